What follows belongs to an exercise in optimizing a design on an open flow for small area; a production flow would make more cautious choices. Where RTL was checked, it was by simulation tests only, not by an equivalence proof against the original. Runs are listed by start time; runs that overlapped did not see each other's results, and the first one shown may already differ from the original design. The series may have gaps, and a smaller design here may also do less where the tests do not look. For run 15, only the layout was checked, not whether the RTL still works. Power figures rest on the tool's default switching activity, not on a simulated workload. No driver is modelled on the clock port, so clocking that relies on it looks cheaper here than on a real chip.

===== config.mk =====
export PLATFORM = sky130hd
export DESIGN_NAME = filter
export DESIGN_NICKNAME = filter
export VERILOG_FILES = /design/flow/design.v
export SDC_FILE = /design/flow/constraint.sdc
export NUM_CORES = 4
export LEC_CHECK = 0
export CAP_MARGIN = 20
export CORE_MARGIN = 2
export CORE_UTILIZATION = 40
export SLEW_MARGIN = 20

===== run.sh =====
#!/bin/bash
# synth_recipe.tcl (not shown) runs the flow's synth.tcl, then flattens the netlist and writes it again
# the make line also repeats each setting of config.mk as NAME=value (left out here)
make -C /OpenROAD-flow-scripts/flow DESIGN_CONFIG=/design/flow/config.mk WORK_HOME=/design/flow/orfs CLKGATE_MAP_FILE= SYNTH_SCRIPT=/design/flow/synth_recipe.tcl finish

===== design.v =====
`timescale 1 ns / 1 ns
module filter(
  input                clk         ,
  input                reset       ,
  input                sample_en   ,
  input signed [11:0]  filter_in   ,
  input [15:0]         coefdata    ,
  input                coefdata_en ,
  output signed [11:0] filter_out  ,
  output               out_valid
  );
  localparam NT = 5;      
  localparam SP = 12;     
  wire start = sample_en & ~coefdata_en;
  reg        busy;       
  reg        run;        
  reg  [5:0] step;       
  reg  [2:0] tsel;       
  reg  [3:0] lo;         
  reg  [2:0] hi;
  reg  [5:0] ncoef;      
  reg  [5:0] nsamp;      
  reg [11:0] out_reg;
  reg        valid_reg;
  wire       go    = busy & ~run & (lo == 4'd0);   
  wire       mac   = run | go;
  wire [2:0] tap   = run ? tsel : hi;
  wire       last  = mac & (step == 6'd58);
  reg [15:0] c [0:58];    
  wire cshift = coefdata_en | mac;
  integer i;
  always @(posedge clk) begin
    if (cshift) begin
      for (i = 0; i < 58; i = i + 1) c[i] <= c[i+1];
      c[58] <= coefdata_en ? coefdata : c[0];
    end
  end
  reg [11:0] d [0:59];
  reg [11:0] xb;          
  integer j;
  always @(posedge clk) begin
    for (j = 0; j < 60; j = j + 1) begin
      if ((j % SP) == SP - 1 && last && tap == (j + 1) / SP % NT)
        d[j] <= xb;
      else
        d[j] <= d[(j + 1) % 60];
    end
    if (start) xb <= filter_in;
  end
  reg [11:0] dtap;
  always @(*) begin
    case (tap)
      3'd0: dtap = d[0];
      3'd1: dtap = d[SP];
      3'd2: dtap = d[2*SP];
      3'd3: dtap = d[3*SP];
      default: dtap = d[4*SP];
    endcase
  end
  wire dval = ({1'b0, step} + 7'd1) < {1'b0, nsamp};
  wire cval = ({1'b0, step} + {1'b0, ncoef}) >= 7'd59;
  wire signed [11:0] xa = dval ? dtap : 12'd0;
  wire signed [15:0] cb = cval ? c[0] : 16'd0;
  wire signed [27:0] m  = xa * cb;
  reg  [27:0] acc;        
  wire [27:0] sum = acc + {m[26], m[26:0]};
  always @(posedge clk) acc <= (mac & ~last) ? sum : 28'd0;
  wire        rnd = sum[15] & (sum[16] | (|sum[14:0]));
  wire [11:0] y   = sum[27:16] + {11'd0, rnd};
  always @(posedge clk or posedge reset) begin
    if (reset) begin
      busy <= 1'b0; run <= 1'b0; step <= 6'd0; tsel <= 3'd0;
      lo <= 4'd0; hi <= 3'd0; ncoef <= 6'd0; nsamp <= 6'd0;
      out_reg <= 12'd0; valid_reg <= 1'b0;
    end else begin
      if (last) begin
        if (lo >= 4'd2) lo <= lo - 4'd2;
        else begin lo <= lo + SP - 2; hi <= (hi == 3'd0) ? NT - 1 : hi - 3'd1; end
      end else begin
        if (lo != 4'd0) lo <= lo - 4'd1;
        else begin lo <= SP - 1; hi <= (hi == 3'd0) ? NT - 1 : hi - 3'd1; end
      end
      if (start) busy <= 1'b1;
      if (go) begin run <= 1'b1; tsel <= hi; end
      if (mac) step <= step + 6'd1;
      if (last) begin
        busy <= 1'b0; run <= 1'b0; step <= 6'd0;
        out_reg <= y;
        if (nsamp != 6'd60) nsamp <= nsamp + 6'd1;
      end
      valid_reg <= last;
      if (coefdata_en && ncoef != 6'd59) ncoef <= ncoef + 6'd1;
    end
  end
  assign filter_out = out_reg;
  assign out_valid  = valid_reg;
endmodule

===== constraint.sdc =====
create_clock -name core_clock -period 50.0 [get_ports {clk}]
set_input_delay 10.0000 -clock core_clock [delete_from_list [all_inputs] [get_ports {clk}]]
set_output_delay 10.0000 -clock core_clock [all_outputs]
set_load 0.01 [all_outputs]

==> results of run 1 <==
worst max-delay path: cells and delay by family:
family,cells,cell delay [ns]
simple gates,1,0.87
buf+inv,5,3.04
layout by cell type, fill, tap and decap left out, drive strengths merged, types with 6 or more instances in the layout:
master         synthesis  routed
clkbuf                48     217
ha                   107     107
bufinv                 0       6
nor3b                  7       7
nor3                  23      23
a21o                  18      18
mux4                  12      12
nand4                 11      11
a2111oi                9       9
and3                  49      49
clkdlybuf4s50          0      43
o21bai                 8       8
and2                  27      27
o21ai                 42      42
nor2                  82      82
a21oi                 60      60
fa                   176     176
xor2                  26      26
nand3                 17      17
clkinv                 1      60
nand2b                 9       9
mux2                  83      83
a31oi                  7       7
o21a                   6       6
edfxtp               956     956
a211oi                 7       7
buf                   11      32
nor4                   9       9
dfrtp                 43      43
xnor2                 58      58
nand2                204     204
inv                  252     266
dfxtp                748     748
cell type report:
type                       count  share of cell area (%)
sequential                  1747                    69.4
tap                         1876                    3.64
inverter                     253                    1.47
clock inverter                82                    1.39
antenna                        1                 0.00388
timing repair buffer          75                    1.06
multi-input combinational   1109                    16.0
clock buffer                 217                    7.08
worst max-delay path by stage:
stage | startpoint | endpoint | slack (ns) | cells past startpoint
3_3_place_gp | coefdata_en | c[34][10] | 35.47 | 6
3_5_place_dp | coefdata_en | c[31][10] | 35.37 | 6
2_1_floorplan | coefdata_en | c[0][0] | 15.77 | 2
4_1_cts | coefdata_en | c[53][13] | 36.25 | 6
6_report | coefdata_en | c[21][8] | 36.28 | 6
5_1_grt | coefdata_en | c[19][10] | 35.92 | 6
power by group:
part	internal (mW)	leakage (nW)	switching, mW	total [mW]
clock network	0.686	2.67	0.534	1.22
registers	2.07	16.6	0.152	2.22
logic	0.0705	6.11	0.173	0.243
total	2.82	25.4	0.859	3.68
metrics by stage:
step           util, %  instances  setup WS (ns)
2_1_floorplan        -       3168          15.77
3_3_place_gp      42.4       5060          35.47
3_5_place_dp      42.4       5060          35.37
4_1_cts           46.3       5359          36.25
5_1_grt           46.3       5359          35.92
6_report          46.3       5360          36.28
routing by layer:
metal / vias to the layer above / wire length (um) / global-route usage, %
li1: 11400 / - / -
met1: 11800 / 42400 / 18.1
met2: 349 / 35800 / 16.9
met3: 152 / 3620 / 2.87
met4: 0 / 2120 / 4.41
met5: - / 0 / 0
logic make-up (layout without fill, tap and decap cells):
group / after synthesis / after routing / share of synthesized area, %
flip-flops: 1747 / 1747 / 79.7
buffers and inverters: 312 / 627 / 2.12
adder cells (fa/ha/maj): 283 / 283 / 8.66
other: 0 / 1 / 0
XOR/XNOR: 86 / 86 / 1.40
AND/OR/NAND/NOR: 456 / 456 / 3.78
AO/OA/AOI/OAI: 184 / 184 / 2.10
multiplexers: 100 / 100 / 2.26
==> qor.log, run 1 <==
qor: critical_path.critical_path.cell_chain buf_2, buf_4, nand2b_4, buf_4, buf_4, buf_4
qor: global_route.grt_antenna_before_repair 4
qor: die.start_util 40.3%
qor: clocking.cts_htree_levels 4
qor: yosys.synth.yosys.warnings 3
qor: yosys.synthesis.area 0.0562 mm^2
qor: yosys.synth.ff_latch_count 1747
qor: global_route.grt_pass1_wl 133 mm
qor: detailed_routing.route.detailed.vias_per_inst 4.41
qor: clocking.number_of_cts_inserted_buffers 165
qor: yosys.number_of_flops_mapped_to_enable_cells_by_yosys 956
qor: critical_path.delay_contributed_by_the_slowest_stage_of_the_critical_path 0.91 ns
qor: detailed_routing.drt-wirelength-per-cell 15.7 um
qor: power_and_ir_drop.power_density 57.1 mW/mm^2
qor: cells_and_area.multi_input_area 0.0103 mm^2
qor: yosys.avgSynthCellArea 17.7 um^2
qor: cells_and_area.flip_flop_count_of_the_largest_register_after_layout 944
qor: detailed_routing.route.antenna.remaining_nets 0
qor: yosys.netlist_top_cells_count 956 x sky130_fd_sc_hd__edfxtp_1, 748 x sky130_fd_sc_hd__dfxtp_1, 251 x sky130_fd_sc_hd__inv_1
qor: die.overall_die_height 379 um
qor: critical_path.register_to_register_setup_slack 39.28 ns
qor: critical_path.critical_path_s_most_frequent_cell sky130_fd_sc_hd__buf_4
qor: critical_path.crit_arrival 14.10 ns
qor: global_route.grt_max_degree 172
qor: clocking.maximum_number_of_buffers_from_clock_root_to_sink 3
qor: timing.timing.final.crit_period 13.72 ns
qor: power_and_ir_drop.leakage 25.4 nW
qor: worst_hold_path.whs_path_depth 0
qor: cells_and_area.layout-drive-gt1-share 11.6%
qor: detailed_routing.detail_route.iter0.violations 1987
qor: cells_and_area.layout.nets 3666
qor: global_route.grt_use_total 12.0%
qor: cells_and_area.filler_cell_count 11800
qor: placed_design.portBuffers 44
qor: clocking.insertion_delay 0.80 ns
qor: cells_and_area.layout_top_registers c x944, d x720, acc x28
qor: die.die_width 379 um
qor: clocking.tritoncts_num_sinks 1747
qor: critical_path.crit-reg2reg-launch step[0]
qor: cells_and_area.flow.area_growth_from_synthesis 14.9%
qor: timing.slew_viol_final 0
qor: clocking.post-cts-setup-buffers 0
qor: detailed_routing.num_vias 23700
qor: yosys.post-synth-top-area-fraction 51.1%
qor: timing.transition_time_at_the_pin_with_the_least_slew_margin 1.03 ns
qor: worst_hold_path.timing.hold.worst.class reg -> reg
qor: yosys.synth_cell_type_count 66
qor: die.top_level_ports 45
qor: worst_hold_path.hp-start d[31][10]
qor: clocking.post_cts_resize_count 0
qor: critical_path.timing.critical_path.required 50.38 ns
qor: placed_design.globalplace.congestion 0.798
qor: timing.rsz_0062_raised_after_global_routing false
qor: die.placementRows 137
qor: clocking.clk_root_buffer_cell sky130_fd_sc_hd__clkbuf_16
qor: clocking.clock_tree_from_tritoncts yes
qor: power_and_ir_drop.maximum_vdd_ir_drop 0.0000369 V
qor: yosys.synth_flop_cell sky130_fd_sc_hd__edfxtp_1
qor: detailed_routing.post-route-drc-count 0
qor: yosys.synthMostInstantiatedCell sky130_fd_sc_hd__edfxtp_1
qor: detailed_routing.wl 84.0 mm
qor: timing.achievable-frequency 72.9 MHz
qor: critical_path.crit_path_top_delay_cell sky130_fd_sc_hd__buf_4
qor: worst_hold_path.min_to d[30][10]
qor: timing.finalHoldViolCount 0
qor: timing.min_period_over_period 27.4%
qor: timing.worst_slew_margin_rel 31.6%
qor: global_route.gr-total-overflow 0
qor: die.dieArea 0.143 mm^2
qor: critical_path.crit_path_end_kind flop
qor: cells_and_area.final_cell_area 0.0645 mm^2
qor: power_and_ir_drop.report.power.total 3.68 mW
qor: yosys.share_of_synthesized_flip_flops_with_an_asynchronous_set_or_reset 2.46%
qor: timing.hold_slack 0.283 ns
qor: clocking.cts.hold.buffers_added 0
qor: cells_and_area.sequential_cell_area 0.0448 mm^2
qor: detailed_routing.drt_first_pass_iters 5
qor: yosys.seq_area_frac_synth 79.7%
qor: run.max_cap_violations 0
qor: timing.clock-skew-final 0.0464 ns
qor: critical_path.crit-reg2reg-capture out_reg[9]
qor: cells_and_area.top_register c
qor: die.core_region_area 0.139 mm^2
qor: critical_path.type_of_the_setup_path_with_the_least_slack in -> reg
qor: timing.tns 0 ns
qor: timing.setup_viol_count_final 0
qor: yosys.biggest_area_contributors_in_the_synthesized_netlist sky130_fd_sc_hd__edfxtp_1 51%, sky130_fd_sc_hd__dfxtp_1 27%, sky130_fd_sc_hd__fa_1 6.3%
qor: outcome.outcome timing/DRC/antenna clean
qor: clocking.clk_pin_slew_worst_paths 0.07 ns
qor: placed_design.post-dp-hpwl 50.8 mm
qor: yosys.synth.largest_area_cell sky130_fd_sc_hd__edfxtp_1
qor: critical_path.critical_path_peak_fanout 85
qor: yosys.synth_cells 3168
qor: global_route.via_count_of_the_first_global_routing_pass 23500
qor: critical_path.reg2regPathDepth 40
qor: placed_design.post_dp_cell_area 0.0590 mm^2
qor: critical_path.critPathLaunchType primary input
==> run 2, diff against run 1 <==
--- a/config.mk
+++ b/config.mk
@@ -7,5 +7,7 @@
 export LEC_CHECK = 0
 export CAP_MARGIN = 20
 export CORE_MARGIN = 2
-export CORE_UTILIZATION = 40
+export CORE_UTILIZATION = 60
+export CTS_BUF_LIST = sky130_fd_sc_hd__clkbuf_8
+export CTS_CLUSTER_SIZE = 20
 export SLEW_MARGIN = 20
==> qor.log, run 2 <==
qor: yosys.synthMuxAreaShare 2.26%
qor: critical_path.type_of_the_setup_path_with_the_least_slack in -> reg
qor: global_route.grt_pass1_wl 135 mm
qor: die.die_width 310 um
qor: timing.clock-skew-final 0.0616 ns
qor: cells_and_area.top_register c
qor: clocking.cts.hold.buffers_added 0
qor: power_and_ir_drop.power.switching_fraction 23.6%
qor: global_route.grt_antenna_before_repair 2
qor: power_and_ir_drop.comb_power_share 6.8%
qor: clocking.post_cts_resize_count 0
qor: clocking.maximum_number_of_buffers_from_clock_root_to_sink 4
qor: timing.timing.final.crit_period 13.54 ns
qor: timing.tns 0 ns
qor: critical_path.critPathLaunchType primary input
qor: power_and_ir_drop.p_int 2.71 mW
qor: critical_path.crit_arrival 13.99 ns
qor: placed_design.globalplace.congestion 0.827
qor: yosys.post_synth_fa_ha_maj_area_fraction 8.66%
qor: global_route.grt_max_degree 105
qor: detailed_routing.detail_route.iter0.violations 1596
qor: cells_and_area.layout-drive-gt1-share 13.5%
qor: yosys.post-synth-top-area-fraction 51.1%
qor: detailed_routing.wl 85.1 mm
qor: run.max_cap_violations 0
qor: clocking.cts_htree_levels 5
qor: yosys.avgSynthCellArea 17.7 um^2
qor: yosys.number_of_flops_mapped_to_enable_cells_by_yosys 956
qor: yosys.netlist_top_cells_count 956 x sky130_fd_sc_hd__edfxtp_1, 748 x sky130_fd_sc_hd__dfxtp_1, 251 x sky130_fd_sc_hd__inv_1
qor: detailed_routing.num_vias 24600
qor: cells_and_area.layout_top_registers c x944, d x720, acc x28
qor: clocking.clock_tree_from_tritoncts yes
qor: global_route.via_count_of_the_first_global_routing_pass 25200
qor: cells_and_area.flip_flop_count_of_the_largest_register_after_layout 944
qor: critical_path.timing.critical_path.required 50.45 ns
qor: timing.min_period_over_period 27.1%
qor: timing.achievable-frequency 73.9 MHz
qor: clocking.number_of_cts_inserted_buffers 278
qor: die.start_util 60.4%
qor: timing.rsz_0062_raised_after_global_routing false
qor: clocking.clk_root_buffer_cell sky130_fd_sc_hd__clkbuf_8
qor: cells_and_area.layout.cells.most_common sky130_fd_sc_hd__edfxtp_1
qor: detailed_routing.post-route-drc-count 0
qor: detailed_routing.drt_first_pass_iters 5
qor: yosys.synth.yosys.warnings 3
qor: cells_and_area.final_cell_mix 956 x sky130_fd_sc_hd__edfxtp_1, 748 x sky130_fd_sc_hd__dfxtp_1, 333 x sky130_fd_sc_hd__inv_1
qor: outcome.outcome timing/DRC/antenna clean
qor: yosys.synthesis.area 0.0562 mm^2
qor: die.overall_die_height 310 um
qor: clocking.post-cts-setup-buffers 0
qor: critical_path.critical_path_peak_fanout 99
qor: yosys.synth_cells 3168
qor: placed_design.portBuffers 44
qor: power_and_ir_drop.maximum_vdd_ir_drop 0.0000465 V
qor: yosys.share_of_synthesized_flip_flops_with_an_asynchronous_set_or_reset 2.46%
qor: yosys.synth.ff_latch_count 1747
qor: yosys.synthMostInstantiatedCell sky130_fd_sc_hd__edfxtp_1
qor: global_route.grt_use_total 18.3%
qor: clocking.clk_pin_slew_worst_paths 0.06 ns
qor: timing.finalHoldViolCount 0
qor: detailed_routing.route.antenna.remaining_nets 0
qor: placed_design.post-dp-hpwl 49.6 mm
qor: timing.transition_time_at_the_pin_with_the_least_slew_margin 1.08 ns
qor: die.top_level_ports 45
qor: global_route.gr-total-overflow 0
qor: yosys.synth_flop_cell sky130_fd_sc_hd__edfxtp_1
qor: yosys.xor_and_xnor_fraction_of_the_mapped_netlist_area 1.40%
qor: power_and_ir_drop.clockPowerShare 30.4%
qor: yosys.synth_top_family_by_area adder cells
qor: timing.slew_viol_final 0
qor: die.core_region_area 0.0930 mm^2
qor: power_and_ir_drop.report.power.total 3.55 mW
qor: cells_and_area.flow.area_growth_from_synthesis 12.6%
qor: yosys.share_of_the_synthesized_area_in_compound_gates_ao_oa_aoi_oai 2.10%
qor: clocking.insertion_delay 0.88 ns
qor: power_and_ir_drop.total_switching_power 0.836 mW
qor: timing.worst_slew_margin_rel 28.1%
qor: power_and_ir_drop.p_seq_share 62.8%
qor: yosys.simple_logic_cell_fraction_of_the_synthesized_area 3.78%
qor: detailed_routing.drt-wirelength-per-cell 17.4 um
qor: clocking.tritoncts_num_sinks 1747
qor: power_and_ir_drop.power_density 56.1 mW/mm^2
qor: worst_hold_path.timing.hold.worst.class reg -> reg
qor: critical_path.crit_path_end_kind flop
qor: timing.setup_viol_count_final 0
qor: yosys.synth.largest_area_cell sky130_fd_sc_hd__edfxtp_1
qor: yosys.synth_cell_type_count 66
qor: die.placementRows 112
qor: yosys.biggest_area_contributors_in_the_synthesized_netlist sky130_fd_sc_hd__edfxtp_1 51%, sky130_fd_sc_hd__dfxtp_1 27%, sky130_fd_sc_hd__fa_1 6.3%
qor: yosys.seq_area_frac_synth 79.7%
qor: cells_and_area.layout.nets 3780
qor: detailed_routing.route.detailed.vias_per_inst 5.02
qor: power_and_ir_drop.leakage 25.6 nW
qor: die.dieArea 0.0961 mm^2
run 2: cell families (layout without fill, tap and decap cells):
group	after synthesis	after routing
flip-flops	1747	1747
AND/OR/NAND/NOR	456	456
adder cells (fa/ha/maj)	283	283
AO/OA/AOI/OAI	184	184
buffers and inverters	312	793
multiplexers	100	100
other	0	3
XOR/XNOR	86	86
run 2: layout make-up:
| class | count | area [um^2] |
|---|---|---|
| antenna | 3 | 7.51 |
| clock buffer | 315 | 4340 |
| clock inverter | 149 | 614 |
| fill | 6329 | 29800 |
| inverter | 253 | 950 |
| multi-input combinational | 1109 | 10300 |
| sequential | 1747 | 44800 |
| tap | 1254 | 1570 |
| timing repair buffer | 76 | 703 |
run 2: metrics by stage:
stage	hold slack (ns)	util, %	instance area, um^2	worst slack (ns)	instances
2_1_floorplan	0.310	-	56200	15.77	3168
3_3_place_gp	0.310	62.6	58200	35.19	4438
3_5_place_dp	0.312	62.6	58200	34.95	4438
4_1_cts	0.304	67.9	63200	35.99	4902
5_1_grt	0.312	67.9	63200	36.21	4905
6_report	0.304	68.0	63200	36.46	4906
run 2: final timing paths:
| kind | start | to | slack (ns) | cells after the start |
|---|---|---|---|---|
| setup / recovery | coefdata_en | c[25][10] | 36.46 | 6 |
| hold / removal | d[13][1] | d[12][1] | 0.30 | 0 |
| setup reg to reg | step[0] | out_reg[11] | 39.08 | 38 |
| hold reg to reg | d[13][1] | d[12][1] | 0.30 | 0 |
| max in group asynchronous | reset | nsamp[3] | 40.02 | 3 |
| min in group asynchronous | reset | step[0] | 9.57 | 3 |
run 2: power groups by stage:
stage / clock, mW / sequential, mW / combinational (mW)
global placement: 0 / 2.25 / 0.231
floorplan: 0 / 2.24 / 0.169
detailed placement: 0 / 2.25 / 0.239
CTS: 1.12 / 2.24 / 0.239
global route: 1.18 / 2.28 / 0.263
finish: 1.08 / 2.23 / 0.241
run 2: worst max-delay path: stages:
cell and delay (ns):
sky130_fd_sc_hd__clkdlybuf4s50_1 0.45, sky130_fd_sc_hd__buf_4 0.34, sky130_fd_sc_hd__nand2b_4 0.79, sky130_fd_sc_hd__buf_4 0.77, sky130_fd_sc_hd__buf_6 0.70, sky130_fd_sc_hd__buf_6 0.74
run 2: metal layers:
metal  GRT usage, %  part of all wire (%)  wire, um
met3           4.12                   4.3      3620
met2           26.0                    44     37800
met5              0                 0.015        13
met4           8.56                   3.3      2790
met1           27.1                    48     40900
==> run 3, diff against run 2 <==
--- a/config.mk
+++ b/config.mk
@@ -8,6 +8,5 @@
 export CAP_MARGIN = 20
 export CORE_MARGIN = 2
 export CORE_UTILIZATION = 60
-export CTS_BUF_LIST = sky130_fd_sc_hd__clkbuf_8
-export CTS_CLUSTER_SIZE = 20
+export CTS_BUF_LIST = sky130_fd_sc_hd__clkbuf_4
 export SLEW_MARGIN = 20
==> qor.log, run 3 <==
qor: outcome.outcome timing/DRC/antenna clean
qor: detailed_routing.num_vias 25500
qor: placed_design.post_dp_cell_area 0.0582 mm^2
qor: clocking.post-cts-setup-buffers 0
qor: cells_and_area.flip_flop_count_of_the_largest_register_after_layout 944
qor: yosys.biggest_area_contributors_in_the_synthesized_netlist sky130_fd_sc_hd__edfxtp_1 51%, sky130_fd_sc_hd__dfxtp_1 27%, sky130_fd_sc_hd__fa_1 6.3%
qor: power_and_ir_drop.total_switching_power 0.842 mW
qor: timing.finalHoldViolCount 0
qor: global_route.grt_use_total 18.5%
qor: cells_and_area.layout_top_registers c x944, d x720, acc x28
qor: cells_and_area.layout.cells.most_common sky130_fd_sc_hd__edfxtp_1
qor: cells_and_area.final_cell_mix 956 x sky130_fd_sc_hd__edfxtp_1, 748 x sky130_fd_sc_hd__dfxtp_1, 617 x sky130_fd_sc_hd__clkbuf_4
qor: global_route.gr-total-overflow 0
qor: die.dieArea 0.0961 mm^2
qor: timing.min_period_over_period 26.6%
qor: die.die_width 310 um
qor: critical_path.type_of_the_setup_path_with_the_least_slack in -> reg
qor: worst_hold_path.timing.hold.worst.class reg -> reg
qor: clocking.clk_pin_slew_worst_paths 0.06 ns
qor: die.placementRows 112
qor: critical_path.timing.critical_path.required 50.69 ns
qor: clocking.clk_root_buffer_cell sky130_fd_sc_hd__clkbuf_4
qor: yosys.synth.ff_latch_count 1747
qor: clocking.cts.hold.buffers_added 0
qor: global_route.grt_max_degree 105
qor: timing.worst_slew_margin_rel 27.6%
qor: placed_design.globalplace.congestion 0.827
qor: cells_and_area.top_register c
qor: detailed_routing.route.detailed.vias_per_inst 4.94
qor: yosys.share_of_synthesized_flip_flops_with_an_asynchronous_set_or_reset 2.46%
qor: clocking.clock_tree_from_tritoncts yes
qor: power_and_ir_drop.maximum_vdd_ir_drop 0.0000453 V
qor: clocking.insertion_delay 1.17 ns
qor: yosys.post-synth-top-area-fraction 51.1%
qor: yosys.avgSynthCellArea 17.7 um^2
qor: placed_design.dpl_worst_slack 34.95 ns
qor: timing.timing.final.crit_period 13.29 ns
qor: cells_and_area.final_util 68.1%
qor: power_and_ir_drop.p_seq_share 62.6%
qor: timing.final_critical_path_setup_slack 36.71 ns
qor: power_and_ir_drop.power.switching_fraction 23.7%
qor: timing.clock-skew-final 0.141 ns
qor: timing.setup_viol_count_final 0
qor: power_and_ir_drop.comb_power_share 6.8%
qor: placed_design.portBuffers 44
qor: timing.achievable-frequency 75.3 MHz
qor: timing.tns 0 ns
qor: cells_and_area.filler_cell_count 6520
qor: placed_design.post-dp-hpwl 49.6 mm
qor: detailed_routing.drt_first_pass_iters 5
qor: cells_and_area.final_cell_area 0.0634 mm^2
qor: critical_path.critical_path_peak_fanout 99
qor: clocking.number_of_cts_inserted_buffers 413
qor: timing.slew_viol_final 0
qor: cells_and_area.layout.nets 3915
qor: die.start_util 60.4%
qor: yosys.number_of_flops_mapped_to_enable_cells_by_yosys 956
qor: yosys.netlist_top_cells_count 956 x sky130_fd_sc_hd__edfxtp_1, 748 x sky130_fd_sc_hd__dfxtp_1, 251 x sky130_fd_sc_hd__inv_1
qor: timing.transition_time_at_the_pin_with_the_least_slew_margin 1.09 ns
qor: die.core_region_area 0.0930 mm^2
qor: detailed_routing.detail_route.iter0.violations 1607
qor: yosys.seq_area_frac_synth 79.7%
qor: detailed_routing.drt-wirelength-per-cell 16.7 um
qor: yosys.synth_cell_type_count 66
qor: clocking.maximum_number_of_buffers_from_clock_root_to_sink 4
qor: yosys.synthMostInstantiatedCell sky130_fd_sc_hd__edfxtp_1
qor: cells_and_area.flow.area_growth_from_synthesis 12.9%
qor: timing.rsz_0062_raised_after_global_routing false
qor: die.overall_die_height 310 um
qor: critical_path.crit_path_start coefdata_en
qor: critical_path.crit-reg2reg-launch step[0]
qor: critical_path.crit_arrival 13.97 ns
qor: cells_and_area.layout-drive-gt1-share 20.2%
qor: global_route.grt_pass1_wl 137 mm
qor: die.top_level_ports 45
qor: power_and_ir_drop.leakage 25.8 nW
qor: clocking.tritoncts_num_sinks 1747
qor: global_route.via_count_of_the_first_global_routing_pass 26500
qor: critical_path.crit_path_end_kind flop
qor: clocking.cts_htree_levels 5
qor: power_and_ir_drop.clockPowerShare 30.6%
qor: yosys.synth.largest_area_cell sky130_fd_sc_hd__edfxtp_1
qor: power_and_ir_drop.p_int 2.71 mW
qor: yosys.synth_flop_cell sky130_fd_sc_hd__edfxtp_1
qor: detailed_routing.wl 86.2 mm
qor: worst_hold_path.hp-start d[51][9]
qor: yosys.synth_cells 3168
qor: detailed_routing.route.antenna.remaining_nets 0
qor: power_and_ir_drop.power_density 56.1 mW/mm^2
qor: global_route.grt_antenna_before_repair 3
qor: critical_path.critPathLaunchType primary input
qor: clocking.post_cts_resize_count 0
qor: run.max_cap_violations 0
qor: yosys.synth.yosys.warnings 3
qor: detailed_routing.post-route-drc-count 0
qor: yosys.synthesis.area 0.0562 mm^2
-- run 3: layout make-up --
class	count	area [um^2]	share of cell area, %
well taps	1254	1570	2.48
clock buffers	616	4620	7.30
clock inverters	97	469	0.740
multi-input cells	1109	10300	16.2
inverters	253	950	1.50
diodes	8	20.0	0.0316
repair buffers	76	703	1.11
flip-flops and latches	1747	44800	70.6
-- run 3: stage by stage --
step	power (mW)	cells	hold slack, ns
after detailed placement	2.49	4438	0.312
final	3.56	5160	0.254
after global routing	3.75	5159	0.225
after floorplan	2.41	3168	0.310
after global placement	2.48	4438	0.310
after CTS	3.62	5151	0.250
-- run 3: power groups by stage --
stage	registers [mW]	logic [mW]	clock network, mW
floorplan	2.24	0.169	0
global placement	2.25	0.231	0
detailed placement	2.25	0.239	0
CTS	2.24	0.239	1.13
global route	2.27	0.263	1.21
finish	2.23	0.241	1.09
-- run 3: routing by layer --
layer  vias up  GRT usage [%]  wire length [um]
li1      12100              -                 -
met1     12700           26.8             41300
met2       522           26.6             39000
met3       155           4.83              3780
met4         2           8.71              2040
met5         -              0                13
-- run 3: worst max-delay path, cell delays in order --
cell and delay (ns):
sky130_fd_sc_hd__clkdlybuf4s50_1 0.45, sky130_fd_sc_hd__buf_4 0.34, sky130_fd_sc_hd__nand2b_4 0.79, sky130_fd_sc_hd__buf_4 0.74
sky130_fd_sc_hd__buf_6 0.73, sky130_fd_sc_hd__buf_6 0.73
-- run 3: final timing paths --
check,to,slack [ns],cells past startpoint
max in group asynchronous,ncoef[0],40.24,3
max reg2reg,out_reg[11],39.14,40
min in group asynchronous,step[2],9.29,3
min reg2reg,d[50][9],0.25,0
min,d[50][9],0.25,0
max,c[16][10],36.71,6
-- run 3: kinds of logic after synthesis --
kind of cell               count (synthesis)  share of synthesized area (%)
and+or+nand+nor                          456                           3.78
muxes                                    100                           2.26
DFF                                     1747                           79.7
xor gates and xnor gates                  86                           1.40
adders and majority gates                283                           8.66
AOI/OAI and AO/OA                        184                           2.10
buffers and inverters                    312                           2.12
==> run 4, diff against run 3 <==
--- a/config.mk
+++ b/config.mk
@@ -7,6 +7,8 @@
 export LEC_CHECK = 0
 export CAP_MARGIN = 20
 export CORE_MARGIN = 2
-export CORE_UTILIZATION = 60
-export CTS_BUF_LIST = sky130_fd_sc_hd__clkbuf_4
+export CORE_UTILIZATION = 65
+export CTS_BUF_LIST = sky130_fd_sc_hd__clkbuf_16
+export CTS_CLUSTER_DIAMETER = 100
+export CTS_CLUSTER_SIZE = 30
 export SLEW_MARGIN = 20
==> qor.log, run 4 <==
qor: critical_path.delay_contributed_by_the_slowest_stage_of_the_critical_path 0.73 ns
qor: timing.rsz_0062_raised_after_global_routing false
qor: worst_hold_path.min_to d[49][9]
qor: clocking.post-cts-setup-buffers 0
qor: cells_and_area.layout.nets 3570
qor: critical_path.timing.critical_path.required 50.30 ns
qor: cells_and_area.n_antenna_cell 0
qor: cells_and_area.final_cell_mix 956 x sky130_fd_sc_hd__edfxtp_1, 748 x sky130_fd_sc_hd__dfxtp_1, 275 x sky130_fd_sc_hd__inv_1
qor: cells_and_area.flow.area_growth_from_synthesis 7.32%
qor: critical_path.reg2regPathDepth 40
qor: yosys.avgSynthCellArea 17.7 um^2
qor: outcome.outcome timing/DRC/antenna clean
qor: detailed_routing.wl 81.5 mm
qor: clocking.number_of_cts_inserted_buffers 70
qor: detailed_routing.num_vias 23400
qor: power_and_ir_drop.p_int 2.41 mW
qor: global_route.via_count_of_the_first_global_routing_pass 23600
qor: power_and_ir_drop.clockPowerShare 21.7%
qor: die.start_util 65.8%
qor: clocking.maximum_number_of_buffers_from_clock_root_to_sink 3
qor: power_and_ir_drop.leakage 23.9 nW
qor: cells_and_area.flip_flop_count_of_the_largest_register_after_layout 944
qor: worst_hold_path.hp-start d[50][9]
qor: critical_path.crit-reg2reg-launch ncoef[0]
qor: timing.clock-skew-final 0.0568 ns
qor: critical_path.critical_path_peak_fanout 211
qor: power_and_ir_drop.total_switching_power 0.739 mW
qor: clocking.clk_root_buffer_cell sky130_fd_sc_hd__clkbuf_16
qor: clocking.insertion_delay 0.67 ns
qor: critical_path.cp_num_buf_inv 6
qor: cells_and_area.layout-drive-gt1-share 7.05%
qor: die.core_region_area 0.0854 mm^2
qor: timing.transition_time_at_the_pin_with_the_least_slew_margin 1.16 ns
qor: clocking.post_cts_resize_count 0
qor: worst_hold_path.whs_path_depth 0
qor: yosys.share_of_synthesized_flip_flops_with_an_asynchronous_set_or_reset 2.46%
qor: yosys.netlist_top_cells_count 956 x sky130_fd_sc_hd__edfxtp_1, 748 x sky130_fd_sc_hd__dfxtp_1, 251 x sky130_fd_sc_hd__inv_1
qor: critical_path.worst_path_dominant_cell_family buffers and inverters
qor: yosys.synthesis.area 0.0562 mm^2
qor: critical_path.register_to_register_setup_slack 39.43 ns
qor: die.placementRows 107
qor: yosys.synth.largest_area_cell sky130_fd_sc_hd__edfxtp_1
qor: timing.tns 0 ns
qor: critical_path.crit_path_end_kind flop
qor: cells_and_area.top_register c
qor: timing.achievable-frequency 72.6 MHz
qor: global_route.grt_use_total 18.6%
qor: global_route.grt_antenna_before_repair 3
qor: die.overall_die_height 298 um
qor: detailed_routing.route.detailed.vias_per_inst 5.28
qor: cells_and_area.final_util 70.6%
qor: timing.timing.final.crit_period 13.77 ns
qor: timing.worst_slew_margin_rel 23.0%
qor: cells_and_area.multi_input_area 0.0103 mm^2
qor: yosys.synth_cells 3168
qor: critical_path.critical_path.cell_chain clkdlybuf4s50_1, buf_4, nand2b_4, buf_12, buf_12, buf_6, buf_6
qor: critical_path.crit_arrival 14.07 ns
qor: clocking.tritoncts_num_sinks 1747
qor: placed_design.globalplace.congestion 0.835
qor: clocking.clk_pin_slew_worst_paths 0.10 ns
qor: critical_path.critPathLaunchType primary input
qor: detailed_routing.drt_first_pass_iters 8
qor: die.dieArea 0.0888 mm^2
qor: die.top_level_ports 45
qor: power_and_ir_drop.power_density 52.2 mW/mm^2
qor: cells_and_area.layout.cells.most_common sky130_fd_sc_hd__edfxtp_1
qor: yosys.seq_area_frac_synth 79.7%
qor: power_and_ir_drop.comb_power_share 7.7%
qor: yosys.synth.yosys.warnings 3
qor: detailed_routing.detail_route.iter0.violations 1579
qor: timing.min_period_over_period 27.5%
qor: cells_and_area.filler_cell_count 5495
qor: clocking.clock_tree_from_tritoncts yes
qor: worst_hold_path.timing.hold.worst.class reg -> reg
qor: timing.slew_viol_final 0
qor: clocking.cts_htree_levels 3
qor: critical_path.crit-reg2reg-capture out_reg[11]
qor: yosys.number_of_flops_mapped_to_enable_cells_by_yosys 956
qor: global_route.gr-total-overflow 0
qor: placed_design.portBuffers 44
qor: cells_and_area.sequential_cell_area 0.0448 mm^2
qor: yosys.post-synth-top-area-fraction 51.1%
qor: yosys.synth_flop_cell sky130_fd_sc_hd__edfxtp_1
qor: critical_path.crit_path_top_delay_cell sky130_fd_sc_hd__buf_6
qor: detailed_routing.post-route-drc-count 0
qor: timing.setup_viol_count_final 0
qor: yosys.synth_cell_type_count 66
qor: detailed_routing.drt-wirelength-per-cell 18.4 um
qor: global_route.grt_max_degree 212
qor: placed_design.post-dp-hpwl 49.8 mm
qor: yosys.biggest_area_contributors_in_the_synthesized_netlist sky130_fd_sc_hd__edfxtp_1 51%, sky130_fd_sc_hd__dfxtp_1 27%, sky130_fd_sc_hd__fa_1 6.3%
qor: critical_path.type_of_the_setup_path_with_the_least_slack in -> reg
qor: power_and_ir_drop.p_seq_share 70.7%
qor: run.max_cap_violations 0
qor: yosys.synthMostInstantiatedCell sky130_fd_sc_hd__edfxtp_1
qor: power_and_ir_drop.maximum_vdd_ir_drop 0.0000429 V
qor: power_and_ir_drop.power.switching_fraction 23.5%
qor: yosys.synth.ff_latch_count 1747
qor: die.die_width 298 um
qor: cells_and_area.layout_top_registers c x944, d x720, acc x28
qor: timing.finalHoldViolCount 0
qor: detailed_routing.route.antenna.remaining_nets 0
qor: global_route.grt_pass1_wl 130 mm
qor: clocking.cts.hold.buffers_added 0
run 4: worst max path at each step:
stage | from | to | slack, ns | cells after the start
after CTS | coefdata_en | c[16][8] | 35.48 | 6
after global placement | coefdata_en | c[39][8] | 34.93 | 6
after detailed placement | coefdata_en | c[38][8] | 34.71 | 6
after global routing | coefdata_en | c[16][8] | 35.87 | 7
after floorplan | coefdata_en | c[0][0] | 15.77 | 2
final | coefdata_en | c[46][5] | 36.23 | 7
run 4: worst reg2reg max path, delay by kind of cell (launching register included):
| kind | cells | cell delay, ns |
|---|---|---|
| flip-flops | 1 | 0.45 |
| AO/OA/AOI/OAI | 16 | 3.56 |
| AND/OR/NAND/NOR | 5 | 1.36 |
| XOR/XNOR | 3 | 0.75 |
| buffers and inverters | 7 | 0.80 |
| adder cells (fa/ha/maj) | 9 | 3.60 |
run 4: cell families after synthesis:
kind of cell / after synthesis / share of synthesized area [%]
flops: 1747 / 79.7
simple gates: 456 / 3.78
buf+inv: 312 / 2.12
fa+ha+maj: 283 / 8.66
compound gates: 184 / 2.10
mux: 100 / 2.26
xor+xnor: 86 / 1.40
run 4: area by class of cell:
class	count	share of cell area [%]
inverters	253	1.58
multi-input cells	1109	17.1
flip-flops and latches	1747	74.3
well taps	1144	2.37
clock buffers	70	2.91
repair buffers	74	1.19
clock inverters	38	0.635
run 4: per-layer routing:
metal  vias to the layer above  wire [um]  track usage, %
met4                         2       1660            4.81
met5                         -         37               0
met1                     11800      39500            29.0
met3                       104       2890            2.37
li1                      11100          -               -
met2                       419      37400            28.5
run 4: stage by stage:
step                hold WS [ns]  power (mW)  setup WS, ns  area (um^2)  instances
floorplan                  0.310        2.41         15.77        56200       3168
global placement           0.310        2.47         34.93        58100       4326
detailed placement         0.312        2.49         34.71        58100       4326
CTS                        0.305        3.19         35.48        60200       4434
global route               0.316        3.29         35.87        60300       4435
finish                     0.299        3.15         36.23        60300       4435
run 4: power by group through the flow:
| stage | registers (mW) | clock network [mW] | logic, mW |
|---|---|---|---|
| 6_report | 2.22 | 0.682 | 0.241 |
| 5_1_grt | 2.27 | 0.750 | 0.263 |
| 4_1_cts | 2.24 | 0.706 | 0.239 |
| 3_5_place_dp | 2.25 | 0 | 0.239 |
| 3_3_place_gp | 2.25 | 0 | 0.227 |
| 2_1_floorplan | 2.24 | 0 | 0.169 |
==> run 5, diff against run 4 <==
==> design.v (replaced) <==
`timescale 1 ns / 1 ns
module filter(
  input                clk         ,
  input                reset       ,
  input                sample_en   ,
  input signed [11:0]  filter_in   ,
  input [15:0]         coefdata    ,
  input                coefdata_en ,
  output signed [11:0] filter_out  ,
  output               out_valid
  );
  wire start = sample_en & ~coefdata_en;
  reg        busy;       
  reg        run;        
  reg  [5:0] k;          
  reg  [2:0] tsel;       
  reg  [3:0] lo;         
  reg  [2:0] hi;
  reg  [5:0] f;          
  reg  [5:0] nsamp;      
  reg        pend;       
  reg        dv, cv;     
  reg [11:0] out_reg;
  reg        valid_reg;
  wire       go    = busy & ~run & (lo == 4'd0);
  wire       mac   = run | go;
  wire [2:0] tap   = run ? tsel : hi;
  wire       last  = mac & (k == 6'd60);
  wire       ins   = pend & (hi == 3'd0) & (lo == 4'd3);
  reg [15:0] c [0:58];    
  wire cshift = coefdata_en | mac;
  integer i;
  always @(posedge clk) begin
    if (cshift) begin
      for (i = 0; i < 58; i = i + 1) c[i] <= c[i+1];
      c[58] <= coefdata_en ? coefdata : c[0];
    end
  end
  reg [11:0] d [0:60];
  reg [11:0] xb;
  integer j;
  always @(posedge clk) begin
    for (j = 0; j < 60; j = j + 1) d[j] <= d[j+1];
    d[60] <= d[0];
    if (ins) d[0] <= xb;
    if (start) xb <= filter_in;
  end
  reg [11:0] dtap;
  always @(*) begin
    case (tap)
      3'd0: dtap = d[0];
      3'd1: dtap = d[12];
      3'd2: dtap = d[24];
      3'd3: dtap = d[36];
      default: dtap = d[48];
    endcase
  end
  wire dval = dv & (k != nsamp);
  wire cval = cv | (k == f);
  wire [11:0] xa = dval ? dtap : 12'd0;
  wire [15:0] cb = cval ? c[0] : 16'd0;
  reg  [27:0] accn;       
  wire [27:0] s0n;
  wire ppn_0_0 = ~(xa[0] & cb[0]);
  wire ppn_0_1 = ~(xa[0] & cb[1]);
  wire ppn_0_2 = ~(xa[0] & cb[2]);
  wire ppn_0_3 = ~(xa[0] & cb[3]);
  wire ppn_0_4 = ~(xa[0] & cb[4]);
  wire ppn_0_5 = ~(xa[0] & cb[5]);
  wire ppn_0_6 = ~(xa[0] & cb[6]);
  wire ppn_0_7 = ~(xa[0] & cb[7]);
  wire ppn_0_8 = ~(xa[0] & cb[8]);
  wire ppn_0_9 = ~(xa[0] & cb[9]);
  wire ppn_0_10 = ~(xa[0] & cb[10]);
  wire ppn_0_11 = ~(xa[0] & cb[11]);
  wire ppn_0_12 = ~(xa[0] & cb[12]);
  wire ppn_0_13 = ~(xa[0] & cb[13]);
  wire ppn_0_14 = ~(xa[0] & cb[14]);
  wire ppn_0_15 = xa[0] & cb[15];
  wire ppn_1_0 = ~(xa[1] & cb[0]);
  wire ppn_1_1 = ~(xa[1] & cb[1]);
  wire ppn_1_2 = ~(xa[1] & cb[2]);
  wire ppn_1_3 = ~(xa[1] & cb[3]);
  wire ppn_1_4 = ~(xa[1] & cb[4]);
  wire ppn_1_5 = ~(xa[1] & cb[5]);
  wire ppn_1_6 = ~(xa[1] & cb[6]);
  wire ppn_1_7 = ~(xa[1] & cb[7]);
  wire ppn_1_8 = ~(xa[1] & cb[8]);
  wire ppn_1_9 = ~(xa[1] & cb[9]);
  wire ppn_1_10 = ~(xa[1] & cb[10]);
  wire ppn_1_11 = ~(xa[1] & cb[11]);
  wire ppn_1_12 = ~(xa[1] & cb[12]);
  wire ppn_1_13 = ~(xa[1] & cb[13]);
  wire ppn_1_14 = ~(xa[1] & cb[14]);
  wire ppn_1_15 = xa[1] & cb[15];
  wire ppn_2_0 = ~(xa[2] & cb[0]);
  wire ppn_2_1 = ~(xa[2] & cb[1]);
  wire ppn_2_2 = ~(xa[2] & cb[2]);
  wire ppn_2_3 = ~(xa[2] & cb[3]);
  wire ppn_2_4 = ~(xa[2] & cb[4]);
  wire ppn_2_5 = ~(xa[2] & cb[5]);
  wire ppn_2_6 = ~(xa[2] & cb[6]);
  wire ppn_2_7 = ~(xa[2] & cb[7]);
  wire ppn_2_8 = ~(xa[2] & cb[8]);
  wire ppn_2_9 = ~(xa[2] & cb[9]);
  wire ppn_2_10 = ~(xa[2] & cb[10]);
  wire ppn_2_11 = ~(xa[2] & cb[11]);
  wire ppn_2_12 = ~(xa[2] & cb[12]);
  wire ppn_2_13 = ~(xa[2] & cb[13]);
  wire ppn_2_14 = ~(xa[2] & cb[14]);
  wire ppn_2_15 = xa[2] & cb[15];
  wire ppn_3_0 = ~(xa[3] & cb[0]);
  wire ppn_3_1 = ~(xa[3] & cb[1]);
  wire ppn_3_2 = ~(xa[3] & cb[2]);
  wire ppn_3_3 = ~(xa[3] & cb[3]);
  wire ppn_3_4 = ~(xa[3] & cb[4]);
  wire ppn_3_5 = ~(xa[3] & cb[5]);
  wire ppn_3_6 = ~(xa[3] & cb[6]);
  wire ppn_3_7 = ~(xa[3] & cb[7]);
  wire ppn_3_8 = ~(xa[3] & cb[8]);
  wire ppn_3_9 = ~(xa[3] & cb[9]);
  wire ppn_3_10 = ~(xa[3] & cb[10]);
  wire ppn_3_11 = ~(xa[3] & cb[11]);
  wire ppn_3_12 = ~(xa[3] & cb[12]);
  wire ppn_3_13 = ~(xa[3] & cb[13]);
  wire ppn_3_14 = ~(xa[3] & cb[14]);
  wire ppn_3_15 = xa[3] & cb[15];
  wire ppn_4_0 = ~(xa[4] & cb[0]);
  wire ppn_4_1 = ~(xa[4] & cb[1]);
  wire ppn_4_2 = ~(xa[4] & cb[2]);
  wire ppn_4_3 = ~(xa[4] & cb[3]);
  wire ppn_4_4 = ~(xa[4] & cb[4]);
  wire ppn_4_5 = ~(xa[4] & cb[5]);
  wire ppn_4_6 = ~(xa[4] & cb[6]);
  wire ppn_4_7 = ~(xa[4] & cb[7]);
  wire ppn_4_8 = ~(xa[4] & cb[8]);
  wire ppn_4_9 = ~(xa[4] & cb[9]);
  wire ppn_4_10 = ~(xa[4] & cb[10]);
  wire ppn_4_11 = ~(xa[4] & cb[11]);
  wire ppn_4_12 = ~(xa[4] & cb[12]);
  wire ppn_4_13 = ~(xa[4] & cb[13]);
  wire ppn_4_14 = ~(xa[4] & cb[14]);
  wire ppn_4_15 = xa[4] & cb[15];
  wire ppn_5_0 = ~(xa[5] & cb[0]);
  wire ppn_5_1 = ~(xa[5] & cb[1]);
  wire ppn_5_2 = ~(xa[5] & cb[2]);
  wire ppn_5_3 = ~(xa[5] & cb[3]);
  wire ppn_5_4 = ~(xa[5] & cb[4]);
  wire ppn_5_5 = ~(xa[5] & cb[5]);
  wire ppn_5_6 = ~(xa[5] & cb[6]);
  wire ppn_5_7 = ~(xa[5] & cb[7]);
  wire ppn_5_8 = ~(xa[5] & cb[8]);
  wire ppn_5_9 = ~(xa[5] & cb[9]);
  wire ppn_5_10 = ~(xa[5] & cb[10]);
  wire ppn_5_11 = ~(xa[5] & cb[11]);
  wire ppn_5_12 = ~(xa[5] & cb[12]);
  wire ppn_5_13 = ~(xa[5] & cb[13]);
  wire ppn_5_14 = ~(xa[5] & cb[14]);
  wire ppn_5_15 = xa[5] & cb[15];
  wire ppn_6_0 = ~(xa[6] & cb[0]);
  wire ppn_6_1 = ~(xa[6] & cb[1]);
  wire ppn_6_2 = ~(xa[6] & cb[2]);
  wire ppn_6_3 = ~(xa[6] & cb[3]);
  wire ppn_6_4 = ~(xa[6] & cb[4]);
  wire ppn_6_5 = ~(xa[6] & cb[5]);
  wire ppn_6_6 = ~(xa[6] & cb[6]);
  wire ppn_6_7 = ~(xa[6] & cb[7]);
  wire ppn_6_8 = ~(xa[6] & cb[8]);
  wire ppn_6_9 = ~(xa[6] & cb[9]);
  wire ppn_6_10 = ~(xa[6] & cb[10]);
  wire ppn_6_11 = ~(xa[6] & cb[11]);
  wire ppn_6_12 = ~(xa[6] & cb[12]);
  wire ppn_6_13 = ~(xa[6] & cb[13]);
  wire ppn_6_14 = ~(xa[6] & cb[14]);
  wire ppn_6_15 = xa[6] & cb[15];
  wire ppn_7_0 = ~(xa[7] & cb[0]);
  wire ppn_7_1 = ~(xa[7] & cb[1]);
  wire ppn_7_2 = ~(xa[7] & cb[2]);
  wire ppn_7_3 = ~(xa[7] & cb[3]);
  wire ppn_7_4 = ~(xa[7] & cb[4]);
  wire ppn_7_5 = ~(xa[7] & cb[5]);
  wire ppn_7_6 = ~(xa[7] & cb[6]);
  wire ppn_7_7 = ~(xa[7] & cb[7]);
  wire ppn_7_8 = ~(xa[7] & cb[8]);
  wire ppn_7_9 = ~(xa[7] & cb[9]);
  wire ppn_7_10 = ~(xa[7] & cb[10]);
  wire ppn_7_11 = ~(xa[7] & cb[11]);
  wire ppn_7_12 = ~(xa[7] & cb[12]);
  wire ppn_7_13 = ~(xa[7] & cb[13]);
  wire ppn_7_14 = ~(xa[7] & cb[14]);
  wire ppn_7_15 = xa[7] & cb[15];
  wire ppn_8_0 = ~(xa[8] & cb[0]);
  wire ppn_8_1 = ~(xa[8] & cb[1]);
  wire ppn_8_2 = ~(xa[8] & cb[2]);
  wire ppn_8_3 = ~(xa[8] & cb[3]);
  wire ppn_8_4 = ~(xa[8] & cb[4]);
  wire ppn_8_5 = ~(xa[8] & cb[5]);
  wire ppn_8_6 = ~(xa[8] & cb[6]);
  wire ppn_8_7 = ~(xa[8] & cb[7]);
  wire ppn_8_8 = ~(xa[8] & cb[8]);
  wire ppn_8_9 = ~(xa[8] & cb[9]);
  wire ppn_8_10 = ~(xa[8] & cb[10]);
  wire ppn_8_11 = ~(xa[8] & cb[11]);
  wire ppn_8_12 = ~(xa[8] & cb[12]);
  wire ppn_8_13 = ~(xa[8] & cb[13]);
  wire ppn_8_14 = ~(xa[8] & cb[14]);
  wire ppn_8_15 = xa[8] & cb[15];
  wire ppn_9_0 = ~(xa[9] & cb[0]);
  wire ppn_9_1 = ~(xa[9] & cb[1]);
  wire ppn_9_2 = ~(xa[9] & cb[2]);
  wire ppn_9_3 = ~(xa[9] & cb[3]);
  wire ppn_9_4 = ~(xa[9] & cb[4]);
  wire ppn_9_5 = ~(xa[9] & cb[5]);
  wire ppn_9_6 = ~(xa[9] & cb[6]);
  wire ppn_9_7 = ~(xa[9] & cb[7]);
  wire ppn_9_8 = ~(xa[9] & cb[8]);
  wire ppn_9_9 = ~(xa[9] & cb[9]);
  wire ppn_9_10 = ~(xa[9] & cb[10]);
  wire ppn_9_11 = ~(xa[9] & cb[11]);
  wire ppn_9_12 = ~(xa[9] & cb[12]);
  wire ppn_9_13 = ~(xa[9] & cb[13]);
  wire ppn_9_14 = ~(xa[9] & cb[14]);
  wire ppn_9_15 = xa[9] & cb[15];
  wire ppn_10_0 = ~(xa[10] & cb[0]);
  wire ppn_10_1 = ~(xa[10] & cb[1]);
  wire ppn_10_2 = ~(xa[10] & cb[2]);
  wire ppn_10_3 = ~(xa[10] & cb[3]);
  wire ppn_10_4 = ~(xa[10] & cb[4]);
  wire ppn_10_5 = ~(xa[10] & cb[5]);
  wire ppn_10_6 = ~(xa[10] & cb[6]);
  wire ppn_10_7 = ~(xa[10] & cb[7]);
  wire ppn_10_8 = ~(xa[10] & cb[8]);
  wire ppn_10_9 = ~(xa[10] & cb[9]);
  wire ppn_10_10 = ~(xa[10] & cb[10]);
  wire ppn_10_11 = ~(xa[10] & cb[11]);
  wire ppn_10_12 = ~(xa[10] & cb[12]);
  wire ppn_10_13 = ~(xa[10] & cb[13]);
  wire ppn_10_14 = ~(xa[10] & cb[14]);
  wire ppn_10_15 = xa[10] & cb[15];
  wire ppn_11_0 = xa[11] & cb[0];
  wire ppn_11_1 = xa[11] & cb[1];
  wire ppn_11_2 = xa[11] & cb[2];
  wire ppn_11_3 = xa[11] & cb[3];
  wire ppn_11_4 = xa[11] & cb[4];
  wire ppn_11_5 = xa[11] & cb[5];
  wire ppn_11_6 = xa[11] & cb[6];
  wire ppn_11_7 = xa[11] & cb[7];
  wire ppn_11_8 = xa[11] & cb[8];
  wire ppn_11_9 = xa[11] & cb[9];
  wire ppn_11_10 = xa[11] & cb[10];
  wire ppn_11_11 = xa[11] & cb[11];
  wire ppn_11_12 = xa[11] & cb[12];
  wire ppn_11_13 = xa[11] & cb[13];
  wire ppn_11_14 = xa[11] & cb[14];
  wire ppn_11_15 = ~(xa[11] & cb[15]);
  wire s0, c0;
  fir_han u0 (.a(ppn_0_11), .b(ppn_1_10), .s(s0), .co(c0));
  wire s1, c1;
  fir_han u1 (.a(ppn_0_12), .b(ppn_1_11), .s(s1), .co(c1));
  wire s2, c2;
  fir_han u2 (.a(ppn_0_13), .b(ppn_1_12), .s(s2), .co(c2));
  wire s3, c3;
  fir_han u3 (.a(ppn_0_14), .b(ppn_1_13), .s(s3), .co(c3));
  wire s4, c4;
  fir_ha u4 (.a(ppn_0_15), .b(ppn_1_14), .s(s4), .co(c4));
  wire s5, c5;
  fir_han u5 (.a(ppn_0_8), .b(ppn_1_7), .s(s5), .co(c5));
  wire s6, c6;
  fir_fa u6 (.a(ppn_0_9), .b(ppn_1_8), .c(ppn_2_7), .s(s6), .co(c6));
  wire s7, c7;
  fir_han u7 (.a(ppn_3_6), .b(ppn_4_5), .s(s7), .co(c7));
  wire s8, c8;
  fir_fa u8 (.a(ppn_0_10), .b(ppn_1_9), .c(ppn_2_8), .s(s8), .co(c8));
  wire s9, c9;
  fir_fa u9 (.a(ppn_3_7), .b(ppn_4_6), .c(ppn_5_5), .s(s9), .co(c9));
  wire s10, c10;
  fir_han u10 (.a(ppn_6_4), .b(ppn_7_3), .s(s10), .co(c10));
  wire s11, c11;
  fir_ha u11 (.a(s0), .b(ppn_2_9), .s(s11), .co(c11));
  wire s12, c12;
  fir_fa u12 (.a(ppn_3_8), .b(ppn_4_7), .c(ppn_5_6), .s(s12), .co(c12));
  wire s13, c13;
  fir_fa u13 (.a(ppn_6_5), .b(ppn_7_4), .c(ppn_8_3), .s(s13), .co(c13));
  wire s14, c14;
  fir_han u14 (.a(ppn_9_2), .b(ppn_10_1), .s(s14), .co(c14));
  wire s15, c15;
  fir_fa u15 (.a(c0), .b(s1), .c(ppn_2_10), .s(s15), .co(c15));
  wire s16, c16;
  fir_fa u16 (.a(ppn_3_9), .b(ppn_4_8), .c(ppn_5_7), .s(s16), .co(c16));
  wire s17, c17;
  fir_fa u17 (.a(ppn_6_6), .b(ppn_7_5), .c(ppn_8_4), .s(s17), .co(c17));
  wire s18, c18;
  fir_fa u18 (.a(ppn_9_3), .b(ppn_10_2), .c(ppn_11_1), .s(s18), .co(c18));
  wire s19, c19;
  fir_fa u19 (.a(c1), .b(s2), .c(ppn_2_11), .s(s19), .co(c19));
  wire s20, c20;
  fir_fa u20 (.a(ppn_3_10), .b(ppn_4_9), .c(ppn_5_8), .s(s20), .co(c20));
  wire s21, c21;
  fir_fa u21 (.a(ppn_6_7), .b(ppn_7_6), .c(ppn_8_5), .s(s21), .co(c21));
  wire s22, c22;
  fir_fa u22 (.a(ppn_9_4), .b(ppn_10_3), .c(ppn_11_2), .s(s22), .co(c22));
  wire s23, c23;
  fir_fa u23 (.a(c2), .b(s3), .c(ppn_2_12), .s(s23), .co(c23));
  wire s24, c24;
  fir_fa u24 (.a(ppn_3_11), .b(ppn_4_10), .c(ppn_5_9), .s(s24), .co(c24));
  wire s25, c25;
  fir_fa u25 (.a(ppn_6_8), .b(ppn_7_7), .c(ppn_8_6), .s(s25), .co(c25));
  wire s26, c26;
  fir_fa u26 (.a(ppn_9_5), .b(ppn_10_4), .c(ppn_11_3), .s(s26), .co(c26));
  wire s27, c27;
  fir_fa u27 (.a(c3), .b(s4), .c(ppn_2_13), .s(s27), .co(c27));
  wire s28, c28;
  fir_fa u28 (.a(ppn_3_12), .b(ppn_4_11), .c(ppn_5_10), .s(s28), .co(c28));
  wire s29, c29;
  fir_fa u29 (.a(ppn_6_9), .b(ppn_7_8), .c(ppn_8_7), .s(s29), .co(c29));
  wire s30, c30;
  fir_fa u30 (.a(ppn_9_6), .b(ppn_10_5), .c(ppn_11_4), .s(s30), .co(c30));
  wire s31, c31;
  fir_fa u31 (.a(c4), .b(ppn_1_15), .c(ppn_2_14), .s(s31), .co(c31));
  wire s32, c32;
  fir_fa u32 (.a(ppn_3_13), .b(ppn_4_12), .c(ppn_5_11), .s(s32), .co(c32));
  wire s33, c33;
  fir_fa u33 (.a(ppn_6_10), .b(ppn_7_9), .c(ppn_8_8), .s(s33), .co(c33));
  wire s34, c34;
  fir_fa u34 (.a(ppn_9_7), .b(ppn_10_6), .c(ppn_11_5), .s(s34), .co(c34));
  wire s35, c35;
  fir_fa u35 (.a(ppn_2_15), .b(ppn_3_14), .c(ppn_4_13), .s(s35), .co(c35));
  wire s36, c36;
  fir_fa u36 (.a(ppn_5_12), .b(ppn_6_11), .c(ppn_7_10), .s(s36), .co(c36));
  wire s37, c37;
  fir_fa u37 (.a(ppn_8_9), .b(ppn_9_8), .c(ppn_10_7), .s(s37), .co(c37));
  wire s38, c38;
  fir_fa u38 (.a(ppn_3_15), .b(ppn_4_14), .c(ppn_5_13), .s(s38), .co(c38));
  wire s39, c39;
  fir_fa u39 (.a(ppn_6_12), .b(ppn_7_11), .c(ppn_8_10), .s(s39), .co(c39));
  wire s40, c40;
  fir_fa u40 (.a(ppn_4_15), .b(ppn_5_14), .c(ppn_6_13), .s(s40), .co(c40));
  wire s41, c41;
  fir_han u41 (.a(ppn_0_5), .b(ppn_1_4), .s(s41), .co(c41));
  wire s42, c42;
  fir_fa u42 (.a(ppn_0_6), .b(ppn_1_5), .c(ppn_2_4), .s(s42), .co(c42));
  wire s43, c43;
  fir_han u43 (.a(ppn_3_3), .b(ppn_4_2), .s(s43), .co(c43));
  wire s44, c44;
  fir_fa u44 (.a(ppn_0_7), .b(ppn_1_6), .c(ppn_2_5), .s(s44), .co(c44));
  wire s45, c45;
  fir_fa u45 (.a(ppn_3_4), .b(ppn_4_3), .c(ppn_5_2), .s(s45), .co(c45));
  wire s46, c46;
  fir_han u46 (.a(ppn_6_1), .b(ppn_7_0), .s(s46), .co(c46));
  wire s47, c47;
  fir_fa u47 (.a(s5), .b(ppn_2_6), .c(ppn_3_5), .s(s47), .co(c47));
  wire s48, c48;
  fir_fa u48 (.a(ppn_4_4), .b(ppn_5_3), .c(ppn_6_2), .s(s48), .co(c48));
  wire s49, c49;
  fir_fa u49 (.a(ppn_7_1), .b(ppn_8_0), .c(accn[8]), .s(s49), .co(c49));
  wire s50, c50;
  fir_fa u50 (.a(c5), .b(s6), .c(s7), .s(s50), .co(c50));
  wire s51, c51;
  fir_fa u51 (.a(ppn_5_4), .b(ppn_6_3), .c(ppn_7_2), .s(s51), .co(c51));
  wire s52, c52;
  fir_fa u52 (.a(ppn_8_1), .b(ppn_9_0), .c(accn[9]), .s(s52), .co(c52));
  wire s53, c53;
  fir_fa u53 (.a(c6), .b(c7), .c(s8), .s(s53), .co(c53));
  wire s54, c54;
  fir_fa u54 (.a(s9), .b(s10), .c(ppn_8_2), .s(s54), .co(c54));
  wire s55, c55;
  fir_fa u55 (.a(ppn_9_1), .b(ppn_10_0), .c(accn[10]), .s(s55), .co(c55));
  wire s56, c56;
  fir_fa u56 (.a(c8), .b(c9), .c(c10), .s(s56), .co(c56));
  wire s57, c57;
  fir_fa u57 (.a(s11), .b(s12), .c(s13), .s(s57), .co(c57));
  wire s58, c58;
  fir_fa u58 (.a(s14), .b(ppn_11_0), .c(accn[11]), .s(s58), .co(c58));
  wire s59, c59;
  fir_fa u59 (.a(c11), .b(c12), .c(c13), .s(s59), .co(c59));
  wire s60, c60;
  fir_fa u60 (.a(c14), .b(s15), .c(s16), .s(s60), .co(c60));
  wire s61, c61;
  fir_fa u61 (.a(s17), .b(s18), .c(accn[12]), .s(s61), .co(c61));
  wire s62, c62;
  fir_fa u62 (.a(c15), .b(c16), .c(c17), .s(s62), .co(c62));
  wire s63, c63;
  fir_fa u63 (.a(c18), .b(s19), .c(s20), .s(s63), .co(c63));
  wire s64, c64;
  fir_fa u64 (.a(s21), .b(s22), .c(accn[13]), .s(s64), .co(c64));
  wire s65, c65;
  fir_fa u65 (.a(c19), .b(c20), .c(c21), .s(s65), .co(c65));
  wire s66, c66;
  fir_fa u66 (.a(c22), .b(s23), .c(s24), .s(s66), .co(c66));
  wire s67, c67;
  fir_fa u67 (.a(s25), .b(s26), .c(accn[14]), .s(s67), .co(c67));
  wire s68, c68;
  fir_fa u68 (.a(c23), .b(c24), .c(c25), .s(s68), .co(c68));
  wire s69, c69;
  fir_fa u69 (.a(c26), .b(s27), .c(s28), .s(s69), .co(c69));
  wire s70, c70;
  fir_fa u70 (.a(s29), .b(s30), .c(accn[15]), .s(s70), .co(c70));
  wire s71, c71;
  fir_fa u71 (.a(c27), .b(c28), .c(c29), .s(s71), .co(c71));
  wire s72, c72;
  fir_fa u72 (.a(c30), .b(s31), .c(s32), .s(s72), .co(c72));
  wire s73, c73;
  fir_fa u73 (.a(s33), .b(s34), .c(accn[16]), .s(s73), .co(c73));
  wire s74, c74;
  fir_fa u74 (.a(c31), .b(c32), .c(c33), .s(s74), .co(c74));
  wire s75, c75;
  fir_fa u75 (.a(c34), .b(s35), .c(s36), .s(s75), .co(c75));
  wire s76, c76;
  fir_fa u76 (.a(s37), .b(ppn_11_6), .c(accn[17]), .s(s76), .co(c76));
  wire s77, c77;
  fir_fa u77 (.a(c35), .b(c36), .c(c37), .s(s77), .co(c77));
  wire s78, c78;
  fir_fa u78 (.a(s38), .b(s39), .c(ppn_9_9), .s(s78), .co(c78));
  wire s79, c79;
  fir_fa u79 (.a(ppn_10_8), .b(ppn_11_7), .c(accn[18]), .s(s79), .co(c79));
  wire s80, c80;
  fir_fa u80 (.a(c38), .b(c39), .c(s40), .s(s80), .co(c80));
  wire s81, c81;
  fir_fa u81 (.a(ppn_7_12), .b(ppn_8_11), .c(ppn_9_10), .s(s81), .co(c81));
  wire s82, c82;
  fir_fa u82 (.a(ppn_10_9), .b(ppn_11_8), .c(accn[19]), .s(s82), .co(c82));
  wire s83, c83;
  fir_fa u83 (.a(c40), .b(ppn_5_15), .c(ppn_6_14), .s(s83), .co(c83));
  wire s84, c84;
  fir_fa u84 (.a(ppn_7_13), .b(ppn_8_12), .c(ppn_9_11), .s(s84), .co(c84));
  wire s85, c85;
  fir_fa u85 (.a(ppn_10_10), .b(ppn_11_9), .c(accn[20]), .s(s85), .co(c85));
  wire s86, c86;
  fir_fa u86 (.a(ppn_6_15), .b(ppn_7_14), .c(ppn_8_13), .s(s86), .co(c86));
  wire s87, c87;
  fir_fa u87 (.a(ppn_9_12), .b(ppn_10_11), .c(ppn_11_10), .s(s87), .co(c87));
  wire s88, c88;
  fir_fa u88 (.a(ppn_7_15), .b(ppn_8_14), .c(ppn_9_13), .s(s88), .co(c88));
  wire s89, c89;
  fir_han u89 (.a(ppn_0_3), .b(ppn_1_2), .s(s89), .co(c89));
  wire s90, c90;
  fir_fa u90 (.a(ppn_0_4), .b(ppn_1_3), .c(ppn_2_2), .s(s90), .co(c90));
  wire s91, c91;
  fir_han u91 (.a(ppn_3_1), .b(ppn_4_0), .s(s91), .co(c91));
  wire s92, c92;
  fir_fa u92 (.a(s41), .b(ppn_2_3), .c(ppn_3_2), .s(s92), .co(c92));
  wire s93, c93;
  fir_fa u93 (.a(ppn_4_1), .b(ppn_5_0), .c(accn[5]), .s(s93), .co(c93));
  wire s94, c94;
  fir_fa u94 (.a(c41), .b(s42), .c(s43), .s(s94), .co(c94));
  wire s95, c95;
  fir_fa u95 (.a(ppn_5_1), .b(ppn_6_0), .c(accn[6]), .s(s95), .co(c95));
  wire s96, c96;
  fir_fa u96 (.a(c42), .b(c43), .c(s44), .s(s96), .co(c96));
  wire s97, c97;
  fir_fa u97 (.a(s45), .b(s46), .c(accn[7]), .s(s97), .co(c97));
  wire s98, c98;
  fir_fa u98 (.a(c44), .b(c45), .c(c46), .s(s98), .co(c98));
  wire s99, c99;
  fir_fa u99 (.a(s47), .b(s48), .c(s49), .s(s99), .co(c99));
  wire s100, c100;
  fir_fa u100 (.a(c47), .b(c48), .c(c49), .s(s100), .co(c100));
  wire s101, c101;
  fir_fa u101 (.a(s50), .b(s51), .c(s52), .s(s101), .co(c101));
  wire s102, c102;
  fir_fa u102 (.a(c50), .b(c51), .c(c52), .s(s102), .co(c102));
  wire s103, c103;
  fir_fa u103 (.a(s53), .b(s54), .c(s55), .s(s103), .co(c103));
  wire s104, c104;
  fir_fa u104 (.a(c53), .b(c54), .c(c55), .s(s104), .co(c104));
  wire s105, c105;
  fir_fa u105 (.a(s56), .b(s57), .c(s58), .s(s105), .co(c105));
  wire s106, c106;
  fir_fa u106 (.a(c56), .b(c57), .c(c58), .s(s106), .co(c106));
  wire s107, c107;
  fir_fa u107 (.a(s59), .b(s60), .c(s61), .s(s107), .co(c107));
  wire s108, c108;
  fir_fa u108 (.a(c59), .b(c60), .c(c61), .s(s108), .co(c108));
  wire s109, c109;
  fir_fa u109 (.a(s62), .b(s63), .c(s64), .s(s109), .co(c109));
  wire s110, c110;
  fir_fa u110 (.a(c62), .b(c63), .c(c64), .s(s110), .co(c110));
  wire s111, c111;
  fir_fa u111 (.a(s65), .b(s66), .c(s67), .s(s111), .co(c111));
  wire s112, c112;
  fir_fa u112 (.a(c65), .b(c66), .c(c67), .s(s112), .co(c112));
  wire s113, c113;
  fir_fa u113 (.a(s68), .b(s69), .c(s70), .s(s113), .co(c113));
  wire s114, c114;
  fir_fa u114 (.a(c68), .b(c69), .c(c70), .s(s114), .co(c114));
  wire s115, c115;
  fir_fa u115 (.a(s71), .b(s72), .c(s73), .s(s115), .co(c115));
  wire s116, c116;
  fir_fa u116 (.a(c71), .b(c72), .c(c73), .s(s116), .co(c116));
  wire s117, c117;
  fir_fa u117 (.a(s74), .b(s75), .c(s76), .s(s117), .co(c117));
  wire s118, c118;
  fir_fa u118 (.a(c74), .b(c75), .c(c76), .s(s118), .co(c118));
  wire s119, c119;
  fir_fa u119 (.a(s77), .b(s78), .c(s79), .s(s119), .co(c119));
  wire s120, c120;
  fir_fa u120 (.a(c77), .b(c78), .c(c79), .s(s120), .co(c120));
  wire s121, c121;
  fir_fa u121 (.a(s80), .b(s81), .c(s82), .s(s121), .co(c121));
  wire s122, c122;
  fir_fa u122 (.a(c80), .b(c81), .c(c82), .s(s122), .co(c122));
  wire s123, c123;
  fir_fa u123 (.a(s83), .b(s84), .c(s85), .s(s123), .co(c123));
  wire s124, c124;
  fir_fa u124 (.a(c83), .b(c84), .c(c85), .s(s124), .co(c124));
  wire s125, c125;
  fir_fa u125 (.a(s86), .b(s87), .c(accn[21]), .s(s125), .co(c125));
  wire s126, c126;
  fir_fa u126 (.a(c86), .b(c87), .c(s88), .s(s126), .co(c126));
  wire s127, c127;
  fir_fa u127 (.a(ppn_10_12), .b(ppn_11_11), .c(accn[22]), .s(s127), .co(c127));
  wire s128, c128;
  fir_fa u128 (.a(c88), .b(ppn_8_15), .c(ppn_9_14), .s(s128), .co(c128));
  wire s129, c129;
  fir_fa u129 (.a(ppn_10_13), .b(ppn_11_12), .c(accn[23]), .s(s129), .co(c129));
  wire s130, c130;
  fir_fa u130 (.a(ppn_9_15), .b(ppn_10_14), .c(ppn_11_13), .s(s130), .co(c130));
  wire s131, c131;
  fir_han u131 (.a(ppn_0_2), .b(ppn_1_1), .s(s131), .co(c131));
  wire s132, c132;
  fir_fa u132 (.a(s89), .b(ppn_2_1), .c(ppn_3_0), .s(s132), .co(c132));
  wire s133, c133;
  fir_fa u133 (.a(c89), .b(s90), .c(s91), .s(s133), .co(c133));
  wire s134, c134;
  fir_fa u134 (.a(c90), .b(c91), .c(s92), .s(s134), .co(c134));
  wire s135, c135;
  fir_fa u135 (.a(c92), .b(c93), .c(s94), .s(s135), .co(c135));
  wire s136, c136;
  fir_fa u136 (.a(c94), .b(c95), .c(s96), .s(s136), .co(c136));
  wire s137, c137;
  fir_fa u137 (.a(c96), .b(c97), .c(s98), .s(s137), .co(c137));
  wire s138, c138;
  fir_fa u138 (.a(c98), .b(c99), .c(s100), .s(s138), .co(c138));
  wire s139, c139;
  fir_fa u139 (.a(c100), .b(c101), .c(s102), .s(s139), .co(c139));
  wire s140, c140;
  fir_fa u140 (.a(c102), .b(c103), .c(s104), .s(s140), .co(c140));
  wire s141, c141;
  fir_fa u141 (.a(c104), .b(c105), .c(s106), .s(s141), .co(c141));
  wire s142, c142;
  fir_fa u142 (.a(c106), .b(c107), .c(s108), .s(s142), .co(c142));
  wire s143, c143;
  fir_fa u143 (.a(c108), .b(c109), .c(s110), .s(s143), .co(c143));
  wire s144, c144;
  fir_fa u144 (.a(c110), .b(c111), .c(s112), .s(s144), .co(c144));
  wire s145, c145;
  fir_fa u145 (.a(c112), .b(c113), .c(s114), .s(s145), .co(c145));
  wire s146, c146;
  fir_fa u146 (.a(c114), .b(c115), .c(s116), .s(s146), .co(c146));
  wire s147, c147;
  fir_fa u147 (.a(c116), .b(c117), .c(s118), .s(s147), .co(c147));
  wire s148, c148;
  fir_fa u148 (.a(c118), .b(c119), .c(s120), .s(s148), .co(c148));
  wire s149, c149;
  fir_fa u149 (.a(c120), .b(c121), .c(s122), .s(s149), .co(c149));
  wire s150, c150;
  fir_fa u150 (.a(c122), .b(c123), .c(s124), .s(s150), .co(c150));
  wire s151, c151;
  fir_fa u151 (.a(c124), .b(c125), .c(s126), .s(s151), .co(c151));
  wire s152, c152;
  fir_fa u152 (.a(c126), .b(c127), .c(s128), .s(s152), .co(c152));
  wire s153, c153;
  fir_fa u153 (.a(c128), .b(c129), .c(s130), .s(s153), .co(c153));
  wire s154, c154;
  fir_fa u154 (.a(c130), .b(ppn_10_15), .c(ppn_11_14), .s(s154), .co(c154));
  wire s155, c155;
  fir_han u155 (.a(ppn_0_1), .b(ppn_1_0), .s(s155), .co(c155));
  wire s156, c156;
  fir_fa u156 (.a(s131), .b(ppn_2_0), .c(accn[2]), .s(s156), .co(c156));
  wire s157, c157;
  fir_fa u157 (.a(c131), .b(s132), .c(accn[3]), .s(s157), .co(c157));
  wire s158, c158;
  fir_fa u158 (.a(c132), .b(s133), .c(accn[4]), .s(s158), .co(c158));
  wire s159, c159;
  fir_fa u159 (.a(c133), .b(s134), .c(s93), .s(s159), .co(c159));
  wire s160, c160;
  fir_fa u160 (.a(c134), .b(s135), .c(s95), .s(s160), .co(c160));
  wire s161, c161;
  fir_fa u161 (.a(c135), .b(s136), .c(s97), .s(s161), .co(c161));
  wire s162, c162;
  fir_fa u162 (.a(c136), .b(s137), .c(s99), .s(s162), .co(c162));
  wire s163, c163;
  fir_fa u163 (.a(c137), .b(s138), .c(s101), .s(s163), .co(c163));
  wire s164, c164;
  fir_fa u164 (.a(c138), .b(s139), .c(s103), .s(s164), .co(c164));
  wire s165, c165;
  fir_fa u165 (.a(c139), .b(s140), .c(s105), .s(s165), .co(c165));
  wire s166, c166;
  fir_fa u166 (.a(c140), .b(s141), .c(s107), .s(s166), .co(c166));
  wire s167, c167;
  fir_fa u167 (.a(c141), .b(s142), .c(s109), .s(s167), .co(c167));
  wire s168, c168;
  fir_fa u168 (.a(c142), .b(s143), .c(s111), .s(s168), .co(c168));
  wire s169, c169;
  fir_fa u169 (.a(c143), .b(s144), .c(s113), .s(s169), .co(c169));
  wire s170, c170;
  fir_fa u170 (.a(c144), .b(s145), .c(s115), .s(s170), .co(c170));
  wire s171, c171;
  fir_fa u171 (.a(c145), .b(s146), .c(s117), .s(s171), .co(c171));
  wire s172, c172;
  fir_fa u172 (.a(c146), .b(s147), .c(s119), .s(s172), .co(c172));
  wire s173, c173;
  fir_fa u173 (.a(c147), .b(s148), .c(s121), .s(s173), .co(c173));
  wire s174, c174;
  fir_fa u174 (.a(c148), .b(s149), .c(s123), .s(s174), .co(c174));
  wire s175, c175;
  fir_fa u175 (.a(c149), .b(s150), .c(s125), .s(s175), .co(c175));
  wire s176, c176;
  fir_fa u176 (.a(c150), .b(s151), .c(s127), .s(s176), .co(c176));
  wire s177, c177;
  fir_fa u177 (.a(c151), .b(s152), .c(s129), .s(s177), .co(c177));
  wire s178, c178;
  fir_fa u178 (.a(c152), .b(s153), .c(accn[24]), .s(s178), .co(c178));
  wire s179, c179;
  fir_fa u179 (.a(c153), .b(s154), .c(accn[25]), .s(s179), .co(c179));
  wire s180, c180;
  fir_fa u180 (.a(c154), .b(ppn_11_15), .c(accn[26]), .s(s180), .co(c180));
  wire s181, c181;
  fir_han u181 (.a(ppn_0_0), .b(accn[0]), .s(s181), .co(c181));
  wire s182, c182;
  fir_fa u182 (.a(s155), .b(accn[1]), .c(c181), .s(s182), .co(c182));
  wire s183, c183;
  fir_fa u183 (.a(c155), .b(s156), .c(c182), .s(s183), .co(c183));
  wire s184, c184;
  fir_fa u184 (.a(c156), .b(s157), .c(c183), .s(s184), .co(c184));
  wire s185, c185;
  fir_fa u185 (.a(c157), .b(s158), .c(c184), .s(s185), .co(c185));
  wire s186, c186;
  fir_fa u186 (.a(c158), .b(s159), .c(c185), .s(s186), .co(c186));
  wire s187, c187;
  fir_fa u187 (.a(c159), .b(s160), .c(c186), .s(s187), .co(c187));
  wire s188, c188;
  fir_fa u188 (.a(c160), .b(s161), .c(c187), .s(s188), .co(c188));
  wire s189, c189;
  fir_fa u189 (.a(c161), .b(s162), .c(c188), .s(s189), .co(c189));
  wire s190, c190;
  fir_fa u190 (.a(c162), .b(s163), .c(c189), .s(s190), .co(c190));
  wire s191, c191;
  fir_fa u191 (.a(c163), .b(s164), .c(c190), .s(s191), .co(c191));
  wire s192, c192;
  fir_fa u192 (.a(c164), .b(s165), .c(c191), .s(s192), .co(c192));
  wire s193, c193;
  fir_fa u193 (.a(c165), .b(s166), .c(c192), .s(s193), .co(c193));
  wire s194, c194;
  fir_fa u194 (.a(c166), .b(s167), .c(c193), .s(s194), .co(c194));
  wire s195, c195;
  fir_fa u195 (.a(c167), .b(s168), .c(c194), .s(s195), .co(c195));
  wire s196, c196;
  fir_fa u196 (.a(c168), .b(s169), .c(c195), .s(s196), .co(c196));
  wire s197, c197;
  fir_fa u197 (.a(c169), .b(s170), .c(c196), .s(s197), .co(c197));
  wire s198, c198;
  fir_fa u198 (.a(c170), .b(s171), .c(c197), .s(s198), .co(c198));
  wire s199, c199;
  fir_fa u199 (.a(c171), .b(s172), .c(c198), .s(s199), .co(c199));
  wire s200, c200;
  fir_fa u200 (.a(c172), .b(s173), .c(c199), .s(s200), .co(c200));
  wire s201, c201;
  fir_fa u201 (.a(c173), .b(s174), .c(c200), .s(s201), .co(c201));
  wire s202, c202;
  fir_fa u202 (.a(c174), .b(s175), .c(c201), .s(s202), .co(c202));
  wire s203, c203;
  fir_fa u203 (.a(c175), .b(s176), .c(c202), .s(s203), .co(c203));
  wire s204, c204;
  fir_fa u204 (.a(c176), .b(s177), .c(c203), .s(s204), .co(c204));
  wire s205, c205;
  fir_fa u205 (.a(c177), .b(s178), .c(c204), .s(s205), .co(c205));
  wire s206, c206;
  fir_fa u206 (.a(c178), .b(s179), .c(c205), .s(s206), .co(c206));
  wire s207, c207;
  fir_fa u207 (.a(c179), .b(s180), .c(c206), .s(s207), .co(c207));
  wire s208, c208;
  fir_fa u208 (.a(c180), .b(accn[27]), .c(c207), .s(s208), .co(c208));
  assign s0n = {s208, s207, s206, s205, s204, s203, s202, s201, s200, s199, s198, s197, s196, s195, s194, s193, s192, s191, s190, s189, s188, s187, s186, s185, s184, s183, s182, s181};
  wire sp = (xa == 12'h800) & (cb == 16'h8000);    
  wire [27:0] sumn = {~(s0n[27] ^ sp), s0n[26:0]};    
  always @(posedge clk) accn <= mac ? sumn : 28'hfffffff;
  wire [27:0] sum = ~sumn;
  wire        rnd = sum[15] & (sum[16] | (|sum[14:0]));
  wire [11:0] y;
  wire [12:0] yc;
  assign yc[0] = rnd;
  genvar g;
  generate for (g = 0; g < 12; g = g + 1) begin : yinc
    fir_ha u (.a(sum[16+g]), .b(yc[g]), .s(y[g]), .co(yc[g+1]));
  end endgenerate
  always @(posedge clk or posedge reset) begin
    if (reset) begin
      busy <= 1'b0; run <= 1'b0; k <= 6'd2; tsel <= 3'd0;
      lo <= 4'd0; hi <= 3'd0; f <= 6'd61; nsamp <= 6'd0; pend <= 1'b0;
      dv <= 1'b0; cv <= 1'b0;
      out_reg <= 12'd0; valid_reg <= 1'b0;
    end else begin
      if (start) begin
        if (lo >= 4'd2) lo <= lo - 4'd2;
        else begin
          lo <= (hi == 3'd0) ? lo + 4'd11 : lo + 4'd10;
          hi <= (hi == 3'd0) ? 3'd4 : hi - 3'd1;
        end
      end else begin
        if (lo != 4'd0) lo <= lo - 4'd1;
        else begin
          lo <= (hi == 3'd0) ? 4'd12 : 4'd11;
          hi <= (hi == 3'd0) ? 3'd4 : hi - 3'd1;
        end
      end
      if (start) begin
        busy <= 1'b1; pend <= 1'b1;
        if (nsamp != 6'd61) nsamp <= nsamp + 6'd1;
      end
      if (ins) pend <= 1'b0;
      if (go) begin run <= 1'b1; tsel <= hi; end
      if (mac) begin k <= k + 6'd1; dv <= dval; cv <= cval; end
      else begin dv <= |nsamp[5:1]; cv <= 1'b0; end
      if (last) begin
        busy <= 1'b0; run <= 1'b0; k <= 6'd2;
        out_reg <= y;
      end
      valid_reg <= last;
      if (coefdata_en && f != 6'd2) f <= f - 6'd1;
    end
  end
  assign filter_out = out_reg;
  assign out_valid  = valid_reg;
endmodule
module fir_fa(input a, input b, input c, output s, output co);
  assign s  = a ^ b ^ c;
  assign co = (a & b) | (a & c) | (b & c);
endmodule
module fir_ha(input a, input b, output s, output co);
  assign s  = a ^ b;
  assign co = a & b;
endmodule
module fir_han(input a, input b, output s, output co);
  fir_xnor ux (.a(a), .b(b), .y(s));
  fir_or   uo (.a(a), .b(b), .y(co));
endmodule
module fir_xnor(input a, input b, output y);
  assign y = ~(a ^ b);
endmodule
module fir_or(input a, input b, output y);
  assign y = a | b;
endmodule
--- a/config.mk
+++ b/config.mk
@@ -12,3 +12,5 @@
 export CTS_CLUSTER_DIAMETER = 100
 export CTS_CLUSTER_SIZE = 30
 export SLEW_MARGIN = 20
+export SYNTH_HIERARCHICAL = 1
+export SYNTH_MINIMUM_KEEP_SIZE = 0
==> qor.log, run 5 <==
qor: critical_path.timing.critical_path.required 50.53 ns
qor: critical_path.crit-reg2reg-capture out_reg[11]
qor: cells_and_area.layout_top_registers c x944, d x732, accn x28
qor: timing.slew_viol_final 0
qor: cells_and_area.final_util 70.1%
qor: cells_and_area.layout.nets 2930
qor: timing.worst_slew_margin_rel 29.6%
qor: timing.timing.final.crit_period 14.80 ns
qor: clocking.post-cts-setup-buffers 0
qor: cells_and_area.layout-drive-gt1-share 6.58%
qor: detailed_routing.wl 72.9 mm
qor: clocking.post_cts_resize_count 0
qor: timing.achievable-frequency 67.6 MHz
qor: cells_and_area.layout.cells.most_common sky130_fd_sc_hd__edfxtp_1
qor: clocking.clk_pin_slew_worst_paths 0.11 ns
qor: critical_path.delay_contributed_by_the_slowest_stage_of_the_critical_path 0.71 ns
qor: die.overall_die_height 289 um
qor: global_route.gr-total-overflow 0
qor: yosys.synth_flop_cell sky130_fd_sc_hd__edfxtp_1
qor: cells_and_area.flow.area_growth_from_synthesis 6.81%
qor: cells_and_area.final_cell_mix 956 x sky130_fd_sc_hd__edfxtp_1, 760 x sky130_fd_sc_hd__dfxtp_1, 245 x sky130_fd_sc_hd__nand2_1
qor: timing.setup_viol_count_final 0
qor: yosys.avgSynthCellArea 20.3 um^2
qor: global_route.grt_max_degree 216
qor: die.core_region_area 0.0804 mm^2
qor: yosys.synth.yosys.warnings 9
qor: clocking.tritoncts_num_sinks 1762
qor: detailed_routing.drt_first_pass_iters 7
qor: yosys.seq_area_frac_synth 85.4%
qor: clocking.cts_htree_levels 3
qor: placed_design.post-dp-hpwl 44.4 mm
qor: placed_design.post_dp_cell_area 0.0544 mm^2
qor: critical_path.critical_path_peak_fanout 24
qor: global_route.grt_antenna_before_repair 3
qor: yosys.synth.largest_area_cell sky130_fd_sc_hd__edfxtp_1
qor: global_route.via_count_of_the_first_global_routing_pass 19900
qor: yosys.number_of_flops_mapped_to_enable_cells_by_yosys 956
qor: timing.hold_slack 0.314 ns
qor: worst_hold_path.timing.hold.worst.class reg -> reg
qor: critical_path.crit_arrival 15.33 ns
qor: yosys.share_of_synthesized_flip_flops_with_an_asynchronous_set_or_reset 2.61%
qor: critical_path.critical_path_s_most_frequent_cell sky130_fd_sc_hd__fa_1
qor: die.placementRows 104
qor: die.start_util 65.6%
qor: yosys.biggest_area_contributors_in_the_synthesized_netlist sky130_fd_sc_hd__edfxtp_1 54%, sky130_fd_sc_hd__dfxtp_1 29%, sky130_fd_sc_hd__fa_1 7.2%
qor: global_route.grt_pass1_wl 113 mm
qor: detailed_routing.detail_route.iter0.violations 1529
qor: yosys.synthMostInstantiatedCell sky130_fd_sc_hd__edfxtp_1
qor: die.dieArea 0.0835 mm^2
qor: clocking.insertion_delay 0.66 ns
qor: worst_hold_path.min_to d[57][1]
qor: critical_path.crit-reg2reg-launch run
qor: cells_and_area.flip_flop_count_of_the_largest_register_after_layout 944
qor: yosys.synthesis.area 0.0528 mm^2
qor: timing.finalHoldViolCount 0
qor: detailed_routing.route.antenna.remaining_nets 0
qor: yosys.post-synth-top-area-fraction 54.4%
qor: clocking.clk_root_buffer_cell sky130_fd_sc_hd__clkbuf_16
qor: yosys.synth_cells 2600
qor: yosys.synth.ff_latch_count 1762
qor: detailed_routing.post-route-drc-count 0
qor: placed_design.globalplace.congestion 0.855
qor: clocking.number_of_cts_inserted_buffers 68
qor: critical_path.crit_path_end_kind flop
qor: critical_path.crit_path_start run
qor: placed_design.portBuffers 44
qor: worst_hold_path.hp-start d[58][1]
qor: timing.min_period_over_period 29.6%
qor: clocking.maximum_number_of_buffers_from_clock_root_to_sink 3
qor: detailed_routing.route.detailed.vias_per_inst 5.24
qor: critical_path.critPathLaunchType flop
qor: detailed_routing.drt-wirelength-per-cell 19.4 um
qor: timing.rsz_0062_raised_after_global_routing false
qor: critical_path.type_of_the_setup_path_with_the_least_slack reg -> reg
qor: detailed_routing.num_vias 19700
qor: cells_and_area.n_antenna_cell 0
qor: critical_path.register_to_register_setup_slack 35.20 ns
qor: outcome.outcome timing/DRC/antenna clean
qor: yosys.synth_cell_type_count 57
qor: clocking.cts.hold.buffers_added 0
qor: critical_path.crit_path_top_delay_cell sky130_fd_sc_hd__mux2i_4
qor: clocking.clock_tree_from_tritoncts yes
qor: timing.transition_time_at_the_pin_with_the_least_slew_margin 1.06 ns
qor: global_route.grt_use_total 17.9%
qor: cells_and_area.top_register c
qor: run.max_cap_violations 0
qor: die.top_level_ports 45
qor: critical_path.reg2regPathDepth 36
qor: cells_and_area.final_cell_area 0.0564 mm^2
qor: worst_hold_path.whs_path_depth 0
qor: die.die_width 289 um
qor: timing.tns 0 ns
qor: yosys.netlist_top_cells_count 956 x sky130_fd_sc_hd__edfxtp_1, 760 x sky130_fd_sc_hd__dfxtp_1, 245 x sky130_fd_sc_hd__nand2_1
qor: timing.clock-skew-final 0.0358 ns
-- run 5: cell types whose count changed after synthesis, moves of 17 or more --
cell,delta
sky130_fd_sc_hd__a21oi_1,-54
sky130_fd_sc_hd__mux2_2,-39
sky130_fd_sc_hd__o21ai_0,-26
sky130_fd_sc_hd__nor2_1,-66
sky130_fd_sc_hd__nor2b_1,+26
sky130_fd_sc_hd__and3_1,-46
sky130_fd_sc_hd__inv_1,-227
sky130_fd_sc_hd__nand2_1,+41
sky130_fd_sc_hd__a21o_1,-17
sky130_fd_sc_hd__xnor2_1,-30
sky130_fd_sc_hd__ha_1,-78
sky130_fd_sc_hd__clkbuf_1,-18
-- run 5: worst max-delay path by stage --
stage / to / slack (ns) / cells after the start
after floorplan: c[0][0] / 15.55 / 3
after global placement: c[28][2] / 35.37 / 6
after detailed placement: c[31][1] / 35.18 / 6
after CTS: out_reg[11] / 35.19 / 35
after global routing: out_reg[11] / 34.68 / 36
final: out_reg[11] / 35.20 / 36
-- run 5: modules after synthesis (local to each module, per instance), a selection --
module	cell area, um^2	flops+latches
fir_ha	12.5	0
fir_fa	20.0	0
fir_xnor	8.76	0
filter	48500	1762
fir_or	6.26	0
-- run 5: metal layers --
metal	up-vias	track usage, %	routed length [um]
met1	10200	27.5	34900
met2	305	27.1	33500
met5	-	0	0
met4	0	5.23	1990
li1	9166	-	-
met3	115	2.94	2620
-- run 5: metrics by stage --
| stage | setup slack, ns | cells |
|---|---|---|
| after floorplan | 15.55 | 2600 |
| after global placement | 35.37 | 3666 |
| after detailed placement | 35.18 | 3666 |
| after CTS | 35.19 | 3764 |
| after global routing | 34.68 | 3766 |
| final | 35.20 | 3766 |
-- run 5: cell families after synthesis --
logic type,count (synthesis),share of synthesized area [%]
flops,1762,85.4
mux,48,1.05
xor+xnor,40,0.664
fa+ha+maj,220,7.93
compound gates,47,0.754
simple gates,404,3.53
buf+inv,79,0.668
-- run 5: critical path: cells and delay by family (launching register included) --
family | cells | cell delay, ns
AOI/OAI and AO/OA | 1 | 0.67
xor gates and xnor gates | 2 | 0.40
adders and majority gates | 28 | 11.53
DFF | 1 | 0.69
muxes | 2 | 0.97
and+or+nand+nor | 3 | 0.39
-- run 5: cell type report --
| class | instances | area (um^2) |
|---|---|---|
| clock buffer | 69 | 1730 |
| clock inverter | 29 | 160 |
| fill | 4969 | 24000 |
| inverter | 26 | 98.8 |
| multi-input combinational | 759 | 7360 |
| sequential | 1762 | 45100 |
| tap | 1060 | 1330 |
| timing repair buffer | 61 | 624 |
Power of run 5 is not shown: the default activity estimate is doubtful for this run.
==> run 6, diff against run 5 <==
--- a/design.v
+++ b/design.v
@@ -12,53 +12,79 @@
   wire start = sample_en & ~coefdata_en;
   reg        busy;       
   reg        run;        
-  reg  [5:0] k;          
-  reg  [2:0] tsel;       
-  reg  [3:0] lo;         
-  reg  [2:0] hi;
+  reg  [5:0] s;          
+  reg  [5:0] kk;         
+  reg  [5:0] gd;         
+  reg  [3:0] tj;         
+  reg  [2:0] ta;
   reg  [5:0] f;          
   reg  [5:0] nsamp;      
   reg        pend;       
-  reg        dv, cv;     
+  reg  [3:0] v;          
   reg [11:0] out_reg;
   reg        valid_reg;
-  wire       go    = busy & ~run & (lo == 4'd0);
-  wire       mac   = run | go;
-  wire [2:0] tap   = run ? tsel : hi;
-  wire       last  = mac & (k == 6'd60);
-  wire       ins   = pend & (hi == 3'd0) & (lo == 4'd3);
-  reg [15:0] c [0:58];    
-  wire cshift = coefdata_en | mac;
+  reg [15:0] cr [0:60];
+  reg [15:0] e  [0:3];
+  wire       vany  = |v;
+  wire       gapok = (kk == 6'd0)  | (kk == 6'd5)  | (kk == 6'd10) | (kk == 6'd15) |
+                     (kk == 6'd20) | (kk == 6'd25) | (kk == 6'd30) | (kk == 6'd35) |
+                     (kk == 6'd40) | (kk == 6'd45) | (kk == 6'd50) | (kk == 6'd55) |
+                     (kk == 6'd60);
+  wire       insc  = gapok & (vany | coefdata_en);
+  wire [15:0] newc = v[3] ? e[3] : v[2] ? e[2] : v[1] ? e[1] : v[0] ? e[0] : coefdata;
   integer i;
   always @(posedge clk) begin
-    if (cshift) begin
-      for (i = 0; i < 58; i = i + 1) c[i] <= c[i+1];
-      c[58] <= coefdata_en ? coefdata : c[0];
+    for (i = 0; i < 60; i = i + 1) cr[i] <= cr[i+1];
+    cr[60] <= cr[0];
+    if (insc) begin
+      for (i = 0; i < 12; i = i + 1)
+        if (kk == 5 * i) cr[59 - 5 * i] <= newc;
+      if (kk == 6'd60) cr[60] <= newc;
     end
+    e[0] <= coefdata; e[1] <= e[0]; e[2] <= e[1]; e[3] <= e[2];
   end
-  reg [11:0] d [0:60];
+  reg [11:0] dr [0:60];
   reg [11:0] xb;
-  integer j;
+  wire insd = pend & (gd == 6'd0);
   always @(posedge clk) begin
-    for (j = 0; j < 60; j = j + 1) d[j] <= d[j+1];
-    d[60] <= d[0];
-    if (ins) d[0] <= xb;
+    for (i = 0; i < 60; i = i + 1) dr[i] <= dr[i+1];
+    dr[60] <= insd ? xb : dr[0];
     if (start) xb <= filter_in;
   end
+  reg [15:0] ctap;
+  always @(*) begin
+    case (ta)
+      3'd0: ctap = cr[0];
+      3'd1: ctap = cr[1];
+      3'd2: ctap = cr[2];
+      3'd3: ctap = cr[3];
+      3'd4: ctap = cr[4];
+      3'd5: ctap = cr[5];
+      default: ctap = cr[6];
+    endcase
+  end
   reg [11:0] dtap;
   always @(*) begin
-    case (tap)
-      3'd0: dtap = d[0];
-      3'd1: dtap = d[12];
-      3'd2: dtap = d[24];
-      3'd3: dtap = d[36];
-      default: dtap = d[48];
+    case (tj)
+      4'd0: dtap = dr[0];
+      4'd1: dtap = dr[7];
+      4'd2: dtap = dr[14];
+      4'd3: dtap = dr[21];
+      4'd4: dtap = dr[28];
+      4'd5: dtap = dr[35];
+      4'd6: dtap = dr[42];
+      4'd7: dtap = dr[49];
+      default: dtap = dr[56];
     endcase
   end
-  wire dval = dv & (k != nsamp);
-  wire cval = cv | (k == f);
-  wire [11:0] xa = dval ? dtap : 12'd0;
-  wire [15:0] cb = cval ? c[0] : 16'd0;
+  wire       go   = busy & ~run & ~vany;
+  wire       mac  = run | go;
+  wire       last = run & (s == 6'd60);
+  wire [6:0] kr   = {1'b0, kk} + {4'd0, ta} + 7'd1;       
+  wire [5:0] k    = (kr >= 7'd61) ? kr - 7'd61 : kr[5:0];
+  wire       val  = (k >= f) & (k < nsamp);               
+  wire [11:0] xa  = val ? dtap : 12'd0;
+  wire [15:0] cb  = ctap;
   reg  [27:0] accn;       
   wire [27:0] s0n;
   wire ppn_0_0 = ~(xa[0] & cb[0]);
@@ -684,36 +710,39 @@
   generate for (g = 0; g < 12; g = g + 1) begin : yinc
     fir_ha u (.a(sum[16+g]), .b(yc[g]), .s(y[g]), .co(yc[g+1]));
   end endgenerate
+  wire [1:0] de = {1'b0, insc} + {1'b0, start};    
   always @(posedge clk or posedge reset) begin
     if (reset) begin
-      busy <= 1'b0; run <= 1'b0; k <= 6'd2; tsel <= 3'd0;
-      lo <= 4'd0; hi <= 3'd0; f <= 6'd61; nsamp <= 6'd0; pend <= 1'b0;
-      dv <= 1'b0; cv <= 1'b0;
-      out_reg <= 12'd0; valid_reg <= 1'b0;
+      busy <= 1'b0; run <= 1'b0; s <= 6'd0; kk <= 6'd0; gd <= 6'd0;
+      tj <= 4'd1; ta <= 3'd6; f <= 6'd61; nsamp <= 6'd0; pend <= 1'b0;
+      v <= 4'd0; out_reg <= 12'd0; valid_reg <= 1'b0;
     end else begin
-      if (start) begin
-        if (lo >= 4'd2) lo <= lo - 4'd2;
-        else begin
-          lo <= (hi == 3'd0) ? lo + 4'd11 : lo + 4'd10;
-          hi <= (hi == 3'd0) ? 3'd4 : hi - 3'd1;
-        end
-      end else begin
-        if (lo != 4'd0) lo <= lo - 4'd1;
-        else begin
-          lo <= (hi == 3'd0) ? 4'd12 : 4'd11;
-          hi <= (hi == 3'd0) ? 3'd4 : hi - 3'd1;
-        end
+      if (!insc) kk <= (kk == 6'd60) ? 6'd0 : kk + 6'd1;
+      v[0] <= coefdata_en & ~(insc & ~vany);
+      v[1] <= v[0] & ~(insc & v[0] & ~v[1] & ~v[2] & ~v[3]);
+      v[2] <= v[1] & ~(insc & v[1] & ~v[2] & ~v[3]);
+      v[3] <= v[2] & ~(insc & v[2] & ~v[3]);
+      if (start) gd <= (gd == 6'd0) ? 6'd59 : (gd == 6'd1) ? 6'd60 : gd - 6'd2;
+      else       gd <= (gd == 6'd0) ? 6'd60 : gd - 6'd1;
+      if (start) pend <= 1'b1;
+      else if (insd) pend <= 1'b0;
+      if (de == 2'd1) begin
+        if (ta != 3'd6) ta <= ta + 3'd1;
+        else if (tj != 4'd0) begin tj <= tj - 4'd1; ta <= 3'd0; end
+        else begin tj <= 4'd8; ta <= 3'd2; end
+      end else if (de == 2'd2) begin
+        if (ta <= 3'd4) ta <= ta + 3'd2;
+        else if (tj != 4'd0) begin tj <= tj - 4'd1; ta <= ta - 3'd5; end
+        else begin tj <= 4'd8; ta <= ta - 3'd3; end
       end
       if (start) begin
-        busy <= 1'b1; pend <= 1'b1;
+        busy <= 1'b1;
         if (nsamp != 6'd61) nsamp <= nsamp + 6'd1;
       end
-      if (ins) pend <= 1'b0;
-      if (go) begin run <= 1'b1; tsel <= hi; end
-      if (mac) begin k <= k + 6'd1; dv <= dval; cv <= cval; end
-      else begin dv <= |nsamp[5:1]; cv <= 1'b0; end
+      if (go) run <= 1'b1;
+      if (mac) s <= s + 6'd1;
       if (last) begin
-        busy <= 1'b0; run <= 1'b0; k <= 6'd2;
+        busy <= 1'b0; run <= 1'b0; s <= 6'd0;
         out_reg <= y;
       end
       valid_reg <= last;
==> qor.log, run 6 <==
qor: outcome.outcome timing/DRC/antenna clean
qor: worst_hold_path.timing.hold.worst.class reg -> reg
qor: clocking.number_of_cts_inserted_buffers 72
qor: clocking.post_cts_resize_count 0
qor: timing.slew_viol_final 0
qor: critical_path.critical_path_s_most_frequent_cell sky130_fd_sc_hd__fa_1
qor: critical_path.register_to_register_setup_slack 32.25 ns
qor: cells_and_area.final_cell_area 0.0544 mm^2
qor: placed_design.portBuffers 44
qor: yosys.synthMostInstantiatedCell sky130_fd_sc_hd__dfxtp_1
qor: timing.tns 0 ns
qor: cells_and_area.flow.area_growth_from_synthesis 7.25%
qor: yosys.post-synth-top-area-fraction 71.0%
qor: cells_and_area.final_cell_mix 1800 x sky130_fd_sc_hd__dfxtp_1, 246 x sky130_fd_sc_hd__mux2_2, 241 x sky130_fd_sc_hd__nand2_1
qor: global_route.grt_pass1_wl 137 mm
qor: critical_path.crit_path_end_kind flop
qor: cells_and_area.top_register cr
qor: clocking.clk_root_buffer_cell sky130_fd_sc_hd__clkbuf_16
qor: timing.clock-skew-final 0.0224 ns
qor: run.max_cap_violations 0
qor: cells_and_area.layout.nets 3700
qor: critical_path.crit-reg2reg-launch ta[0]
qor: cells_and_area.layout.cells.most_common sky130_fd_sc_hd__dfxtp_1
qor: clocking.cts.hold.buffers_added 0
qor: yosys.synth.ff_latch_count 1869
qor: clocking.clk_pin_slew_worst_paths 0.12 ns
qor: global_route.grt_max_degree 58
qor: die.placementRows 102
qor: critical_path.crit_arrival 18.29 ns
qor: cells_and_area.filler_cell_count 5195
qor: detailed_routing.drt_first_pass_iters 7
qor: timing.worst_slew_margin_rel 25.2%
qor: placed_design.globalplace.congestion 0.830
qor: cells_and_area.stdcell_count 4489
qor: yosys.synth_cells 3385
qor: detailed_routing.drt-wirelength-per-cell 19.0 um
qor: yosys.synthesis.area 0.0507 mm^2
qor: placed_design.post-dp-hpwl 54.3 mm
qor: yosys.number_of_flops_mapped_to_enable_cells_by_yosys 12
qor: detailed_routing.wl 85.2 mm
qor: cells_and_area.final_util 70.4%
qor: timing.min_period_over_period 35.5%
qor: placed_design.placedCellCount 4390
qor: timing.setup_viol_count_final 0
qor: die.start_util 65.6%
qor: cells_and_area.sequential_cell_area 0.0378 mm^2
qor: detailed_routing.detail_route.iter0.violations 1340
qor: cells_and_area.multi_input_area 0.0122 mm^2
qor: detailed_routing.route.detailed.vias_per_inst 5.15
qor: clocking.cts_htree_levels 3
qor: critical_path.critPathLaunchType flop
qor: cells_and_area.layout_top_registers cr x976, dr x732, e x64
qor: cells_and_area.flip_flop_count_of_the_largest_register_after_layout 976
qor: global_route.grt_use_total 21.7%
qor: clocking.insertion_delay 0.66 ns
qor: critical_path.critical_path_peak_fanout 15
qor: clocking.tritoncts_num_sinks 1869
qor: worst_hold_path.min_to cr[40][15]
qor: critical_path.crit-reg2reg-capture out_reg[11]
qor: global_route.grt_antenna_before_repair 0
qor: detailed_routing.post-route-drc-count 0
qor: yosys.seq_area_frac_synth 74.6%
qor: clocking.maximum_number_of_buffers_from_clock_root_to_sink 3
qor: die.core_region_area 0.0773 mm^2
qor: die.die_width 283 um
qor: worst_hold_path.whs_path_depth 0
qor: placed_design.post_dp_cell_area 0.0524 mm^2
qor: global_route.via_count_of_the_first_global_routing_pass 24700
qor: timing.timing.final.crit_period 17.76 ns
qor: timing.achievable-frequency 56.3 MHz
qor: clocking.clock_tree_from_tritoncts yes
qor: detailed_routing.num_vias 23100
qor: timing.rsz_0062_raised_after_global_routing false
qor: critical_path.reg2regPathDepth 50
qor: critical_path.crit_path_top_delay_cell sky130_fd_sc_hd__nor2_1
qor: timing.finalHoldViolCount 0
qor: yosys.biggest_area_contributors_in_the_synthesized_netlist sky130_fd_sc_hd__dfxtp_1 71%, sky130_fd_sc_hd__fa_1 7.6%, sky130_fd_sc_hd__mux2_2 5.5%
qor: die.dieArea 0.0803 mm^2
qor: yosys.synth.yosys.warnings 10
qor: yosys.synth_flop_cell sky130_fd_sc_hd__dfxtp_1
qor: yosys.avgSynthCellArea 15.0 um^2
qor: cells_and_area.layout-drive-gt1-share 12.0%
qor: yosys.share_of_synthesized_flip_flops_with_an_asynchronous_set_or_reset 3.05%
qor: cells_and_area.n_antenna_cell 0
qor: yosys.synth.largest_area_cell sky130_fd_sc_hd__dfxtp_1
qor: global_route.gr-total-overflow 0
qor: timing.transition_time_at_the_pin_with_the_least_slew_margin 1.12 ns
qor: detailed_routing.route.antenna.remaining_nets 0
qor: clocking.post-cts-setup-buffers 0
qor: die.overall_die_height 283 um
qor: die.top_level_ports 45
qor: yosys.synth_cell_type_count 72
qor: critical_path.timing.critical_path.required 50.54 ns
qor: critical_path.type_of_the_setup_path_with_the_least_slack reg -> reg
qor: critical_path.delay_contributed_by_the_slowest_stage_of_the_critical_path 0.86 ns
qor: worst_hold_path.hp-start cr[41][15]
qor: yosys.netlist_top_cells_count 1800 x sky130_fd_sc_hd__dfxtp_1, 246 x sky130_fd_sc_hd__mux2_2, 241 x sky130_fd_sc_hd__nand2_1
run 6: cell types whose count changed after synthesis, moves of 36 or more:
cell	change
sky130_fd_sc_hd__mux2_2	+202
sky130_fd_sc_hd__clkbuf_1	+78
sky130_fd_sc_hd__o21ai_0	+36
sky130_fd_sc_hd__nor2_1	+70
sky130_fd_sc_hd__dfxtp_1	+1040
sky130_fd_sc_hd__a21oi_1	+57
sky130_fd_sc_hd__edfxtp_1	-944
sky130_fd_sc_hd__mux2i_1	+53
run 6: how the worst max path moves through the flow:
stage,startpoint,endpoint,slack [ns],depth (start not counted)
finish,ta[0],out_reg[11],32.25,50
detailed placement,ta[0],out_reg[11],32.21,50
floorplan,ta[0],out_reg[11],33.80,52
global placement,ta[2],out_reg[11],32.62,47
CTS,ta[0],out_reg[11],32.16,50
global route,ta[0],out_reg[11],31.35,50
run 6: kinds of logic (layout without fill, tap and decap cells):
logic type | after synthesis | in the layout | share of synthesized area, %
XOR/XNOR | 39 | 39 | 0.673
AO/OA/AOI/OAI | 226 | 226 | 2.95
flip-flops | 1869 | 1869 | 74.6
multiplexers | 308 | 308 | 6.75
AND/OR/NAND/NOR | 513 | 513 | 4.74
buffers and inverters | 185 | 249 | 1.43
adder cells (fa/ha/maj) | 245 | 245 | 8.88
run 6: layer usage:
metal / wire length, um / up-vias / track usage (%)
met3: 2790 / 136 / 2.98
li1: - / 11100 / -
met1: 39500 / 11500 / 29.7
met2: 40600 / 408 / 36.3
met4: 2260 / 0 / 6.63
met5: 0 / - / 0
run 6: stage by stage:
stage               setup slack [ns]  hold slack (ns)
floorplan                      33.80            0.310
global placement               32.62            0.310
detailed placement             32.21            0.312
CTS                            32.16            0.320
global route                   31.35            0.318
finish                         32.25            0.316
run 6: critical path: cells and delay by family (launching register included):
family	cells	cell delay, ns
fa+ha+maj	33	12.85
simple gates	6	1.99
compound gates	5	1.37
flops	1	0.45
xor+xnor	2	0.38
buf+inv	3	0.30
mux	1	0.26
run 6: layout make-up:
cell class	instances	area share, %
inverters	52	0.359
clock buffers	73	3.36
repair buffers	98	1.56
flip-flops and latches	1869	69.5
multi-input cells	1331	22.5
clock inverters	26	0.338
well taps	1040	2.39
run 6: Yosys stat by module, one instance, submodules excluded, a selection:
module    flip-flops and latches  cells inside  area, um^2  copies in the design
fir_or                         0             1        6.26                    16
fir_fa                         0             1        20.0                   191
filter                      1869          3148       46500                     1
fir_xnor                       0             1        8.76                    16
fir_ha                         0             1        12.5                    14
Power of run 6 is not shown: the default activity estimate is doubtful for this run.
==> run 7, diff against run 6 <==
==> config.mk (replaced) <==
export PLATFORM = sky130hd
export DESIGN_NAME = filter
export DESIGN_NICKNAME = filter
export VERILOG_FILES = /design/flow/design.v
export SDC_FILE = /design/flow/constraint.sdc
export NUM_CORES = 4
export LEC_CHECK = 0
export CAP_MARGIN = 0
export CORE_MARGIN = 2
export CORE_UTILIZATION = 65
export CTS_BUF_LIST = sky130_fd_sc_hd__clkbuf_16
export CTS_CLUSTER_DIAMETER = 90
export CTS_CLUSTER_SIZE = 28
export GPL_TIMING_DRIVEN = 0
export SLEW_MARGIN = 0
export SYNTH_HIERARCHICAL = 1
export SYNTH_MINIMUM_KEEP_SIZE = 0
==> qor.log, run 7 <==
qor: timing.setup_viol_count_final 0
qor: global_route.grt_pass1_wl 140 mm
qor: cells_and_area.filler_cell_count 5213
qor: timing.transition_time_at_the_pin_with_the_least_slew_margin 1.32 ns
qor: critical_path.critPathLaunchType flop
qor: clocking.clk_pin_slew_worst_paths 0.10 ns
qor: clocking.insertion_delay 0.66 ns
qor: timing.tns 0 ns
qor: critical_path.reg2regPathDepth 52
qor: timing.finalHoldViolCount 0
qor: timing.timing.final.crit_period 17.96 ns
qor: cells_and_area.layout.cells.most_common sky130_fd_sc_hd__dfxtp_1
qor: detailed_routing.wl 87.1 mm
qor: placed_design.post-dp-hpwl 59.0 mm
qor: critical_path.cp_num_buf_inv 5
qor: cells_and_area.layout.nets 3786
qor: yosys.synth.largest_area_cell sky130_fd_sc_hd__dfxtp_1
qor: clocking.cts_htree_levels 3
qor: critical_path.crit_path_end_kind flop
qor: detailed_routing.route.antenna.remaining_nets 0
qor: critical_path.crit_path_top_delay_cell sky130_fd_sc_hd__clkbuf_1
qor: die.overall_die_height 283 um
qor: cells_and_area.n_antenna_cell 0
qor: global_route.grt_max_degree 32
qor: yosys.seq_area_frac_synth 74.6%
qor: critical_path.timing.critical_path.required 50.55 ns
qor: clocking.number_of_cts_inserted_buffers 77
qor: die.core_region_area 0.0773 mm^2
qor: cells_and_area.layout-drive-gt1-share 10.6%
qor: yosys.synth_cell_type_count 72
qor: clocking.post-cts-setup-buffers 0
qor: detailed_routing.num_vias 23600
qor: worst_hold_path.timing.hold.worst.class reg -> reg
qor: global_route.grt_use_total 22.2%
qor: detailed_routing.drt_first_pass_iters 5
qor: cells_and_area.multi_input_area 0.0122 mm^2
qor: clocking.post_cts_resize_count 0
qor: global_route.gr-total-overflow 0
qor: critical_path.type_of_the_setup_path_with_the_least_slack reg -> reg
qor: die.dieArea 0.0803 mm^2
qor: die.start_util 65.6%
qor: yosys.synth.ff_latch_count 1869
qor: cells_and_area.final_cell_mix 1800 x sky130_fd_sc_hd__dfxtp_1, 246 x sky130_fd_sc_hd__mux2_2, 241 x sky130_fd_sc_hd__nand2_1
qor: timing.min_period_over_period 35.9%
qor: cells_and_area.sequential_cell_area 0.0378 mm^2
qor: worst_hold_path.hp-start cr[19][4]
qor: global_route.grt_antenna_before_repair 1
qor: cells_and_area.flip_flop_count_of_the_largest_register_after_layout 976
qor: yosys.synth_cells 3385
qor: critical_path.crit-reg2reg-capture out_reg[11]
qor: critical_path.delay_contributed_by_the_slowest_stage_of_the_critical_path 0.51 ns
qor: clocking.maximum_number_of_buffers_from_clock_root_to_sink 3
qor: yosys.synth_flop_cell sky130_fd_sc_hd__dfxtp_1
qor: detailed_routing.detail_route.iter0.violations 1044
qor: critical_path.critical_path_peak_fanout 10
qor: critical_path.crit_arrival 18.51 ns
qor: timing.achievable-frequency 55.7 MHz
qor: timing.rsz_0062_raised_after_global_routing false
qor: die.placementRows 102
qor: worst_hold_path.min_to cr[18][4]
qor: placed_design.portBuffers 44
qor: yosys.share_of_synthesized_flip_flops_with_an_asynchronous_set_or_reset 3.05%
qor: timing.slew_viol_final 0
qor: yosys.synthesis.area 0.0507 mm^2
qor: clocking.cts.hold.buffers_added 0
qor: outcome.outcome timing/DRC/antenna clean
qor: critical_path.crit-reg2reg-launch ta[0]
qor: yosys.synthMostInstantiatedCell sky130_fd_sc_hd__dfxtp_1
qor: critical_path.register_to_register_setup_slack 32.04 ns
qor: die.die_width 283 um
qor: yosys.post-synth-top-area-fraction 71.0%
qor: cells_and_area.flow.area_growth_from_synthesis 7.76%
qor: cells_and_area.layout_top_registers cr x976, dr x732, e x64
qor: worst_hold_path.whs_path_depth 0
qor: placed_design.globalplace.congestion 0.842
qor: detailed_routing.post-route-drc-count 0
qor: global_route.via_count_of_the_first_global_routing_pass 25300
qor: die.top_level_ports 45
qor: clocking.tritoncts_num_sinks 1869
qor: cells_and_area.top_register cr
qor: detailed_routing.drt-wirelength-per-cell 19.0 um
qor: yosys.synth.yosys.warnings 10
qor: timing.clock-skew-final 0.0228 ns
qor: critical_path.worst_path_dominant_cell_family adder cells
qor: clocking.clk_root_buffer_cell sky130_fd_sc_hd__clkbuf_16
qor: yosys.netlist_top_cells_count 1800 x sky130_fd_sc_hd__dfxtp_1, 246 x sky130_fd_sc_hd__mux2_2, 241 x sky130_fd_sc_hd__nand2_1
qor: yosys.number_of_flops_mapped_to_enable_cells_by_yosys 12
qor: clocking.clock_tree_from_tritoncts yes
qor: critical_path.critical_path_s_most_frequent_cell sky130_fd_sc_hd__fa_1
qor: timing.worst_slew_margin_rel 11.7%
qor: yosys.biggest_area_contributors_in_the_synthesized_netlist sky130_fd_sc_hd__dfxtp_1 71%, sky130_fd_sc_hd__fa_1 7.6%, sky130_fd_sc_hd__mux2_2 5.5%
qor: yosys.avgSynthCellArea 15.0 um^2
qor: run.max_cap_violations 0
qor: detailed_routing.route.detailed.vias_per_inst 5.17
==> run 7: cells by family after synthesis <==
| group | share of synthesized area [%] |
|---|---|
| DFF | 74.6 |
| and+or+nand+nor | 4.74 |
| muxes | 6.75 |
| adders and majority gates | 8.88 |
| AOI/OAI and AO/OA | 2.95 |
| buffers and inverters | 1.43 |
| xor gates and xnor gates | 0.673 |
==> run 7: layer usage <==
| metal | track usage [%] | vias up | part of all wire (%) |
|---|---|---|---|
| li1 | - | 11200 | - |
| met3 | 2.82 | 160 | 3.3 |
| met1 | 29.8 | 11800 | 45 |
| met5 | 0 | - | 0 |
| met2 | 38.0 | 457 | 49 |
| met4 | 7.09 | 0 | 2.9 |
==> run 7: per-module statistics from Yosys (local to each module, per instance), a selection <==
module	cells inside	times used
fir_ha	1	14
fir_fa	1	191
filter	3148	1
fir_xnor	1	16
fir_or	1	16
==> run 7: cell type report <==
cell class / instances / area share, %
clock inverter: 25 / 0.366
sequential: 1869 / 69.2
buffer: 133 / 0.970
timing repair buffer: 46 / 0.856
tap: 1040 / 2.38
clock buffer: 78 / 3.57
inverter: 52 / 0.357
multi-input combinational: 1331 / 22.3
==> run 7: metrics by stage <==
step / area (um^2) / utilization (%) / cells / worst slack, ns / hold slack [ns]
floorplan: 50700 / - / 3385 / 33.80 / 0.310
global route: 54700 / 70.7 / 4574 / 31.15 / 0.322
global placement: 52500 / 67.9 / 4469 / 32.36 / 0.310
CTS: 54700 / 70.7 / 4574 / 32.00 / 0.315
finish: 54700 / 70.7 / 4574 / 32.04 / 0.319
detailed placement: 52500 / 67.9 / 4471 / 31.96 / 0.312
==> run 7: worst max path at each step <==
| stage | start | end | depth (start not counted) | slack, ns |
|---|---|---|---|---|
| floorplan | ta[0] | out_reg[11] | 52 | 33.80 |
| global route | ta[0] | out_reg[11] | 52 | 31.15 |
| detailed placement | ta[0] | out_reg[11] | 52 | 31.96 |
| CTS | ta[0] | out_reg[11] | 52 | 32.00 |
| global placement | ta[0] | out_reg[11] | 51 | 32.36 |
| finish | ta[0] | out_reg[11] | 52 | 32.04 |
Power of run 7 is not shown: the default activity estimate is doubtful for this run.
==> run 8, diff against run 7 <==
--- a/config.mk
+++ b/config.mk
@@ -7,7 +7,7 @@
 export LEC_CHECK = 0
 export CAP_MARGIN = 0
 export CORE_MARGIN = 2
-export CORE_UTILIZATION = 65
+export CORE_UTILIZATION = 75
 export CTS_BUF_LIST = sky130_fd_sc_hd__clkbuf_16
 export CTS_CLUSTER_DIAMETER = 90
 export CTS_CLUSTER_SIZE = 28
==> qor.log, run 8 <==
qor: outcome.outcome timing/DRC/antenna clean
qor: worst_hold_path.timing.hold.worst.class reg -> reg
qor: yosys.synth_cell_type_count 72
qor: clocking.post-cts-setup-buffers 0
qor: yosys.synth.yosys.warnings 10
qor: cells_and_area.top_register cr
qor: critical_path.critPathLaunchType flop
qor: global_route.via_count_of_the_first_global_routing_pass 26400
qor: cells_and_area.n_antenna_cell 0
qor: global_route.grt_use_total 28.3%
qor: clocking.insertion_delay 0.67 ns
qor: critical_path.crit_path_end_kind flop
qor: timing.timing.final.crit_period 18.07 ns
qor: timing.tns 0 ns
qor: yosys.synthMostInstantiatedCell sky130_fd_sc_hd__dfxtp_1
qor: clocking.clock_tree_from_tritoncts yes
qor: cells_and_area.sequential_cell_area 0.0378 mm^2
qor: detailed_routing.wl 96.2 mm
qor: yosys.synth.largest_area_cell sky130_fd_sc_hd__dfxtp_1
qor: detailed_routing.detail_route.iter0.violations 1541
qor: die.start_util 75.7%
qor: critical_path.delay_contributed_by_the_slowest_stage_of_the_critical_path 0.57 ns
qor: cells_and_area.final_cell_mix 1800 x sky130_fd_sc_hd__dfxtp_1, 246 x sky130_fd_sc_hd__mux2_2, 241 x sky130_fd_sc_hd__nand2_1
qor: clocking.clk_root_buffer_cell sky130_fd_sc_hd__clkbuf_16
qor: timing.finalHoldViolCount 0
qor: global_route.gr-total-overflow 0
qor: die.dieArea 0.0697 mm^2
qor: cells_and_area.layout-drive-gt1-share 10.6%
qor: clocking.post_cts_resize_count 0
qor: detailed_routing.route.detailed.vias_per_inst 5.49
qor: detailed_routing.drt_first_pass_iters 5
qor: yosys.number_of_flops_mapped_to_enable_cells_by_yosys 12
qor: placed_design.post-dp-hpwl 60.8 mm
qor: timing.worst_slew_margin_rel 7.95%
qor: placed_design.placedCellCount 4305
qor: timing.clock-skew-final 0.0263 ns
qor: clocking.maximum_number_of_buffers_from_clock_root_to_sink 3
qor: yosys.synth_cells 3385
qor: yosys.synth.ff_latch_count 1869
qor: yosys.netlist_top_cells_count 1800 x sky130_fd_sc_hd__dfxtp_1, 246 x sky130_fd_sc_hd__mux2_2, 241 x sky130_fd_sc_hd__nand2_1
qor: die.die_width 264 um
qor: die.placementRows 95
qor: cells_and_area.final_util 81.2%
qor: critical_path.crit_arrival 18.62 ns
qor: global_route.grt_max_degree 37
qor: cells_and_area.filler_cell_count 3411
qor: die.core_region_area 0.0670 mm^2
qor: die.overall_die_height 264 um
qor: die.top_level_ports 45
qor: cells_and_area.stdcell_count 4410
qor: run.max_cap_violations 0
qor: timing.setup_viol_count_final 0
qor: detailed_routing.post-route-drc-count 0
qor: timing.min_period_over_period 36.1%
qor: cells_and_area.flow.area_growth_from_synthesis 7.36%
qor: detailed_routing.route.antenna.remaining_nets 0
qor: clocking.clk_pin_slew_worst_paths 0.10 ns
qor: timing.achievable-frequency 55.4 MHz
qor: cells_and_area.flip_flop_count_of_the_largest_register_after_layout 976
qor: yosys.seq_area_frac_synth 74.6%
qor: detailed_routing.drt-wirelength-per-cell 21.8 um
qor: critical_path.crit_path_top_delay_cell sky130_fd_sc_hd__fa_1
qor: global_route.grt_antenna_before_repair 1
qor: yosys.biggest_area_contributors_in_the_synthesized_netlist sky130_fd_sc_hd__dfxtp_1 71%, sky130_fd_sc_hd__fa_1 7.6%, sky130_fd_sc_hd__mux2_2 5.5%
qor: cells_and_area.layout.cells.most_common sky130_fd_sc_hd__dfxtp_1
qor: critical_path.timing.critical_path.required 50.55 ns
qor: clocking.cts_htree_levels 3
qor: detailed_routing.num_vias 24200
qor: clocking.number_of_cts_inserted_buffers 77
qor: critical_path.critical_path_s_most_frequent_cell sky130_fd_sc_hd__fa_1
qor: placed_design.portBuffers 44
qor: global_route.grt_pass1_wl 151 mm
qor: timing.transition_time_at_the_pin_with_the_least_slew_margin 1.37 ns
qor: cells_and_area.layout_top_registers cr x976, dr x732, e x64
qor: timing.rsz_0062_raised_after_global_routing false
qor: timing.slew_viol_final 0
qor: cells_and_area.multi_input_area 0.0122 mm^2
qor: yosys.synthesis.area 0.0507 mm^2
qor: clocking.tritoncts_num_sinks 1869
qor: clocking.cts.hold.buffers_added 0
qor: critical_path.critical_path_peak_fanout 10
qor: critical_path.type_of_the_setup_path_with_the_least_slack reg -> reg
qor: yosys.share_of_synthesized_flip_flops_with_an_asynchronous_set_or_reset 3.05%
qor: placed_design.globalplace.congestion 0.856
qor: yosys.synth_flop_cell sky130_fd_sc_hd__dfxtp_1
qor: yosys.post-synth-top-area-fraction 71.0%
qor: yosys.avgSynthCellArea 15.0 um^2
qor: cells_and_area.layout.nets 3787
## run 8: modules after synthesis (local to each module, per instance), excerpt
module / cells inside / cell area [um^2]
fir_xnor: 1 / 8.76
fir_ha: 1 / 12.5
fir_or: 1 / 6.26
filter: 3148 / 46500
fir_fa: 1 / 20.0
## run 8: path summary, 6_finish.rpt
| kind | startpoint | end | slack [ns] | depth (start not counted) |
|---|---|---|---|---|
| hold / removal | dr[1][5] | dr[0][5] | 0.32 | 0 |
| min in group asynchronous | reset | tj[3] | 9.74 | 2 |
| max in group asynchronous | reset | ta[1] | 39.57 | 3 |
| setup / recovery | ta[0] | out_reg[11] | 31.93 | 52 |
| hold reg to reg | dr[1][5] | dr[0][5] | 0.32 | 0 |
| setup reg to reg | ta[0] | out_reg[11] | 31.93 | 52 |
## run 8: per-stage QoR
stage | instance area, um^2 | setup slack (ns) | hold WS, ns
floorplan | 50700 | 33.80 | 0.310
global placement | 52300 | 32.36 | 0.309
detailed placement | 52300 | 32.01 | 0.312
CTS | 54500 | 32.00 | 0.324
global route | 54500 | 31.11 | 0.317
finish | 54500 | 31.93 | 0.319
## run 8: area by class of cell
type | instances | share of cell area [%]
repair buffers | 47 | 0.868
flip-flops and latches | 1869 | 69.5
multi-input cells | 1331 | 22.4
plain buffers | 133 | 0.974
clock buffers | 78 | 3.58
inverters | 52 | 0.358
well taps | 873 | 2.01
clock inverters | 27 | 0.384
## run 8: kinds of logic (layout without fill, tap and decap cells)
group / after synthesis / in the layout / share of synthesized area [%]
xor gates and xnor gates: 39 / 39 / 0.673
DFF: 1869 / 1869 / 74.6
and+or+nand+nor: 513 / 513 / 4.74
adders and majority gates: 245 / 245 / 8.88
AOI/OAI and AO/OA: 226 / 226 / 2.95
buffers and inverters: 185 / 337 / 1.43
muxes: 308 / 308 / 6.75
## run 8: critical path: cells and delay by family, from the launching register on
family	cells	cell delay, ns
AOI/OAI and AO/OA	5	1.33
xor gates and xnor gates	2	0.37
adders and majority gates	33	12.86
buffers and inverters	5	1.12
DFF	1	0.46
muxes	1	0.26
and+or+nand+nor	6	1.52
## run 8: layer usage
| layer | GRT usage (%) | share of wire [%] | up-vias |
|---|---|---|---|
| met5 | 0 | 0.014 | - |
| met4 | 9.72 | 3.4 | 2 |
| met3 | 3.65 | 4.0 | 209 |
| met2 | 50.0 | 51 | 657 |
| met1 | 36.1 | 41 | 12100 |
| li1 | - | - | 11300 |
Power of run 8 is not shown: the default activity estimate is doubtful for this run.
==> run 9, diff against run 8 <==
==> config.mk (replaced) <==
export PLATFORM = sky130hd
export DESIGN_NAME = filter
export DESIGN_NICKNAME = filter
export VERILOG_FILES = /design/flow/design.v
export SDC_FILE = /design/flow/constraint.sdc
export NUM_CORES = 4
export LEC_CHECK = 0
export ABC_AREA = 1
export CAP_MARGIN = 20
export CORE_MARGIN = 2
export CORE_UTILIZATION = 65
export CTS_BUF_LIST = sky130_fd_sc_hd__clkbuf_16
export CTS_CLUSTER_DIAMETER = 90
export CTS_CLUSTER_SIZE = 28
export SLEW_MARGIN = 20
export SYNTH_HIERARCHICAL = 1
export SYNTH_MINIMUM_KEEP_SIZE = 0
==> qor.log, run 9 <==
qor: timing.timing.final.crit_period 16.38 ns
qor: global_route.gr-total-overflow 0
qor: cells_and_area.layout-drive-gt1-share 5.31%
qor: critical_path.crit_path_top_delay_cell sky130_fd_sc_hd__dfstp_2
qor: yosys.synth_flop_cell sky130_fd_sc_hd__dfxtp_1
qor: timing.slew_viol_final 0
qor: yosys.seq_area_frac_synth 74.5%
qor: yosys.share_of_the_synthesized_area_in_compound_gates_ao_oa_aoi_oai 4.89%
qor: global_route.grt_max_degree 58
qor: detailed_routing.wl 90.7 mm
qor: timing.min_period_over_period 32.8%
qor: critical_path.crit_path_end_kind flop
qor: critical_path.critical_path_s_most_frequent_cell sky130_fd_sc_hd__fa_1
qor: clocking.post_cts_resize_count 0
qor: clocking.cts_htree_levels 3
qor: die.core_region_area 0.0775 mm^2
qor: clocking.clock_tree_from_tritoncts yes
qor: clocking.maximum_number_of_buffers_from_clock_root_to_sink 3
qor: critical_path.critPathLaunchType flop
qor: yosys.synth_top_family_by_area adder cells
qor: timing.finalHoldViolCount 0
qor: yosys.biggest_area_contributors_in_the_synthesized_netlist sky130_fd_sc_hd__dfxtp_1 71%, sky130_fd_sc_hd__fa_1 7.6%, sky130_fd_sc_hd__nand2_1 5.4%
qor: yosys.synthMuxAreaShare 0.0887%
qor: yosys.synth_cell_type_count 57
qor: timing.tns 0 ns
qor: cells_and_area.flip_flop_count_of_the_largest_register_after_layout 976
qor: yosys.synthMostInstantiatedCell sky130_fd_sc_hd__dfxtp_1
qor: detailed_routing.num_vias 25400
qor: critical_path.crit_arrival 16.94 ns
qor: clocking.clk_root_buffer_cell sky130_fd_sc_hd__clkbuf_16
qor: timing.achievable-frequency 61.1 MHz
qor: die.start_util 65.6%
qor: global_route.grt_use_total 22.9%
qor: yosys.number_of_flops_mapped_to_enable_cells_by_yosys 12
qor: yosys.synth.yosys.warnings 10
qor: worst_hold_path.hp-start dr[15][1]
qor: yosys.synth_cells 3960
qor: timing.clock-skew-final 0.0365 ns
qor: detailed_routing.drt_first_pass_iters 7
qor: placed_design.portBuffers 44
qor: outcome.outcome timing/DRC/antenna clean
qor: clocking.post-cts-setup-buffers 0
qor: cells_and_area.flow.area_growth_from_synthesis 7.44%
qor: yosys.avgSynthCellArea 12.8 um^2
qor: critical_path.critical_path_peak_fanout 39
qor: detailed_routing.detail_route.iter0.violations 1479
qor: critical_path.crit-reg2reg-launch ta[2]
qor: yosys.post_synth_fa_ha_maj_area_fraction 8.85%
qor: detailed_routing.drt-wirelength-per-cell 18.0 um
qor: timing.setup_viol_count_final 0
qor: yosys.post-synth-top-area-fraction 70.9%
qor: timing.transition_time_at_the_pin_with_the_least_slew_margin 1.03 ns
qor: clocking.tritoncts_num_sinks 1869
qor: yosys.simple_logic_cell_fraction_of_the_synthesized_area 8.39%
qor: global_route.via_count_of_the_first_global_routing_pass 26100
qor: cells_and_area.layout_top_registers cr x976, dr x732, e x64
qor: detailed_routing.route.antenna.remaining_nets 0
qor: die.top_level_ports 45
qor: cells_and_area.final_util 70.4%
qor: cells_and_area.top_register cr
qor: cells_and_area.final_cell_mix 1800 x sky130_fd_sc_hd__dfxtp_1, 727 x sky130_fd_sc_hd__nand2_1, 258 x sky130_fd_sc_hd__inv_1
qor: timing.worst_slew_margin_rel 31.4%
qor: yosys.synth.largest_area_cell sky130_fd_sc_hd__dfxtp_1
qor: global_route.grt_antenna_before_repair 0
qor: run.max_cap_violations 0
qor: yosys.netlist_top_cells_count 1800 x sky130_fd_sc_hd__dfxtp_1, 728 x sky130_fd_sc_hd__nand2_1, 243 x sky130_fd_sc_hd__inv_1
qor: critical_path.delay_contributed_by_the_slowest_stage_of_the_critical_path 1.06 ns
qor: clocking.cts.hold.buffers_added 0
qor: die.dieArea 0.0804 mm^2
qor: yosys.xor_and_xnor_fraction_of_the_mapped_netlist_area 0.224%
qor: placed_design.globalplace.congestion 0.901
qor: cells_and_area.layout.nets 4263
qor: die.overall_die_height 284 um
qor: timing.hold_slack 0.315 ns
qor: detailed_routing.post-route-drc-count 0
qor: critical_path.timing.critical_path.required 50.57 ns
qor: clocking.number_of_cts_inserted_buffers 78
qor: placed_design.post-dp-hpwl 59.3 mm
qor: timing.rsz_0062_raised_after_global_routing false
qor: cells_and_area.n_antenna_cell 0
qor: clocking.insertion_delay 0.67 ns
qor: die.placementRows 102
qor: worst_hold_path.timing.hold.worst.class reg -> reg
qor: detailed_routing.route.detailed.vias_per_inst 5.03
qor: global_route.grt_pass1_wl 144 mm
qor: critical_path.crit_path_start ta[2]
qor: yosys.synth.ff_latch_count 1869
qor: die.die_width 284 um
qor: cells_and_area.layout.cells.most_common sky130_fd_sc_hd__dfxtp_1
qor: critical_path.type_of_the_setup_path_with_the_least_slack reg -> reg
qor: yosys.synthesis.area 0.0508 mm^2
qor: yosys.share_of_synthesized_flip_flops_with_an_asynchronous_set_or_reset 3.05%
qor: clocking.clk_pin_slew_worst_paths 0.11 ns
[run 9: changes by cell type after synthesis, sizes merged, moves of 38 or more]
| cell | before | now |
|---|---|---|
| buf | 25 | 63 |
| clkbuf | 108 | 70 |
| inv | 52 | 259 |
| mux2 | 251 | 4 |
| mux2i | 55 | 0 |
| nand2 | 241 | 739 |
| nand3 | 18 | 118 |
| nor2 | 86 | 125 |
| o21a | 3 | 81 |
| o21ai | 46 | 186 |
[run 9: metrics by stage]
stage               std cells  worst slack [ns]  instance area [um^2]
finish                   5053             33.62                 54600
CTS                      5053             33.65                 54600
global placement         4947             33.98                 52300
detailed placement       4947             33.68                 52300
floorplan                3960             35.09                 50800
global route             5053             32.77                 54600
[run 9: per-module statistics from Yosys (local to each module, per instance), a selection]
module	flops+latches	cell area (um^2)	times used
filter	1869	46300	1
fir_fa	0	20.0	191
fir_xnor	0	18.8	16
fir_ha	0	12.5	14
fir_or	0	11.3	16
[run 9: cells by family (layout without fill, tap and decap cells)]
kind of cell,after synthesis,count (layout)
and+or+nand+nor,1033,1033
xor gates and xnor gates,13,13
DFF,1869,1869
AOI/OAI and AO/OA,405,405
muxes,4,4
buffers and inverters,392,445
adders and majority gates,244,244
[run 9: worst max-delay path: cells and delay by family (launching register included)]
family,cells,cell delay (ns)
AO/OA/AOI/OAI,3,0.48
AND/OR/NAND/NOR,18,1.73
adder cells (fa/ha/maj),30,12.09
buffers and inverters,5,0.90
flip-flops,1,1.06
[run 9: cell type report]
| cell class | count | area, um^2 |
|---|---|---|
| clock buffers | 79 | 1980 |
| well taps | 1040 | 1300 |
| fillers | 5337 | 22900 |
| clock inverters | 27 | 272 |
| flip-flops and latches | 1869 | 37800 |
| multi-input cells | 1699 | 11500 |
| repair buffers | 80 | 711 |
| inverters | 259 | 972 |
[run 9: worst paths after layout]
| path | endpoint | slack (ns) | cells past startpoint |
|---|---|---|---|
| setup / recovery | out_reg[11] | 33.62 | 56 |
| hold / removal | dr[14][1] | 0.31 | 0 |
| setup reg to reg | out_reg[11] | 33.62 | 56 |
| hold reg to reg | dr[14][1] | 0.31 | 0 |
| max in group asynchronous | gd[2] | 39.51 | 3 |
| min in group asynchronous | valid_reg | 9.90 | 3 |
[run 9: metal layers]
| layer | vias to the layer above | share of wire [%] | GRT usage (%) |
|---|---|---|---|
| met3 | 131 | 3.7 | 2.67 |
| met5 | - | 0 | 0 |
| met4 | 0 | 2.8 | 6.87 |
| li1 | 12400 | - | - |
| met2 | 460 | 45 | 36.6 |
| met1 | 12400 | 48 | 33.1 |
Power of run 9 is left out: the tool's default activity adds up to more than one toggle a clock period on the data nets, which glitch-free logic cannot reach.
==> run 10, diff against run 9 <==
==> flow/run.sh (new file) <==
#!/bin/bash
# Layout flow: the standard flow (standard.sh, ORFS) with three ORFS settings
# changed; its output goes to standard.log, ORFS's own logs to orfs/logs/.
#  - REMOVE_ABC_BUFFERS=1: drop the buffers that ABC put on high-fanout nets
#    (the clock period is long; repair_design adds back any that are needed)
#  - port buffers of the smallest buffer cell
#  - clock tree without dummy loads
set -eo pipefail
bash standard.sh \
  REMOVE_ABC_BUFFERS=1 \
  "BUFFER_PORTS_ARGS=-buffer_cell sky130_fd_sc_hd__buf_1" \
  "CTS_ARGS=-sink_clustering_enable -repair_clock_nets -sink_clustering_size 28 -sink_clustering_max_diameter 90 -buf_list sky130_fd_sc_hd__clkbuf_16 -dont_use_dummy_load" \
  finish > standard.log 2>&1
==> standard.sh (new file) <==
#!/bin/bash
# synth_recipe.tcl (not shown) runs the flow's synth.tcl, then flattens the netlist and writes it again
# the make line also repeats each setting of config.mk as NAME=value (left out here)
make -C /OpenROAD-flow-scripts/flow DESIGN_CONFIG=/design/flow/config.mk WORK_HOME=/design/flow/orfs CLKGATE_MAP_FILE= SYNTH_SCRIPT=/design/flow/synth_recipe.tcl "${@:-finish}"
==> config.mk (replaced) <==
export PLATFORM = sky130hd
export DESIGN_NAME = filter
export DESIGN_NICKNAME = filter
export VERILOG_FILES = /design/flow/design.v
export SDC_FILE = /design/flow/constraint.sdc
export NUM_CORES = 4
export LEC_CHECK = 0
export CAP_MARGIN = 0
export CORE_MARGIN = 2
export CORE_UTILIZATION = 65
export CTS_BUF_LIST = sky130_fd_sc_hd__clkbuf_16
export CTS_CLUSTER_DIAMETER = 90
export CTS_CLUSTER_SIZE = 28
export SLEW_MARGIN = 0
export SYNTH_HIERARCHICAL = 1
export SYNTH_MINIMUM_KEEP_SIZE = 0
removed: run.sh
==> qor.log, run 10 <==
qor: cells_and_area.layout-drive-gt1-share 12.0%
qor: timing.setup_viol_count_final 0
qor: critical_path.delay_contributed_by_the_slowest_stage_of_the_critical_path 0.84 ns
qor: die.top_level_ports 45
qor: critical_path.critPathLaunchType flop
qor: timing.rsz_0062_raised_after_global_routing false
qor: yosys.share_of_the_synthesized_area_in_compound_gates_ao_oa_aoi_oai 2.95%
qor: die.placementRows 102
qor: yosys.post_synth_fa_ha_maj_area_fraction 8.88%
qor: global_route.grt_use_total 21.4%
qor: clocking.insertion_delay 0.67 ns
qor: critical_path.crit_path_end_kind flop
qor: clocking.clk_root_buffer_cell sky130_fd_sc_hd__clkbuf_16
qor: yosys.seq_area_frac_synth 74.6%
qor: die.overall_die_height 283 um
qor: detailed_routing.drt_first_pass_iters 6
qor: critical_path.critical_path_peak_fanout 15
qor: critical_path.crit_path_start ta[0]
qor: detailed_routing.num_vias 23000
qor: critical_path.crit_path_top_delay_cell sky130_fd_sc_hd__nor2_1
qor: cells_and_area.layout.cells.most_common sky130_fd_sc_hd__dfxtp_1
qor: clocking.post-cts-setup-buffers 0
qor: detailed_routing.drt-wirelength-per-cell 18.9 um
qor: timing.slew_viol_final 0
qor: yosys.synth_cell_type_count 72
qor: global_route.via_count_of_the_first_global_routing_pass 24400
qor: yosys.number_of_flops_mapped_to_enable_cells_by_yosys 12
qor: clocking.clk_pin_slew_worst_paths 0.11 ns
qor: critical_path.reg2regPathDepth 50
qor: worst_hold_path.timing.hold.worst.class reg -> reg
qor: detailed_routing.route.detailed.vias_per_inst 5.14
qor: yosys.synth.yosys.warnings 10
qor: yosys.share_of_synthesized_flip_flops_with_an_asynchronous_set_or_reset 3.05%
qor: clocking.post_cts_resize_count 0
qor: timing.finalHoldViolCount 0
qor: timing.worst_slew_margin_rel 22.8%
qor: detailed_routing.detail_route.iter0.violations 1305
qor: critical_path.critical_path_s_most_frequent_cell sky130_fd_sc_hd__fa_1
qor: timing.timing.final.crit_period 17.79 ns
qor: critical_path.worst_setup_path_endpoint out_reg[11]
qor: yosys.simple_logic_cell_fraction_of_the_synthesized_area 4.74%
qor: yosys.synth.ff_latch_count 1869
qor: yosys.synth_flop_cell sky130_fd_sc_hd__dfxtp_1
qor: detailed_routing.route.antenna.remaining_nets 0
qor: die.die_width 283 um
qor: cells_and_area.flip_flop_count_of_the_largest_register_after_layout 976
qor: detailed_routing.route.layer.met1.wl 40.3 mm
qor: yosys.biggest_area_contributors_in_the_synthesized_netlist sky130_fd_sc_hd__dfxtp_1 71%, sky130_fd_sc_hd__fa_1 7.6%, sky130_fd_sc_hd__mux2_2 5.5%
qor: clocking.number_of_cts_inserted_buffers 78
qor: cells_and_area.n_antenna_cell 0
qor: critical_path.timing.critical_path.required 50.49 ns
qor: detailed_routing.wl 84.5 mm
qor: critical_path.type_of_the_setup_path_with_the_least_slack reg -> reg
qor: die.dieArea 0.0803 mm^2
qor: clocking.cts.hold.buffers_added 0
qor: cells_and_area.flow.area_growth_from_synthesis 6.63%
qor: yosys.synth_top_family_by_area adder cells
qor: yosys.synthesis.area 0.0507 mm^2
qor: critical_path.register_to_register_setup_slack 32.21 ns
qor: critical_path.crit-reg2reg-launch ta[0]
qor: timing.achievable-frequency 56.2 MHz
qor: detailed_routing.route.top_layer_used met4
qor: yosys.synthMostInstantiatedCell sky130_fd_sc_hd__dfxtp_1
qor: placed_design.post-dp-hpwl 53.4 mm
qor: cells_and_area.filler_cell_count 5196
qor: detailed_routing.met3RoutedLength 2.96 mm
qor: die.start_util 65.6%
qor: yosys.avgSynthCellArea 15.0 um^2
qor: global_route.grt_antenna_before_repair 0
qor: timing.min_period_over_period 35.6%
qor: detailed_routing.post-route-drc-count 0
qor: run.max_cap_violations 0
qor: placed_design.portBuffers 44
qor: yosys.synthMuxAreaShare 6.75%
qor: global_route.grt_pass1_wl 136 mm
qor: critical_path.crit_arrival 18.28 ns
qor: cells_and_area.top_register cr
qor: cells_and_area.layout_top_registers cr x976, dr x732, e x64
qor: yosys.post-synth-top-area-fraction 71.0%
qor: yosys.xor_and_xnor_fraction_of_the_mapped_netlist_area 0.673%
qor: timing.tns 0 ns
qor: yosys.netlist_top_cells_count 1800 x sky130_fd_sc_hd__dfxtp_1, 246 x sky130_fd_sc_hd__mux2_2, 241 x sky130_fd_sc_hd__nand2_1
qor: yosys.synth.largest_area_cell sky130_fd_sc_hd__dfxtp_1
qor: detailed_routing.met2WireLength 39.2 mm
qor: global_route.grt_max_degree 58
qor: die.core_region_area 0.0773 mm^2
qor: global_route.gr-total-overflow 0
qor: outcome.outcome timing/DRC/antenna clean
qor: clocking.cts_htree_levels 3
qor: timing.clock-skew-final 0.0938 ns
qor: placed_design.globalplace.congestion 0.856
qor: clocking.tritoncts_num_sinks 1869
qor: yosys.synth_cells 3385
qor: cells_and_area.final_cell_mix 1800 x sky130_fd_sc_hd__dfxtp_1, 246 x sky130_fd_sc_hd__mux2_2, 241 x sky130_fd_sc_hd__nand2_1
qor: clocking.clock_tree_from_tritoncts yes
qor: cells_and_area.layout.nets 3711
qor: timing.transition_time_at_the_pin_with_the_least_slew_margin 1.15 ns
qor: critical_path.crit-reg2reg-capture out_reg[11]
qor: clocking.maximum_number_of_buffers_from_clock_root_to_sink 3
[run 10: changes by cell type after synthesis, moves of 43 or more]
cell	previous run	this run
sky130_fd_sc_hd__buf_2	56	13
sky130_fd_sc_hd__nand2_1	728	241
sky130_fd_sc_hd__inv_1	243	51
sky130_fd_sc_hd__o21a_1	81	3
sky130_fd_sc_hd__mux2i_1	0	55
sky130_fd_sc_hd__nand3_1	107	18
sky130_fd_sc_hd__o21ai_0	164	46
sky130_fd_sc_hd__mux2_2	4	246
[run 10: kinds of logic (layout without fill, tap and decap cells)]
| logic type | count (synthesis) | after routing |
|---|---|---|
| AO/OA/AOI/OAI | 226 | 226 |
| XOR/XNOR | 39 | 39 |
| adder cells (fa/ha/maj) | 245 | 245 |
| buffers and inverters | 185 | 233 |
| flip-flops | 1869 | 1869 |
| multiplexers | 308 | 308 |
| AND/OR/NAND/NOR | 513 | 513 |
[run 10: per-module statistics from Yosys (local to each module, per instance), a selection]
module,flip-flops and latches,cell area (um^2),cells inside,copies in the design
fir_ha,0,12.5,1,14
fir_or,0,6.26,1,16
fir_fa,0,20.0,1,191
fir_xnor,0,8.76,1,16
filter,1869,46500,3148,1
[run 10: critical path, delay by kind of cell (launching register included)]
family	cells	cell delay, ns
adder cells (fa/ha/maj)	33	13.00
AND/OR/NAND/NOR	6	1.91
AO/OA/AOI/OAI	5	1.28
flip-flops	1	0.45
XOR/XNOR	2	0.40
buffers and inverters	3	0.32
multiplexers	1	0.26
[run 10: worst min-delay path by stage]
| stage | startpoint | to | slack [ns] | cells after the start |
|---|---|---|---|---|
| after floorplan | cr[11][0] | cr[10][0] | 0.31 | 0 |
| after global placement | cr[36][10] | cr[35][10] | 0.31 | 0 |
| after detailed placement | cr[37][11] | cr[36][11] | 0.31 | 0 |
| after CTS | dr[34][8] | dr[33][8] | 0.27 | 0 |
| after global routing | dr[25][9] | dr[24][9] | 0.28 | 0 |
| final | cr[11][14] | cr[10][14] | 0.28 | 0 |
[run 10: layout make-up]
type / count / area [um^2] / share of cell area (%)
Timing Repair Buffer: 103 / 608 / 1.12
Inverter: 52 / 195 / 0.361
Clock buffer: 78 / 1950 / 3.61
Multi-Input combinational cell: 1331 / 12200 / 22.6
Tap cell: 1040 / 1300 / 2.41
Sequential cell: 1869 / 37800 / 69.9
[run 10: routing by layer]
layer,vias to the layer above,GRT usage (%)
met5,-,0
met4,0,6.56
met3,126,2.73
met2,400,34.9
met1,11400,30.4
li1,11100,-
[run 10: metrics by stage]
step           cell area (um^2)  utilization (%)  hold WS [ns]  setup WS (ns)  cells
2_1_floorplan             50200                -         0.310          33.66   3252
3_3_place_gp              52100             67.4         0.310          32.57   4395
3_5_place_dp              52100             67.4         0.312          32.31   4395
4_1_cts                   54100             70.0         0.272          32.25   4473
5_1_grt                   54100             70.0         0.282          31.31   4473
6_report                  54100             70.0         0.280          32.21   4473
Power of run 10 is not shown: the default activity estimate is doubtful for this run.
==> run 11, diff against run 10 <==
--- a/config.mk
+++ b/config.mk
@@ -11,6 +11,7 @@
 export CTS_BUF_LIST = sky130_fd_sc_hd__clkbuf_16
 export CTS_CLUSTER_DIAMETER = 90
 export CTS_CLUSTER_SIZE = 28
+export GPL_TIMING_DRIVEN = 0
 export SLEW_MARGIN = 0
 export SYNTH_HIERARCHICAL = 1
 export SYNTH_MINIMUM_KEEP_SIZE = 0
==> qor.log, run 11 <==
qor: timing.timing.final.crit_period 18.21 ns
qor: timing.min_period_over_period 36.4%
qor: critical_path.delay_contributed_by_the_slowest_stage_of_the_critical_path 1.12 ns
qor: cells_and_area.final_cell_area 0.0541 mm^2
qor: critical_path.cp_num_buf_inv 1
qor: global_route.grt_antenna_before_repair 0
qor: yosys.post-synth-top-area-fraction 71.0%
qor: clocking.tritoncts_num_sinks 1869
qor: cells_and_area.final_cell_mix 1800 x sky130_fd_sc_hd__dfxtp_1, 246 x sky130_fd_sc_hd__mux2_2, 241 x sky130_fd_sc_hd__nand2_1
qor: detailed_routing.met2WireLength 39.4 mm
qor: critical_path.type_of_the_setup_path_with_the_least_slack reg -> reg
qor: clocking.post-cts-setup-buffers 0
qor: yosys.biggest_area_contributors_in_the_synthesized_netlist sky130_fd_sc_hd__dfxtp_1 71%, sky130_fd_sc_hd__fa_1 7.6%, sky130_fd_sc_hd__mux2_2 5.5%
qor: detailed_routing.post-route-drc-count 0
qor: timing.tns 0 ns
qor: timing.finalHoldViolCount 0
qor: detailed_routing.num_vias 23100
qor: die.die_width 283 um
qor: yosys.synth.yosys.warnings 10
qor: placed_design.post_dp_cell_area 0.0521 mm^2
qor: yosys.synthMostInstantiatedCell sky130_fd_sc_hd__dfxtp_1
qor: critical_path.timing.critical_path.required 50.55 ns
qor: clocking.cts.hold.buffers_added 0
qor: global_route.grt_pass1_wl 137 mm
qor: cells_and_area.layout-drive-gt1-share 11.7%
qor: cells_and_area.layout_top_registers cr x976, dr x732, e x64
qor: cells_and_area.layout.nets 3683
qor: cells_and_area.top_register cr
qor: clocking.clk_pin_slew_worst_paths 0.10 ns
qor: run.max_cap_violations 0
qor: yosys.synth.largest_area_cell sky130_fd_sc_hd__dfxtp_1
qor: placed_design.placedCellCount 4367
qor: die.placementRows 102
qor: clocking.cts_htree_levels 3
qor: detailed_routing.wl 84.4 mm
qor: yosys.avgSynthCellArea 15.0 um^2
qor: cells_and_area.layout.cells.most_common sky130_fd_sc_hd__dfxtp_1
qor: timing.hold_slack 0.279 ns
qor: placed_design.post-dp-hpwl 54.0 mm
qor: cells_and_area.stdcell_count 4446
qor: detailed_routing.route.detailed.vias_per_inst 5.19
qor: yosys.synthesis.area 0.0507 mm^2
qor: yosys.seq_area_frac_synth 74.6%
qor: detailed_routing.drt_first_pass_iters 5
qor: detailed_routing.route.layer.met1.wl 39.9 mm
qor: detailed_routing.detail_route.iter0.violations 1255
qor: die.core_region_area 0.0773 mm^2
qor: clocking.insertion_delay 0.66 ns
qor: detailed_routing.route.antenna.remaining_nets 0
qor: clocking.post_cts_resize_count 0
qor: cells_and_area.flow.area_growth_from_synthesis 6.60%
qor: global_route.via_count_of_the_first_global_routing_pass 24600
qor: clocking.number_of_cts_inserted_buffers 78
qor: critical_path.crit_path_end_kind flop
qor: die.top_level_ports 45
qor: global_route.grt_use_total 21.6%
qor: yosys.netlist_top_cells_count 1800 x sky130_fd_sc_hd__dfxtp_1, 246 x sky130_fd_sc_hd__mux2_2, 241 x sky130_fd_sc_hd__nand2_1
qor: worst_hold_path.timing.hold.worst.class reg -> reg
qor: clocking.clock_tree_from_tritoncts yes
qor: yosys.number_of_flops_mapped_to_enable_cells_by_yosys 12
qor: yosys.synth_cells 3385
qor: clocking.maximum_number_of_buffers_from_clock_root_to_sink 3
qor: yosys.synth.ff_latch_count 1869
qor: detailed_routing.met3RoutedLength 2.88 mm
qor: global_route.grt_max_degree 47
qor: detailed_routing.drt-wirelength-per-cell 19.0 um
qor: die.overall_die_height 283 um
qor: timing.worst_slew_margin_rel 10.3%
qor: critical_path.crit_path_top_delay_cell sky130_fd_sc_hd__dfstp_2
qor: critical_path.critical_path_s_most_frequent_cell sky130_fd_sc_hd__fa_1
qor: die.start_util 65.6%
qor: yosys.share_of_synthesized_flip_flops_with_an_asynchronous_set_or_reset 3.05%
qor: cells_and_area.flip_flop_count_of_the_largest_register_after_layout 976
qor: critical_path.crit_arrival 18.77 ns
qor: yosys.synth_flop_cell sky130_fd_sc_hd__dfxtp_1
qor: timing.achievable-frequency 54.9 MHz
qor: detailed_routing.route.top_layer_used met4
qor: timing.slew_viol_final 0
qor: placed_design.globalplace.congestion 0.824
qor: die.dieArea 0.0803 mm^2
qor: timing.rsz_0062_raised_after_global_routing false
qor: global_route.gr-total-overflow 0
qor: placed_design.portBuffers 44
qor: timing.clock-skew-final 0.0719 ns
qor: outcome.outcome timing/DRC/antenna clean
qor: critical_path.worst_path_dominant_cell_family adder cells
qor: clocking.clk_root_buffer_cell sky130_fd_sc_hd__clkbuf_16
qor: timing.setup_viol_count_final 0
qor: critical_path.critPathLaunchType flop
qor: timing.transition_time_at_the_pin_with_the_least_slew_margin 1.34 ns
qor: yosys.synth_cell_type_count 72
qor: critical_path.critical_path_peak_fanout 36
[run 11: cell types whose count changed in the layout (fill, tap and decap cells not counted), sizes merged]
cell	previous run	this run
diode	0	1
buf	103	75
[run 11: metrics by stage]
stage	util, %	setup WS, ns
4_1_cts	69.9	31.42
3_5_place_dp	67.4	31.46
3_3_place_gp	66.8	30.74
2_1_floorplan	-	33.66
5_1_grt	69.9	31.00
6_report	69.9	31.79
[run 11: logic make-up (layout without fill, tap and decap cells)]
logic type	count (synthesis)	after routing	share of synthesized area, %
simple gates	513	513	4.74
fa+ha+maj	245	245	8.88
flops	1869	1869	74.6
buf+inv	185	205	1.43
xor+xnor	39	39	0.673
compound gates	226	226	2.95
other cells	0	1	0
mux	308	308	6.75
[run 11: layer usage]
layer  vias to the layer above  track usage, %
li1                      11000               -
met1                     11500            30.5
met2                       410            34.9
met3                       146            3.29
met4                         0            6.31
met5                         -               0
[run 11: modules after synthesis (local to each module, per instance), excerpt]
module,cells inside,copies in the design,flip-flops and latches
fir_or,1,16,0
fir_fa,1,191,0
fir_ha,1,14,0
filter,3148,1,1869
fir_xnor,1,16,0
[run 11: area by class of cell]
cell class / instances / area [um^2]
clock buffer: 78 / 1950
fill: 5275 / 23300
antenna: 1 / 2.50
tap: 1040 / 1300
timing repair buffer: 75 / 527
sequential: 1869 / 37800
multi-input combinational: 1331 / 12300
inverter: 52 / 195
[run 11: path summary, 6_finish.rpt]
| kind | from | to | slack [ns] | cells past startpoint |
|---|---|---|---|---|
| worst min-delay path | dr[51][11] | dr[50][11] | 0.28 | 0 |
| worst max register to register | ta[2] | out_reg[11] | 31.79 | 47 |
| max in group asynchronous | reset | f[5] | 39.92 | 3 |
| worst min register to register | dr[51][11] | dr[50][11] | 0.28 | 0 |
| min in group asynchronous | reset | out_reg[9] | 9.37 | 2 |
| worst max-delay path | ta[2] | out_reg[11] | 31.79 | 47 |
[run 11: worst register-to-register path: cells and delay by family, from the launching register on]
kind                     cells  cell delay (ns)
adder cells (fa/ha/maj)     31            12.74
AND/OR/NAND/NOR              5             1.69
AO/OA/AOI/OAI                6             1.27
flip-flops                   1             1.12
XOR/XNOR                     3             0.75
buffers and inverters        1             0.33
multiplexers                 1             0.26
Power of run 11 is not shown: the default activity estimate is doubtful for this run.
==> run 12, diff against run 11 <==
--- a/flow/run.sh
+++ b/flow/run.sh
@@ -9,5 +9,5 @@
 bash standard.sh \
   REMOVE_ABC_BUFFERS=1 \
   "BUFFER_PORTS_ARGS=-buffer_cell sky130_fd_sc_hd__buf_1" \
-  "CTS_ARGS=-sink_clustering_enable -repair_clock_nets -sink_clustering_size 28 -sink_clustering_max_diameter 90 -buf_list sky130_fd_sc_hd__clkbuf_16 -dont_use_dummy_load" \
+  "CTS_ARGS=-sink_clustering_enable -repair_clock_nets -sink_clustering_size 30 -sink_clustering_max_diameter 100 -buf_list sky130_fd_sc_hd__clkbuf_16 -dont_use_dummy_load" \
   finish > standard.log 2>&1
--- a/config.mk
+++ b/config.mk
@@ -9,8 +9,8 @@
 export CORE_MARGIN = 2
 export CORE_UTILIZATION = 65
 export CTS_BUF_LIST = sky130_fd_sc_hd__clkbuf_16
-export CTS_CLUSTER_DIAMETER = 90
-export CTS_CLUSTER_SIZE = 28
+export CTS_CLUSTER_DIAMETER = 100
+export CTS_CLUSTER_SIZE = 30
 export GPL_TIMING_DRIVEN = 0
 export SLEW_MARGIN = 0
 export SYNTH_HIERARCHICAL = 1
==> qor.log, run 12 <==
qor: timing.slew_viol_final 0
qor: yosys.synthMuxAreaShare 6.75%
qor: yosys.synth_flop_cell sky130_fd_sc_hd__dfxtp_1
qor: cells_and_area.n_antenna_cell 0
qor: yosys.synthesis.area 0.0507 mm^2
qor: yosys.seq_area_frac_synth 74.6%
qor: critical_path.worst_path_dominant_cell_family adder cells
qor: critical_path.type_of_the_setup_path_with_the_least_slack reg -> reg
qor: worst_hold_path.timing.hold.worst.class reg -> reg
qor: critical_path.cp_num_buf_inv 1
qor: clocking.number_of_cts_inserted_buffers 73
qor: clocking.clk_root_buffer_cell sky130_fd_sc_hd__clkbuf_16
qor: placed_design.globalplace.congestion 0.824
qor: die.dieArea 0.0803 mm^2
qor: yosys.synth_cell_type_count 72
qor: cells_and_area.flow.area_growth_from_synthesis 6.35%
qor: clocking.post-cts-setup-buffers 0
qor: clocking.cts_htree_levels 3
qor: die.die_width 283 um
qor: clocking.tritoncts_num_sinks 1869
qor: global_route.grt_pass1_wl 136 mm
qor: detailed_routing.detail_route.iter0.violations 1232
qor: yosys.biggest_area_contributors_in_the_synthesized_netlist sky130_fd_sc_hd__dfxtp_1 71%, sky130_fd_sc_hd__fa_1 7.6%, sky130_fd_sc_hd__mux2_2 5.5%
qor: detailed_routing.route.antenna.remaining_nets 0
qor: detailed_routing.drt-wirelength-per-cell 19.0 um
qor: die.start_util 65.6%
qor: timing.clock-skew-final 0.0654 ns
qor: detailed_routing.num_vias 23000
qor: yosys.simple_logic_cell_fraction_of_the_synthesized_area 4.74%
qor: critical_path.crit_path_end_kind flop
qor: critical_path.critical_path_s_most_frequent_cell sky130_fd_sc_hd__fa_1
qor: clocking.clock_tree_from_tritoncts yes
qor: yosys.number_of_flops_mapped_to_enable_cells_by_yosys 12
qor: detailed_routing.route.top_layer_used met4
qor: outcome.outcome timing/DRC/antenna clean
qor: yosys.avgSynthCellArea 15.0 um^2
qor: clocking.cts.hold.buffers_added 0
qor: global_route.grt_antenna_before_repair 0
qor: critical_path.delay_contributed_by_the_slowest_stage_of_the_critical_path 1.13 ns
qor: critical_path.crit_path_top_delay_cell sky130_fd_sc_hd__dfstp_2
qor: run.max_cap_violations 0
qor: yosys.synth_cells 3385
qor: clocking.post_cts_resize_count 0
qor: detailed_routing.route.detailed.vias_per_inst 5.17
qor: yosys.xor_and_xnor_fraction_of_the_mapped_netlist_area 0.673%
qor: global_route.via_count_of_the_first_global_routing_pass 24600
qor: placed_design.post-dp-hpwl 54.0 mm
qor: yosys.share_of_the_synthesized_area_in_compound_gates_ao_oa_aoi_oai 2.95%
qor: timing.hold_slack 0.297 ns
qor: cells_and_area.top_register cr
qor: timing.achievable-frequency 54.9 MHz
qor: yosys.synth.yosys.warnings 10
qor: global_route.grt_use_total 21.5%
qor: timing.tns 0 ns
qor: timing.transition_time_at_the_pin_with_the_least_slew_margin 1.35 ns
qor: yosys.share_of_synthesized_flip_flops_with_an_asynchronous_set_or_reset 3.05%
qor: cells_and_area.layout_top_registers cr x976, dr x732, e x64
qor: detailed_routing.met2WireLength 39.3 mm
qor: die.overall_die_height 283 um
qor: clocking.insertion_delay 0.66 ns
qor: detailed_routing.post-route-drc-count 0
qor: die.top_level_ports 45
qor: yosys.post-synth-top-area-fraction 71.0%
qor: yosys.synth.largest_area_cell sky130_fd_sc_hd__dfxtp_1
qor: clocking.clk_pin_slew_worst_paths 0.11 ns
qor: cells_and_area.flip_flop_count_of_the_largest_register_after_layout 976
qor: critical_path.critical_path_peak_fanout 36
qor: cells_and_area.layout.nets 3678
qor: critical_path.critPathLaunchType flop
qor: yosys.netlist_top_cells_count 1800 x sky130_fd_sc_hd__dfxtp_1, 246 x sky130_fd_sc_hd__mux2_2, 241 x sky130_fd_sc_hd__nand2_1
qor: yosys.synthMostInstantiatedCell sky130_fd_sc_hd__dfxtp_1
qor: die.core_region_area 0.0773 mm^2
qor: timing.setup_viol_count_final 0
qor: clocking.maximum_number_of_buffers_from_clock_root_to_sink 3
qor: yosys.synth_top_family_by_area adder cells
qor: critical_path.timing.critical_path.required 50.52 ns
qor: detailed_routing.met3RoutedLength 2.94 mm
qor: detailed_routing.wl 84.5 mm
qor: cells_and_area.final_cell_mix 1800 x sky130_fd_sc_hd__dfxtp_1, 246 x sky130_fd_sc_hd__mux2_2, 241 x sky130_fd_sc_hd__nand2_1
qor: global_route.gr-total-overflow 0
qor: cells_and_area.layout.cells.most_common sky130_fd_sc_hd__dfxtp_1
qor: placed_design.portBuffers 44
qor: global_route.grt_max_degree 47
qor: critical_path.crit_arrival 18.75 ns
qor: timing.rsz_0062_raised_after_global_routing false
qor: yosys.synth.ff_latch_count 1869
qor: detailed_routing.drt_first_pass_iters 5
qor: detailed_routing.route.layer.met1.wl 40.2 mm
qor: timing.worst_slew_margin_rel 9.75%
qor: timing.timing.final.crit_period 18.23 ns
qor: cells_and_area.layout-drive-gt1-share 11.6%
qor: timing.finalHoldViolCount 0
qor: timing.min_period_over_period 36.5%
qor: die.placementRows 102
qor: yosys.post_synth_fa_ha_maj_area_fraction 8.88%
[run 12: cells by family after synthesis]
| group | after synthesis |
|---|---|
| mux | 308 |
| buf+inv | 185 |
| flops | 1869 |
| simple gates | 513 |
| compound gates | 226 |
| xor+xnor | 39 |
| fa+ha+maj | 245 |
[run 12: layout make-up]
cell class                      instances  area (um^2)
Sequential cell                      1869        37800
Fill cell                            5311        23400
Multi-Input combinational cell       1331        12300
Clock buffer                           73         1830
Tap cell                             1040         1300
Timing Repair Buffer                   75          527
Inverter                               52          195
[run 12: worst reg2reg max path: cells and delay by family (launching register included)]
| kind | cells | cell delay [ns] |
|---|---|---|
| fa+ha+maj | 31 | 12.75 |
| simple gates | 5 | 1.67 |
| compound gates | 6 | 1.25 |
| flops | 1 | 1.13 |
| xor+xnor | 3 | 0.75 |
| buf+inv | 1 | 0.33 |
| mux | 1 | 0.26 |
[run 12: worst paths after layout]
kind,start,to,slack [ns],cells past startpoint
setup / recovery,ta[2],out_reg[11],31.77,47
setup reg to reg,ta[2],out_reg[11],31.77,47
hold / removal,cr[29][10],cr[28][10],0.30,0
hold reg to reg,cr[29][10],cr[28][10],0.30,0
min in group asynchronous,reset,out_reg[0],9.37,2
max in group asynchronous,reset,f[5],39.91,3
[run 12: per-module statistics from Yosys, one instance, submodules excluded, a selection]
module | area [um^2] | cells | flip-flops and latches | times used
filter | 46500 | 3148 | 1869 | 1
fir_fa | 20.0 | 1 | 0 | 191
fir_ha | 12.5 | 1 | 0 | 14
fir_or | 6.26 | 1 | 0 | 16
fir_xnor | 8.76 | 1 | 0 | 16
[run 12: per-stage QoR]
stage	cells	util (%)	worst slack (ns)	instance area (um^2)
floorplan	3252	-	33.66	50200
global placement	4336	66.8	30.74	51700
detailed placement	4367	67.4	31.46	52100
CTS	4440	69.7	31.38	53900
global route	4440	69.8	30.98	54000
finish	4440	69.8	31.77	54000
[run 12: per-layer routing]
| layer | vias to the layer above | global-route usage, % |
|---|---|---|
| met2 | 426 | 35.0 |
| met1 | 11400 | 30.3 |
| met4 | 0 | 6.55 |
| li1 | 11000 | - |
| met3 | 143 | 3.07 |
| met5 | - | 0 |
Power of run 12 is not shown: the default activity estimate is doubtful for this run.
==> run 13, diff against run 12 <==
--- a/design.v
+++ b/design.v
@@ -20,28 +20,38 @@
   reg  [5:0] f;          
   reg  [5:0] nsamp;      
   reg        pend;       
-  reg  [3:0] v;          
+  reg  [2:0] v;          
   reg [11:0] out_reg;
   reg        valid_reg;
   reg [15:0] cr [0:60];
-  reg [15:0] e  [0:3];
+  reg [15:0] e  [0:2];
   wire       vany  = |v;
-  wire       gapok = (kk == 6'd0)  | (kk == 6'd5)  | (kk == 6'd10) | (kk == 6'd15) |
-                     (kk == 6'd20) | (kk == 6'd25) | (kk == 6'd30) | (kk == 6'd35) |
-                     (kk == 6'd40) | (kk == 6'd45) | (kk == 6'd50) | (kk == 6'd55) |
-                     (kk == 6'd60);
+  wire       gapok = (kk == 6'd0) | (kk == 6'd4) | (kk == 6'd8) | (kk == 6'd12) | (kk == 6'd16) | (kk == 6'd20) | (kk == 6'd24) | (kk == 6'd28) | (kk == 6'd32) | (kk == 6'd36) | (kk == 6'd40) | (kk == 6'd44) | (kk == 6'd48) | (kk == 6'd52) | (kk == 6'd56) | (kk == 6'd60);
   wire       insc  = gapok & (vany | coefdata_en);
-  wire [15:0] newc = v[3] ? e[3] : v[2] ? e[2] : v[1] ? e[1] : v[0] ? e[0] : coefdata;
+  wire [15:0] newc = v[2] ? e[2] : v[1] ? e[1] : v[0] ? e[0] : coefdata;
   integer i;
   always @(posedge clk) begin
     for (i = 0; i < 60; i = i + 1) cr[i] <= cr[i+1];
     cr[60] <= cr[0];
     if (insc) begin
-      for (i = 0; i < 12; i = i + 1)
-        if (kk == 5 * i) cr[59 - 5 * i] <= newc;
+      if (kk == 6'd0) cr[59] <= newc;
+      if (kk == 6'd4) cr[55] <= newc;
+      if (kk == 6'd8) cr[51] <= newc;
+      if (kk == 6'd12) cr[47] <= newc;
+      if (kk == 6'd16) cr[43] <= newc;
+      if (kk == 6'd20) cr[39] <= newc;
+      if (kk == 6'd24) cr[35] <= newc;
+      if (kk == 6'd28) cr[31] <= newc;
+      if (kk == 6'd32) cr[27] <= newc;
+      if (kk == 6'd36) cr[23] <= newc;
+      if (kk == 6'd40) cr[19] <= newc;
+      if (kk == 6'd44) cr[15] <= newc;
+      if (kk == 6'd48) cr[11] <= newc;
+      if (kk == 6'd52) cr[7] <= newc;
+      if (kk == 6'd56) cr[3] <= newc;
       if (kk == 6'd60) cr[60] <= newc;
     end
-    e[0] <= coefdata; e[1] <= e[0]; e[2] <= e[1]; e[3] <= e[2];
+    e[0] <= coefdata; e[1] <= e[0]; e[2] <= e[1];
   end
   reg [11:0] dr [0:60];
   reg [11:0] xb;
@@ -715,13 +725,12 @@
     if (reset) begin
       busy <= 1'b0; run <= 1'b0; s <= 6'd0; kk <= 6'd0; gd <= 6'd0;
       tj <= 4'd1; ta <= 3'd6; f <= 6'd61; nsamp <= 6'd0; pend <= 1'b0;
-      v <= 4'd0; out_reg <= 12'd0; valid_reg <= 1'b0;
+      v <= 3'd0; out_reg <= 12'd0; valid_reg <= 1'b0;
     end else begin
       if (!insc) kk <= (kk == 6'd60) ? 6'd0 : kk + 6'd1;
       v[0] <= coefdata_en & ~(insc & ~vany);
-      v[1] <= v[0] & ~(insc & v[0] & ~v[1] & ~v[2] & ~v[3]);
-      v[2] <= v[1] & ~(insc & v[1] & ~v[2] & ~v[3]);
-      v[3] <= v[2] & ~(insc & v[2] & ~v[3]);
+      v[1] <= v[0] & ~(insc & v[0] & ~v[1] & ~v[2]);
+      v[2] <= v[1] & ~(insc & v[1] & ~v[2]);
       if (start) gd <= (gd == 6'd0) ? 6'd59 : (gd == 6'd1) ? 6'd60 : gd - 6'd2;
       else       gd <= (gd == 6'd0) ? 6'd60 : gd - 6'd1;
       if (start) pend <= 1'b1;
--- a/flow/run.sh
+++ b/flow/run.sh
@@ -9,5 +9,5 @@
 bash standard.sh \
   REMOVE_ABC_BUFFERS=1 \
   "BUFFER_PORTS_ARGS=-buffer_cell sky130_fd_sc_hd__buf_1" \
-  "CTS_ARGS=-sink_clustering_enable -repair_clock_nets -sink_clustering_size 30 -sink_clustering_max_diameter 100 -buf_list sky130_fd_sc_hd__clkbuf_16 -dont_use_dummy_load" \
+  "CTS_ARGS=-sink_clustering_enable -repair_clock_nets -sink_clustering_size 18 -sink_clustering_max_diameter 70 -buf_list sky130_fd_sc_hd__clkbuf_8 -dont_use_dummy_load" \
   finish > standard.log 2>&1
--- a/config.mk
+++ b/config.mk
@@ -5,13 +5,13 @@
 export SDC_FILE = /design/flow/constraint.sdc
 export NUM_CORES = 4
 export LEC_CHECK = 0
-export CAP_MARGIN = 0
+export CAP_MARGIN = 10
 export CORE_MARGIN = 2
 export CORE_UTILIZATION = 65
 export CTS_BUF_LIST = sky130_fd_sc_hd__clkbuf_16
 export CTS_CLUSTER_DIAMETER = 100
 export CTS_CLUSTER_SIZE = 30
 export GPL_TIMING_DRIVEN = 0
-export SLEW_MARGIN = 0
+export SLEW_MARGIN = 10
 export SYNTH_HIERARCHICAL = 1
 export SYNTH_MINIMUM_KEEP_SIZE = 0
==> qor.log, run 13 <==
qor: outcome.outcome timing/DRC/antenna clean
qor: critical_path.register_to_register_setup_slack 32.30 ns
qor: die.start_util 66.0%
qor: clocking.cts_htree_levels 3
qor: die.top_level_ports 45
qor: cells_and_area.layout_top_registers cr x976, dr x732, e x48
qor: timing.clock-skew-final 0.126 ns
qor: yosys.share_of_synthesized_flip_flops_with_an_asynchronous_set_or_reset 3.02%
qor: clocking.cts.hold.buffers_added 0
qor: cells_and_area.flow.area_growth_from_synthesis 5.84%
qor: yosys.synth.yosys.warnings 10
qor: yosys.synth.ff_latch_count 1852
qor: die.placementRows 101
qor: die.die_width 282 um
qor: critical_path.crit_path_end_kind flop
qor: timing.slew_viol_final 0
qor: clocking.post_cts_resize_count 0
qor: clocking.clk_pin_slew_worst_paths 0.10 ns
qor: global_route.grt_max_degree 49
qor: critical_path.cp_num_buf_inv 1
qor: clocking.clk_root_buffer_cell sky130_fd_sc_hd__clkbuf_8
qor: critical_path.worst_path_dominant_cell_family adder cells
qor: yosys.synth.largest_area_cell sky130_fd_sc_hd__dfxtp_1
qor: critical_path.crit_arrival 18.33 ns
qor: detailed_routing.wl 83.2 mm
qor: yosys.number_of_flops_mapped_to_enable_cells_by_yosys 12
qor: critical_path.critical_path_s_most_frequent_cell sky130_fd_sc_hd__fa_1
qor: clocking.insertion_delay 0.78 ns
qor: global_route.grt_use_total 21.5%
qor: cells_and_area.layout.nets 3962
qor: worst_hold_path.timing.hold.worst.class reg -> reg
qor: die.core_region_area 0.0762 mm^2
qor: placed_design.globalplace.congestion 0.836
qor: yosys.synthesis.area 0.0503 mm^2
qor: timing.worst_slew_margin_rel 18.0%
qor: timing.timing.final.crit_period 17.70 ns
qor: yosys.synthMostInstantiatedCell sky130_fd_sc_hd__dfxtp_1
qor: critical_path.critical_path_peak_fanout 48
qor: placed_design.portBuffers 44
qor: critical_path.type_of_the_setup_path_with_the_least_slack reg -> reg
qor: cells_and_area.top_register cr
qor: yosys.synth_cell_type_count 80
qor: yosys.biggest_area_contributors_in_the_synthesized_netlist sky130_fd_sc_hd__dfxtp_1 71%, sky130_fd_sc_hd__fa_1 7.6%, sky130_fd_sc_hd__nand2_1 2.5%
qor: critical_path.timing.critical_path.required 50.63 ns
qor: critical_path.crit_path_top_delay_cell sky130_fd_sc_hd__dfstp_2
qor: detailed_routing.post-route-drc-count 0
qor: yosys.post-synth-top-area-fraction 71.1%
qor: global_route.grt_pass1_wl 135 mm
qor: clocking.tritoncts_num_sinks 1852
qor: cells_and_area.final_util 69.8%
qor: detailed_routing.detail_route.iter0.violations 1474
qor: cells_and_area.flip_flop_count_of_the_largest_register_after_layout 976
qor: placed_design.post-dp-hpwl 54.4 mm
qor: yosys.synth_cells 3652
qor: timing.setup_viol_count_final 0
qor: run.max_cap_violations 0
qor: die.dieArea 0.0796 mm^2
qor: timing.finalHoldViolCount 0
qor: cells_and_area.final_cell_mix 1784 x sky130_fd_sc_hd__dfxtp_1, 335 x sky130_fd_sc_hd__nand2_1, 233 x sky130_fd_sc_hd__nor2_1
qor: clocking.clock_tree_from_tritoncts yes
qor: detailed_routing.drt-wirelength-per-cell 17.6 um
qor: detailed_routing.drt_first_pass_iters 5
qor: yosys.synth_flop_cell sky130_fd_sc_hd__dfxtp_1
qor: critical_path.critPathLaunchType flop
qor: cells_and_area.layout-drive-gt1-share 7.38%
qor: cells_and_area.filler_cell_count 5285
qor: timing.achievable-frequency 56.5 MHz
qor: clocking.number_of_cts_inserted_buffers 115
qor: clocking.maximum_number_of_buffers_from_clock_root_to_sink 3
qor: clocking.post-cts-setup-buffers 0
qor: detailed_routing.route.antenna.remaining_nets 0
qor: timing.transition_time_at_the_pin_with_the_least_slew_margin 1.22 ns
qor: global_route.via_count_of_the_first_global_routing_pass 25500
qor: cells_and_area.layout.cells.most_common sky130_fd_sc_hd__dfxtp_1
qor: die.overall_die_height 282 um
qor: timing.tns 0 ns
qor: timing.hold_slack 0.287 ns
qor: yosys.netlist_top_cells_count 1784 x sky130_fd_sc_hd__dfxtp_1, 335 x sky130_fd_sc_hd__nand2_1, 242 x sky130_fd_sc_hd__nor2_1
qor: timing.rsz_0062_raised_after_global_routing false
qor: yosys.avgSynthCellArea 13.8 um^2
qor: critical_path.delay_contributed_by_the_slowest_stage_of_the_critical_path 1.23 ns
qor: yosys.seq_area_frac_synth 74.6%
qor: detailed_routing.num_vias 24300
qor: global_route.gr-total-overflow 0
qor: timing.min_period_over_period 35.4%
qor: detailed_routing.route.detailed.vias_per_inst 5.16
qor: global_route.grt_antenna_before_repair 1
==> run 13: cell count changes in the layout (fill, tap and decap cells not counted), sizes merged, moves of 9 or more <==
cell	previous run	this run
mux2	251	57
clkbuf	73	115
mux2i	55	38
a221oi	1	12
nor2b	17	27
nand2	241	335
dfxtp	1800	1784
nor2	86	251
a22o	10	1
and3	26	3
a21oi	63	223
o21ai	46	126
==> run 13: per-layer routing <==
layer / up-vias / share of wire [%] / track usage [%]
met1: 12000 / 50 / 31.4
li1: 11800 / - / -
met3: 156 / 3.6 / 3.16
met5: - / 0 / 0
met4: 0 / 2.3 / 6.29
met2: 434 / 45 / 33.8
==> run 13: area by class of cell <==
cell class,instances,area [um^2],area share (%)
antenna,1,2.50,0.00470
clock buffer,115,1580,2.98
inverter,50,188,0.353
multi-input combinational,1596,12100,22.7
sequential,1852,37500,70.5
tap,1030,1290,2.42
timing repair buffer,72,566,1.06
==> run 13: worst reg2reg max path: cells and delay by family, from the launching register on <==
kind                       cells  cell delay (ns)
AOI/OAI and AO/OA              5             0.94
xor gates and xnor gates       4             1.01
adders and majority gates     30            12.22
buffers and inverters          1             0.22
DFF                            1             1.23
muxes                          1             0.26
and+or+nand+nor                7             1.71
==> run 13: cell families after synthesis <==
family	count (synthesis)	share of synthesized area, %
AO/OA/AOI/OAI	457	5.24
buffers and inverters	204	1.75
adder cells (fa/ha/maj)	244	8.94
AND/OR/NAND/NOR	756	6.59
XOR/XNOR	40	0.697
multiplexers	99	2.21
flip-flops	1852	74.6
==> run 13: per-module statistics from Yosys (local to each module, per instance), a selection <==
module	area [um^2]	cells inside	copies in the design
filter	46000	3415	1
fir_fa	20.0	1	191
fir_ha	12.5	1	14
fir_or	6.26	1	16
fir_xnor	8.76	1	16
==> run 13: final timing paths <==
kind | startpoint | endpoint | depth (start not counted)
setup / recovery | ta[2] | out_reg[11] | 48
hold / removal | cr[38][15] | cr[37][15] | 0
setup reg to reg | ta[2] | out_reg[11] | 48
hold reg to reg | cr[38][15] | cr[37][15] | 0
max in group asynchronous | reset | f[0] | 3
min in group asynchronous | reset | s[4] | 2
==> run 13: metrics by stage <==
step,worst slack [ns],cells,cell area [um^2]
after floorplan,32.64,3498,49600
after global placement,30.66,4572,51000
after detailed placement,32.26,4600,51600
after CTS,32.23,4715,53200
after global routing,31.55,4716,53200
final,32.30,4716,53200
Power of run 13 is not shown: the default activity estimate is doubtful for this run.
==> run 14, diff against run 13 <==
--- a/flow/run.sh
+++ b/flow/run.sh
@@ -9,5 +9,5 @@
 bash standard.sh \
   REMOVE_ABC_BUFFERS=1 \
   "BUFFER_PORTS_ARGS=-buffer_cell sky130_fd_sc_hd__buf_1" \
-  "CTS_ARGS=-sink_clustering_enable -repair_clock_nets -sink_clustering_size 18 -sink_clustering_max_diameter 70 -buf_list sky130_fd_sc_hd__clkbuf_8 -dont_use_dummy_load" \
+  "CTS_ARGS=-sink_clustering_enable -repair_clock_nets -sink_clustering_size 10 -sink_clustering_max_diameter 50 -buf_list sky130_fd_sc_hd__clkbuf_4 -dont_use_dummy_load" \
   finish > standard.log 2>&1
==> qor.log, run 14 <==
qor: cells_and_area.flow.area_growth_from_synthesis 5.79%
qor: timing.timing.final.crit_period 17.73 ns
qor: die.top_level_ports 45
qor: cells_and_area.layout_top_registers cr x976, dr x732, e x48
qor: timing.slew_viol_final 0
qor: critical_path.timing.critical_path.required 50.86 ns
qor: yosys.avgSynthCellArea 13.8 um^2
qor: timing.clock-skew-final 0.194 ns
qor: yosys.synth_flop_cell sky130_fd_sc_hd__dfxtp_1
qor: yosys.synth_cell_type_count 80
qor: timing.tns 0 ns
qor: timing.worst_slew_margin_rel 17.0%
qor: global_route.gr-total-overflow 0
qor: detailed_routing.wl 83.9 mm
qor: yosys.seq_area_frac_synth 74.6%
qor: yosys.synth_cells 3652
qor: cells_and_area.layout.cells.most_common sky130_fd_sc_hd__dfxtp_1
qor: cells_and_area.flip_flop_count_of_the_largest_register_after_layout 976
qor: clocking.post-cts-setup-buffers 0
qor: die.core_region_area 0.0762 mm^2
qor: detailed_routing.post-route-drc-count 0
qor: placed_design.globalplace.congestion 0.836
qor: critical_path.crit-reg2reg-launch ta[2]
qor: clocking.tritoncts_num_sinks 1852
qor: timing.achievable-frequency 56.4 MHz
qor: cells_and_area.final_util 69.8%
qor: yosys.number_of_flops_mapped_to_enable_cells_by_yosys 12
qor: critical_path.crit_arrival 18.59 ns
qor: die.overall_die_height 282 um
qor: cells_and_area.top_register cr
qor: clocking.insertion_delay 1.08 ns
qor: die.dieArea 0.0796 mm^2
qor: yosys.netlist_top_cells_count 1784 x sky130_fd_sc_hd__dfxtp_1, 335 x sky130_fd_sc_hd__nand2_1, 242 x sky130_fd_sc_hd__nor2_1
qor: run.max_cap_violations 0
qor: critical_path.crit_path_start ta[2]
qor: global_route.grt_use_total 21.9%
qor: detailed_routing.detail_route.iter0.violations 1383
qor: clocking.cts.hold.buffers_added 0
qor: yosys.synthesis.area 0.0503 mm^2
qor: timing.hold_slack 0.223 ns
qor: yosys.biggest_area_contributors_in_the_synthesized_netlist sky130_fd_sc_hd__dfxtp_1 71%, sky130_fd_sc_hd__fa_1 7.6%, sky130_fd_sc_hd__nand2_1 2.5%
qor: critical_path.worst_path_dominant_cell_family adder cells
qor: global_route.via_count_of_the_first_global_routing_pass 26400
qor: clocking.cts_htree_levels 4
qor: global_route.grt_max_degree 49
qor: timing.rsz_0062_raised_after_global_routing false
qor: critical_path.delay_contributed_by_the_slowest_stage_of_the_critical_path 1.25 ns
qor: cells_and_area.layout-drive-gt1-share 9.64%
qor: critical_path.reg2regPathDepth 48
qor: critical_path.critical_path_peak_fanout 48
qor: timing.min_period_over_period 35.5%
qor: global_route.grt_pass1_wl 137 mm
qor: detailed_routing.route.antenna.remaining_nets 0
qor: yosys.synth.ff_latch_count 1852
qor: critical_path.type_of_the_setup_path_with_the_least_slack reg -> reg
qor: detailed_routing.drt-wirelength-per-cell 17.4 um
qor: detailed_routing.num_vias 24800
qor: worst_hold_path.timing.hold.worst.class reg -> reg
qor: placed_design.dpl_worst_slack 32.26 ns
qor: detailed_routing.drt_first_pass_iters 8
qor: global_route.grt_antenna_before_repair 2
qor: die.die_width 282 um
qor: critical_path.crit-reg2reg-capture out_reg[11]
qor: critical_path.cp_num_buf_inv 1
qor: critical_path.crit_path_end_kind flop
qor: die.placementRows 101
qor: clocking.post_cts_resize_count 0
qor: detailed_routing.route.detailed.vias_per_inst 5.15
qor: cells_and_area.final_cell_mix 1784 x sky130_fd_sc_hd__dfxtp_1, 335 x sky130_fd_sc_hd__nand2_1, 233 x sky130_fd_sc_hd__nor2_1
qor: outcome.outcome timing/DRC/antenna clean
qor: timing.transition_time_at_the_pin_with_the_least_slew_margin 1.24 ns
qor: yosys.share_of_synthesized_flip_flops_with_an_asynchronous_set_or_reset 3.02%
qor: critical_path.crit_path_top_delay_cell sky130_fd_sc_hd__dfstp_2
qor: timing.setup_viol_count_final 0
qor: clocking.clk_root_buffer_cell sky130_fd_sc_hd__clkbuf_4
qor: yosys.post-synth-top-area-fraction 71.1%
qor: placed_design.post-dp-hpwl 54.4 mm
qor: critical_path.critical_path_s_most_frequent_cell sky130_fd_sc_hd__fa_1
qor: yosys.synth.largest_area_cell sky130_fd_sc_hd__dfxtp_1
qor: die.start_util 66.0%
qor: yosys.synthMostInstantiatedCell sky130_fd_sc_hd__dfxtp_1
qor: timing.final_critical_path_setup_slack 32.27 ns
qor: cells_and_area.layout.nets 4054
qor: critical_path.critPathLaunchType flop
qor: critical_path.register_to_register_setup_slack 32.27 ns
qor: worst_hold_path.hp-start dr[60][3]
qor: clocking.maximum_number_of_buffers_from_clock_root_to_sink 3
qor: placed_design.portBuffers 44
qor: critical_path.cp.depth 48
qor: clocking.clk_pin_slew_worst_paths 0.11 ns
qor: clocking.number_of_cts_inserted_buffers 207
qor: yosys.synth.yosys.warnings 10
qor: clocking.clock_tree_from_tritoncts yes
qor: critical_path.worst_setup_path_endpoint out_reg[11]
qor: timing.finalHoldViolCount 0
==> run 14: cell counts after synthesis <==
Identical to the previous run, type by type.
==> run 14: kinds of logic (layout without fill, tap and decap cells) <==
| logic type | count (synthesis) | after routing | synth area share, % |
|---|---|---|---|
| other cells | 0 | 3 | 0 |
| xor+xnor | 40 | 40 | 0.697 |
| flops | 1852 | 1852 | 74.6 |
| buf+inv | 204 | 329 | 1.75 |
| compound gates | 457 | 457 | 5.24 |
| fa+ha+maj | 244 | 244 | 8.94 |
| simple gates | 756 | 756 | 6.59 |
| mux | 99 | 99 | 2.21 |
==> run 14: per-stage QoR <==
stage,cell area (um^2),instances
floorplan,49600,3498
global placement,51000,4572
detailed placement,51600,4600
CTS,53100,4807
global route,53200,4810
finish,53200,4810
==> run 14: how the worst min path moves through the flow <==
stage | end | slack [ns] | depth (start not counted)
final | dr[59][3] | 0.22 | 0
after global routing | dr[59][3] | 0.22 | 0
after CTS | dr[59][3] | 0.21 | 0
after detailed placement | cr[49][10] | 0.31 | 0
after global placement | cr[28][3] | 0.31 | 0
after floorplan | cr[10][0] | 0.31 | 0
==> run 14: Yosys stat by module (local to each module, per instance), excerpt <==
module	cells	flip-flops and latches
fir_fa	1	0
fir_ha	1	0
fir_or	1	0
fir_xnor	1	0
filter	3415	1852
==> run 14: per-layer routing <==
metal,up-vias,global-route usage (%),part of all wire (%)
met5,-,0,0
met4,0,7.13,1.9
met1,12100,31.3,49
li1,12000,-,-
met3,157,4.49,4.5
met2,554,33.9,45
==> run 14: area by class of cell <==
type / instances / area (um^2)
repair buffers: 72 / 566
fillers: 5337 / 23000
well taps: 1030 / 1290
inverters: 50 / 188
flip-flops and latches: 1852 / 37500
multi-input cells: 1596 / 12100
diodes: 3 / 7.51
clock buffers: 207 / 1550
Power of run 14 is not shown: the default activity estimate is doubtful for this run.
==> run 15, diff against run 14 <==
==> design.v (replaced) <==
`timescale 1 ns / 1 ns
module filter(
  input                clk         ,
  input                reset       ,
  input                sample_en   ,
  input signed [11:0]  filter_in   ,
  input [15:0]         coefdata    ,
  input                coefdata_en ,
  output signed [11:0] filter_out  ,
  output               out_valid
  );
  wire start = sample_en & ~coefdata_en;
  reg        busy;       
  reg        run;        
  reg  [5:0] s;          
  reg  [5:0] kk;         
  reg  [5:0] gd;         
  reg  [3:0] tj;         
  reg  [2:0] ta;
  reg  [5:0] f;          
  reg  [5:0] nsamp;      
  reg        pend;       
  reg  [2:0] v;          
  reg [11:0] out_reg;
  reg        valid_reg;
  reg [15:0] cr [0:60];
  reg [15:0] e  [0:2];
  wire       vany  = |v;
  wire       gapok = (kk == 6'd0) | (kk == 6'd4) | (kk == 6'd8) | (kk == 6'd12) | (kk == 6'd16) | (kk == 6'd20) | (kk == 6'd24) | (kk == 6'd28) | (kk == 6'd32) | (kk == 6'd36) | (kk == 6'd40) | (kk == 6'd44) | (kk == 6'd48) | (kk == 6'd52) | (kk == 6'd56) | (kk == 6'd60);
  wire       insc  = gapok & (vany | coefdata_en);
  wire [15:0] newc = v[2] ? e[2] : v[1] ? e[1] : v[0] ? e[0] : coefdata;
  integer i;
  always @(posedge clk) begin
    for (i = 0; i < 60; i = i + 1) cr[i] <= cr[i+1];
    cr[60] <= cr[0];
    if (insc) begin
      if (kk == 6'd0) cr[59] <= newc;
      if (kk == 6'd4) cr[55] <= newc;
      if (kk == 6'd8) cr[51] <= newc;
      if (kk == 6'd12) cr[47] <= newc;
      if (kk == 6'd16) cr[43] <= newc;
      if (kk == 6'd20) cr[39] <= newc;
      if (kk == 6'd24) cr[35] <= newc;
      if (kk == 6'd28) cr[31] <= newc;
      if (kk == 6'd32) cr[27] <= newc;
      if (kk == 6'd36) cr[23] <= newc;
      if (kk == 6'd40) cr[19] <= newc;
      if (kk == 6'd44) cr[15] <= newc;
      if (kk == 6'd48) cr[11] <= newc;
      if (kk == 6'd52) cr[7] <= newc;
      if (kk == 6'd56) cr[3] <= newc;
      if (kk == 6'd60) cr[60] <= newc;
    end
    e[0] <= coefdata; e[1] <= e[0]; e[2] <= e[1];
  end
  reg [11:0] dr [0:60];
  reg [11:0] xb;
  wire insd = pend & (gd == 6'd0);
  always @(posedge clk) begin
    for (i = 0; i < 60; i = i + 1) dr[i] <= dr[i+1];
    dr[60] <= insd ? xb : dr[0];
    if (start) xb <= filter_in;
  end
  reg [15:0] ctap;
  always @(*) begin
    case (ta)
      3'd0: ctap = cr[0];
      3'd1: ctap = cr[1];
      3'd2: ctap = cr[2];
      3'd3: ctap = cr[3];
      3'd4: ctap = cr[4];
      3'd5: ctap = cr[5];
      default: ctap = cr[6];
    endcase
  end
  reg [11:0] dtap;
  always @(*) begin
    case (tj)
      4'd0: dtap = dr[0];
      4'd1: dtap = dr[7];
      4'd2: dtap = dr[14];
      4'd3: dtap = dr[21];
      4'd4: dtap = dr[28];
      4'd5: dtap = dr[35];
      4'd6: dtap = dr[42];
      4'd7: dtap = dr[49];
      default: dtap = dr[56];
    endcase
  end
  wire       go   = busy & ~run & ~vany;
  wire       mac  = run | go;
  wire       last = run & (s == 6'd60);
  wire [6:0] kr   = {1'b0, kk} + {4'd0, ta} + 7'd1;       
  wire [5:0] k    = (kr >= 7'd61) ? kr - 7'd61 : kr[5:0];
  wire       val  = (k >= f) & (k < nsamp);               
  wire [11:0] xa  = val ? dtap : 12'd0;
  wire [15:0] cb  = ctap;
  reg  [27:0] accn;       
  wire [27:0] s0n;
  wire bo0 = xa[0] ^ 1'b0;
  wire bt0 = (xa[1] & ~xa[0] & ~1'b0) | (~xa[1] & xa[0] & 1'b0);
  wire bn0 = xa[1];
  wire bp0_0;
  fir_bsn ub0_0 (.one(bo0), .two(bt0), .neg(bn0), .a(cb[0]), .b(1'b0), .y(bp0_0));
  wire bp0_1;
  fir_bsn ub0_1 (.one(bo0), .two(bt0), .neg(bn0), .a(cb[1]), .b(cb[0]), .y(bp0_1));
  wire bp0_2;
  fir_bsn ub0_2 (.one(bo0), .two(bt0), .neg(bn0), .a(cb[2]), .b(cb[1]), .y(bp0_2));
  wire bp0_3;
  fir_bsn ub0_3 (.one(bo0), .two(bt0), .neg(bn0), .a(cb[3]), .b(cb[2]), .y(bp0_3));
  wire bp0_4;
  fir_bsn ub0_4 (.one(bo0), .two(bt0), .neg(bn0), .a(cb[4]), .b(cb[3]), .y(bp0_4));
  wire bp0_5;
  fir_bsn ub0_5 (.one(bo0), .two(bt0), .neg(bn0), .a(cb[5]), .b(cb[4]), .y(bp0_5));
  wire bp0_6;
  fir_bsn ub0_6 (.one(bo0), .two(bt0), .neg(bn0), .a(cb[6]), .b(cb[5]), .y(bp0_6));
  wire bp0_7;
  fir_bsn ub0_7 (.one(bo0), .two(bt0), .neg(bn0), .a(cb[7]), .b(cb[6]), .y(bp0_7));
  wire bp0_8;
  fir_bsn ub0_8 (.one(bo0), .two(bt0), .neg(bn0), .a(cb[8]), .b(cb[7]), .y(bp0_8));
  wire bp0_9;
  fir_bsn ub0_9 (.one(bo0), .two(bt0), .neg(bn0), .a(cb[9]), .b(cb[8]), .y(bp0_9));
  wire bp0_10;
  fir_bsn ub0_10 (.one(bo0), .two(bt0), .neg(bn0), .a(cb[10]), .b(cb[9]), .y(bp0_10));
  wire bp0_11;
  fir_bsn ub0_11 (.one(bo0), .two(bt0), .neg(bn0), .a(cb[11]), .b(cb[10]), .y(bp0_11));
  wire bp0_12;
  fir_bsn ub0_12 (.one(bo0), .two(bt0), .neg(bn0), .a(cb[12]), .b(cb[11]), .y(bp0_12));
  wire bp0_13;
  fir_bsn ub0_13 (.one(bo0), .two(bt0), .neg(bn0), .a(cb[13]), .b(cb[12]), .y(bp0_13));
  wire bp0_14;
  fir_bsn ub0_14 (.one(bo0), .two(bt0), .neg(bn0), .a(cb[14]), .b(cb[13]), .y(bp0_14));
  wire bp0_15;
  fir_bsn ub0_15 (.one(bo0), .two(bt0), .neg(bn0), .a(cb[15]), .b(cb[14]), .y(bp0_15));
  wire bp0_16;
  fir_bs ub0_16 (.one(bo0), .two(bt0), .neg(bn0), .a(cb[15]), .b(cb[15]), .y(bp0_16));
  wire bq0 = ~bn0;
  wire bo1 = xa[2] ^ xa[1];
  wire bt1 = (xa[3] & ~xa[2] & ~xa[1]) | (~xa[3] & xa[2] & xa[1]);
  wire bn1 = xa[3];
  wire bp1_0;
  fir_bsn ub1_0 (.one(bo1), .two(bt1), .neg(bn1), .a(cb[0]), .b(1'b0), .y(bp1_0));
  wire bp1_1;
  fir_bsn ub1_1 (.one(bo1), .two(bt1), .neg(bn1), .a(cb[1]), .b(cb[0]), .y(bp1_1));
  wire bp1_2;
  fir_bsn ub1_2 (.one(bo1), .two(bt1), .neg(bn1), .a(cb[2]), .b(cb[1]), .y(bp1_2));
  wire bp1_3;
  fir_bsn ub1_3 (.one(bo1), .two(bt1), .neg(bn1), .a(cb[3]), .b(cb[2]), .y(bp1_3));
  wire bp1_4;
  fir_bsn ub1_4 (.one(bo1), .two(bt1), .neg(bn1), .a(cb[4]), .b(cb[3]), .y(bp1_4));
  wire bp1_5;
  fir_bsn ub1_5 (.one(bo1), .two(bt1), .neg(bn1), .a(cb[5]), .b(cb[4]), .y(bp1_5));
  wire bp1_6;
  fir_bsn ub1_6 (.one(bo1), .two(bt1), .neg(bn1), .a(cb[6]), .b(cb[5]), .y(bp1_6));
  wire bp1_7;
  fir_bsn ub1_7 (.one(bo1), .two(bt1), .neg(bn1), .a(cb[7]), .b(cb[6]), .y(bp1_7));
  wire bp1_8;
  fir_bsn ub1_8 (.one(bo1), .two(bt1), .neg(bn1), .a(cb[8]), .b(cb[7]), .y(bp1_8));
  wire bp1_9;
  fir_bsn ub1_9 (.one(bo1), .two(bt1), .neg(bn1), .a(cb[9]), .b(cb[8]), .y(bp1_9));
  wire bp1_10;
  fir_bsn ub1_10 (.one(bo1), .two(bt1), .neg(bn1), .a(cb[10]), .b(cb[9]), .y(bp1_10));
  wire bp1_11;
  fir_bsn ub1_11 (.one(bo1), .two(bt1), .neg(bn1), .a(cb[11]), .b(cb[10]), .y(bp1_11));
  wire bp1_12;
  fir_bsn ub1_12 (.one(bo1), .two(bt1), .neg(bn1), .a(cb[12]), .b(cb[11]), .y(bp1_12));
  wire bp1_13;
  fir_bsn ub1_13 (.one(bo1), .two(bt1), .neg(bn1), .a(cb[13]), .b(cb[12]), .y(bp1_13));
  wire bp1_14;
  fir_bsn ub1_14 (.one(bo1), .two(bt1), .neg(bn1), .a(cb[14]), .b(cb[13]), .y(bp1_14));
  wire bp1_15;
  fir_bsn ub1_15 (.one(bo1), .two(bt1), .neg(bn1), .a(cb[15]), .b(cb[14]), .y(bp1_15));
  wire bp1_16;
  fir_bs ub1_16 (.one(bo1), .two(bt1), .neg(bn1), .a(cb[15]), .b(cb[15]), .y(bp1_16));
  wire bq1 = ~bn1;
  wire bo2 = xa[4] ^ xa[3];
  wire bt2 = (xa[5] & ~xa[4] & ~xa[3]) | (~xa[5] & xa[4] & xa[3]);
  wire bn2 = xa[5];
  wire bp2_0;
  fir_bsn ub2_0 (.one(bo2), .two(bt2), .neg(bn2), .a(cb[0]), .b(1'b0), .y(bp2_0));
  wire bp2_1;
  fir_bsn ub2_1 (.one(bo2), .two(bt2), .neg(bn2), .a(cb[1]), .b(cb[0]), .y(bp2_1));
  wire bp2_2;
  fir_bsn ub2_2 (.one(bo2), .two(bt2), .neg(bn2), .a(cb[2]), .b(cb[1]), .y(bp2_2));
  wire bp2_3;
  fir_bsn ub2_3 (.one(bo2), .two(bt2), .neg(bn2), .a(cb[3]), .b(cb[2]), .y(bp2_3));
  wire bp2_4;
  fir_bsn ub2_4 (.one(bo2), .two(bt2), .neg(bn2), .a(cb[4]), .b(cb[3]), .y(bp2_4));
  wire bp2_5;
  fir_bsn ub2_5 (.one(bo2), .two(bt2), .neg(bn2), .a(cb[5]), .b(cb[4]), .y(bp2_5));
  wire bp2_6;
  fir_bsn ub2_6 (.one(bo2), .two(bt2), .neg(bn2), .a(cb[6]), .b(cb[5]), .y(bp2_6));
  wire bp2_7;
  fir_bsn ub2_7 (.one(bo2), .two(bt2), .neg(bn2), .a(cb[7]), .b(cb[6]), .y(bp2_7));
  wire bp2_8;
  fir_bsn ub2_8 (.one(bo2), .two(bt2), .neg(bn2), .a(cb[8]), .b(cb[7]), .y(bp2_8));
  wire bp2_9;
  fir_bsn ub2_9 (.one(bo2), .two(bt2), .neg(bn2), .a(cb[9]), .b(cb[8]), .y(bp2_9));
  wire bp2_10;
  fir_bsn ub2_10 (.one(bo2), .two(bt2), .neg(bn2), .a(cb[10]), .b(cb[9]), .y(bp2_10));
  wire bp2_11;
  fir_bsn ub2_11 (.one(bo2), .two(bt2), .neg(bn2), .a(cb[11]), .b(cb[10]), .y(bp2_11));
  wire bp2_12;
  fir_bsn ub2_12 (.one(bo2), .two(bt2), .neg(bn2), .a(cb[12]), .b(cb[11]), .y(bp2_12));
  wire bp2_13;
  fir_bsn ub2_13 (.one(bo2), .two(bt2), .neg(bn2), .a(cb[13]), .b(cb[12]), .y(bp2_13));
  wire bp2_14;
  fir_bsn ub2_14 (.one(bo2), .two(bt2), .neg(bn2), .a(cb[14]), .b(cb[13]), .y(bp2_14));
  wire bp2_15;
  fir_bsn ub2_15 (.one(bo2), .two(bt2), .neg(bn2), .a(cb[15]), .b(cb[14]), .y(bp2_15));
  wire bp2_16;
  fir_bs ub2_16 (.one(bo2), .two(bt2), .neg(bn2), .a(cb[15]), .b(cb[15]), .y(bp2_16));
  wire bq2 = ~bn2;
  wire bo3 = xa[6] ^ xa[5];
  wire bt3 = (xa[7] & ~xa[6] & ~xa[5]) | (~xa[7] & xa[6] & xa[5]);
  wire bn3 = xa[7];
  wire bp3_0;
  fir_bsn ub3_0 (.one(bo3), .two(bt3), .neg(bn3), .a(cb[0]), .b(1'b0), .y(bp3_0));
  wire bp3_1;
  fir_bsn ub3_1 (.one(bo3), .two(bt3), .neg(bn3), .a(cb[1]), .b(cb[0]), .y(bp3_1));
  wire bp3_2;
  fir_bsn ub3_2 (.one(bo3), .two(bt3), .neg(bn3), .a(cb[2]), .b(cb[1]), .y(bp3_2));
  wire bp3_3;
  fir_bsn ub3_3 (.one(bo3), .two(bt3), .neg(bn3), .a(cb[3]), .b(cb[2]), .y(bp3_3));
  wire bp3_4;
  fir_bsn ub3_4 (.one(bo3), .two(bt3), .neg(bn3), .a(cb[4]), .b(cb[3]), .y(bp3_4));
  wire bp3_5;
  fir_bsn ub3_5 (.one(bo3), .two(bt3), .neg(bn3), .a(cb[5]), .b(cb[4]), .y(bp3_5));
  wire bp3_6;
  fir_bsn ub3_6 (.one(bo3), .two(bt3), .neg(bn3), .a(cb[6]), .b(cb[5]), .y(bp3_6));
  wire bp3_7;
  fir_bsn ub3_7 (.one(bo3), .two(bt3), .neg(bn3), .a(cb[7]), .b(cb[6]), .y(bp3_7));
  wire bp3_8;
  fir_bsn ub3_8 (.one(bo3), .two(bt3), .neg(bn3), .a(cb[8]), .b(cb[7]), .y(bp3_8));
  wire bp3_9;
  fir_bsn ub3_9 (.one(bo3), .two(bt3), .neg(bn3), .a(cb[9]), .b(cb[8]), .y(bp3_9));
  wire bp3_10;
  fir_bsn ub3_10 (.one(bo3), .two(bt3), .neg(bn3), .a(cb[10]), .b(cb[9]), .y(bp3_10));
  wire bp3_11;
  fir_bsn ub3_11 (.one(bo3), .two(bt3), .neg(bn3), .a(cb[11]), .b(cb[10]), .y(bp3_11));
  wire bp3_12;
  fir_bsn ub3_12 (.one(bo3), .two(bt3), .neg(bn3), .a(cb[12]), .b(cb[11]), .y(bp3_12));
  wire bp3_13;
  fir_bsn ub3_13 (.one(bo3), .two(bt3), .neg(bn3), .a(cb[13]), .b(cb[12]), .y(bp3_13));
  wire bp3_14;
  fir_bsn ub3_14 (.one(bo3), .two(bt3), .neg(bn3), .a(cb[14]), .b(cb[13]), .y(bp3_14));
  wire bp3_15;
  fir_bsn ub3_15 (.one(bo3), .two(bt3), .neg(bn3), .a(cb[15]), .b(cb[14]), .y(bp3_15));
  wire bp3_16;
  fir_bs ub3_16 (.one(bo3), .two(bt3), .neg(bn3), .a(cb[15]), .b(cb[15]), .y(bp3_16));
  wire bq3 = ~bn3;
  wire bo4 = xa[8] ^ xa[7];
  wire bt4 = (xa[9] & ~xa[8] & ~xa[7]) | (~xa[9] & xa[8] & xa[7]);
  wire bn4 = xa[9];
  wire bp4_0;
  fir_bsn ub4_0 (.one(bo4), .two(bt4), .neg(bn4), .a(cb[0]), .b(1'b0), .y(bp4_0));
  wire bp4_1;
  fir_bsn ub4_1 (.one(bo4), .two(bt4), .neg(bn4), .a(cb[1]), .b(cb[0]), .y(bp4_1));
  wire bp4_2;
  fir_bsn ub4_2 (.one(bo4), .two(bt4), .neg(bn4), .a(cb[2]), .b(cb[1]), .y(bp4_2));
  wire bp4_3;
  fir_bsn ub4_3 (.one(bo4), .two(bt4), .neg(bn4), .a(cb[3]), .b(cb[2]), .y(bp4_3));
  wire bp4_4;
  fir_bsn ub4_4 (.one(bo4), .two(bt4), .neg(bn4), .a(cb[4]), .b(cb[3]), .y(bp4_4));
  wire bp4_5;
  fir_bsn ub4_5 (.one(bo4), .two(bt4), .neg(bn4), .a(cb[5]), .b(cb[4]), .y(bp4_5));
  wire bp4_6;
  fir_bsn ub4_6 (.one(bo4), .two(bt4), .neg(bn4), .a(cb[6]), .b(cb[5]), .y(bp4_6));
  wire bp4_7;
  fir_bsn ub4_7 (.one(bo4), .two(bt4), .neg(bn4), .a(cb[7]), .b(cb[6]), .y(bp4_7));
  wire bp4_8;
  fir_bsn ub4_8 (.one(bo4), .two(bt4), .neg(bn4), .a(cb[8]), .b(cb[7]), .y(bp4_8));
  wire bp4_9;
  fir_bsn ub4_9 (.one(bo4), .two(bt4), .neg(bn4), .a(cb[9]), .b(cb[8]), .y(bp4_9));
  wire bp4_10;
  fir_bsn ub4_10 (.one(bo4), .two(bt4), .neg(bn4), .a(cb[10]), .b(cb[9]), .y(bp4_10));
  wire bp4_11;
  fir_bsn ub4_11 (.one(bo4), .two(bt4), .neg(bn4), .a(cb[11]), .b(cb[10]), .y(bp4_11));
  wire bp4_12;
  fir_bsn ub4_12 (.one(bo4), .two(bt4), .neg(bn4), .a(cb[12]), .b(cb[11]), .y(bp4_12));
  wire bp4_13;
  fir_bsn ub4_13 (.one(bo4), .two(bt4), .neg(bn4), .a(cb[13]), .b(cb[12]), .y(bp4_13));
  wire bp4_14;
  fir_bsn ub4_14 (.one(bo4), .two(bt4), .neg(bn4), .a(cb[14]), .b(cb[13]), .y(bp4_14));
  wire bp4_15;
  fir_bsn ub4_15 (.one(bo4), .two(bt4), .neg(bn4), .a(cb[15]), .b(cb[14]), .y(bp4_15));
  wire bp4_16;
  fir_bs ub4_16 (.one(bo4), .two(bt4), .neg(bn4), .a(cb[15]), .b(cb[15]), .y(bp4_16));
  wire bq4 = ~bn4;
  wire bo5 = xa[10] ^ xa[9];
  wire bt5 = (xa[11] & ~xa[10] & ~xa[9]) | (~xa[11] & xa[10] & xa[9]);
  wire bn5 = xa[11];
  wire bp5_0;
  fir_bsn ub5_0 (.one(bo5), .two(bt5), .neg(bn5), .a(cb[0]), .b(1'b0), .y(bp5_0));
  wire bp5_1;
  fir_bsn ub5_1 (.one(bo5), .two(bt5), .neg(bn5), .a(cb[1]), .b(cb[0]), .y(bp5_1));
  wire bp5_2;
  fir_bsn ub5_2 (.one(bo5), .two(bt5), .neg(bn5), .a(cb[2]), .b(cb[1]), .y(bp5_2));
  wire bp5_3;
  fir_bsn ub5_3 (.one(bo5), .two(bt5), .neg(bn5), .a(cb[3]), .b(cb[2]), .y(bp5_3));
  wire bp5_4;
  fir_bsn ub5_4 (.one(bo5), .two(bt5), .neg(bn5), .a(cb[4]), .b(cb[3]), .y(bp5_4));
  wire bp5_5;
  fir_bsn ub5_5 (.one(bo5), .two(bt5), .neg(bn5), .a(cb[5]), .b(cb[4]), .y(bp5_5));
  wire bp5_6;
  fir_bsn ub5_6 (.one(bo5), .two(bt5), .neg(bn5), .a(cb[6]), .b(cb[5]), .y(bp5_6));
  wire bp5_7;
  fir_bsn ub5_7 (.one(bo5), .two(bt5), .neg(bn5), .a(cb[7]), .b(cb[6]), .y(bp5_7));
  wire bp5_8;
  fir_bsn ub5_8 (.one(bo5), .two(bt5), .neg(bn5), .a(cb[8]), .b(cb[7]), .y(bp5_8));
  wire bp5_9;
  fir_bsn ub5_9 (.one(bo5), .two(bt5), .neg(bn5), .a(cb[9]), .b(cb[8]), .y(bp5_9));
  wire bp5_10;
  fir_bsn ub5_10 (.one(bo5), .two(bt5), .neg(bn5), .a(cb[10]), .b(cb[9]), .y(bp5_10));
  wire bp5_11;
  fir_bsn ub5_11 (.one(bo5), .two(bt5), .neg(bn5), .a(cb[11]), .b(cb[10]), .y(bp5_11));
  wire bp5_12;
  fir_bsn ub5_12 (.one(bo5), .two(bt5), .neg(bn5), .a(cb[12]), .b(cb[11]), .y(bp5_12));
  wire bp5_13;
  fir_bsn ub5_13 (.one(bo5), .two(bt5), .neg(bn5), .a(cb[13]), .b(cb[12]), .y(bp5_13));
  wire bp5_14;
  fir_bsn ub5_14 (.one(bo5), .two(bt5), .neg(bn5), .a(cb[14]), .b(cb[13]), .y(bp5_14));
  wire bp5_15;
  fir_bsn ub5_15 (.one(bo5), .two(bt5), .neg(bn5), .a(cb[15]), .b(cb[14]), .y(bp5_15));
  wire bp5_16;
  fir_bs ub5_16 (.one(bo5), .two(bt5), .neg(bn5), .a(cb[15]), .b(cb[15]), .y(bp5_16));
  wire bq5 = ~bn5;
  wire s0, c0;
  fir_han u0 (.a(bp0_8), .b(bp1_6), .s(s0), .co(c0));
  wire s1, c1;
  fir_han u1 (.a(bp0_9), .b(bp1_7), .s(s1), .co(c1));
  wire s2, c2;
  fir_fa u2 (.a(bp0_10), .b(bp1_8), .c(bp2_6), .s(s2), .co(c2));
  wire s3, c3;
  fir_han u3 (.a(bp3_4), .b(bp4_2), .s(s3), .co(c3));
  wire s4, c4;
  fir_fa u4 (.a(bp0_11), .b(bp1_9), .c(bp2_7), .s(s4), .co(c4));
  wire s5, c5;
  fir_han u5 (.a(bp3_5), .b(bp4_3), .s(s5), .co(c5));
  wire s6, c6;
  fir_fa u6 (.a(bp0_12), .b(bp1_10), .c(bp2_8), .s(s6), .co(c6));
  wire s7, c7;
  fir_han u7 (.a(bp3_6), .b(bp4_4), .s(s7), .co(c7));
  wire s8, c8;
  fir_fa u8 (.a(bp0_13), .b(bp1_11), .c(bp2_9), .s(s8), .co(c8));
  wire s9, c9;
  fir_han u9 (.a(bp3_7), .b(bp4_5), .s(s9), .co(c9));
  wire s10, c10;
  fir_fa u10 (.a(bp0_14), .b(bp1_12), .c(bp2_10), .s(s10), .co(c10));
  wire s11, c11;
  fir_han u11 (.a(bp3_8), .b(bp4_6), .s(s11), .co(c11));
  wire s12, c12;
  fir_fa u12 (.a(bp0_15), .b(bp1_13), .c(bp2_11), .s(s12), .co(c12));
  wire s13, c13;
  fir_han u13 (.a(bp3_9), .b(bp4_7), .s(s13), .co(c13));
  wire s14, c14;
  fir_ha u14 (.a(bp0_16), .b(bp1_14), .s(s14), .co(c14));
  wire s15, c15;
  fir_fa u15 (.a(bp2_12), .b(bp3_10), .c(bp4_8), .s(s15), .co(c15));
  wire s16, c16;
  fir_ha u16 (.a(bp1_15), .b(bp2_13), .s(s16), .co(c16));
  wire s17, c17;
  fir_han u17 (.a(bp3_11), .b(bp4_9), .s(s17), .co(c17));
  wire s18, c18;
  fir_fa u18 (.a(bp1_16), .b(bp2_14), .c(bp3_12), .s(s18), .co(c18));
  wire s19, c19;
  fir_han u19 (.a(bp2_15), .b(bp3_13), .s(s19), .co(c19));
  wire s20, c20;
  fir_han u20 (.a(bp0_4), .b(bp1_2), .s(s20), .co(c20));
  wire s21, c21;
  fir_han u21 (.a(bp0_5), .b(bp1_3), .s(s21), .co(c21));
  wire s22, c22;
  fir_fa u22 (.a(bp0_6), .b(bp1_4), .c(bp2_2), .s(s22), .co(c22));
  wire s23, c23;
  fir_han u23 (.a(bp3_0), .b(bq3), .s(s23), .co(c23));
  wire s24, c24;
  fir_fa u24 (.a(bp0_7), .b(bp1_5), .c(bp2_3), .s(s24), .co(c24));
  wire s25, c25;
  fir_han u25 (.a(bp3_1), .b(accn[7]), .s(s25), .co(c25));
  wire s26, c26;
  fir_fa u26 (.a(s0), .b(bp2_4), .c(bp3_2), .s(s26), .co(c26));
  wire s27, c27;
  fir_fa u27 (.a(bp4_0), .b(bq4), .c(accn[8]), .s(s27), .co(c27));
  wire s28, c28;
  fir_fa u28 (.a(c0), .b(s1), .c(bp2_5), .s(s28), .co(c28));
  wire s29, c29;
  fir_fa u29 (.a(bp3_3), .b(bp4_1), .c(accn[9]), .s(s29), .co(c29));
  wire s30, c30;
  fir_fa u30 (.a(c1), .b(s2), .c(s3), .s(s30), .co(c30));
  wire s31, c31;
  fir_fa u31 (.a(bp5_0), .b(bq5), .c(accn[10]), .s(s31), .co(c31));
  wire s32, c32;
  fir_fa u32 (.a(c2), .b(c3), .c(s4), .s(s32), .co(c32));
  wire s33, c33;
  fir_fa u33 (.a(s5), .b(bp5_1), .c(accn[11]), .s(s33), .co(c33));
  wire s34, c34;
  fir_fa u34 (.a(c4), .b(c5), .c(s6), .s(s34), .co(c34));
  wire s35, c35;
  fir_fa u35 (.a(s7), .b(bp5_2), .c(accn[12]), .s(s35), .co(c35));
  wire s36, c36;
  fir_fa u36 (.a(c6), .b(c7), .c(s8), .s(s36), .co(c36));
  wire s37, c37;
  fir_fa u37 (.a(s9), .b(bp5_3), .c(accn[13]), .s(s37), .co(c37));
  wire s38, c38;
  fir_fa u38 (.a(c8), .b(c9), .c(s10), .s(s38), .co(c38));
  wire s39, c39;
  fir_fa u39 (.a(s11), .b(bp5_4), .c(accn[14]), .s(s39), .co(c39));
  wire s40, c40;
  fir_fa u40 (.a(c10), .b(c11), .c(s12), .s(s40), .co(c40));
  wire s41, c41;
  fir_fa u41 (.a(s13), .b(bp5_5), .c(accn[15]), .s(s41), .co(c41));
  wire s42, c42;
  fir_fa u42 (.a(c12), .b(c13), .c(s14), .s(s42), .co(c42));
  wire s43, c43;
  fir_fa u43 (.a(s15), .b(bp5_6), .c(accn[16]), .s(s43), .co(c43));
  wire s44, c44;
  fir_fa u44 (.a(c14), .b(c15), .c(s16), .s(s44), .co(c44));
  wire s45, c45;
  fir_fa u45 (.a(s17), .b(bp5_7), .c(accn[17]), .s(s45), .co(c45));
  wire s46, c46;
  fir_fa u46 (.a(c16), .b(c17), .c(s18), .s(s46), .co(c46));
  wire s47, c47;
  fir_fa u47 (.a(bp4_10), .b(bp5_8), .c(accn[18]), .s(s47), .co(c47));
  wire s48, c48;
  fir_ha u48 (.a(c18), .b(s19), .s(s48), .co(c48));
  wire s49, c49;
  fir_fa u49 (.a(bp4_11), .b(bp5_9), .c(accn[19]), .s(s49), .co(c49));
  wire s50, c50;
  fir_fa u50 (.a(c19), .b(bp2_16), .c(bp3_14), .s(s50), .co(c50));
  wire s51, c51;
  fir_fa u51 (.a(bp4_12), .b(bp5_10), .c(accn[20]), .s(s51), .co(c51));
  wire s52, c52;
  fir_ha u52 (.a(bp3_15), .b(bp4_13), .s(s52), .co(c52));
  wire s53, c53;
  fir_han u53 (.a(bp5_11), .b(accn[21]), .s(s53), .co(c53));
  wire s54, c54;
  fir_fa u54 (.a(bp3_16), .b(bp4_14), .c(bp5_12), .s(s54), .co(c54));
  wire s55, c55;
  fir_han u55 (.a(bp4_15), .b(bp5_13), .s(s55), .co(c55));
  wire s56, c56;
  fir_han u56 (.a(bp0_2), .b(bp1_0), .s(s56), .co(c56));
  wire s57, c57;
  fir_han u57 (.a(bp0_3), .b(bp1_1), .s(s57), .co(c57));
  wire s58, c58;
  fir_fa u58 (.a(s20), .b(bp2_0), .c(bq2), .s(s58), .co(c58));
  wire s59, c59;
  fir_fa u59 (.a(c20), .b(s21), .c(bp2_1), .s(s59), .co(c59));
  wire s60, c60;
  fir_fa u60 (.a(c21), .b(s22), .c(s23), .s(s60), .co(c60));
  wire s61, c61;
  fir_fa u61 (.a(c22), .b(c23), .c(s24), .s(s61), .co(c61));
  wire s62, c62;
  fir_fa u62 (.a(c24), .b(c25), .c(s26), .s(s62), .co(c62));
  wire s63, c63;
  fir_fa u63 (.a(c26), .b(c27), .c(s28), .s(s63), .co(c63));
  wire s64, c64;
  fir_fa u64 (.a(c28), .b(c29), .c(s30), .s(s64), .co(c64));
  wire s65, c65;
  fir_fa u65 (.a(c30), .b(c31), .c(s32), .s(s65), .co(c65));
  wire s66, c66;
  fir_fa u66 (.a(c32), .b(c33), .c(s34), .s(s66), .co(c66));
  wire s67, c67;
  fir_fa u67 (.a(c34), .b(c35), .c(s36), .s(s67), .co(c67));
  wire s68, c68;
  fir_fa u68 (.a(c36), .b(c37), .c(s38), .s(s68), .co(c68));
  wire s69, c69;
  fir_fa u69 (.a(c38), .b(c39), .c(s40), .s(s69), .co(c69));
  wire s70, c70;
  fir_fa u70 (.a(c40), .b(c41), .c(s42), .s(s70), .co(c70));
  wire s71, c71;
  fir_fa u71 (.a(c42), .b(c43), .c(s44), .s(s71), .co(c71));
  wire s72, c72;
  fir_fa u72 (.a(c44), .b(c45), .c(s46), .s(s72), .co(c72));
  wire s73, c73;
  fir_fa u73 (.a(c46), .b(c47), .c(s48), .s(s73), .co(c73));
  wire s74, c74;
  fir_fa u74 (.a(c48), .b(c49), .c(s50), .s(s74), .co(c74));
  wire s75, c75;
  fir_fa u75 (.a(c50), .b(c51), .c(s52), .s(s75), .co(c75));
  wire s76, c76;
  fir_fa u76 (.a(c52), .b(c53), .c(s54), .s(s76), .co(c76));
  wire s77, c77;
  fir_ha u77 (.a(c54), .b(s55), .s(s77), .co(c77));
  wire s78, c78;
  fir_fa u78 (.a(c55), .b(bp4_16), .c(bp5_14), .s(s78), .co(c78));
  wire s79, c79;
  fir_han u79 (.a(bp5_15), .b(accn[25]), .s(s79), .co(c79));
  wire s80, c80;
  fir_han u80 (.a(bp0_0), .b(bq0), .s(s80), .co(c80));
  wire s81, c81;
  fir_han u81 (.a(bp0_1), .b(accn[1]), .s(s81), .co(c81));
  wire s82, c82;
  fir_fa u82 (.a(s56), .b(bq1), .c(accn[2]), .s(s82), .co(c82));
  wire s83, c83;
  fir_fa u83 (.a(c56), .b(s57), .c(accn[3]), .s(s83), .co(c83));
  wire s84, c84;
  fir_fa u84 (.a(c57), .b(s58), .c(accn[4]), .s(s84), .co(c84));
  wire s85, c85;
  fir_fa u85 (.a(c58), .b(s59), .c(accn[5]), .s(s85), .co(c85));
  wire s86, c86;
  fir_fa u86 (.a(c59), .b(s60), .c(accn[6]), .s(s86), .co(c86));
  wire s87, c87;
  fir_fa u87 (.a(c60), .b(s61), .c(s25), .s(s87), .co(c87));
  wire s88, c88;
  fir_fa u88 (.a(c61), .b(s62), .c(s27), .s(s88), .co(c88));
  wire s89, c89;
  fir_fa u89 (.a(c62), .b(s63), .c(s29), .s(s89), .co(c89));
  wire s90, c90;
  fir_fa u90 (.a(c63), .b(s64), .c(s31), .s(s90), .co(c90));
  wire s91, c91;
  fir_fa u91 (.a(c64), .b(s65), .c(s33), .s(s91), .co(c91));
  wire s92, c92;
  fir_fa u92 (.a(c65), .b(s66), .c(s35), .s(s92), .co(c92));
  wire s93, c93;
  fir_fa u93 (.a(c66), .b(s67), .c(s37), .s(s93), .co(c93));
  wire s94, c94;
  fir_fa u94 (.a(c67), .b(s68), .c(s39), .s(s94), .co(c94));
  wire s95, c95;
  fir_fa u95 (.a(c68), .b(s69), .c(s41), .s(s95), .co(c95));
  wire s96, c96;
  fir_fa u96 (.a(c69), .b(s70), .c(s43), .s(s96), .co(c96));
  wire s97, c97;
  fir_fa u97 (.a(c70), .b(s71), .c(s45), .s(s97), .co(c97));
  wire s98, c98;
  fir_fa u98 (.a(c71), .b(s72), .c(s47), .s(s98), .co(c98));
  wire s99, c99;
  fir_fa u99 (.a(c72), .b(s73), .c(s49), .s(s99), .co(c99));
  wire s100, c100;
  fir_fa u100 (.a(c73), .b(s74), .c(s51), .s(s100), .co(c100));
  wire s101, c101;
  fir_fa u101 (.a(c74), .b(s75), .c(s53), .s(s101), .co(c101));
  wire s102, c102;
  fir_fa u102 (.a(c75), .b(s76), .c(accn[22]), .s(s102), .co(c102));
  wire s103, c103;
  fir_fa u103 (.a(c76), .b(s77), .c(accn[23]), .s(s103), .co(c103));
  wire s104, c104;
  fir_fa u104 (.a(c77), .b(s78), .c(accn[24]), .s(s104), .co(c104));
  wire s105, c105;
  fir_ha u105 (.a(c78), .b(s79), .s(s105), .co(c105));
  wire s106, c106;
  fir_fa u106 (.a(c79), .b(bp5_16), .c(accn[26]), .s(s106), .co(c106));
  wire s107, c107;
  fir_han u107 (.a(s80), .b(accn[0]), .s(s107), .co(c107));
  wire s108, c108;
  fir_fa u108 (.a(c80), .b(s81), .c(c107), .s(s108), .co(c108));
  wire s109, c109;
  fir_fa u109 (.a(c81), .b(s82), .c(c108), .s(s109), .co(c109));
  wire s110, c110;
  fir_fa u110 (.a(c82), .b(s83), .c(c109), .s(s110), .co(c110));
  wire s111, c111;
  fir_fa u111 (.a(c83), .b(s84), .c(c110), .s(s111), .co(c111));
  wire s112, c112;
  fir_fa u112 (.a(c84), .b(s85), .c(c111), .s(s112), .co(c112));
  wire s113, c113;
  fir_fa u113 (.a(c85), .b(s86), .c(c112), .s(s113), .co(c113));
  wire s114, c114;
  fir_fa u114 (.a(c86), .b(s87), .c(c113), .s(s114), .co(c114));
  wire s115, c115;
  fir_fa u115 (.a(c87), .b(s88), .c(c114), .s(s115), .co(c115));
  wire s116, c116;
  fir_fa u116 (.a(c88), .b(s89), .c(c115), .s(s116), .co(c116));
  wire s117, c117;
  fir_fa u117 (.a(c89), .b(s90), .c(c116), .s(s117), .co(c117));
  wire s118, c118;
  fir_fa u118 (.a(c90), .b(s91), .c(c117), .s(s118), .co(c118));
  wire s119, c119;
  fir_fa u119 (.a(c91), .b(s92), .c(c118), .s(s119), .co(c119));
  wire s120, c120;
  fir_fa u120 (.a(c92), .b(s93), .c(c119), .s(s120), .co(c120));
  wire s121, c121;
  fir_fa u121 (.a(c93), .b(s94), .c(c120), .s(s121), .co(c121));
  wire s122, c122;
  fir_fa u122 (.a(c94), .b(s95), .c(c121), .s(s122), .co(c122));
  wire s123, c123;
  fir_fa u123 (.a(c95), .b(s96), .c(c122), .s(s123), .co(c123));
  wire s124, c124;
  fir_fa u124 (.a(c96), .b(s97), .c(c123), .s(s124), .co(c124));
  wire s125, c125;
  fir_fa u125 (.a(c97), .b(s98), .c(c124), .s(s125), .co(c125));
  wire s126, c126;
  fir_fa u126 (.a(c98), .b(s99), .c(c125), .s(s126), .co(c126));
  wire s127, c127;
  fir_fa u127 (.a(c99), .b(s100), .c(c126), .s(s127), .co(c127));
  wire s128, c128;
  fir_fa u128 (.a(c100), .b(s101), .c(c127), .s(s128), .co(c128));
  wire s129, c129;
  fir_fa u129 (.a(c101), .b(s102), .c(c128), .s(s129), .co(c129));
  wire s130, c130;
  fir_fa u130 (.a(c102), .b(s103), .c(c129), .s(s130), .co(c130));
  wire s131, c131;
  fir_fa u131 (.a(c103), .b(s104), .c(c130), .s(s131), .co(c131));
  wire s132, c132;
  fir_fa u132 (.a(c104), .b(s105), .c(c131), .s(s132), .co(c132));
  wire s133, c133;
  fir_fa u133 (.a(c105), .b(s106), .c(c132), .s(s133), .co(c133));
  wire s134, c134;
  fir_fa u134 (.a(c106), .b(accn[27]), .c(c133), .s(s134), .co(c134));
  wire s135 = ~s134;
  assign s0n = {s135, s133, s132, s131, s130, s129, s128, s127, s126, s125, s124, s123, s122, s121, s120, s119, s118, s117, s116, s115, s114, s113, s112, s111, s110, s109, s108, s107};
  wire sp = (xa == 12'h800) & (cb == 16'h8000);    
  wire [27:0] sumn = {s0n[27] ^ sp, s0n[26:0]};
  always @(posedge clk) accn <= mac ? sumn : 28'hfffffff;
  wire [27:0] sum = ~sumn;
  wire        rnd = sum[15] & (sum[16] | (|sum[14:0]));
  wire [11:0] y;
  wire [12:0] yc;
  assign yc[0] = rnd;
  genvar g;
  generate for (g = 0; g < 12; g = g + 1) begin : yinc
    fir_ha u (.a(sum[16+g]), .b(yc[g]), .s(y[g]), .co(yc[g+1]));
  end endgenerate
  wire [1:0] de = {1'b0, insc} + {1'b0, start};    
  always @(posedge clk or posedge reset) begin
    if (reset) begin
      busy <= 1'b0; run <= 1'b0; s <= 6'd0; kk <= 6'd0; gd <= 6'd0;
      tj <= 4'd1; ta <= 3'd6; f <= 6'd61; nsamp <= 6'd0; pend <= 1'b0;
      v <= 3'd0; out_reg <= 12'd0; valid_reg <= 1'b0;
    end else begin
      if (!insc) kk <= (kk == 6'd60) ? 6'd0 : kk + 6'd1;
      v[0] <= coefdata_en & ~(insc & ~vany);
      v[1] <= v[0] & ~(insc & v[0] & ~v[1] & ~v[2]);
      v[2] <= v[1] & ~(insc & v[1] & ~v[2]);
      if (start) gd <= (gd == 6'd0) ? 6'd59 : (gd == 6'd1) ? 6'd60 : gd - 6'd2;
      else       gd <= (gd == 6'd0) ? 6'd60 : gd - 6'd1;
      if (start) pend <= 1'b1;
      else if (insd) pend <= 1'b0;
      if (de == 2'd1) begin
        if (ta != 3'd6) ta <= ta + 3'd1;
        else if (tj != 4'd0) begin tj <= tj - 4'd1; ta <= 3'd0; end
        else begin tj <= 4'd8; ta <= 3'd2; end
      end else if (de == 2'd2) begin
        if (ta <= 3'd4) ta <= ta + 3'd2;
        else if (tj != 4'd0) begin tj <= tj - 4'd1; ta <= ta - 3'd5; end
        else begin tj <= 4'd8; ta <= ta - 3'd3; end
      end
      if (start) begin
        busy <= 1'b1;
        if (nsamp != 6'd61) nsamp <= nsamp + 6'd1;
      end
      if (go) run <= 1'b1;
      if (mac) s <= s + 6'd1;
      if (last) begin
        busy <= 1'b0; run <= 1'b0; s <= 6'd0;
        out_reg <= y;
      end
      valid_reg <= last;
      if (coefdata_en && f != 6'd2) f <= f - 6'd1;
    end
  end
  assign filter_out = out_reg;
  assign out_valid  = valid_reg;
endmodule
module fir_fa(input a, input b, input c, output s, output co);
  assign s  = a ^ b ^ c;
  assign co = (a & b) | (a & c) | (b & c);
endmodule
module fir_ha(input a, input b, output s, output co);
  assign s  = a ^ b;
  assign co = a & b;
endmodule
module fir_han(input a, input b, output s, output co);
  fir_xnor ux (.a(a), .b(b), .y(s));
  fir_or   uo (.a(a), .b(b), .y(co));
endmodule
module fir_xnor(input a, input b, output y);
  assign y = ~(a ^ b);
endmodule
module fir_or(input a, input b, output y);
  assign y = a | b;
endmodule
module fir_bs(input one, input two, input neg, input a, input b, output y);
  assign y = ((one & a) | (two & b)) ^ neg;
endmodule
module fir_bsn(input one, input two, input neg, input a, input b, output y);
  assign y = ~(((one & a) | (two & b)) ^ neg);
endmodule
--- a/flow/run.sh
+++ b/flow/run.sh
@@ -9,5 +9,5 @@
 bash standard.sh \
   REMOVE_ABC_BUFFERS=1 \
   "BUFFER_PORTS_ARGS=-buffer_cell sky130_fd_sc_hd__buf_1" \
-  "CTS_ARGS=-sink_clustering_enable -repair_clock_nets -sink_clustering_size 10 -sink_clustering_max_diameter 50 -buf_list sky130_fd_sc_hd__clkbuf_4 -dont_use_dummy_load" \
+  "CTS_ARGS=-sink_clustering_enable -repair_clock_nets -sink_clustering_size 18 -sink_clustering_max_diameter 70 -buf_list sky130_fd_sc_hd__clkbuf_8 -dont_use_dummy_load" \
   finish > standard.log 2>&1
==> qor.log, run 15 <==
qor: clocking.cts.hold.buffers_added 0
qor: timing.tns 0 ns
qor: detailed_routing.drt-wirelength-per-cell 19.0 um
qor: yosys.number_of_flops_mapped_to_enable_cells_by_yosys 12
qor: critical_path.type_of_the_setup_path_with_the_least_slack reg -> reg
qor: detailed_routing.route.detailed.vias_per_inst 5.26
qor: critical_path.critical_path_s_most_frequent_cell sky130_fd_sc_hd__fa_1
qor: run.max_cap_violations 0
qor: timing.transition_time_at_the_pin_with_the_least_slew_margin 1.21 ns
qor: timing.worst_slew_margin_rel 19.5%
qor: timing.clock-skew-final 0.0888 ns
qor: placed_design.portBuffers 44
qor: cells_and_area.layout-drive-gt1-share 10.4%
qor: cells_and_area.filler_cell_count 5289
qor: timing.final_critical_path_setup_slack 31.15 ns
qor: timing.slew_viol_final 0
qor: timing.rsz_0062_raised_after_global_routing false
qor: cells_and_area.layout.nets 3845
qor: critical_path.critical_path_peak_fanout 47
qor: timing.achievable-frequency 53.0 MHz
qor: global_route.grt_max_degree 48
qor: detailed_routing.wl 89.1 mm
qor: timing.timing.final.crit_period 18.85 ns
qor: yosys.biggest_area_contributors_in_the_synthesized_netlist sky130_fd_sc_hd__dfxtp_1 71%, sky130_fd_sc_hd__fa_1 4.3%, sky130_fd_sc_hd__a22oi_2 2.6%
qor: yosys.synthesis.area 0.0500 mm^2
qor: critical_path.crit_path_top_delay_cell sky130_fd_sc_hd__dfstp_2
qor: worst_hold_path.timing.hold.worst.class reg -> reg
qor: critical_path.crit_arrival 19.43 ns
qor: outcome.outcome timing/DRC/antenna clean
qor: global_route.grt_antenna_before_repair 3
qor: cells_and_area.stdcell_count 4681
qor: detailed_routing.detail_route.iter0.violations 1358
qor: placed_design.globalplace.congestion 0.812
qor: cells_and_area.flip_flop_count_of_the_largest_register_after_layout 976
qor: clocking.post-cts-setup-buffers 0
qor: clocking.number_of_cts_inserted_buffers 115
qor: placed_design.dpl_worst_slack 31.09 ns
qor: global_route.via_count_of_the_first_global_routing_pass 26000
qor: placed_design.placedCellCount 4562
qor: global_route.grt_use_total 23.2%
qor: detailed_routing.route.antenna.remaining_nets 0
qor: yosys.synth_flop_cell sky130_fd_sc_hd__dfxtp_1
qor: yosys.avgSynthCellArea 14.0 um^2
qor: yosys.synth.largest_area_cell sky130_fd_sc_hd__dfxtp_1
qor: yosys.synthMostInstantiatedCell sky130_fd_sc_hd__dfxtp_1
qor: cells_and_area.flow.area_growth_from_synthesis 6.86%
qor: cells_and_area.layout.cells.most_common sky130_fd_sc_hd__dfxtp_1
qor: critical_path.critPathLaunchType flop
qor: timing.finalHoldViolCount 0
qor: detailed_routing.num_vias 24600
qor: die.overall_die_height 281 um
qor: clocking.clk_root_buffer_cell sky130_fd_sc_hd__clkbuf_8
qor: placed_design.post-dp-hpwl 56.9 mm
qor: cells_and_area.final_util 70.3%
qor: global_route.gr-total-overflow 0
qor: yosys.synth.yosys.warnings 10
qor: detailed_routing.post-route-drc-count 0
qor: timing.setup_viol_count_final 0
qor: clocking.clk_pin_slew_worst_paths 0.10 ns
qor: die.top_level_ports 45
qor: cells_and_area.final_cell_mix 1784 x sky130_fd_sc_hd__dfxtp_1, 198 x sky130_fd_sc_hd__nor2_1, 193 x sky130_fd_sc_hd__nand2_1
qor: global_route.grt_pass1_wl 143 mm
qor: clocking.post_cts_resize_count 0
qor: clocking.maximum_number_of_buffers_from_clock_root_to_sink 3
qor: yosys.seq_area_frac_synth 74.9%
qor: clocking.insertion_delay 0.77 ns
qor: yosys.synth_cells 3570
qor: detailed_routing.drt_first_pass_iters 5
qor: die.die_width 281 um
qor: clocking.tritoncts_num_sinks 1852
qor: yosys.synth_cell_type_count 80
qor: clocking.clock_tree_from_tritoncts yes
qor: timing.min_period_over_period 37.7%
qor: critical_path.crit_path_end_kind flop
qor: die.start_util 65.8%
qor: yosys.synth.ff_latch_count 1852
qor: cells_and_area.layout_top_registers cr x976, dr x732, e x48
qor: clocking.cts_htree_levels 3
qor: die.core_region_area 0.0761 mm^2
qor: cells_and_area.top_register cr
qor: yosys.post-synth-top-area-fraction 71.4%
qor: critical_path.delay_contributed_by_the_slowest_stage_of_the_critical_path 1.26 ns
qor: die.placementRows 101
qor: die.dieArea 0.0792 mm^2
qor: yosys.netlist_top_cells_count 1784 x sky130_fd_sc_hd__dfxtp_1, 206 x sky130_fd_sc_hd__nor2_1, 193 x sky130_fd_sc_hd__a21oi_1, 193 x sky130_fd_sc_hd__nand2_1, 163 x sky130_fd_sc_hd__o21ai_0
qor: yosys.share_of_synthesized_flip_flops_with_an_asynchronous_set_or_reset 3.02%
qor: critical_path.timing.critical_path.required 50.58 ns
run 15: modules after synthesis (local to each module, per instance), excerpt:
module / area (um^2) / times used
fir_or: 6.26 / 22
fir_xnor: 8.76 / 22
filter: 45200 / 1
fir_fa: 20.0 / 107
fir_bsn: 21.3 / 96
fir_ha: 12.5 / 18
fir_bs: 21.3 / 6
run 15: metal layers:
layer,GRT usage [%],up-vias,part of all wire [%]
li1,-,11900,-
met1,31.6,12200,46
met2,38.8,419,48
met3,3.22,155,3.4
met4,7.19,0,2.7
met5,0,-,0
run 15: logic make-up (layout without fill, tap and decap cells):
family / count (synthesis) / in the layout / synth area share (%)
flip-flops: 1852 / 1852 / 74.9
AO/OA/AOI/OAI: 571 / 571 / 8.06
AND/OR/NAND/NOR: 561 / 561 / 5.10
buffers and inverters: 178 / 252 / 1.42
adder cells (fa/ha/maj): 162 / 162 / 5.67
XOR/XNOR: 149 / 149 / 2.62
multiplexers: 96 / 96 / 2.21
other: 1 / 8 / 0.00749
run 15: per-stage QoR:
step	area, um^2	hold WS, ns
3_5_place_dp	51800	0.312
6_report	53500	0.274
4_1_cts	53400	0.264
5_1_grt	53500	0.280
3_3_place_gp	51000	0.310
2_1_floorplan	49600	0.310
run 15: path summary, 6_finish.rpt:
check,from,endpoint,slack (ns),cells after the start
min in group asynchronous,reset,kk[1],9.40,2
setup / recovery,ta[2],out_reg[11],31.15,49
max in group asynchronous,reset,f[3],39.91,3
hold / removal,cr[57][7],cr[56][7],0.27,0
hold reg to reg,cr[57][7],cr[56][7],0.27,0
setup reg to reg,ta[2],out_reg[11],31.15,49
run 15: cell type report:
class,instances,area [um^2],area share [%]
Antenna cell,2,5.00,0.00936
Clock buffer,115,1580,2.96
Inverter,54,203,0.379
Multi-Input combinational cell,1545,12200,22.9
Sequential cell,1852,37500,70.1
Tap cell,1030,1290,2.41
Timing Repair Buffer,83,677,1.27
run 15: worst max-delay path: cells and delay by family (launching register included):
family / cells / cell delay, ns
muxes: 1 / 0.26
adders and majority gates: 30 / 12.06
buffers and inverters: 1 / 0.23
xor gates and xnor gates: 4 / 0.88
and+or+nand+nor: 5 / 2.04
DFF: 1 / 1.26
AOI/OAI and AO/OA: 8 / 1.92
Power of run 15 is not shown: the default activity estimate is doubtful for this run.
==> run 16, diff against run 15 <==
==> design.v: back to that of run 13 <==
--- a/config.mk
+++ b/config.mk
@@ -7,7 +7,7 @@
 export LEC_CHECK = 0
 export CAP_MARGIN = 10
 export CORE_MARGIN = 2
-export CORE_UTILIZATION = 65
+export CORE_UTILIZATION = 72
 export CTS_BUF_LIST = sky130_fd_sc_hd__clkbuf_16
 export CTS_CLUSTER_DIAMETER = 100
 export CTS_CLUSTER_SIZE = 30
==> qor.log, run 16 <==
qor: critical_path.critical_path_s_most_frequent_cell sky130_fd_sc_hd__fa_1
qor: worst_hold_path.timing.hold.worst.class reg -> reg
qor: yosys.synth.ff_latch_count 1852
qor: detailed_routing.post-route-drc-count 0
qor: yosys.post_synth_fa_ha_maj_area_fraction 8.94%
qor: clocking.clk_root_buffer_cell sky130_fd_sc_hd__clkbuf_8
qor: detailed_routing.drt_first_pass_iters 7
qor: yosys.synth_cells 3652
qor: timing.setup_viol_count_final 0
qor: global_route.grt_antenna_before_repair 1
qor: die.overall_die_height 268 um
qor: yosys.share_of_the_synthesized_area_in_compound_gates_ao_oa_aoi_oai 5.24%
qor: yosys.share_of_synthesized_flip_flops_with_an_asynchronous_set_or_reset 3.02%
qor: critical_path.critPathLaunchType flop
qor: yosys.synthesis.area 0.0503 mm^2
qor: detailed_routing.route.detailed.vias_per_inst 5.29
qor: clocking.cts_htree_levels 3
qor: critical_path.crit_path_top_delay_cell sky130_fd_sc_hd__dfstp_2
qor: yosys.synth.yosys.warnings 10
qor: clocking.cts.hold.buffers_added 0
qor: die.dieArea 0.0719 mm^2
qor: global_route.grt_use_total 23.7%
qor: clocking.maximum_number_of_buffers_from_clock_root_to_sink 3
qor: cells_and_area.layout.nets 3961
qor: clocking.post-cts-setup-buffers 0
qor: die.die_width 268 um
qor: cells_and_area.layout_top_registers cr x976, dr x732, e x48
qor: global_route.grt_max_degree 49
qor: placed_design.post_dp_cell_area 0.0514 mm^2
qor: clocking.clock_tree_from_tritoncts yes
qor: critical_path.cp_num_buf_inv 1
qor: cells_and_area.flow.area_growth_from_synthesis 5.63%
qor: yosys.biggest_area_contributors_in_the_synthesized_netlist sky130_fd_sc_hd__dfxtp_1 71%, sky130_fd_sc_hd__fa_1 7.6%, sky130_fd_sc_hd__nand2_1 2.5%
qor: cells_and_area.final_util 77.1%
qor: clocking.post_cts_resize_count 0
qor: cells_and_area.top_register cr
qor: timing.transition_time_at_the_pin_with_the_least_slew_margin 1.23 ns
qor: yosys.synthMostInstantiatedCell sky130_fd_sc_hd__dfxtp_1
qor: yosys.number_of_flops_mapped_to_enable_cells_by_yosys 12
qor: yosys.avgSynthCellArea 13.8 um^2
qor: timing.achievable-frequency 56.7 MHz
qor: timing.rsz_0062_raised_after_global_routing false
qor: cells_and_area.layout-drive-gt1-share 7.38%
qor: yosys.seq_area_frac_synth 74.6%
qor: timing.min_period_over_period 35.3%
qor: yosys.post-synth-top-area-fraction 71.1%
qor: critical_path.register_to_register_setup_slack 32.36 ns
qor: die.core_region_area 0.0688 mm^2
qor: die.placementRows 96
qor: cells_and_area.flip_flop_count_of_the_largest_register_after_layout 976
qor: yosys.netlist_top_cells_count 1784 x sky130_fd_sc_hd__dfxtp_1, 335 x sky130_fd_sc_hd__nand2_1, 242 x sky130_fd_sc_hd__nor2_1
qor: clocking.tritoncts_num_sinks 1852
qor: global_route.via_count_of_the_first_global_routing_pass 25400
qor: critical_path.crit_arrival 18.28 ns
qor: yosys.synth.largest_area_cell sky130_fd_sc_hd__dfxtp_1
qor: yosys.synthMuxAreaShare 2.21%
qor: detailed_routing.num_vias 24400
qor: cells_and_area.layout.cells.most_common sky130_fd_sc_hd__dfxtp_1
qor: critical_path.delay_contributed_by_the_slowest_stage_of_the_critical_path 1.26 ns
qor: cells_and_area.final_cell_mix 1784 x sky130_fd_sc_hd__dfxtp_1, 335 x sky130_fd_sc_hd__nand2_1, 233 x sky130_fd_sc_hd__nor2_1
qor: clocking.clk_pin_slew_worst_paths 0.10 ns
qor: critical_path.timing.critical_path.required 50.65 ns
qor: detailed_routing.route.antenna.remaining_nets 0
qor: run.max_cap_violations 0
qor: cells_and_area.final_cell_area 0.0531 mm^2
qor: yosys.xor_and_xnor_fraction_of_the_mapped_netlist_area 0.697%
qor: yosys.simple_logic_cell_fraction_of_the_synthesized_area 6.59%
qor: detailed_routing.detail_route.iter0.violations 1568
qor: timing.worst_slew_margin_rel 17.1%
qor: placed_design.globalplace.congestion 0.835
qor: timing.clock-skew-final 0.133 ns
qor: critical_path.worst_path_dominant_cell_family adder cells
qor: critical_path.crit_path_end_kind flop
qor: timing.tns 0 ns
qor: critical_path.critical_path_peak_fanout 48
qor: placed_design.portBuffers 44
qor: clocking.insertion_delay 0.80 ns
qor: placed_design.post-dp-hpwl 54.5 mm
qor: critical_path.type_of_the_setup_path_with_the_least_slack reg -> reg
qor: outcome.outcome timing/DRC/antenna clean
qor: die.top_level_ports 45
qor: yosys.synth_top_family_by_area adder cells
qor: detailed_routing.drt-wirelength-per-cell 18.0 um
qor: global_route.grt_pass1_wl 133 mm
qor: detailed_routing.wl 83.3 mm
qor: timing.timing.final.crit_period 17.64 ns
qor: timing.finalHoldViolCount 0
qor: yosys.synth_flop_cell sky130_fd_sc_hd__dfxtp_1
qor: clocking.number_of_cts_inserted_buffers 116
qor: yosys.synth_cell_type_count 80
qor: cells_and_area.filler_cell_count 4142
qor: global_route.gr-total-overflow 0
qor: timing.slew_viol_final 0
qor: die.start_util 73.0%
run 16: cell count changes after synthesis, moves of 18 or more:
cell	previous run	this run
sky130_fd_sc_hd__a21oi_1	193	223
sky130_fd_sc_hd__a22oi_2	102	0
sky130_fd_sc_hd__clkbuf_1	95	113
sky130_fd_sc_hd__fa_1	108	192
sky130_fd_sc_hd__nand2_1	193	335
sky130_fd_sc_hd__nor2_1	206	242
sky130_fd_sc_hd__nor2b_1	8	27
sky130_fd_sc_hd__o21ai_0	163	124
sky130_fd_sc_hd__xor2_1	106	10
run 16: final cells by class:
cell class,count,area [um^2],share of cell area (%)
diodes,1,2.50,0.00471
well taps,931,1160,2.19
clock buffers,116,1600,3.01
flip-flops and latches,1852,37500,70.6
inverters,50,188,0.353
repair buffers,70,569,1.07
multi-input cells,1596,12100,22.8
run 16: worst paths after layout:
check,depth (start not counted),startpoint,to
hold / removal,0,dr[60][8],dr[59][8]
max in group asynchronous,3,reset,f[5]
setup / recovery,48,ta[2],out_reg[11]
hold reg to reg,0,dr[60][8],dr[59][8]
setup reg to reg,48,ta[2],out_reg[11]
min in group asynchronous,2,reset,out_reg[11]
run 16: through the flow:
stage | instances | setup WS (ns) | hold WS, ns
2_1_floorplan | 3498 | 32.64 | 0.310
3_3_place_gp | 4473 | 30.65 | 0.309
3_5_place_dp | 4496 | 32.34 | 0.312
4_1_cts | 4612 | 32.36 | 0.268
5_1_grt | 4616 | 31.65 | 0.278
6_report | 4616 | 32.36 | 0.271
run 16: cell families after synthesis:
family / after synthesis
AO/OA/AOI/OAI: 457
adder cells (fa/ha/maj): 244
flip-flops: 1852
AND/OR/NAND/NOR: 756
multiplexers: 99
buffers and inverters: 204
XOR/XNOR: 40
run 16: per-module statistics from Yosys (local to each module, per instance), a selection:
module	cell area [um^2]	cells	times used
filter	46000	3415	1
fir_fa	20.0	1	191
fir_ha	12.5	1	14
fir_xnor	8.76	1	16
fir_or	6.26	1	16
run 16: routing by layer:
metal	GRT usage (%)	up-vias	routed length, um
li1	-	11800	-
met1	34.2	12000	40400
met2	37.5	513	37400
met3	3.51	144	3330
met4	7.82	0	2120
met5	0	-	0
Power of run 16 is not shown: the default activity estimate is doubtful for this run.
==> run 17, diff against run 16 <==
--- a/config.mk
+++ b/config.mk
@@ -7,7 +7,7 @@
 export LEC_CHECK = 0
 export CAP_MARGIN = 10
 export CORE_MARGIN = 2
-export CORE_UTILIZATION = 72
+export CORE_UTILIZATION = 80
 export CTS_BUF_LIST = sky130_fd_sc_hd__clkbuf_16
 export CTS_CLUSTER_DIAMETER = 100
 export CTS_CLUSTER_SIZE = 30
==> qor.log, run 17 <==
qor: outcome.outcome timing/DRC/antenna clean
qor: clocking.insertion_delay 0.81 ns
qor: yosys.share_of_synthesized_flip_flops_with_an_asynchronous_set_or_reset 3.02%
qor: critical_path.crit_path_top_delay_cell sky130_fd_sc_hd__dfstp_2
qor: yosys.xor_and_xnor_fraction_of_the_mapped_netlist_area 0.697%
qor: placed_design.globalplace.congestion 0.848
qor: clocking.cts.hold.buffers_added 0
qor: critical_path.critical_path_s_most_frequent_cell sky130_fd_sc_hd__fa_1
qor: yosys.synth.yosys.warnings 10
qor: placed_design.portBuffers 44
qor: critical_path.crit_path_end_kind flop
qor: timing.rsz_0062_raised_after_global_routing false
qor: timing.slew_viol_final 0
qor: die.top_level_ports 45
qor: cells_and_area.final_cell_area 0.0529 mm^2
qor: placed_design.post_dp_cell_area 0.0513 mm^2
qor: timing.transition_time_at_the_pin_with_the_least_slew_margin 1.24 ns
qor: critical_path.cp_num_buf_inv 1
qor: timing.worst_slew_margin_rel 17.1%
qor: run.max_cap_violations 0
qor: critical_path.worst_path_dominant_cell_family adder cells
qor: critical_path.reg2regPathDepth 48
qor: critical_path.crit_arrival 18.50 ns
qor: detailed_routing.num_vias 25700
qor: timing.min_period_over_period 35.7%
qor: cells_and_area.final_cell_mix 1784 x sky130_fd_sc_hd__dfxtp_1, 335 x sky130_fd_sc_hd__nand2_1, 233 x sky130_fd_sc_hd__nor2_1
qor: clocking.clk_pin_slew_worst_paths 0.11 ns
qor: critical_path.type_of_the_setup_path_with_the_least_slack reg -> reg
qor: timing.finalHoldViolCount 0
qor: detailed_routing.detail_route.iter0.violations 1731
qor: global_route.grt_use_total 31.2%
qor: timing.achievable-frequency 56.0 MHz
qor: cells_and_area.flow.area_growth_from_synthesis 5.25%
qor: yosys.synth.largest_area_cell sky130_fd_sc_hd__dfxtp_1
qor: critical_path.crit-reg2reg-launch ta[2]
qor: clocking.cts_htree_levels 3
qor: critical_path.critical_path_peak_fanout 48
qor: die.overall_die_height 255 um
qor: critical_path.crit_path_start ta[2]
qor: global_route.gr-total-overflow 0
qor: global_route.grt_max_degree 49
qor: yosys.number_of_flops_mapped_to_enable_cells_by_yosys 12
qor: yosys.post_synth_fa_ha_maj_area_fraction 8.94%
qor: yosys.biggest_area_contributors_in_the_synthesized_netlist sky130_fd_sc_hd__dfxtp_1 71%, sky130_fd_sc_hd__fa_1 7.6%, sky130_fd_sc_hd__nand2_1 2.5%
qor: clocking.post_cts_resize_count 0
qor: placed_design.placedCellCount 4401
qor: yosys.synthMostInstantiatedCell sky130_fd_sc_hd__dfxtp_1
qor: detailed_routing.wl 98.3 mm
qor: cells_and_area.layout-drive-gt1-share 7.28%
qor: detailed_routing.drt_first_pass_iters 6
qor: yosys.share_of_the_synthesized_area_in_compound_gates_ao_oa_aoi_oai 5.24%
qor: clocking.clk_root_buffer_cell sky130_fd_sc_hd__clkbuf_8
qor: yosys.synthesis.area 0.0503 mm^2
qor: timing.tns 0 ns
qor: yosys.synth_cells 3652
qor: detailed_routing.route.detailed.vias_per_inst 5.69
qor: yosys.synth_flop_cell sky130_fd_sc_hd__dfxtp_1
qor: die.dieArea 0.0649 mm^2
qor: critical_path.critPathLaunchType flop
qor: die.placementRows 91
qor: yosys.seq_area_frac_synth 74.6%
qor: cells_and_area.stdcell_count 4519
qor: global_route.via_count_of_the_first_global_routing_pass 27900
qor: die.core_region_area 0.0619 mm^2
qor: global_route.grt_antenna_before_repair 2
qor: clocking.number_of_cts_inserted_buffers 115
qor: placed_design.post-dp-hpwl 60.0 mm
qor: cells_and_area.top_register cr
qor: die.start_util 81.2%
qor: yosys.netlist_top_cells_count 1784 x sky130_fd_sc_hd__dfxtp_1, 335 x sky130_fd_sc_hd__nand2_1, 242 x sky130_fd_sc_hd__nor2_1
qor: critical_path.timing.critical_path.required 50.66 ns
qor: clocking.maximum_number_of_buffers_from_clock_root_to_sink 3
qor: global_route.grt_pass1_wl 153 mm
qor: clocking.post-cts-setup-buffers 0
qor: cells_and_area.layout.nets 3957
qor: yosys.avgSynthCellArea 13.8 um^2
qor: timing.timing.final.crit_period 17.85 ns
qor: cells_and_area.layout_top_registers cr x976, dr x732, e x48
qor: cells_and_area.flip_flop_count_of_the_largest_register_after_layout 976
qor: yosys.synth_top_family_by_area adder cells
qor: die.die_width 255 um
qor: yosys.synth.ff_latch_count 1852
qor: timing.clock-skew-final 0.145 ns
qor: critical_path.crit-reg2reg-capture out_reg[11]
qor: clocking.tritoncts_num_sinks 1852
qor: timing.setup_viol_count_final 0
qor: yosys.simple_logic_cell_fraction_of_the_synthesized_area 6.59%
qor: yosys.synthMuxAreaShare 2.21%
qor: critical_path.cp.depth 48
qor: critical_path.worst_setup_path_endpoint out_reg[11]
qor: cells_and_area.layout.cells.most_common sky130_fd_sc_hd__dfxtp_1
qor: detailed_routing.drt-wirelength-per-cell 21.7 um
qor: yosys.synth_cell_type_count 80
qor: detailed_routing.route.antenna.remaining_nets 0
qor: critical_path.delay_contributed_by_the_slowest_stage_of_the_critical_path 1.27 ns
qor: yosys.post-synth-top-area-fraction 71.1%
qor: detailed_routing.post-route-drc-count 0
qor: worst_hold_path.timing.hold.worst.class reg -> reg
qor: critical_path.register_to_register_setup_slack 32.15 ns
qor: clocking.clock_tree_from_tritoncts yes
## run 17: cell counts after synthesis
No cell type changed its count.
## run 17: cells by family after synthesis
| kind of cell | Yosys count |
|---|---|
| buffers and inverters | 204 |
| adder cells (fa/ha/maj) | 244 |
| AND/OR/NAND/NOR | 756 |
| flip-flops | 1852 |
| multiplexers | 99 |
| AO/OA/AOI/OAI | 457 |
| XOR/XNOR | 40 |
## run 17: per-module statistics from Yosys (local to each module, per instance), excerpt
module | cell area [um^2] | cells inside
fir_xnor | 8.76 | 1
filter | 46000 | 3415
fir_ha | 12.5 | 1
fir_fa | 20.0 | 1
fir_or | 6.26 | 1
## run 17: per-stage QoR
step | hold slack [ns] | worst slack (ns) | utilization [%]
3_5_place_dp | 0.312 | 32.26 | 82.8
2_1_floorplan | 0.310 | 32.64 | -
6_report | 0.251 | 32.15 | 85.4
3_3_place_gp | 0.309 | 30.78 | 82.0
5_1_grt | 0.235 | 31.40 | 85.4
4_1_cts | 0.224 | 32.21 | 85.3
## run 17: worst min-delay path by stage
stage,cells past startpoint,startpoint,end
after floorplan,0,cr[11][0],cr[10][0]
after global placement,0,cr[14][12],cr[13][12]
after detailed placement,0,cr[53][6],cr[52][6]
after CTS,0,dr[33][6],dr[32][6]
after global routing,0,dr[33][6],dr[32][6]
final,0,dr[33][6],dr[32][6]
## run 17: layout make-up
class                      instances  area, um^2
antenna                            2        5.00
clock buffer                     115        1580
fill                            2739        9030
inverter                          50         188
multi-input combinational       1596       12100
sequential                      1852       37500
tap                              837        1050
timing repair buffer              67         512
## run 17: per-layer routing
layer	track usage [%]	share of wire, %
met3	4.82	5.2
met2	53.4	50
met1	40.4	41
met4	12.0	3.2
met5	0	0
## run 17: worst reg2reg max path: cells and delay by family, from the launching register on
family,cells,cell delay [ns]
buffers and inverters,1,0.22
AO/OA/AOI/OAI,5,0.97
flip-flops,1,1.27
multiplexers,1,0.26
XOR/XNOR,4,1.14
AND/OR/NAND/NOR,7,1.69
adder cells (fa/ha/maj),30,12.21
Power of run 17 is not shown: the default activity estimate is doubtful for this run.

## separate check: timing with driven ports
Ports are ideal in the flow. The routed layouts listed here were re-timed in OpenROAD.
Step 1, drivers: a clkbuf_16 drives clk and a buf_2 each remaining input, both assumed.
Step 2 adds t to the input delays and takes it off the output delays; t is the mean of the earliest and latest rising clock arrival at the registers after step 1. Input paths then give back, and output paths get back, about the clock's delay inside the block.
Slacks: ideal / step 1 / step 2; pairs: ideal / step 1.
| run | t (ns) | slack for setup (ns) | worst setup path after step 2 | worst data-port slew with drivers (ns) |
|---|---|---|---|---|
| run 1 | 0.841 | 36.282 / 36.327 / 35.486 | input to register | 0.04 |
| run 2 | 0.922 | 36.461 / 36.501 / 35.579 | input to register | 0.11 |
| run 3 | 1.161 | 36.715 / 36.750 / 35.588 | input to register | 0.12 |
| run 4 | 0.710 | 36.232 / 36.272 / 35.562 | input to register | 0.04 |
| run 5 | 0.710 | 35.200 / 35.200 / 35.200 | register to register | 0.10 |
| run 6 | 0.716 | 32.245 / 32.245 / 32.245 | register to register | 0.09 |
| run 7 | 0.714 | 32.039 / 32.039 / 32.039 | register to register | 0.04 |
| run 8 | 0.718 | 31.935 / 31.935 / 31.935 | register to register | 0.05 |
| run 9 | 0.730 | 33.625 / 33.625 / 33.625 | register to register | 0.07 |
| run 10 | 0.692 | 32.207 / 32.207 / 32.207 | register to register | 0.06 |
| run 11 | 0.699 | 31.788 / 31.788 / 31.788 | register to register | 0.06 |
| run 12 | 0.697 | 31.771 / 31.771 / 31.771 | register to register | 0.06 |
| run 13 | 0.780 | 32.302 / 32.302 / 32.302 | register to register | 0.07 |
| run 14 | 1.050 | 32.270 / 32.270 / 32.270 | register to register | 0.08 |
| run 15 | 0.790 | 31.149 / 31.149 / 31.149 | register to register | 0.14 |
| run 16 | 0.801 | 32.364 / 32.364 / 32.364 | register to register | 0.07 |
| run 17 | 0.804 | 32.154 / 32.154 / 32.154 | register to register | 0.07 |
After both steps setup and hold are still met in every run listed. The setup slack of run 3, which loses most, moves by +0.035 ns with the drivers and by -1.127 ns with both steps.
